Context: an optimization exercise on an open-source flow, tuned for small area, a short achievable clock period and few clock cycles. The choices shown serve that exercise and are no tape-out recipe. At most, simulation tests tie the RTL to the original design; equivalence was not proved. The runs stand in the order in which they began. Some may have run side by side, so a run need not build on the results above it, and the first need not be the original design. Some runs may be left out. An edit can pass the tests and still lose a function that they never use. Only the layout flow was run in runs 2 to 6, 10 to 15, 18, 19, 22 to 28, 30 and 33; the RTL was not checked for function there. Power figures rest on the tool's default switching activity, not on a simulated workload.

--- constraint.sdc ---
create_clock -name core_clock -period 3.5 [get_ports {clk}]
set_input_delay 0.7000 -clock core_clock [delete_from_list [all_inputs] [get_ports {clk}]]
set_output_delay 0.7000 -clock core_clock [all_outputs]
set_load 0.01 [all_outputs]
--- run.sh ---
#!/bin/bash
# synth_recipe.tcl (not shown) runs the flow's synth.tcl, then flattens the netlist and writes it again
# the make line also repeats each setting of config.mk as NAME=value (left out here)
make -C /OpenROAD-flow-scripts/flow DESIGN_CONFIG=/design/flow/config.mk WORK_HOME=/design/flow/orfs CLKGATE_MAP_FILE= SYNTH_SCRIPT=/design/flow/synth_recipe.tcl finish
--- design.v ---
module gcd2(
    input clk,
    input rst,
    input start,
    input [15:0] a_in,
    input [15:0] b_in,
    output reg valid,
    output reg [15:0] out
);
    localparam IDLE    = 3'd0;
    localparam COMPARE = 3'd1;
    localparam A_GT_B  = 3'd2;
    localparam B_GT_A  = 3'd3;
    localparam EQUAL   = 3'd4;
    reg [2:0] state, nxt_state;
    reg [15:0] a, b;
    reg signed [16:0] y;
    always @(posedge clk) begin
        if (rst) begin
            state <= IDLE;
            a <= 0;
            b <= 0;
            valid <= 0;
            out <= 0;
        end else begin
            state <= nxt_state;
            case (state)
                IDLE: begin
                    valid <= 0;
                    if (start) begin
                        a <= a_in;
                        b <= b_in;
                    end
                end
                A_GT_B: begin
                    a <= a - b;
                end
                B_GT_A: begin
                    b <= b - a;
                end
                EQUAL: begin
                    valid <= 1;
                    valid <= 1;
                    if (a == 0 || b == 0)
                        out <= 0;
                    else
                        out <= a;
                end
                default: ;
            endcase
        end
    end
    always @(*) begin
        nxt_state = state;
        y = $signed({1'b0, a}) - $signed({1'b0, b});
        case (state)
            IDLE: begin
                if (start)
                    nxt_state = COMPARE;
            end
            COMPARE: begin
                if(a == 0 || b == 0) 
                    nxt_state = EQUAL;
                else if (y > 0)
                    nxt_state = A_GT_B;
                else if (y < 0)
                    nxt_state = B_GT_A;
                else
                    nxt_state = EQUAL;
            end
            A_GT_B,
            B_GT_A: begin
                nxt_state = COMPARE;
            end
            EQUAL: begin
                nxt_state = IDLE;
            end
            default: nxt_state = IDLE;
        endcase
    end
endmodule
module gcd3_top (
    input  wire clk,
    input  wire reset,
    input  wire start,
    input  wire [15:0] A,
    input  wire [15:0] B,
    input  wire [15:0] C,
    output reg valid,
    output reg [15:0] D
);
    reg s;
    reg start_gcd;
    wire valid_gcd;
    wire [15:0] gcd_out;
    reg [15:0] in1, in2;
    reg [15:0] result_ab;
    always @(*) begin
        if (s == 0) begin
            in1 = A;
            in2 = B;
        end else begin
            in1 = result_ab;
            in2 = C;
        end
    end
    localparam IDLE = 2'd0,
               FIRST_PASS = 2'd1,
               SECOND_PASS = 2'd2,
               DONE = 2'd3;
    reg [1:0] state, next_state;
    always @(posedge clk) begin
        if (reset) begin
            state <= IDLE;
            start_gcd <= 0;
            s <= 0;
            result_ab <= 0;
            valid <= 0;
            D <= 0;
        end else begin
            state <= next_state;
            case (state)
                IDLE: begin
                    valid <= 0;
                    if (start) begin
                        start_gcd <= 1;
                        s <= 0;
                    end
                end
                FIRST_PASS: begin
                    start_gcd <= 0;
                    if (valid_gcd) begin
                        result_ab <= gcd_out;
                        start_gcd <= 1;
                        s <= 1;
                    end
                end
                SECOND_PASS: begin
                    start_gcd <= 0;
                    if (valid_gcd) begin
                        D <= gcd_out;
                        valid <= 1;
                    end
                end
                DONE: begin
                    start_gcd <= 0;
                    s <= 0;
                end
            endcase
        end
    end
    always @(*) begin
        next_state = state;
        case (state)
            IDLE: if (start) next_state = FIRST_PASS;
            FIRST_PASS: if (valid_gcd) next_state = SECOND_PASS;
            SECOND_PASS: if (valid_gcd) next_state = DONE;
            DONE: next_state = IDLE;
        endcase
    end
    gcd2 cal(
        .clk(clk),
        .rst(reset),
        .start(start_gcd),
        .a_in(in1),
        .b_in(in2),
        .valid(valid_gcd),
        .out(gcd_out)
    );
endmodule
--- config.mk ---
export PLATFORM = sky130hd
export DESIGN_NAME = gcd3_top
export DESIGN_NICKNAME = gcd3_top
export VERILOG_FILES = /design/flow/design.v
export SDC_FILE = /design/flow/constraint.sdc
export NUM_CORES = 4
export LEC_CHECK = 0
export CAP_MARGIN = 20
export CORE_MARGIN = 2
export CORE_UTILIZATION = 40
export SLEW_MARGIN = 20
==> results_dict.tcl, run 1 <==
set metrics [dict create \
    cts_root_buf "clkbuf_16" \
    yosys_warnings 2 \
    finalClockSkew_ns 0.00994 \
    hpwl_um 10400 \
    finalHoldViolCount 0 \
    drive_above_1_share_pct 5.29 \
    synthTopCellsByCount "nand2_1, dfxtp_1, a21oi_1, nor2_1, inv_1" \
    postPlaceCellArea_um2 6220 \
    synth_edf_count 0 \
    max-vdd-ir-drop_mv 0.348 \
    rsz0062_at_grt "false" \
    place_ws_ns 0.386 \
    path_cells "ha_1 > inv_1 > fa_1 > a211oi_2 > o21ai_1 > a31oi_4 > xnor2_1 > or3_1 > or4_1 > nor4_2 > nand4_1 > and3_1" \
    final_nets 841 \
    period_share_pct 89.4 \
    r2r_cells 12 \
    pwr_density_cell_nw_per_um2 965 \
    critPathMaxFanout 5 \
    grt_pass1_vias 4661 \
    die_y_um 120 \
    setup_tns_ns 0 \
    post_cts_buffers 0 \
    worst_slew_pin_slew_ns 0.740 \
    worstSetupEndpointType "register" \
    ys_async_sr_fraction_pct 0 \
    worst_slack_ns 0.370 \
    clk_pin_slew_worst_paths_ns 0.06 \
    cts_buffer_depth 2 \
    critPathKind "register to register" \
    num_vias 4906 \
    h-tree-depth 3 \
    grt_max_degree 45 \
    cts_made_buffers 9 \
    status "complete, no violations" \
    avgSynthCellArea_um2 7.62 \
    worst_ep_required_time_ns 3.74 \
    antenna_cells 0 \
    portBuffers 67 \
    synth_top_area_cell "dfxtp_1" \
    areaGrowthSynthToFinish_pct 19.5 \
    grt_antenna_before_repair 0 \
    slew_violations 0 \
    grt_pass1_wl_um 23200 \
    start_kind "register" \
    cts-resized-gates 0 \
    fp.coreArea_um2 13200 \
    cts_hold_buf 0 \
    cts_num_sinks 89 \
    ys_top_cells_by_area "dfxtp_1, ha_1, a21oi_1, nand2_1, mux2i_1" \
    start_util_pct 41.0 \
    antenna_left 0 \
    via_per_inst 5.26 \
    drcViolationCount 0 \
    setup_violations 0 \
    design_area_um2 6480 \
    slowest_delay_ns 0.43 \
    gp_congestion 0.850 \
    routedWlPerCell_um 14.7 \
    hold_class "register to register" \
    finalPower_uw 6250 \
    critPathArrivalTime_ns 3.37 \
    drt-total-wl_um 13700 \
    p_leak_uw 0.00231 \
    synthFlopType "dfxtp_1" \
    grt_overflow 0 \
    grt_use_total_pct 19.7 \
    synth_top_area_share_pct 32.8 \
    rows 42 \
    ys_seq_area_share_pct 32.8 \
    hold_slack_ns 0.454 \
    relSlewSlack_pct 50.5 \
    die_x_um 120 \
    fill_cells 1344 \
    synth_seq_cells 89 \
    cap_violations 0 \
    fmax_ghz 0.319 \
    clk_latency_ns 0.35 \
    yosysMostFrequentCell "nand2_1" \
    drtPass1Iterations 4 \
    ys_types 56 \
    synthCells 712 \
    period_minus_slack_ns 3.13 \
    cts_tree "built" \
    drt_iter0_markers 313 \
    dieArea_um2 14500 \
    critical-path-slowest-cell "fa_1" \
    holdPathStages 2 \
    syn_area_um2 5430 \
    pin_count 68 \
]
## stage by stage
stage | std cells | util [%]
after floorplan | 712 | -
after global placement | 917 | 46.9
after detailed placement | 917 | 46.9
after CTS | 932 | 49.0
after global routing | 932 | 49.0
final | 932 | 49.0
## cells by family (layout without fill, tap and decap cells)
| group | after synthesis | count (layout) | share of synthesized area, % |
|---|---|---|---|
| adder cells (fa/ha/maj) | 38 | 38 | 9.04 |
| XOR/XNOR | 21 | 21 | 3.39 |
| buffers and inverters | 91 | 135 | 6.53 |
| AND/OR/NAND/NOR | 253 | 253 | 20.4 |
| multiplexers | 40 | 40 | 7.54 |
| AO/OA/AOI/OAI | 180 | 180 | 20.2 |
| flip-flops | 89 | 89 | 32.8 |
## state kept, by name, summed over array words and instances (netlist names)
signal	count
s	1
cal.a	16
result_ab	16
cal.out	16
D	16
valid	1
start_gcd	1
cal.b	16
cal.valid	1
cal.state	3
state	2
## path summary, 6_finish.rpt
check / slack [ns] / end / from
max: 0.37 / cal.state[1] / cal.b[0]
min reg2reg: 0.45 / result_ab[0] / result_ab[0]
max reg2reg: 0.37 / cal.state[1] / cal.b[0]
min: 0.45 / result_ab[0] / result_ab[0]
## power by group
part / switching, uW / leakage (uW) / total [uW] / internal, uW
combinational: 2240 / 0.00145 / 3900 / 1660
clock: 427 / 0.000136 / 908 / 481
sequential: 248 / 0.000724 / 1440 / 1190
## cell type report
class	count	area, um2	area share [%]
flip-flops and latches	89	1780	27.5
repair buffers	75	738	11.4
clock buffers	9	225	3.47
multi-input cells	532	3310	51.0
well taps	176	220	3.40
inverters	45	169	2.61
clock inverters	6	41.3	0.637
## per-layer routing
metal	global-route usage (%)	wire length [um]	vias up
li1	-	-	2533
met1	27.9	6770	2266
met2	30.3	6150	90
met3	3.25	556	17
met4	7.19	251	0
met5	0	0	-
## cells in the final DEF, fill, tap and decap left out, drive strengths merged, types with 4 or more instances in the layout
cell type,instances
nand2,111
dfxtp,89
a21oi,88
nor2,73
clkdlybuf4s50,66
inv,48
ha,36
mux2i,33
a211oi,26
o21ai,25
nand3,17
xnor2,12
nor3,11
nor4,11
xor2,9
clkbuf,9
buf,9
mux2,7
a31oi,7
a21o,6
and2,5
o22ai,5
nand2b,4
o21a,4
and3,4
or3,4
## critical path: cells and delay by family, from the launching register on
kind,cells,cell delay [ns]
AOI/OAI and AO/OA,3,0.62
xor gates and xnor gates,1,0.10
adders and majority gates,2,0.61
buffers and inverters,1,0.05
DFF,1,0.42
and+or+nand+nor,5,1.23
Testbench counts, summed over its fixed seeds: cycles 5,339,654.
==> run 2: changes to the inputs <==
==> design.v (replaced) <==
module gcd3_top #(parameter S = 4) (
    input  wire        clk,
    input  wire        reset,
    input  wire        start,
    input  wire [15:0] A,
    input  wire [15:0] B,
    input  wire [15:0] C,
    output wire        valid,
    output wire [15:0] D
);
    localparam IDLE = 2'd0, P1 = 2'd1, P2 = 2'd2, SHL = 2'd3;
    reg [1:0]  state;
    reg [15:0] a, b;
    reg [3:0]  cnt;
    function [15:0] strip(input [15:0] v);
        integer j;
        reg stop;
        begin
            strip = v;
            stop = 1'b0;
            for (j = 0; j < S; j = j + 1)
                if (!stop && !strip[0]) strip = strip >> 1;
                else stop = 1'b1;
        end
    endfunction
    wire [15:0] x    = A | B | C;
    wire        zero = ~|A | ~|B | ~|C;
    reg  [3:0]  kx;
    integer i;
    always @(*) begin
        kx = 4'd0;
        for (i = 15; i >= 0; i = i - 1)
            if (x[i]) kx = i;
    end
    wire        a_ev = ~a[0];
    wire        b_ev = ~b[0];
    wire [16:0] dab  = {1'b0, a} - {1'b0, b};
    wire [15:0] dba  = b - a;
    wire        a_gt = ~dab[16];
    wire        eq   = (a == b);
    wire        a1   = (a == 16'd1);
    wire        b1   = (b == 16'd1);
    wire        c0   = (cnt == 4'd0);
    wire fin_p1 = (state == P1) & (a1 | b1);    
    wire fin_p2 = (state == P2) & (eq | a1 | b1);
    wire fin    = fin_p1 | fin_p2;
    assign valid = c0 & ((state == SHL) | ((state == P2) & (eq | a1)) | ((state == P1) & a1));
    assign D     = a;
    always @(posedge clk) begin
        if (reset) begin
            state <= IDLE;
        end else begin
            case (state)
                IDLE: if (start) begin
                    a     <= zero ? 16'd0 : strip(A);
                    b     <= zero ? 16'd0 : strip(B);
                    cnt   <= zero ? 4'd0 : kx;
                    state <= zero ? P2 : P1;
                end
                SHL: begin
                    if (c0) state <= IDLE;
                    else begin
                        a   <= a << 1;
                        cnt <= cnt - 4'd1;
                    end
                end
                default: begin  
                    if (fin) begin
                        if (c0 & (eq | a1)) state <= IDLE;
                        else if (c0) begin
                            a     <= 16'd1;
                            state <= SHL;
                        end else begin
                            a     <= (a1 | b1) ? 16'd2 : {a[14:0], 1'b0};
                            cnt   <= cnt - 4'd1;
                            state <= SHL;
                        end
                    end else if (state == P1 && eq) begin
                        b     <= strip(C);
                        state <= P2;
                    end else if (a_ev | b_ev) begin
                        if (a_ev) a <= strip(a);
                        if (b_ev) b <= strip(b);
                    end else if (a_gt) begin
                        a <= strip(dab[15:0]);
                    end else begin
                        b <= strip(dba);
                    end
                end
            endcase
        end
    end
endmodule
==> run 2 against run 1 <==
  * Worst setup slack worse by 0.20 ns
  * Highest routed layer unchanged
  * First-iteration DRC count rose to 3.8 times the previous value
  * Via count up 100%
  * Cell count up 67%
==> results_dict.tcl, run 2 <==
set metrics [dict create \
    critPathArrivalTime_ns 3.48 \
    grt_use_total_pct 32.3 \
    finalHoldViolCount 0 \
    antenna_cells 0 \
    status "complete, no violations" \
    synth_top_area_share_pct 13.7 \
    cap_violations 0 \
    avgSynthCellArea_um2 6.70 \
    synth_seq_cells 38 \
    path_cells "inv_1 > ha_1 > and4_1 > nand2_1 > nor4_4 > buf_4 > a21oi_2 > nand2_2 > a21oi_2 > a311oi_1 > buf_4 > nand2_1" \
    synth_top_family_by_area "compound AO/OA/AOI/OAI gates" \
    final_nets 1378 \
    synthTopCellsByCount "nor2_1, a21oi_1, nand2_1, o21ai_0, clkbuf_1" \
    slowest_delay_ns 0.47 \
    fp.coreArea_um2 19500 \
    synth_compound_area_share_pct 35.8 \
    final_common_cell "nor2_1" \
    grt.met1_usage_pct 45.6 \
    dieArea_um2 20900 \
    met3_usage_pct 4.57 \
    h-tree-depth 2 \
    grt_antenna_before_repair 0 \
    met2_usage_pct 50.8 \
    drtPass1Iterations 6 \
    cts_buffer_depth 2 \
    period_minus_slack_ns 3.33 \
    fmax_ghz 0.300 \
    worst_ep_required_time_ns 3.65 \
    period_share_pct 95.1 \
    drt-total-wl_um 33900 \
    rows 51 \
    critPathMaxFanout 9 \
    r2r-end "b[12]" \
    busiest_layer "met2" \
    syn_area_um2 7920 \
    portBuffers 67 \
    grt_max_degree 34 \
    yosys_warnings 1 \
    grt_overflow 0 \
    cts_made_buffers 5 \
    drive_above_1_share_pct 13.0 \
    critical-path-slowest-cell "a21oi_2" \
    drcViolationCount 0 \
    yosysMostFrequentCell "nor2_1" \
    die_y_um 145 \
    start_util_pct 40.7 \
    finalClockSkew_ns 0.00835 \
    hpwl_um 26800 \
    synth_fa_ha_area_share_pct 6.35 \
    cts_num_sinks 38 \
    reg2reg_setup_slack_ns 0.17 \
    drt_iter0_markers 1197 \
    r2r_cells 12 \
    layout_common_cells "nor2_1, a21oi_1, buf_4, nand2_1, o21ai_0" \
    hold_class "register to register" \
    synth_edf_count 36 \
    reg_top3 "a (16), b (16), cnt (4)" \
    fill_cells 1954 \
    cts_hold_buf 0 \
    synthFlopType "edfxtp_1" \
    synth-simple-area-share_pct 25.9 \
    critPathKind "register to register" \
    relSlewSlack_pct 46.4 \
    worstSetupEndpointType "register" \
    cts_tree "built" \
    slew_violations 0 \
    clk_pin_slew_worst_paths_ns 0.06 \
    worst_slew_pin_slew_ns 0.804 \
    grt_pass1_wl_um 51700 \
    synthCells 1181 \
    areaGrowthSynthToFinish_pct 22.3 \
    crit_path_end "b[12]" \
    antenna_left 0 \
    rr_startpoint "a[4]" \
    grt_pass1_vias 8744 \
    synth_top_area_cell "edfxtp_1" \
    gp_congestion 1.05 \
    synthMuxAreaShare_pct 6.72 \
    start_kind "register" \
    ys_seq_area_share_pct 14.2 \
    die_x_um 145 \
    setup_tns_ns 0 \
    synth_xor_area_share_pct 3.21 \
    rsz0062_at_grt "false" \
    setup_violations 0 \
    routedWlPerCell_um 21.8 \
    clk_latency_ns 0.29 \
    cts_root_buf "clkbuf_16" \
    via_per_inst 6.33 \
    ys_async_sr_fraction_pct 0 \
    num_vias 9834 \
    cp-startpoint "a[4]" \
    ys_types 85 \
    ys_top_cells_by_area "edfxtp_1, a21oi_1, nor2_1, mux2i_1, ha_1" \
    pin_count 68 \
]
-- run 2: changes by cell type in the layout (fill, tap and decap cells not counted), moves of 16 or more --
cell	change
a21oi_1	+49
nand3_1	+16
nor2_1	+77
dfxtp_1	-86
edfxtp_1	+36
buf_4	+114
o22ai_1	+22
o21ai_0	+66
nor3_1	+28
o211ai_1	+17
mux2i_1	+19
-- run 2: critical path, delay by kind of cell (launching register included) --
family / cells / cell delay, ns
AOI/OAI and AO/OA: 3 / 1.13
adders and majority gates: 1 / 0.29
buffers and inverters: 3 / 0.56
DFF: 1 / 0.39
and+or+nand+nor: 5 / 0.81
-- run 2: final cells by class --
cell class                      instances  area [um2]  area share [%]
Clock buffer                            7         143            1.47
Timing Repair Buffer                  189        1590            16.4
Inverter                               61         229            2.36
Tap cell                              265         332            3.42
Multi-Input combinational cell        993        6240            64.4
Clock inverter                          1        30.0           0.310
Sequential cell                        38        1120            11.6
-- run 2: per-stage QoR --
step / hold WS [ns] / instances / worst slack (ns) / utilization [%] / instance area [um2]
floorplan: 0.504 / 1181 / 0.111 / - / 7920
global placement: 0.526 / 1543 / 0.128 / 48.5 / 9430
detailed placement: 0.542 / 1543 / 0.0754 / 48.5 / 9430
CTS: 0.550 / 1554 / 0.0112 / 49.5 / 9630
global route: 0.601 / 1554 / 0.0157 / 49.8 / 9680
finish: 0.554 / 1554 / 0.172 / 49.8 / 9680
-- run 2: cell families after synthesis --
logic type | count (synthesis)
buf+inv | 150
simple gates | 435
fa+ha+maj | 39
mux | 53
flops | 38
xor+xnor | 29
compound gates | 437
-- run 2: layer usage --
metal  up-vias  wire [um]  share of wire [%]
li1       4604          -                  -
met1      4569      14400                 43
met2       576      15200                 45
met3        85       3070                9.0
met4         0       1230                3.6
met5         -          0                  0
-- run 2: how the worst min path moves through the flow --
stage          depth (start not counted)       end  slack [ns]      from
2_1_floorplan                          2  state[1]        0.50  state[1]
3_5_place_dp                           2  state[0]        0.54  state[0]
6_report                               2  state[0]        0.55  state[0]
5_1_grt                                2  state[0]        0.60  state[0]
3_3_place_gp                           2  state[0]        0.53  state[0]
4_1_cts                                2  state[0]        0.55  state[0]
-- run 2: timing repair --
action | CTS | global route
endpoints found under the setup margin | 1 | 37
pin swaps | 0 | 1
setup buffers | 3 | 0
hold endpoints to repair | 0 | 0
resized for setup | 0 | 12
Power of run 2 is not shown: the default activity estimate is doubtful for this run.
==> run 3: changes to the inputs <==
--- a/design.v
+++ b/design.v
@@ -1,4 +1,4 @@
-module gcd3_top #(parameter S = 4) (
+module gcd3_top #(parameter S = 2) (
     input  wire        clk,
     input  wire        reset,
     input  wire        start,
==> run 3 against run 2 <==
  * Routed wire length shrank 21%
  * Count of clock-buffer cells in the layout fell by 2
  * Register-to-register slack better by 0.12 ns
  * Global-route usage shrank 2.3 points
==> results_dict.tcl, run 3 <==
set metrics [dict create \
    fmax_ghz 0.294 \
    avgSynthCellArea_um2 7.49 \
    critPathKind "register to output pin" \
    grt_use_total_pct 30.0 \
    hold_class "register to register" \
    finalClockSkew_ns 0.00862 \
    cts_hold_buf 0 \
    critPathArrivalTime_ns 2.70 \
    rsz0062_at_grt "false" \
    final_common_cell "buf_4" \
    finalHoldViolCount 0 \
    slew_violations 0 \
    die_y_um 132 \
    via_per_inst 6.36 \
    setup_tns_ns 0 \
    period_share_pct 97.2 \
    antenna_left 0 \
    path_cells "inv_1 > ha_2 > nand2_2 > nor4_1 > buf_4 > nand2_1 > a21oi_1 > nor2_1 > nor2_1 > clkdlybuf4s50_1" \
    cts_tree "built" \
    drcViolationCount 0 \
    routedWlPerCell_um 22.4 \
    syn_area_um2 6510 \
    critical-path-slowest-cell "clkdlybuf4s50_1" \
    reg_top3 "a (16), b (16), cnt (4)" \
    cts_root_buf "clkbuf_16" \
    dieArea_um2 17300 \
    worst_ep_required_time_ns 2.80 \
    clk_pin_slew_worst_paths_ns 0.06 \
    grt_pass1_wl_um 40800 \
    num_vias 7601 \
    fill_cells 1606 \
    die_x_um 132 \
    h-tree-depth 2 \
    period_minus_slack_ns 3.40 \
    final_nets 1069 \
    ys_top_cells_by_area "edfxtp_1, mux2i_1, ha_1, o21ai_0, nand2_1" \
    layout_common_cells "buf_4, o21ai_0, nand2_1, mux2i_1, clkdlybuf4s50_1" \
    pin_count 68 \
    clk_latency_ns 0.29 \
    synth_top_area_cell "edfxtp_1" \
    grt_overflow 0 \
    slowest_delay_ns 0.54 \
    drive_above_1_share_pct 12.9 \
    ys_async_sr_fraction_pct 0 \
    ys_seq_area_share_pct 17.2 \
    cts_buffer_depth 2 \
    hpwl_um 21700 \
    fp.coreArea_um2 15900 \
    synthCells 870 \
    gp_congestion 1.04 \
    antenna_cells 0 \
    worst_slew_pin_slew_ns 1.00 \
    cts_num_sinks 38 \
    setup_violations 0 \
    critPathMaxFanout 6 \
    place_ws_ns 0.283 \
    critPathMostFrequentCell "nor2_1" \
    drt_iter0_markers 776 \
    areaGrowthSynthToFinish_pct 23.8 \
    synth_top_area_share_pct 16.6 \
    ys_types 83 \
    worst_slack_ns 0.0997 \
    drtPass1Iterations 6 \
    synth_seq_cells 38 \
    yosysMostFrequentCell "o21ai_0" \
    cts_made_buffers 5 \
    portBuffers 67 \
    grt_max_degree 32 \
    synthFlopType "edfxtp_1" \
    cap_violations 0 \
    hold_slack_ns 0.562 \
    start_util_pct 41.0 \
    grt_pass1_vias 6993 \
    rows 46 \
    drt-total-wl_um 26700 \
    status "complete, no violations" \
    worstSetupEndpointType "output pin" \
    yosys_warnings 1 \
    start_kind "register" \
    grt_antenna_before_repair 0 \
    synth_edf_count 36 \
    synthTopCellsByCount "o21ai_0, nand2_1, mux2i_1, a21oi_1, nor2_1" \
    relSlewSlack_pct 32.7 \
]
run 3: cell types whose count changed after synthesis, sizes merged, moves of 12 or more:
cell and change:
a21oi -81, nor2 -96, mux2i +16, nand2 -28
o221ai -12, clkbuf -32, inv -13
run 3: kinds of logic (layout without fill, tap and decap cells):
| group | count (synthesis) | count (layout) | synth area share (%) |
|---|---|---|---|
| AO/OA/AOI/OAI | 317 | 317 | 33.3 |
| XOR/XNOR | 18 | 18 | 2.42 |
| adder cells (fa/ha/maj) | 39 | 39 | 7.72 |
| buffers and inverters | 104 | 214 | 6.80 |
| flip-flops | 38 | 38 | 17.2 |
| multiplexers | 73 | 73 | 11.3 |
| AND/OR/NAND/NOR | 281 | 281 | 21.3 |
run 3: per-stage QoR:
| step | area [um2] | std cells | utilization [%] |
|---|---|---|---|
| after floorplan | 6530 | 870 | - |
| after global placement | 7870 | 1187 | 49.6 |
| after detailed placement | 7870 | 1187 | 49.6 |
| after CTS | 8040 | 1195 | 50.6 |
| after global routing | 8060 | 1196 | 50.8 |
| final | 8060 | 1196 | 50.8 |
run 3: worst paths after layout:
kind,cells past startpoint,start,end,slack (ns)
worst min-delay path,2,state[1],state[1],0.56
worst max-delay path,10,a[1],valid,0.1
worst min register to register,2,state[1],state[1],0.56
worst max register to register,8,b[2],a[14],0.29
run 3: critical path, delay by kind of cell (launching register included):
family	cells	cell delay, ns
and+or+nand+nor	5	0.65
AOI/OAI and AO/OA	1	0.18
buffers and inverters	3	0.82
adders and majority gates	1	0.42
DFF	1	0.35
run 3: cell type report:
class,count,area [um2],share of cell area (%)
Multi-Input combinational cell,728,4980,61.8
Timing Repair Buffer,156,1340,16.6
Sequential cell,38,1120,13.9
Tap cell,216,270,3.35
Inverter,50,188,2.33
Clock buffer,5,125,1.55
Clock inverter,3,40.0,0.497
run 3: layer usage:
layer  GRT usage (%)  wire length, um  share of wire [%]
met1            40.8            11200                 42
met2            48.3            12100                 45
met3            4.01             2240                8.4
met5               0                0                  0
met4            11.1             1200                4.5
run 3: timing repair:
item / in CTS / in global routing
gates resized for setup: 1 / 3
setup endpoints to repair: 1 / 1
setup buffers: 0 / 1
Power of run 3 is not shown: the default activity estimate is doubtful for this run.
==> run 4: changes to the inputs <==
==> design.v (replaced) <==
module gcd3_top #(parameter N = 2) (
    input  wire        clk,
    input  wire        reset,
    input  wire        start,
    input  wire [15:0] A,
    input  wire [15:0] B,
    input  wire [15:0] C,
    output wire        valid,
    output wire [15:0] D
);
    localparam IDLE = 3'd0, P0 = 3'd1, P1 = 3'd2, P2 = 3'd3, SHL = 3'd4;
    reg [2:0]  state;
    reg [16:0] a, b;
    reg [4:0]  al, bl;
    reg [3:0]  cnt;
    wire [15:0] x    = A | B | C;
    wire        zero = ~|A | ~|B | ~|C;
    reg  [3:0]  kx;
    integer i;
    always @(*) begin
        kx = 4'd0;
        for (i = 15; i >= 0; i = i - 1)
            if (x[i]) kx = i;
    end
    wire [16:0] axb  = a ^ b;
    wire        odd2 = a[0] & b[0];
    wire        tz   = odd2 & ((~|axb[16:1]) | (&axb[16:1]));     
    wire        a1   = a[0] & ((~|a[16:1]) | (&a[16:1]));         
    wire        b1   = b[0] & ((~|b[16:1]) | (&b[16:1]));         
    wire        c0   = (cnt == 4'd0);
    wire        run  = (state == P1) | (state == P2);
    wire        sub  = ~(a[1] ^ b[1]);
    wire [17:0] t    = {a[16], a} + ({b[16], b} ^ {18{sub}}) + {17'd0, sub};
    wire        swap = (al >= bl);
    wire [4:0]  mx   = swap ? al : bl;
    reg  [16:0] u;
    reg  [1:0]  usel;    
    always @(*) begin
        if (state == IDLE)                        usel = 2'd2;
        else if (state == P0 & b[0])              usel = 2'd2;
        else if (state == P1 & tz & ~a1 & ~b1)    usel = 2'd2;
        else if (~b[0])                           usel = 2'd1;
        else                                      usel = 2'd0;
        case (usel)
            2'd0:    u = {t[17], t[17:2]};
            2'd1:    u = b;
            default: u = {1'b0, (state == IDLE) ? A : (state == P0) ? B : C};
        endcase
    end
    reg [16:0] su;
    reg [3:0]  ss;
    reg        stop;
    integer j;
    always @(*) begin
        su = u; ss = 4'd0; stop = 1'b0;
        for (j = 0; j < N; j = j + 1)
            if (!stop && !su[0]) begin su = {su[16], su[16:1]}; ss = ss + 4'd1; end
            else stop = 1'b1;
    end
    wire [16:0] abs_a = {a[16:1] ^ {16{a[16]}}, a[0]};
    assign valid = c0 & ((state == SHL) | ((state == P2) & (tz | a1)) | ((state == P1) & a1));
    assign D     = abs_a[15:0];
    always @(posedge clk) begin
        if (reset) begin
            state <= IDLE;
        end else begin
            case (state)
                IDLE: if (start) begin
                    if (zero) begin
                        a     <= 17'd0;
                        cnt   <= 4'd0;
                        state <= SHL;
                    end else begin
                        b     <= su;
                        bl    <= 5'd16 - {1'b0, ss};
                        cnt   <= kx;
                        state <= P0;
                    end
                end
                P0: begin
                    if (b[0]) begin
                        a     <= b;
                        al    <= bl;
                        bl    <= 5'd16 - {1'b0, ss};
                        state <= P1;
                    end else begin
                        bl    <= bl - {1'b0, ss};
                    end
                    b <= su;
                end
                SHL: begin
                    if (c0) state <= IDLE;
                    else begin
                        a   <= {a[15:0], 1'b0};
                        cnt <= cnt - 4'd1;
                    end
                end
                default: begin  
                    if ((state == P1) & tz & ~a1 & ~b1) begin
                        b     <= su;
                        bl    <= 5'd16 - {1'b0, ss};
                        state <= P2;
                    end else if (a1 | b1 | tz) begin
                        if (c0 & ~(b1 & ~a1)) state <= IDLE;
                        else begin
                            state <= SHL;
                            if (c0) a <= 17'd1;
                            else begin
                                a   <= (b1 & ~a1) ? 17'd2 : {abs_a[15:0], 1'b0};
                                cnt <= cnt - 4'd1;
                            end
                        end
                    end else if (!b[0]) begin
                        b  <= su;
                        bl <= bl - {1'b0, ss};
                    end else begin
                        if (swap) begin
                            a  <= b;
                            al <= bl;
                        end
                        b  <= su;
                        bl <= mx - 5'd1 - {1'b0, ss};
                    end
                end
            endcase
        end
    end
endmodule
==> run 4 against run 3 <==
  * The layout now fails its checks (negative setup slack)
  * Cell count decreased by 8.0%
  * Flip-flop and latch count rose by 13
  * Clock skew rose by 0.0077 ns
  * Global-route usage is 1.2 points higher
  * Synthesized area fell by 11%
  * Critical path depth increased by 10
  * Non-clock buffer count rose by 84
  * Routed wire length is 8.4% lower
  * Core utilization increased by 8.9 points
  * Worst setup slack lost 0.54 ns
==> results_dict.tcl, run 4 <==
set metrics [dict create \
    critPathArrivalTime_ns 4.01 \
    drt_iter0_markers 607 \
    period_share_pct 112 \
    antenna_cells 0 \
    die_x_um 124 \
    period_minus_slack_ns 3.94 \
    worst_slack_ns -0.437 \
    cap_violations 0 \
    cts_root_buf "clkbuf_16" \
    reg_top3 "a (17), b (17)" \
    hold_end "al[4]" \
    finalClockSkew_ns 0.0163 \
    pin_count 68 \
    ys_async_sr_fraction_pct 0 \
    grt_use_total_pct 31.2 \
    ys_seq_area_share_pct 25.9 \
    synth_top_family_by_area "compound AO/OA/AOI/OAI gates" \
    finalHoldViolCount 0 \
    final_common_cell "buf_4" \
    fmax_ghz 0.254 \
    grt_max_degree 36 \
    critPathKind "register to register" \
    drtPass1Iterations 7 \
    fill_cells 1285 \
    final_nets 1001 \
    synth_xor_area_share_pct 10.4 \
    ys_top_cells_by_area "edfxtp_1, ha_1, xor2_1, a21oi_1, nand2_1" \
    cts_buffer_depth 2 \
    grt_antenna_before_repair 0 \
    r2r-end "bl[4]" \
    synth_seq_cells 51 \
    syn_area_um2 5790 \
    areaGrowthSynthToFinish_pct 44.2 \
    relSlewSlack_pct 32.3 \
    reg2reg_setup_slack_ns -0.44 \
    cts_num_sinks 51 \
    synth_fa_ha_area_share_pct 6.96 \
    cts_tree "built" \
    r2r_cells 20 \
    hpwl_um 18900 \
    start_kind "register" \
    cp-startpoint "b[1]" \
    via_per_inst 6.24 \
    drive_above_1_share_pct 27.2 \
    gp_congestion 0.965 \
    num_vias 6860 \
    routedWlPerCell_um 22.3 \
    grt_pass1_wl_um 38300 \
    grt_overflow 0 \
    worst_slew_pin_slew_ns 1.01 \
    synth_top_area_share_pct 24.9 \
    setup_violations 7 \
    synthTopCellsByCount "nand2_1, a21oi_1, edfxtp_1, o21ai_0, nor2_1" \
    synthFlopType "edfxtp_1" \
    critPathMaxFanout 4 \
    min_from "bl[4]" \
    yosysMostFrequentCell "nand2_1" \
    start_util_pct 41.4 \
    dieArea_um2 15400 \
    clk_pin_slew_worst_paths_ns 0.08 \
    synthCells 725 \
    yosys_warnings 1 \
    h-tree-depth 2 \
    hold_slack_ns 0.453 \
    layout_common_cells "buf_4, nand2_1, clkdlybuf4s50_1, a21oi_1, edfxtp_1" \
    die_y_um 124 \
    so.violations "negative setup slack" \
    cts_made_buffers 5 \
    grt_pass1_vias 6849 \
    portBuffers 67 \
    worstSetupEndpointType "register" \
    slew_violations 0 \
    synth_top_area_cell "edfxtp_1" \
    synth_edf_count 48 \
    fp.coreArea_um2 14000 \
    drt-total-wl_um 24500 \
    rows 43 \
    hold_class "register to register" \
    drcViolationCount 0 \
    post-route-util_pct 59.6 \
    rsz0062_at_grt "true" \
    avgSynthCellArea_um2 7.98 \
    synthMuxAreaShare_pct 4.22 \
    rr_startpoint "b[1]" \
    holdPathStages 0 \
    clk_latency_ns 0.32 \
    place_ws_ns -0.604 \
    ys_types 68 \
    status "complete, but fails checks" \
    synth_compound_area_share_pct 25.2 \
    worst_ep_required_time_ns 3.57 \
    synth-simple-area-share_pct 21.8 \
    antenna_left 0 \
]
## run 4: how the worst max path moves through the flow
stage	end	cells after the start
final	bl[4]	20
after floorplan	bl[4]	22
after global routing	bl[4]	20
after detailed placement	bl[3]	17
after global placement	cnt[0]	11
after CTS	bl[4]	19
## run 4: cell type report
type / instances / area [um2] / share of cell area, %
tap: 180 / 225 / 2.70
clock inverter: 3 / 20.0 / 0.240
timing repair buffer: 240 / 2030 / 24.3
multi-input combinational: 596 / 4350 / 52.1
sequential: 51 / 1500 / 18.0
clock buffer: 5 / 125 / 1.50
inverter: 25 / 93.8 / 1.12
## run 4: through the flow
stage / instance area, um2 / TNS [ns] / cells
floorplan: 5890 / -2.46 / 725
global placement: 7730 / -2.82 / 1075
detailed placement: 7730 / -3.21 / 1075
CTS: 8070 / -1.20 / 1091
global route: 8340 / -2.97 / 1100
finish: 8340 / -1.68 / 1100
## run 4: logic make-up after synthesis
family,after synthesis
AND/OR/NAND/NOR,251
XOR/XNOR,68
buffers and inverters,78
multiplexers,24
AO/OA/AOI/OAI,222
flip-flops,51
adder cells (fa/ha/maj),31
## run 4: layer usage
metal	GRT usage [%]	wire length [um]
met5	0	0
met1	44.9	11100
met4	8.92	460
met2	48.0	11000
met3	5.28	1870
## run 4: what timing repair did
action	4_1_cts	5_1_grt
buffers inserted	8	11
endpoints found under the setup margin	12	17
pin swaps	12	29
hold buffers	0	0
resized for setup	32	43
## run 4: worst max-delay path: stages (launching register included)
cell and delay (ns):
edfxtp_1 0.44, xor2_2 0.22, xnor2_2 0.14, ha_1 0.34
nand2_1 0.07, o21a_1 0.19, xor2_1 0.14, buf_4 0.16
a21oi_2 0.15, nor2_2 0.06, or3_4 0.39, nor2_4 0.11
inv_2 0.05, ha_4 0.16, fa_2 0.39, nor3_2 0.14
xnor2_1 0.14, nand2_1 0.07, o21ai_1 0.07, o22ai_1 0.07
a21o_1 0.17
Power of run 4 is not shown: the default activity estimate is doubtful for this run.
==> run 5: changes to the inputs <==
--- a/design.v
+++ b/design.v
@@ -1,4 +1,4 @@
-module gcd3_top #(parameter N = 2) (
+module gcd3_top #(parameter N = 3) (
     input  wire        clk,
     input  wire        reset,
     input  wire        start,
==> run 5 against run 4 <==
  * Still fails the layout checks on negative setup slack
  * Critical path depth decreased by 3
  * Die area is 2.9% higher
  * Count of clock-buffer cells in the layout grew 1
  * Synthesized cell count grew 3.7%
  * Final area up 1.2%
  * Sequential share of layout area is 0.23 points lower
==> results_dict.tcl, run 5 <==
set metrics [dict create \
    finalHoldViolCount 0 \
    grt_max_degree 23 \
    rr_startpoint "a[1]" \
    clk_pin_slew_worst_paths_ns 0.07 \
    worst_ep_required_time_ns 3.55 \
    antenna_cells 0 \
    so.violations "negative setup slack" \
    grt_pass1_vias 6809 \
    gp_congestion 1.00 \
    synth_top_area_share_pct 24.2 \
    hpwl_um 17700 \
    grt_antenna_before_repair 0 \
    reg2reg_setup_slack_ns -0.43 \
    h-tree-depth 2 \
    fp.coreArea_um2 14500 \
    drive_above_1_share_pct 27.2 \
    worst_slew_pin_slew_ns 0.687 \
    synth_seq_cells 51 \
    via_per_inst 6.23 \
    routedWlPerCell_um 20.9 \
    r2r_cells 17 \
    synthFlopType "edfxtp_1" \
    yosysMostFrequentCell "nand2_1" \
    critPathMaxFanout 5 \
    die_x_um 126 \
    ys_seq_area_share_pct 25.2 \
    final_common_cell "buf_4" \
    pin_count 68 \
    grt_pass1_wl_um 36500 \
    reg_top3 "a (17), b (17)" \
    portBuffers 67 \
    cts_buffer_depth 2 \
    slew_violations 0 \
    ys_types 74 \
    grt_overflow 0 \
    hold_class "register to register" \
    final_nets 1015 \
    worst_slack_ns -0.434 \
    num_vias 6945 \
    synthCells 752 \
    syn_area_um2 5960 \
    post-route-util_pct 58.1 \
    synth_edf_count 48 \
    drt-total-wl_um 23300 \
    final-seq-area_um2 1500 \
    finalClockSkew_ns 0.00467 \
    dieArea_um2 15900 \
    multiInputGateArea_um2 4590 \
    cts_tree "built" \
    rows 44 \
    synthTopCellsByCount "nand2_1, a21oi_1, edfxtp_1, nor2_1, o21ai_0" \
    die_y_um 126 \
    avgSynthCellArea_um2 7.93 \
    crit_path_end "bl[4]" \
    start_util_pct 41.0 \
    worstSetupEndpointType "register" \
    layout_common_cells "buf_4, nand2_1, clkdlybuf4s50_1, edfxtp_1, nor2_1" \
    fmax_ghz 0.254 \
    drcViolationCount 0 \
    areaGrowthSynthToFinish_pct 41.7 \
    antenna_left 0 \
    critPathKind "register to register" \
    ys_async_sr_fraction_pct 0 \
    relSlewSlack_pct 53.8 \
    drtPass1Iterations 5 \
    period_minus_slack_ns 3.93 \
    cts_root_buf "clkbuf_16" \
    cts_num_sinks 51 \
    cap_violations 0 \
    grt_use_total_pct 28.7 \
    synth_top_area_cell "edfxtp_1" \
    ys_top_cells_by_area "edfxtp_1, ha_1, nand2_1, xor2_1, a21oi_1" \
    setup_violations 18 \
    cp-startpoint "a[1]" \
    critPathArrivalTime_ns 3.99 \
    status "complete, but fails checks" \
    clk_latency_ns 0.31 \
    fill_cells 1305 \
    period_share_pct 112 \
    start_kind "register" \
    drt_iter0_markers 689 \
    yosys_warnings 1 \
    rsz0062_at_grt "true" \
    cts_made_buffers 5 \
    r2r-end "bl[4]" \
]
## run 5: cell types whose count changed after synthesis, sizes merged, moves of 11 or more
cell,change
a21oi,-11
a221o,+11
a221oi,-17
a22oi,+27
mux2i,-16
nand2,+15
nor2b,+12
## run 5: worst min path at each step
stage / end / cells past startpoint / startpoint
floorplan: al[4] / 0 / bl[4]
global placement: al[4] / 0 / bl[4]
detailed placement: al[4] / 0 / bl[4]
CTS: al[4] / 0 / bl[4]
global route: al[4] / 0 / bl[4]
finish: al[4] / 0 / bl[4]
## run 5: layer usage
| metal | share of wire [%] | GRT usage (%) |
|---|---|---|
| met5 | 0 | 0 |
| met4 | 2.8 | 10.2 |
| met3 | 8.6 | 6.80 |
| met2 | 45 | 44.9 |
| met1 | 43 | 38.9 |
## run 5: worst max-delay path, cell delays in order, from the launching register on
cell	delay, ns
edfxtp_1	0.48
xor2_4	0.23
buf_4	0.16
nor4_1	0.34
nand2_1	0.10
o21a_2	0.25
o22a_2	0.29
o221a_4	0.31
and2_4	0.14
or2_4	0.26
inv_2	0.07
ha_4	0.13
inv_2	0.04
fa_2	0.36
nor3_4	0.18
xnor2_1	0.09
a22oi_1	0.16
o21ai_1	0.10
## run 5: layout make-up
type	count	share of cell area, %
Multi-Input combinational cell	621	54.4
Timing Repair Buffer	221	22.2
Sequential cell	51	17.8
Tap cell	184	2.73
Clock buffer	6	1.53
Inverter	29	1.29
Clock inverter	2	0.148
## run 5: cells by family (layout without fill, tap and decap cells)
group / Yosys count / in the layout / synth area share, %
AND/OR/NAND/NOR: 272 / 272 / 22.3
AO/OA/AOI/OAI: 240 / 240 / 28.1
buffers and inverters: 82 / 258 / 5.71
XOR/XNOR: 63 / 63 / 9.57
flip-flops: 51 / 51 / 25.2
adder cells (fa/ha/maj): 35 / 35 / 7.60
multiplexers: 8 / 8 / 1.41
other: 1 / 3 / 0.0629
## run 5: timing repair
item | in CTS | in global routing
hold buffers | 0 | 0
setup endpoints to repair | 20 | 20
gates resized for setup | 51 | 38
cloned | 0 | 0
pin swaps | 27 | 23
setup buffers | 17 | 11
## run 5: per-stage QoR
stage	instance area, um2	setup TNS [ns]	worst slack [ns]	std cells	hold slack (ns)
floorplan	6100	-2.13	-0.626	754	0.426
finish	8440	-3.67	-0.434	1114	0.463
detailed placement	7710	-5.15	-0.460	1079	0.455
CTS	8190	-1.86	-0.362	1104	0.466
global route	8440	-5.61	-0.589	1114	0.470
global placement	7710	-4.26	-0.380	1079	0.430
Power of run 5 is not shown: default switching activity piles up to over one toggle a cycle in this logic, so the estimate is an artifact.
==> run 6: changes to the inputs <==
==> design.v (replaced) <==
module gcd3_top #(parameter N = 2) (
    input  wire        clk,
    input  wire        reset,
    input  wire        start,
    input  wire [15:0] A,
    input  wire [15:0] B,
    input  wire [15:0] C,
    output wire        valid,
    output wire [15:0] D
);
    localparam IDLE = 3'd0, P0 = 3'd1, P1 = 3'd2, P2 = 3'd3, SHL = 3'd4;
    reg [2:0]  state;
    reg [16:0] a, b;
    reg [3:0]  cnt;
    wire [15:0] x    = A | B | C;
    wire        zero = ~|A | ~|B | ~|C;
    reg  [3:0]  kx;
    integer i;
    always @(*) begin
        kx = 4'd0;
        for (i = 15; i >= 0; i = i - 1)
            if (x[i]) kx = i;
    end
    wire [16:0] axb  = a ^ b;
    wire        odd2 = a[0] & b[0];
    wire        tz   = odd2 & ((~|axb[16:1]) | (&axb[16:1]));     
    wire        a1   = a[0] & ((~|a[16:1]) | (&a[16:1]));         
    wire        b1   = b[0] & ((~|b[16:1]) | (&b[16:1]));         
    wire        c0   = (cnt == 4'd0);
    wire        sub  = ~(a[1] ^ b[1]);
    wire [17:0] t    = {a[16], a} + ({b[16], b} ^ {18{sub}}) + {17'd0, sub};
    wire [14:0] ma   = a[15:1] ^ {15{a[16]}};
    wire [14:0] mb   = b[15:1] ^ {15{b[16]}};
    wire        swap = (ma >= mb);
    wire load_p1 = (state == P0) & b[0];
    wire load_p2 = (state == P1) & tz & ~a1 & ~b1;
    reg  [16:0] u;
    always @(*) begin
        if (state == IDLE)  u = {1'b0, A};
        else if (load_p1)   u = {1'b0, B};
        else if (load_p2)   u = {1'b0, C};
        else if (~b[0])     u = b;
        else                u = {t[17], t[17:2]};
    end
    reg [16:0] su;
    reg        stop;
    integer j;
    always @(*) begin
        su = u; stop = 1'b0;
        for (j = 0; j < N; j = j + 1)
            if (!stop && !su[0]) su = {su[16], su[16:1]};
            else stop = 1'b1;
    end
    wire [16:0] abs_a = {a[16:1] ^ {16{a[16]}}, a[0]};
    assign valid = c0 & ((state == SHL) | ((state == P2) & (tz | a1)) | ((state == P1) & a1));
    assign D     = abs_a[15:0];
    always @(posedge clk) b <= su;
    always @(posedge clk) begin
        if (reset) begin
            state <= IDLE;
        end else begin
            case (state)
                IDLE: if (start) begin
                    if (zero) begin
                        a     <= 17'd0;
                        cnt   <= 4'd0;
                        state <= SHL;
                    end else begin
                        cnt   <= kx;
                        state <= P0;
                    end
                end
                P0: if (b[0]) begin
                    a     <= b;
                    state <= P1;
                end
                SHL: begin
                    if (c0) state <= IDLE;
                    else begin
                        a   <= {a[15:0], 1'b0};
                        cnt <= cnt - 4'd1;
                    end
                end
                default: begin  
                    if (load_p2) begin
                        state <= P2;
                    end else if (a1 | b1 | tz) begin
                        if (c0 & ~(b1 & ~a1)) state <= IDLE;
                        else begin
                            state <= SHL;
                            if (c0) a <= 17'd1;
                            else begin
                                a   <= (b1 & ~a1) ? 17'd2 : {abs_a[15:0], 1'b0};
                                cnt <= cnt - 4'd1;
                            end
                        end
                    end else if (b[0] & swap) begin
                        a <= b;
                    end
                end
            endcase
        end
    end
endmodule
==> run 6 against run 5 <==
  * The run now finishes clean
  * Highest routed layer unchanged
  * First-iteration DRC count is 22% lower
  * Flip-flop and latch count is 10 lower
  * Via count is 7.6% lower
==> results_dict.tcl, run 6 <==
set metrics [dict create \
    areaGrowthSynthToFinish_pct 32.1 \
    critPathMostFrequentCell "buf_4" \
    fin_cells 1025 \
    critical-path-slowest-cell "edfxtp_1" \
    cts_tree "built" \
    path_cells "xor2_4 > buf_4 > buf_4 > xnor2_1 > ha_1 > buf_4 > nand2_1 > a31o_4 > a21oi_4 > buf_4 > a31oi_2 > xnor2_1 > o221ai_1 > a31oi_2 > a221o_1" \
    final-seq-area_um2 1030 \
    drcViolationCount 0 \
    cts_made_buffers 5 \
    reg_top3 "a (17), b (17), cnt (4)" \
    slowest_delay_ns 0.50 \
    slew_violations 0 \
    dp.cells 1005 \
    cap_violations 0 \
    worst_ep_required_time_ns 3.68 \
    drt_iter0_markers 539 \
    grt_pass1_wl_um 34500 \
    ys_types 74 \
    yosys_warnings 1 \
    synth_seq_cells 41 \
    gp_congestion 1.01 \
    relSlewSlack_pct 26.9 \
    critPathKind "register to register" \
    ys_async_sr_fraction_pct 0 \
    start_util_pct 41.4 \
    clk_pin_slew_worst_paths_ns 0.06 \
    critPathMaxFanout 5 \
    antenna_left 0 \
    final_nets 935 \
    period_share_pct 97.2 \
    portBuffers 67 \
    design_area_um2 7290 \
    hpwl_um 17200 \
    drive_above_1_share_pct 18.1 \
    start_kind "register" \
    worstSetupEndpointType "register" \
    pin_count 68 \
    fp.coreArea_um2 13300 \
    synth_top_area_cell "edfxtp_1" \
    avgSynthCellArea_um2 7.57 \
    critPathArrivalTime_ns 3.58 \
    dieArea_um2 14800 \
    synthFlopType "edfxtp_1" \
    grt_max_degree 30 \
    cts_num_sinks 41 \
    postPlaceCellArea_um2 6910 \
    synth_edf_count 21 \
    h-tree-depth 2 \
    routedWlPerCell_um 21.4 \
    hold_class "register to register" \
    multiInputGateArea_um2 4320 \
    die_y_um 121 \
    rsz0062_at_grt "true" \
    synthTopCellsByCount "nand2_1, o21ai_0, a21oi_1, nor2_1" \
    grt_pass1_vias 6359 \
    rows 42 \
    grt_overflow 0 \
    ys_seq_area_share_pct 18.7 \
    finalHoldViolCount 0 \
    status "complete, no violations" \
    fmax_ghz 0.294 \
    synth_top_area_share_pct 11.4 \
    final_common_cell "buf_4" \
    via_per_inst 6.26 \
    post-route-util_pct 54.6 \
    num_vias 6416 \
    setup_violations 0 \
    antenna_cells 0 \
    layout_common_cells "buf_4, clkdlybuf4s50_1, nand2_1, o21ai_0, nor2_1" \
    worst-path-buf-inv 4 \
    synthCells 729 \
    crit_family "compound AO/OA/AOI/OAI gates" \
    finalClockSkew_ns 0.00814 \
    hold_slack_ns 0.593 \
    drt-total-wl_um 21900 \
    clk_latency_ns 0.30 \
    grt_use_total_pct 30.1 \
    worst_slew_pin_slew_ns 1.09 \
    fill_cells 1299 \
    die_x_um 121 \
    ys_top_cells_by_area "edfxtp_1, ha_1, dfxtp_1, xnor2_1, xor2_1" \
    cts_root_buf "clkbuf_16" \
    syn_area_um2 5520 \
    drtPass1Iterations 5 \
    grt_antenna_before_repair 0 \
    period_minus_slack_ns 3.40 \
    cts_buffer_depth 2 \
    yosysMostFrequentCell "nand2_1" \
]
## run 6: metal layers
layer | up-vias | global-route usage (%) | wire, um
met3 | 47 | 4.28 | 1450
met4 | 0 | 10.2 | 651
met2 | 320 | 49.9 | 10200
met1 | 3051 | 40.2 | 9630
li1 | 2998 | - | -
met5 | - | 0 | 0
## run 6: worst reg2reg max path: stages (launching register included)
cell and delay [ns]:
edfxtp_1 0.50, xor2_4 0.24, buf_4 0.17, buf_4 0.14
xnor2_1 0.12, ha_1 0.32, buf_4 0.13, nand2_1 0.10
a31o_4 0.25, a21oi_4 0.17, buf_4 0.14, a31oi_2 0.10
xnor2_1 0.15, o221ai_1 0.24, a31oi_2 0.14, a221o_1 0.37
## run 6: layout make-up
cell class                 count  area share (%)
multi-input combinational    607            59.2
timing repair buffer         171            20.7
sequential                    41            14.2
tap                          176            3.02
clock buffer                   8            1.87
inverter                      22            1.13
## run 6: final timing paths
check	startpoint	endpoint	slack (ns)	cells after the start
max reg2reg	a[1]	b[7]	0.1	15
min reg2reg	b[16]	b[16]	0.59	2
min	b[16]	b[16]	0.59	2
max	a[1]	b[7]	0.1	15
## run 6: cell families after synthesis
group / Yosys count / synth area share (%)
flops: 41 / 18.7
mux: 20 / 3.85
buf+inv: 81 / 6.23
xor+xnor: 68 / 11.1
fa+ha+maj: 36 / 8.16
compound gates: 228 / 27.2
simple gates: 255 / 24.7
## run 6: through the flow
step / setup WS [ns] / setup TNS [ns]
global placement: -0.254 / -0.254
detailed placement: -0.262 / -0.266
CTS: 0.0105 / 0
global route: -0.0308 / -0.0879
floorplan: 0.0342 / 0
finish: 0.0979 / 0
## run 6: repair_timing
action	in CTS	in global routing
resized for setup	4	33
endpoints found under the setup margin	4	28
pin swaps	2	19
hold buffers	0	0
setup buffers	8	4
Power of run 6 is not shown: the default activity estimate is doubtful for this run.
==> run 7: changes to the inputs <==
--- a/design.v
+++ b/design.v
@@ -1,4 +1,4 @@
-module gcd3_top #(parameter N = 2) (
+module gcd3_top #(parameter N = 3) (
     input  wire        clk,
     input  wire        reset,
     input  wire        start,
--- a/config.mk
+++ b/config.mk
@@ -5,7 +5,8 @@
 export SDC_FILE = /design/flow/constraint.sdc
 export NUM_CORES = 4
 export LEC_CHECK = 0
-export CAP_MARGIN = 20
+export ABC_AREA = 1
+export CAP_MARGIN = 0
 export CORE_MARGIN = 2
-export CORE_UTILIZATION = 40
-export SLEW_MARGIN = 20
+export CORE_UTILIZATION = 65
+export SLEW_MARGIN = 0
==> run 7 against run 6 <==
  * Still clean on timing, DRC and antenna
  * Worst setup slack got worse by 0.012 ns
  * First-iteration DRC count increased by 51%
  * Hold slack got worse by 0.0059 ns
  * Final area decreased by 3.6%
  * Global-route usage increased by 12 points
  * Clock skew increased by 0.0091 ns
  * Flip-flop and latch count unchanged
  * Routed wire length decreased by 0.91%
  * Highest routed layer unchanged
==> results_dict.tcl, run 7 <==
set metrics [dict create \
    status "complete, no violations" \
    highest_layer "met4" \
    rr_startpoint "a[1]" \
    setup_violations 0 \
    cts_made_buffers 5 \
    clk_latency_ns 0.32 \
    synth_compound_area_share_pct 12.3 \
    antenna_cells 0 \
    period_share_pct 97.6 \
    met3_length_um 2690 \
    grt_pass1_vias 6843 \
    grt_use_total_pct 42.0 \
    ys_seq_area_share_pct 16.8 \
    antenna_left 0 \
    drive_above_1_share_pct 6.34 \
    drt-total-wl_um 21700 \
    synthCells 1064 \
    r2r-end "b[14]" \
    path_cells "inv_1 > nand2_1 > nand2_1 > nor2_1 > nand2_1 > nor2_1 > nand2_1 > nand2_2 > nand2_2 > clkinv_2 > nand4_1 > a31oi_1 > clkdlybuf4s50_1" \
    slew_violations 0 \
    synth_edf_count 21 \
    portBuffers 67 \
    reg_top3 "a (17), b (17), cnt (4)" \
    synth_top_area_share_pct 22.2 \
    areaGrowthSynthToFinish_pct 14.4 \
    hold_slack_ns 0.587 \
    setup_tns_ns 0 \
    h-tree-depth 2 \
    rsz0062_at_grt "false" \
    die_x_um 101 \
    worst_slack_ns 0.0856 \
    hold_class "register to register" \
    pin_count 68 \
    postPlaceCellArea_um2 6900 \
    num_vias 7679 \
    place_ws_ns 0.359 \
    grt_overflow 0 \
    met1_length_um 7890 \
    synthFlopType "edfxtp_1" \
    min_from "state[2]" \
    synth_seq_cells 41 \
    synthMuxAreaShare_pct 0 \
    dr_wl_met2_um 9950 \
    ys_async_sr_fraction_pct 0 \
    critPathMaxFanout 6 \
    synth_top_family_by_area "simple AND/OR/NAND/NOR gates" \
    drtPass1Iterations 14 \
    layout_common_cells "nand2_1, inv_1, nand3_1, nor2_1, clkdlybuf4s50_1" \
    start_kind "register" \
    yosysMostFrequentCell "nand2_1" \
    period_minus_slack_ns 3.41 \
    drt_iter0_markers 812 \
    fmax_ghz 0.293 \
    fp.coreArea_um2 9200 \
    rows 35 \
    ys_top_cells_by_area "nand2_1, edfxtp_1, nand3_1, ha_1, inv_1" \
    cts_root_buf "clkbuf_8" \
    cp-startpoint "b[10]" \
    synth_fa_ha_area_share_pct 7.33 \
    synthTopCellsByCount "nand2_1, inv_1, nand3_1, nor2_1, a21oi_1" \
    grt_pass1_wl_um 33700 \
    critical-path-slowest-cell "clkdlybuf4s50_1" \
    finalHoldViolCount 0 \
    design_area_um2 7030 \
    via_per_inst 6.24 \
    grt_antenna_before_repair 0 \
    reg2reg_setup_slack_ns 0.40 \
    cts_hold_buf 0 \
    dieArea_um2 10300 \
    final_common_cell "nand2_1" \
    ys_types 47 \
    synth-simple-area-share_pct 45.7 \
    r2r_cells 18 \
    gp_congestion 1.03 \
    worst_ep_required_time_ns 2.80 \
    relSlewSlack_pct 55.2 \
    yosys_warnings 1 \
    die_y_um 101 \
    syn_area_um2 6150 \
    routedWlPerCell_um 17.7 \
    synth_xor_area_share_pct 6.27 \
    cts_tree "built" \
    avgSynthCellArea_um2 5.78 \
    finalClockSkew_ns 0.0172 \
    start_util_pct 66.8 \
    worstSetupEndpointType "output pin" \
    clk_pin_slew_worst_paths_ns 0.09 \
    cap_violations 0 \
    critPathKind "register to output pin" \
    hpwl_um 17200 \
    grt_max_degree 28 \
    cts_num_sinks 41 \
    cts_buffer_depth 2 \
    synth_top_area_cell "nand2_1" \
    worst_slew_pin_slew_ns 0.671 \
    slowest_delay_ns 0.57 \
    final_nets 1205 \
    crit_path_end "valid" \
    critPathArrivalTime_ns 2.71 \
    drcViolationCount 0 \
    critPathMostFrequentCell "nand2_1" \
]
run 7: cell count changes after synthesis, moves of 15 or more:
cell / previous run / this run
nor2_1: 41 / 82
xnor2_1: 35 / 15
clkbuf_1: 34 / 13
nand2_1: 55 / 363
nand4_1: 23 / 38
nand3_1: 20 / 97
inv_1: 22 / 113
nand2b_1: 20 / 0
a22oi_1: 36 / 0
run 7: worst min path at each step:
| stage | slack, ns | to | cells after the start |
|---|---|---|---|
| final | 0.59 | state[2] | 2 |
| after detailed placement | 0.56 | state[2] | 2 |
| after global routing | 0.63 | state[2] | 2 |
| after floorplan | 0.54 | state[2] | 2 |
| after CTS | 0.58 | state[2] | 2 |
| after global placement | 0.56 | state[2] | 2 |
run 7: layout make-up:
| cell class | instances | area (um2) |
|---|---|---|
| clock inverters | 3 | 21.3 |
| well taps | 111 | 139 |
| inverters | 128 | 483 |
| multi-input cells | 848 | 4410 |
| clock buffers | 5 | 68.8 |
| fillers | 783 | 2160 |
| repair buffers | 94 | 873 |
| flip-flops and latches | 41 | 1030 |
run 7: metrics by stage:
stage / std cells / util (%)
floorplan: 1064 / -
global placement: 1218 / 75.0
detailed placement: 1218 / 75.0
CTS: 1226 / 76.0
global route: 1230 / 76.5
finish: 1230 / 76.5
run 7: cells by family (layout without fill, tap and decap cells):
kind of cell,count (synthesis),count (layout)
AOI/OAI and AO/OA,125,125
buffers and inverters,175,230
DFF,41,41
xor gates and xnor gates,44,44
adders and majority gates,36,36
and+or+nand+nor,643,643
run 7: routing by layer:
metal,vias to the layer above,GRT usage (%)
li1,3628,-
met1,3359,52.4
met2,570,71.3
met3,122,6.69
met4,0,18.8
met5,-,0
run 7: worst max-delay path: cells and delay by family, from the launching register on:
kind | cells | cell delay [ns]
flops | 1 | 0.54
compound gates | 1 | 0.19
simple gates | 9 | 0.80
buf+inv | 3 | 0.87
run 7: what timing repair did:
item,in CTS,in global routing
gates resized for setup,0,4
endpoints found under the setup margin,0,14
buffers inserted,0,4
Testbench counts for the RTL of run 7, summed over its fixed seeds: cycles 2,517.
Power of run 7 is not shown: default switching activity piles up to over one toggle a cycle in this logic, so the estimate is an artifact.
==> run 8: changes to the inputs <==
--- a/config.mk
+++ b/config.mk
@@ -5,7 +5,6 @@
 export SDC_FILE = /design/flow/constraint.sdc
 export NUM_CORES = 4
 export LEC_CHECK = 0
-export ABC_AREA = 1
 export CAP_MARGIN = 0
 export CORE_MARGIN = 2
 export CORE_UTILIZATION = 65
==> run 8 against run 7 <==
  * Sequential share of layout area rose by 0.36 points
  * Critical path depth is 1 lower
  * Highest routed layer unchanged
  * Via count is 14% lower
  * Largest cell class unchanged
  * Clock skew is essentially flat
  * Routed wire length decreased by 4.7%
  * Non-clock buffer count grew 52
  * Global-route usage is 3.2 points higher
==> results_dict.tcl, run 8 <==
set metrics [dict create \
    setup_tns_ns 0 \
    ys_top_cells_by_area "edfxtp_1, ha_1, dfxtp_1, xnor2_1, xor2_1" \
    synthCells 707 \
    slew_violations 0 \
    synth_top_area_share_pct 11.5 \
    grt_pass1_vias 6236 \
    cp-startpoint "a[1]" \
    clk_pin_slew_worst_paths_ns 0.10 \
    reg2reg_setup_slack_ns 0.09 \
    grt_overflow 0 \
    h-tree-depth 2 \
    drive_above_1_share_pct 16.1 \
    reg_top3 "a (17), b (17), cnt (4)" \
    place_ws_ns 0.0179 \
    critPathKind "register to register" \
    cts_made_buffers 5 \
    grt_pass1_wl_um 32000 \
    period_minus_slack_ns 3.41 \
    ys_types 80 \
    crit_path_end "b[12]" \
    drtPass1Iterations 9 \
    grt_use_total_pct 45.2 \
    avgSynthCellArea_um2 7.76 \
    worst_ep_required_time_ns 3.71 \
    synth_edf_count 21 \
    cts_root_buf "clkbuf_8" \
    fmax_ghz 0.293 \
    antenna_cells 0 \
    cts_tree "built" \
    areaGrowthSynthToFinish_pct 25.2 \
    ys_seq_area_share_pct 18.8 \
    post-route-util_pct 83.6 \
    yosysMostFrequentCell "nand2_1" \
    r2r_cells 12 \
    fill_cells 517 \
    critPathArrivalTime_ns 3.63 \
    rows 33 \
    hold_class "register to register" \
    period_share_pct 97.5 \
    die_x_um 95.9 \
    cts_hold_buf 0 \
    hpwl_um 15900 \
    fp.coreArea_um2 8220 \
    start_kind "register" \
    path_cells "buf_4 > xnor2_1 > xnor2_1 > ha_1 > inv_1 > nor2_1 > a311oi_2 > o41ai_2 > mux2i_1 > o31a_1 > mux2_2 > a221o_1" \
    status "complete, no violations" \
    die_y_um 95.9 \
    drcViolationCount 0 \
    yosys_warnings 1 \
    layout_common_cells "buf_4, clkdlybuf4s50_1, nand2_1, nor2_1" \
    pin_count 68 \
    final-seq-area_um2 1030 \
    critPathMaxFanout 9 \
    dieArea_um2 9200 \
    rr_startpoint "a[1]" \
    worstSetupEndpointType "register" \
    syn_area_um2 5490 \
    cts_num_sinks 41 \
    num_vias 6571 \
    ys_async_sr_fraction_pct 0 \
    start_util_pct 66.8 \
    drt_iter0_markers 819 \
    worst_slack_ns 0.0873 \
    via_per_inst 7.25 \
    final_nets 887 \
    worst_slew_pin_slew_ns 0.635 \
    relSlewSlack_pct 57.3 \
    gp_congestion 1.14 \
    rsz0062_at_grt "true" \
    drt-total-wl_um 20700 \
    cts_buffer_depth 2 \
    grt_max_degree 32 \
    hold_slack_ns 0.638 \
    setup_violations 0 \
    multiInputGateArea_um2 4220 \
    synthFlopType "edfxtp_1" \
    synth_top_area_cell "edfxtp_1" \
    portBuffers 67 \
    synth_seq_cells 41 \
    routedWlPerCell_um 22.9 \
    r2r-end "b[12]" \
    antenna_left 0 \
    critPathMostFrequentCell "xnor2_1" \
    slowest_delay_ns 0.47 \
    critical-path-slowest-cell "edfxtp_1" \
    finalHoldViolCount 0 \
    final_common_cell "buf_4" \
    synthTopCellsByCount "nand2_1, nor2_1, o21ai_0, ha_1" \
    finalClockSkew_ns 0.0172 \
    cap_violations 0 \
    clk_latency_ns 0.31 \
    grt_antenna_before_repair 0 \
]
-- run 8: cell count changes in the layout (fill, tap and decap cells not counted), sizes merged, moves of 15 or more --
cell,previous run,this run
a221o,0,15
nand4,38,20
xnor2,15,35
buf,27,79
mux2i,0,15
nor2,85,51
inv,127,24
nand2,369,52
nand3,106,21
-- run 8: layer usage --
layer,track usage (%),share of wire (%),vias up
met5,0,0,-
met1,53.4,36,2973
met2,71.8,43,555
li1,-,-,2863
met4,29.5,8.4,0
met3,12.3,12,180
-- run 8: final cells by class --
cell class / instances / area share (%)
clock buffers: 6 / 1.37
well taps: 105 / 1.91
clock inverters: 2 / 0.218
multi-input cells: 583 / 61.4
repair buffers: 146 / 18.8
inverters: 23 / 1.26
flip-flops and latches: 41 / 15.0
-- run 8: per-stage QoR --
step	std cells	area [um2]
finish	906	6870
global route	906	6870
CTS	902	6740
detailed placement	891	6580
global placement	891	6580
floorplan	707	5510
-- run 8: worst min path at each step --
stage | from | end | slack [ns] | cells after the start
after floorplan | cnt[0] | cnt[0] | 0.60 | 1
after global placement | state[1] | state[1] | 0.61 | 2
after detailed placement | cnt[0] | cnt[0] | 0.63 | 1
after CTS | cnt[0] | cnt[0] | 0.64 | 1
after global routing | cnt[0] | cnt[0] | 0.68 | 1
final | cnt[0] | cnt[0] | 0.64 | 1
-- run 8: logic make-up (layout without fill, tap and decap cells) --
family                     Yosys count  in the layout  share of synthesized area (%)
AOI/OAI and AO/OA                  207            207                           27.1
xor gates and xnor gates            67             67                           11.0
and+or+nand+nor                    254            254                           24.3
muxes                               19             19                           3.56
DFF                                 41             41                           18.8
buffers and inverters               83            177                           6.98
adders and majority gates           36             36                           8.21
-- run 8: worst max-delay path, delay by kind of cell, from the launching register on --
family | cells | cell delay (ns)
buffers and inverters | 2 | 0.38
adders and majority gates | 1 | 0.34
muxes | 2 | 0.42
DFF | 1 | 0.47
xor gates and xnor gates | 2 | 0.56
and+or+nand+nor | 1 | 0.11
AOI/OAI and AO/OA | 4 | 1.05
-- run 8: what timing repair did --
item,in CTS,in global routing
setup endpoints to repair,3,42
pin swaps,2,4
buffers inserted,3,4
resized for setup,9,22
Power of run 8 is left out for the same reason.
==> run 9: changes to the inputs <==
--- a/config.mk
+++ b/config.mk
@@ -5,7 +5,7 @@
 export SDC_FILE = /design/flow/constraint.sdc
 export NUM_CORES = 4
 export LEC_CHECK = 0
-export CAP_MARGIN = 0
+export CAP_MARGIN = 20
 export CORE_MARGIN = 2
-export CORE_UTILIZATION = 65
-export SLEW_MARGIN = 0
+export CORE_UTILIZATION = 40
+export SLEW_MARGIN = 20
==> run 9 against run 8 <==
  * Via count shrank 5.2%
  * Synthesized area stayed put
  * Synthesized cell count is the same
  * Global-route usage decreased by 14 points
  * Largest cell class unchanged
==> results_dict.tcl, run 9 <==
set metrics [dict create \
    period_share_pct 97.4 \
    finalClockSkew_ns 0.00827 \
    clk_pin_slew_worst_paths_ns 0.07 \
    relSlewSlack_pct 32.9 \
    avgSynthCellArea_um2 7.76 \
    cts_root_buf "clkbuf_16" \
    fp.coreArea_um2 13300 \
    cts_tree "built" \
    areaGrowthSynthToFinish_pct 27.9 \
    synthCells 707 \
    dp.cells 975 \
    worst-path-buf-inv 1 \
    routedWlPerCell_um 23.1 \
    grt_antenna_before_repair 0 \
    rows 42 \
    gp_congestion 1.03 \
    fin_cells 984 \
    grt_max_degree 34 \
    start_util_pct 41.1 \
    dieArea_um2 14700 \
    synth_top_area_share_pct 11.5 \
    status "complete, no violations" \
    grt_pass1_wl_um 35000 \
    critPathArrivalTime_ns 3.60 \
    portBuffers 67 \
    clk_latency_ns 0.31 \
    syn_area_um2 5490 \
    ys_top_cells_by_area "edfxtp_1, ha_1, dfxtp_1, xnor2_1, xor2_1" \
    hold_class "register to register" \
    layout_common_cells "buf_4, clkdlybuf4s50_1, nand2_1, nor2_1" \
    period_minus_slack_ns 3.41 \
    die_x_um 121 \
    final_common_cell "buf_4" \
    fmax_ghz 0.293 \
    critical-path-slowest-cell "or3_1" \
    drt-total-wl_um 22700 \
    worstSetupEndpointType "register" \
    yosys_warnings 1 \
    final_nets 894 \
    setup_tns_ns 0 \
    antenna_left 0 \
    slew_violations 0 \
    drive_above_1_share_pct 16.1 \
    ys_seq_area_share_pct 18.8 \
    worst_slew_pin_slew_ns 1.00 \
    via_per_inst 6.33 \
    critPathMaxFanout 14 \
    path_cells "xor2_4 > buf_12 > nand4_1 > or4_4 > o21a_2 > or3_1 > o211a_4 > nor2_8 > mux2_2 > a221o_1" \
    hpwl_um 18300 \
    cts_num_sinks 41 \
    synthTopCellsByCount "nand2_1, nor2_1, o21ai_0, ha_1" \
    cap_violations 0 \
    num_vias 6231 \
    drtPass1Iterations 5 \
    pin_count 68 \
    critPathKind "register to register" \
    synthFlopType "edfxtp_1" \
    yosysMostFrequentCell "nand2_1" \
    h-tree-depth 2 \
    grt_overflow 0 \
    synth_seq_cells 41 \
    slowest_delay_ns 0.54 \
    cts_buffer_depth 2 \
    finalHoldViolCount 0 \
    drcViolationCount 0 \
    synth_edf_count 21 \
    worst_ep_required_time_ns 3.69 \
    grt_pass1_vias 6005 \
    rsz0062_at_grt "true" \
    die_y_um 121 \
    drt_iter0_markers 565 \
    antenna_cells 0 \
    reg_top3 "a (17), b (17), cnt (4)" \
    synth_top_area_cell "edfxtp_1" \
    start_kind "register" \
    cts_made_buffers 5 \
    ys_async_sr_fraction_pct 0 \
    ys_types 80 \
    grt_use_total_pct 31.3 \
    crit_family "simple AND/OR/NAND/NOR gates" \
    setup_violations 0 \
]
==> run 9: cell counts after synthesis <==
Identical to the previous run, type by type.
==> run 9: cell type report <==
class	count	area, um2
flip-flops and latches	41	1030
well taps	176	220
fillers	1271	6330
clock buffers	6	150
multi-input cells	583	4190
repair buffers	153	1330
inverters	23	86.3
clock inverters	2	15.0
==> run 9: through the flow <==
step | area, um2 | setup WS [ns] | utilization [%] | hold slack (ns)
CTS | 6930 | 0.00993 | 51.9 | 0.643
floorplan | 5510 | 0.0774 | - | 0.597
finish | 7020 | 0.0903 | 52.6 | 0.640
detailed placement | 6760 | -0.0617 | 50.7 | 0.634
global placement | 6760 | -0.00394 | 50.7 | 0.629
global route | 7020 | -0.00423 | 52.6 | 0.674
==> run 9: what timing repair did <==
action                                  CTS  global route
resized for setup                         6            18
endpoints found under the setup margin    3            10
setup buffers                             0             1
endpoints found under the hold margin     0             0
pin swaps                                 1             8
hold buffers                              0             0
==> run 9: kinds of logic (layout without fill, tap and decap cells) <==
group                    Yosys count  in the layout  synth area share (%)
buffers and inverters             83            184                  6.98
AO/OA/AOI/OAI                    207            207                  27.1
adder cells (fa/ha/maj)           36             36                  8.21
flip-flops                        41             41                  18.8
XOR/XNOR                          67             67                  11.0
AND/OR/NAND/NOR                  254            254                  24.3
multiplexers                      19             19                  3.56
==> run 9: final timing paths <==
check,endpoint,slack (ns),from,cells after the start
worst min register to register,cnt[0],0.64,cnt[0],1
worst max-delay path,b[12],0.09,a[1],10
worst max register to register,b[12],0.09,a[1],10
worst min-delay path,cnt[0],0.64,cnt[0],1
==> run 9: metal layers <==
metal / wire length [um] / up-vias / GRT usage [%]
li1: - / 2890 / -
met1: 9920 / 2969 / 41.2
met2: 10500 / 314 / 52.2
met3: 1460 / 58 / 4.37
met4: 825 / 0 / 11.4
met5: 0 / - / 0
==> run 9: worst register-to-register path, cell delays in order (launching register included) <==
cell and delay [ns]:
edfxtp_1 0.47, xor2_4 0.22, buf_12 0.18, nand4_1 0.09, or4_4 0.50, o21a_2 0.19, or3_1 0.54, o211a_4 0.34
nor2_8 0.10, mux2_2 0.34, a221o_1 0.33
Power of run 9 is not shown: the default activity estimate is doubtful for this run.
==> run 10: changes to the inputs <==
==> design.v (replaced) <==
module gcd3_top (
    input  wire        clk,
    input  wire        reset,
    input  wire        start,
    input  wire [15:0] A,
    input  wire [15:0] B,
    input  wire [15:0] C,
    output wire        valid,
    output wire [15:0] D
);
    localparam IDLE = 3'd0, P0 = 3'd1, P1 = 3'd2, P2 = 3'd3, SHL = 3'd4;
    reg [2:0]  state;
    reg [16:0] a, b;
    reg [3:0]  cnt;
    wire [15:0] x    = A | B | C;
    wire        zero = ~|A | ~|B | ~|C;
    reg  [3:0]  kx;
    integer i;
    always @(*) begin
        kx = 4'd0;
        for (i = 15; i >= 0; i = i - 1)
            if (x[i]) kx = i;
    end
    wire        idle = (state == IDLE);
    wire        p0   = (state == P0);
    wire        p1   = (state == P1);
    wire        p2   = (state == P2);
    wire        shl  = (state == SHL);
    wire [16:0] axb  = a ^ b;
    wire        tz   = a[0] & b[0] & ((~|axb[16:1]) | (&axb[16:1]));    
    wire        a1   = a[0] & ((~|a[16:1]) | (&a[16:1]));                
    wire        c0   = (cnt == 4'd0);
    wire        sub  = ~(a[1] ^ b[1]);
    wire [17:0] t    = {a[16], a} + ({b[16], b} ^ {18{sub}}) + {17'd0, sub};
    wire [15:0] t4   = t[17:2];
    wire [16:0] st   = t4[0] ? {t4[15], t4}
                     : t4[1] ? {{2{t4[15]}}, t4[15:1]}
                     : t4[2] ? {{3{t4[15]}}, t4[15:2]}
                     :         {{4{t4[15]}}, t4[15:3]};
    wire [14:0] ma   = a[15:1] ^ {15{a[16]}};
    wire [14:0] mb   = b[15:1] ^ {15{b[16]}};
    wire        swap = (ma >= mb);
    wire load_p1 = p0 & b[0];
    wire load_p2 = p1 & tz & ~a1;
    wire done    = (p1 & a1) | (p2 & (tz | a1));
    wire step    = (p1 | p2) & b[0] & ~tz & ~a1;
    wire [16:0] w    = ({17{idle}}    & {1'b0, A})
                     | ({17{load_p1}} & {1'b0, B})
                     | ({17{load_p2}} & {1'b0, C})
                     | ({17{~idle & ~load_p1 & ~load_p2}} & b);
    wire [16:0] sw   = w[0] ? w
                     : w[1] ? {w[16], w[16:1]}
                     : w[2] ? {{2{w[16]}}, w[16:2]}
                     :        {{3{w[16]}}, w[16:3]};
    always @(posedge clk) b <= step ? st : sw;
    wire [16:0] abs_a = {a[16:1] ^ {16{a[16]}}, a[0]};
    wire        a_b   = load_p1 | (step & swap);
    wire        a_shl = (done & ~c0) | (shl & ~c0);
    always @(posedge clk)
        a <= ({17{a_b}} & b) | ({17{a_shl}} & {abs_a[15:0], 1'b0})
           | ({17{~a_b & ~a_shl & ~(idle & start & zero)}} & a);
    assign valid = c0 & (shl | done);
    assign D     = abs_a[15:0];
    always @(posedge clk) begin
        if (reset) begin
            state <= IDLE;
        end else begin
            case (state)
                IDLE: if (start) begin
                    cnt   <= zero ? 4'd0 : kx;
                    state <= zero ? SHL : P0;
                end
                P0: if (b[0]) state <= P1;
                SHL: begin
                    if (c0) state <= IDLE;
                    else cnt <= cnt - 4'd1;
                end
                default: begin  
                    if (load_p2) state <= P2;
                    else if (done) begin
                        if (c0) state <= IDLE;
                        else begin
                            state <= SHL;
                            cnt   <= cnt - 4'd1;
                        end
                    end
                end
            endcase
        end
    end
endmodule
==> run 10 against run 9 <==
  * Global-route usage down 2.2 points
  * Final area down 2.1%
  * Synthesized cell count down 6.2%
  * Register-to-register slack better by 0.07 ns
  * Die area down 5.8%
  * First-iteration DRC count up 16%
  * Non-clock buffer count up 8
  * Hold slack worse by 0.011 ns
  * Cell count down 2.5%
  * Critical endpoint is now valid
==> results_dict.tcl, run 10 <==
set metrics [dict create \
    worst_slew_pin_slew_ns 0.824 \
    die_y_um 118 \
    cts_tree "built" \
    reg2reg_setup_slack_ns 0.16 \
    rows 41 \
    die_x_um 118 \
    crit_family "simple AND/OR/NAND/NOR gates" \
    synth_top_area_cell "dfxtp_1" \
    synthCells 663 \
    slowest_delay_ns 0.53 \
    gp_congestion 0.993 \
    worst-path-buf-inv 2 \
    critical-path-slowest-cell "or4_1" \
    yosysMostFrequentCell "nor2_1" \
    finalHoldViolCount 0 \
    start_kind "register" \
    reg_top3 "a (17), b (17), cnt (4)" \
    period_share_pct 95.5 \
    syn_area_um2 5160 \
    drtPass1Iterations 6 \
    drt-total-wl_um 20700 \
    layout_common_cells "buf_4, clkdlybuf4s50_1, nor2_1, xnor2_1, nand2_1" \
    worst_ep_required_time_ns 2.80 \
    start_util_pct 40.9 \
    final_common_cell "buf_4" \
    critPathMaxFanout 5 \
    pin_count 68 \
    antenna_cells 0 \
    drcViolationCount 0 \
    cts_made_buffers 5 \
    post-route-util_pct 54.5 \
    via_per_inst 6.18 \
    hold_class "register to register" \
    relSlewSlack_pct 45.0 \
    dieArea_um2 13800 \
    h-tree-depth 2 \
    cap_violations 0 \
    num_vias 5929 \
    cts_num_sinks 41 \
    areaGrowthSynthToFinish_pct 33.2 \
    finalClockSkew_ns 0.00786 \
    design_area_um2 6870 \
    grt_use_total_pct 29.1 \
    critPathKind "register to output pin" \
    drive_above_1_share_pct 19.1 \
    setup_violations 0 \
    portBuffers 67 \
    synthTopCellsByCount "nor2_1, xnor2_1, nand2_1, dfxtp_1, xor2_1" \
    clk_pin_slew_worst_paths_ns 0.07 \
    yosys_warnings 1 \
    clk_latency_ns 0.29 \
    cts_buffer_depth 2 \
    ys_top_cells_by_area "dfxtp_1, ha_1, xnor2_1, xor2_1, a221o_1" \
    synth_edf_count 4 \
    grt_max_degree 23 \
    avgSynthCellArea_um2 7.78 \
    worstSetupEndpointType "output pin" \
    grt_pass1_vias 5674 \
    grt_antenna_before_repair 0 \
    fp.coreArea_um2 12600 \
    synth_seq_cells 41 \
    synth_top_area_share_pct 14.4 \
    ys_types 82 \
    ys_async_sr_fraction_pct 0 \
    synthFlopType "dfxtp_1" \
    grt_overflow 0 \
    path_cells "xor2_4 > buf_4 > nand4_1 > or4_1 > o21a_1 > o31ai_2 > a21oi_2 > nor2_1 > dlygate4sd2_1" \
    slew_violations 0 \
    period_minus_slack_ns 3.34 \
    routedWlPerCell_um 21.6 \
    postPlaceCellArea_um2 6550 \
    status "complete, no violations" \
    critPathArrivalTime_ns 2.64 \
    cts_root_buf "clkbuf_16" \
    hpwl_um 17000 \
    antenna_left 0 \
    drt_iter0_markers 656 \
    ys_seq_area_share_pct 16.7 \
    fmax_ghz 0.299 \
    grt_pass1_wl_um 31600 \
    final_nets 871 \
    setup_tns_ns 0 \
]
run 10: cell families (layout without fill, tap and decap cells):
kind of cell             Yosys count  after routing  synth area share [%]
buffers and inverters             68            192                  5.62
multiplexers                      20             20                  4.12
AO/OA/AOI/OAI                    192            192                  27.5
adder cells (fa/ha/maj)           34             34                  8.24
flip-flops                        41             41                  16.7
XOR/XNOR                          79             79                  13.8
AND/OR/NAND/NOR                  229            229                  24.1
run 10: final timing paths:
path,startpoint,end,cells after the start
worst max register to register,a[1],b[4],12
worst min-delay path,a[0],a[0],2
worst min register to register,a[0],a[0],2
worst max-delay path,a[1],valid,9
run 10: worst register-to-register path, cell delays in order (launching register included):
cell and delay (ns):
dfxtp_2 0.38, xor2_4 0.23, xnor2_1 0.15, ha_1 0.28
a211oi_2 0.27, nor2_1 0.09, or3_1 0.41, a31o_2 0.27
a21o_1 0.20, xor2_2 0.28, mux2i_1 0.14, a2111oi_2 0.40
or3_1 0.17
run 10: layout make-up:
cell class / instances / area [um2]
flip-flops and latches: 41 / 880
fillers: 1241 / 5750
clock buffers: 6 / 150
well taps: 172 / 215
repair buffers: 161 / 1390
multi-input cells: 554 / 4120
inverters: 23 / 86.3
clock inverters: 2 / 35.0
run 10: stage by stage:
step           hold WS [ns]  std cells  setup slack, ns
4_1_cts               0.628        955           0.0401
3_5_place_dp          0.614        946          -0.0203
2_1_floorplan         0.531        663           0.0330
5_1_grt               0.667        959          -0.0160
6_report              0.629        959            0.158
3_3_place_gp          0.608        946            0.120
run 10: repair_timing:
action | CTS | global route
hold buffers | 0 | 0
pin swaps | 1 | 5
endpoints found under the setup margin | 2 | 16
cloned | 0 | 0
resized for setup | 17 | 13
buffers inserted | 1 | 4
run 10: per-layer routing:
metal  GRT usage (%)  vias up  routed length [um]
met5               0        -                   0
met4            8.36        0                 463
met3            3.59       30                1290
met2            51.1      284               10100
met1            37.5     2820                8900
li1                -     2795                   -
Power of run 10 is left out: the tool's default activity adds up to more than one toggle a clock period on the data nets, which glitch-free logic cannot reach.
==> run 11: changes to the inputs <==
==> flow/run.sh (new file) <==
#!/bin/bash
set -euo pipefail
export BUFFER_PORTS_ARGS="-buffer_cell sky130_fd_sc_hd__buf_2"
bash standard.sh > standard_make.log 2>&1
==> standard.sh (new file) <==
#!/bin/bash
# synth_recipe.tcl (not shown) runs the flow's synth.tcl, then flattens the netlist and writes it again
# the make line also repeats each setting of config.mk as NAME=value (left out here)
make -C /OpenROAD-flow-scripts/flow DESIGN_CONFIG=/design/flow/config.mk WORK_HOME=/design/flow/orfs CLKGATE_MAP_FILE= SYNTH_SCRIPT=/design/flow/synth_recipe.tcl "${@:-finish}"
removed: run.sh
==> run 11 against run 10 <==
  * Count of clock-buffer cells in the layout rose by 1
  * Hold slack got worse by 0.0084 ns
  * Clock skew barely moved
  * Routed wire length fell by 4.5%
  * Global-route usage fell by 1.0 points
==> results_dict.tcl, run 11 <==
set metrics [dict create \
    worst_ep_required_time_ns 3.73 \
    die_x_um 118 \
    path_cells "xor2_4 > buf_4 > xnor2_1 > ha_1 > buf_4 > and4_1 > or3_4 > a31o_2 > a31oi_4 > nor2b_1 > mux2i_1 > a221oi_1 > a22o_1" \
    worst_slack_ns 0.129 \
    synthTopCellsByCount "nor2_1, xnor2_1, nand2_1, dfxtp_1, xor2_1" \
    dieArea_um2 13800 \
    grt_pass1_vias 5585 \
    setup_violations 0 \
    holdPathStages 2 \
    relSlewSlack_pct 49.0 \
    portBuffers 67 \
    critPathMostFrequentCell "buf_4" \
    fill_cells 1286 \
    avgSynthCellArea_um2 7.78 \
    final_nets 850 \
    areaGrowthSynthToFinish_pct 23.6 \
    drtPass1Iterations 6 \
    cts_made_buffers 5 \
    final_common_cell "buf_4" \
    finalHoldViolCount 0 \
    highest_layer "met4" \
    r2r_cells 13 \
    synth_top_area_cell "dfxtp_1" \
    start_kind "register" \
    gp_congestion 0.946 \
    slew_violations 0 \
    worst-path-buf-inv 2 \
    cts_buffer_depth 2 \
    grt_max_degree 31 \
    path_depth 13 \
    critPathArrivalTime_ns 3.60 \
    grt_overflow 0 \
    finalClockSkew_ns 0.00836 \
    critPathMaxFanout 4 \
    num_vias 5867 \
    syn_area_um2 5160 \
    synth_edf_count 4 \
    fp.coreArea_um2 12600 \
    period_minus_slack_ns 3.37 \
    ys_seq_area_share_pct 16.7 \
    drcViolationCount 0 \
    h-tree-depth 2 \
    synth_top_area_share_pct 14.4 \
    met3_length_um 1610 \
    antenna_left 0 \
    worstSetupEndpointType "register" \
    rsz0062_at_grt "false" \
    clk_latency_ns 0.29 \
    routedWlPerCell_um 21.1 \
    clk_pin_slew_worst_paths_ns 0.06 \
    synthCells 663 \
    drt-total-wl_um 19800 \
    crit_family "compound AO/OA/AOI/OAI gates" \
    drive_above_1_share_pct 25.3 \
    die_y_um 118 \
    synthFlopType "dfxtp_1" \
    yosysMostFrequentCell "nor2_1" \
    cts_num_sinks 41 \
    post-route-util_pct 50.5 \
    critical-path-slowest-cell "a221oi_1" \
    cts_root_buf "clkbuf_16" \
    ys_types 82 \
    via_per_inst 6.25 \
    grt_use_total_pct 28.1 \
    worst_slew_pin_slew_ns 0.764 \
    dr_wl_met2_um 9440 \
    place_ws_ns -0.0992 \
    grt_antenna_before_repair 0 \
    start_util_pct 40.9 \
    yosys_warnings 1 \
    layout_common_cells "buf_4, buf_2, nor2_1, xnor2_1, nand2_1" \
    grt_pass1_wl_um 30800 \
    cts_tree "built" \
    critPathKind "register to register" \
    synth_seq_cells 41 \
    rows 41 \
    period_share_pct 96.3 \
    hold_class "register to register" \
    status "complete, no violations" \
    hpwl_um 16000 \
    ys_async_sr_fraction_pct 0 \
    cap_violations 0 \
    drt_iter0_markers 698 \
    ys_top_cells_by_area "dfxtp_1, ha_1, xnor2_1, xor2_1, a221o_1" \
    met1_length_um 8290 \
    slowest_delay_ns 0.38 \
    pin_count 68 \
    reg_top3 "a (17), b (17), cnt (4)" \
    antenna_cells 0 \
    fmax_ghz 0.297 \
]
## run 11: cell types whose count changed in the layout (fill, tap and decap cells not counted), moves of 2 or more
cell,change
buf_2,+67
a31oi_4,+2
a21oi_2,-3
clkbuf_1,+2
dfxtp_2,-4
clkdlybuf4s50_1,-66
dfxtp_1,+3
a31oi_1,-2
a21oi_1,+2
buf_4,-20
## run 11: repair_timing
item	4_1_cts	5_1_grt
setup buffers	1	4
pin swaps	2	4
hold buffers	0	0
gates cloned	0	0
endpoints found under the setup margin	11	17
gates resized for setup	9	27
## run 11: final timing paths
| kind | slack, ns | endpoint | start |
|---|---|---|---|
| hold / removal | 0.62 | state[1] | state[0] |
| setup / recovery | 0.13 | b[13] | b[1] |
| hold reg to reg | 0.62 | state[1] | state[0] |
| setup reg to reg | 0.13 | b[13] | b[1] |
## run 11: through the flow
stage,std cells,hold slack (ns),TNS (ns),area [um2]
after global placement,925,0.596,-0.0676,6050
after global routing,938,0.627,0,6380
after detailed placement,925,0.604,-0.201,6050
after CTS,934,0.617,0,6240
after floorplan,663,0.531,0,5180
final,938,0.621,0,6380
## run 11: layer usage
metal,vias up,global-route usage (%)
met1,2812,36.3
met4,0,8.73
met2,269,46.6
met3,42,6.35
met5,-,0
li1,2744,-
## run 11: worst reg2reg max path: cells and delay by family, from the launching register on
family	cells	cell delay [ns]
AOI/OAI and AO/OA	4	1.12
xor gates and xnor gates	2	0.31
adders and majority gates	1	0.32
buffers and inverters	2	0.32
DFF	1	0.36
muxes	1	0.14
and+or+nand+nor	3	0.76
## run 11: cell families (layout without fill, tap and decap cells)
logic type | after synthesis | count (layout) | synth area share [%]
simple gates | 229 | 229 | 24.1
compound gates | 192 | 192 | 27.5
xor+xnor | 79 | 79 | 13.8
buf+inv | 68 | 171 | 5.62
flops | 41 | 41 | 16.7
fa+ha+maj | 34 | 34 | 8.24
mux | 20 | 20 | 4.12
## run 11: final cells by class
type | count | area, um2 | area share (%)
Inverter | 23 | 86.3 | 1.35
Sequential cell | 41 | 878 | 13.8
Multi-Input combinational cell | 554 | 4170 | 65.4
Clock inverter | 1 | 8.76 | 0.137
Clock buffer | 7 | 133 | 2.08
Timing Repair Buffer | 140 | 887 | 13.9
Tap cell | 172 | 215 | 3.37
Power of run 11 is left out for the same reason.
==> run 12: changes to the inputs <==
==> run.sh (new file) <==
#!/bin/bash
# synth_recipe.tcl (not shown) runs the flow's synth.tcl, then flattens the netlist and writes it again
# the make line also repeats each setting of config.mk as NAME=value (left out here)
make -C /OpenROAD-flow-scripts/flow DESIGN_CONFIG=/design/flow/config.mk WORK_HOME=/design/flow/orfs CLKGATE_MAP_FILE= SYNTH_SCRIPT=/design/flow/synth_recipe.tcl finish
--- a/config.mk
+++ b/config.mk
@@ -8,4 +8,5 @@
 export CAP_MARGIN = 20
 export CORE_MARGIN = 2
 export CORE_UTILIZATION = 40
+export SETUP_SLACK_MARGIN = 0.4
 export SLEW_MARGIN = 20
removed: flow/run.sh
removed: standard.sh
==> run 12 against run 11 <==
  * Still clean on timing, DRC and antenna
  * Synthesized area is the same
  * Via count grew 3.3%
  * Sequential share of layout area shrank 2.0 points
  * Worst setup slack lost 0.059 ns
  * Global-route usage grew 3.1 points
==> results_dict.tcl, run 12 <==
set metrics [dict create \
    cts_root_buf "clkbuf_16" \
    hpwl_um 17300 \
    syn_area_um2 5160 \
    period_share_pct 98.0 \
    place_ws_ns 0.121 \
    synthCells 663 \
    synth_edf_count 4 \
    grt_antenna_before_repair 1 \
    reg_top3 "a (17), b (17), cnt (4)" \
    critPathKind "register to register" \
    slowest_delay_ns 0.40 \
    yosys_warnings 1 \
    path_cells "xor2_4 > buf_12 > buf_12 > xnor2_4 > ha_4 > a211oi_4 > o21ai_1 > or3_4 > a31o_4 > a21o_1 > xor2_2 > buf_4 > mux2i_1 > a21oi_1 > a221o_1" \
    start_kind "register" \
    slew_violations 0 \
    cts_tree "built" \
    grt_pass1_wl_um 33500 \
    antenna_left 0 \
    cts_made_buffers 5 \
    critical-path-slowest-cell "or3_4" \
    fp.coreArea_um2 12600 \
    holdPathStages 2 \
    grt_overflow 0 \
    die_y_um 118 \
    areaGrowthSynthToFinish_pct 45.8 \
    worst_ep_required_time_ns 3.69 \
    ys_async_sr_fraction_pct 0 \
    setup_tns_ns 0 \
    relSlewSlack_pct 36.3 \
    synth_top_area_share_pct 14.4 \
    critPathMaxFanout 5 \
    critPathMostFrequentCell "buf_12" \
    finalHoldViolCount 0 \
    routedWlPerCell_um 22.7 \
    hold_class "register to register" \
    crit_family "compound AO/OA/AOI/OAI gates" \
    via_per_inst 6.20 \
    ys_types 82 \
    critPathArrivalTime_ns 3.62 \
    synth_seq_cells 41 \
    hold_slack_ns 0.627 \
    final_nets 890 \
    period_minus_slack_ns 3.43 \
    grt_max_degree 20 \
    r2r_cells 15 \
    antenna_cells 0 \
    die_x_um 118 \
    portBuffers 67 \
    rows 41 \
    drcViolationCount 0 \
    status "complete, no violations" \
    drive_above_1_share_pct 27.7 \
    h-tree-depth 2 \
    synthTopCellsByCount "nor2_1, xnor2_1, nand2_1, dfxtp_1, xor2_1" \
    ys_top_cells_by_area "dfxtp_1, ha_1, xnor2_1, xor2_1, a221o_1" \
    avgSynthCellArea_um2 7.78 \
    num_vias 6061 \
    ys_seq_area_share_pct 16.7 \
    setup_violations 0 \
    path_depth 15 \
    grt_pass1_vias 6023 \
    fmax_ghz 0.292 \
    drt_iter0_markers 492 \
    gp_congestion 1.00 \
    finalClockSkew_ns 0.00918 \
    yosysMostFrequentCell "nor2_1" \
    cts_buffer_depth 2 \
    layout_common_cells "buf_4, clkdlybuf4s50_1, nor2_1, nand2_1, ha_1" \
    synth_top_area_cell "dfxtp_1" \
    pin_count 68 \
    final_common_cell "buf_4" \
    worst_slack_ns 0.0701 \
    worst_slew_pin_slew_ns 0.953 \
    worstSetupEndpointType "register" \
    synthFlopType "dfxtp_1" \
    post-route-util_pct 59.6 \
    drt-total-wl_um 22200 \
    start_util_pct 40.9 \
    grt_use_total_pct 31.2 \
    clk_pin_slew_worst_paths_ns 0.06 \
    drtPass1Iterations 7 \
    clk_latency_ns 0.31 \
    cts_num_sinks 41 \
    dieArea_um2 13800 \
    rsz0062_at_grt "true" \
    cap_violations 0 \
    worst-path-buf-inv 3 \
]
## run 12: per-layer routing
layer / GRT usage [%] / part of all wire, % / up-vias
li1: - / - / 2821
met5: 0 / 0 / -
met1: 37.2 / 40 / 2897
met2: 55.8 / 50 / 279
met3: 4.07 / 5.3 / 64
met4: 14.2 / 4.6 / 0
## run 12: final timing paths
check	slack, ns	from	end
min reg2reg	0.63	state[0]	state[1]
max	0.07	a[1]	b[5]
min	0.63	state[0]	state[1]
max reg2reg	0.07	a[1]	b[5]
## run 12: logic make-up after synthesis
kind of cell	count (synthesis)	synth area share, %
muxes	20	4.12
adders and majority gates	34	8.24
and+or+nand+nor	229	24.1
AOI/OAI and AO/OA	192	27.5
buffers and inverters	68	5.62
xor gates and xnor gates	79	13.8
DFF	41	16.7
## run 12: layout make-up
cell class / instances / area [um2]
fill: 1162 / 5090
multi-input combinational: 555 / 4600
timing repair buffer: 179 / 1600
sequential: 41 / 887
tap: 172 / 215
clock buffer: 6 / 129
inverter: 23 / 86.3
clock inverter: 2 / 13.8
## run 12: per-stage QoR
stage | instance area (um2) | instances
after detailed placement | 6640 | 937
after global routing | 7530 | 978
after global placement | 6640 | 937
final | 7530 | 978
after CTS | 7210 | 966
after floorplan | 5360 | 663
## run 12: repair_timing
action                     4_1_cts  5_1_grt
cloned                           2        0
setup endpoints to repair       24       39
gates resized for setup         56       46
hold endpoints to repair         0        0
buffers inserted                19       12
pin swaps                       32       24
hold buffers                     0        0
## run 12: tightest hold or removal path, cell delays in order, from the launching register on
cell      delay (ns)
dfxtp_1         0.41
nand2_1         0.10
a311oi_1        0.07
Power of run 12 is left out for the same reason.
==> run 13: changes to the inputs <==
--- a/design.v
+++ b/design.v
@@ -30,8 +30,7 @@
     wire        tz   = a[0] & b[0] & ((~|axb[16:1]) | (&axb[16:1]));    
     wire        a1   = a[0] & ((~|a[16:1]) | (&a[16:1]));                
     wire        c0   = (cnt == 4'd0);
-    wire        sub  = ~(a[1] ^ b[1]);
-    wire [17:0] t    = {a[16], a} + ({b[16], b} ^ {18{sub}}) + {17'd0, sub};
+    wire [17:0] t    = {a[16], a} + {b[16], b};
     wire [15:0] t4   = t[17:2];
     wire [16:0] st   = t4[0] ? {t4[15], t4}
                      : t4[1] ? {{2{t4[15]}}, t4[15:1]}
@@ -52,9 +51,13 @@
                      : w[1] ? {w[16], w[16:1]}
                      : w[2] ? {{2{w[16]}}, w[16:2]}
                      :        {{3{w[16]}}, w[16:3]};
-    always @(posedge clk) b <= step ? st : sw;
     wire [16:0] abs_a = {a[16:1] ^ {16{a[16]}}, a[0]};
     wire        a_b   = load_p1 | (step & swap);
+    wire        an1   = a_b ? b[1] : a[1];
+    wire        neg_t = st[0] & ~(st[1] ^ an1);
+    wire        neg_w = ~idle & sw[0] & ~(sw[1] ^ an1);
+    always @(posedge clk)
+        b <= step ? {st[16:1] ^ {16{neg_t}}, st[0]} : {sw[16:1] ^ {16{neg_w}}, sw[0]};
     wire        a_shl = (done & ~c0) | (shl & ~c0);
     always @(posedge clk)
         a <= ({17{a_b}} & b) | ({17{a_shl}} & {abs_a[15:0], 1'b0})
==> flow/run.sh (new file) <==
#!/bin/bash
set -euo pipefail
export BUFFER_PORTS_ARGS="-buffer_cell sky130_fd_sc_hd__buf_2"
bash standard.sh > standard_make.log 2>&1
==> standard.sh (new file) <==
#!/bin/bash
# synth_recipe.tcl (not shown) runs the flow's synth.tcl, then flattens the netlist and writes it again
# the make line also repeats each setting of config.mk as NAME=value (left out here)
make -C /OpenROAD-flow-scripts/flow DESIGN_CONFIG=/design/flow/config.mk WORK_HOME=/design/flow/orfs CLKGATE_MAP_FILE= SYNTH_SCRIPT=/design/flow/synth_recipe.tcl "${@:-finish}"
--- a/config.mk
+++ b/config.mk
@@ -8,5 +8,4 @@
 export CAP_MARGIN = 20
 export CORE_MARGIN = 2
 export CORE_UTILIZATION = 40
-export SETUP_SLACK_MARGIN = 0.4
 export SLEW_MARGIN = 20
removed: run.sh
==> run 13 against run 12 <==
  * Still clean
  * Fmax grew 0.95%
  * Final area fell by 14%
  * Die area rose by 0.33%
  * Critical path depth is 2 lower
  * Cell count shrank 1.2%
==> results_dict.tcl, run 13 <==
set metrics [dict create \
    status "complete, no violations" \
    worst_slew_pin_slew_ns 0.843 \
    hpwl_um 15500 \
    ys_async_sr_fraction_pct 0 \
    grt_use_total_pct 26.6 \
    cts_made_buffers 5 \
    avgSynthCellArea_um2 7.62 \
    start_util_pct 41.0 \
    h-tree-depth 2 \
    yosys_warnings 1 \
    path_depth 13 \
    portBuffers 67 \
    rows 41 \
    drtPass1Iterations 6 \
    crit_family "compound AO/OA/AOI/OAI gates" \
    cts_buffer_depth 2 \
    holdPathStages 2 \
    cts_hold_buf 0 \
    grt_antenna_before_repair 0 \
    die_y_um 118 \
    yosysMostFrequentCell "nand2_1" \
    final_nets 878 \
    fmax_ghz 0.294 \
    routedWlPerCell_um 20.1 \
    critPathMaxFanout 5 \
    highest_layer "met4" \
    antenna_left 0 \
    finalClockSkew_ns 0.00879 \
    fill_cells 1255 \
    ys_types 65 \
    pin_count 68 \
    synthTopCellsByCount "nand2_1, a21oi_1, xnor2_1, nand3_1, nor2_1" \
    ys_top_cells_by_area "dfxtp_1, ha_1, xnor2_1, mux2i_1, xor2_1" \
    clk_latency_ns 0.30 \
    met1_length_um 8300 \
    finalHoldViolCount 0 \
    design_area_um2 6500 \
    setup_violations 0 \
    die_x_um 118 \
    clk_pin_slew_worst_paths_ns 0.07 \
    start_kind "register" \
    slowest_delay_ns 0.40 \
    r2r_cells 13 \
    cts_root_buf "clkbuf_16" \
    cts_num_sinks 41 \
    synth_edf_count 4 \
    min_from "a[15]" \
    path_cells "ha_2 > buf_4 > a211oi_1 > o211ai_1 > a211oi_1 > buf_4 > o211ai_1 > a31oi_1 > xnor2_1 > nor2_1 > o31ai_1 > xnor2_1 > mux2i_1" \
    worst-path-buf-inv 2 \
    relSlewSlack_pct 43.7 \
    synth_seq_cells 41 \
    r2r-end "b[12]" \
    slew_violations 0 \
    num_vias 5894 \
    met3_length_um 1510 \
    synth_top_area_share_pct 14.3 \
    critical-path-slowest-cell "o31ai_1" \
    hold_end "a[15]" \
    areaGrowthSynthToFinish_pct 25.5 \
    grt_pass1_wl_um 29600 \
    synthCells 680 \
    antenna_cells 0 \
    syn_area_um2 5180 \
    ys_seq_area_share_pct 16.6 \
    fp.coreArea_um2 12600 \
    grt_max_degree 19 \
    grt_overflow 0 \
    cap_violations 0 \
    gp_congestion 0.954 \
    drive_above_1_share_pct 25.1 \
    cts_tree "built" \
    grt_pass1_vias 5498 \
    drt-total-wl_um 19400 \
    drt_iter0_markers 637 \
    dr_wl_met2_um 9020 \
    postPlaceCellArea_um2 6170 \
    reg_top3 "a (17), b (17), cnt (4)" \
    synth_top_area_cell "dfxtp_1" \
    final-seq-area_um2 870 \
    layout_common_cells "buf_4, buf_2, nand2_1, a21oi_1, xnor2_1" \
    rr_startpoint "a[2]" \
    reg2reg_setup_slack_ns 0.10 \
    dieArea_um2 13900 \
    critPathKind "register to register" \
    worstSetupEndpointType "register" \
    worst_ep_required_time_ns 3.67 \
    critPathArrivalTime_ns 3.57 \
    synthFlopType "dfxtp_1" \
    multiInputGateArea_um2 4170 \
    period_minus_slack_ns 3.40 \
    via_per_inst 6.10 \
    drcViolationCount 0 \
    final_common_cell "buf_4" \
    hold_class "register to register" \
    period_share_pct 97.1 \
]
## run 13: metrics by stage
step | cells | util (%) | setup slack (ns) | hold WS, ns | TNS, ns
after floorplan | 680 | - | 0.00795 | 0.464 | 0
after global placement | 954 | 48.9 | -0.0805 | 0.507 | -0.289
after detailed placement | 954 | 48.9 | -0.188 | 0.519 | -2.52
after CTS | 962 | 50.2 | 0.0216 | 0.535 | 0
after global routing | 966 | 51.5 | -0.0633 | 0.516 | -0.691
final | 966 | 51.5 | 0.102 | 0.506 | 0
## run 13: kinds of logic after synthesis
group / synth area share [%]
simple gates: 21.5
compound gates: 26.5
xor+xnor: 13.2
buf+inv: 5.82
flops: 16.6
mux: 8.19
fa+ha+maj: 8.21
## run 13: repair_timing
item,in CTS,in global routing
gates resized for setup,5,28
endpoints found under the setup margin,15,15
pin swaps,2,6
cloned,0,1
setup buffers,0,3
## run 13: worst max path at each step
stage / startpoint / to / slack, ns
2_1_floorplan: a[16] / b[3] / 0.008
5_1_grt: b[6] / b[5] / -0.06
6_report: a[2] / b[12] / 0.10
3_3_place_gp: a[16] / b[16] / -0.08
4_1_cts: a[15] / b[12] / 0.02
3_5_place_dp: a[16] / b[12] / -0.19
## run 13: final cells by class
| type | count | area share (%) |
|---|---|---|
| clock inverter | 3 | 0.443 |
| sequential | 41 | 13.4 |
| tap | 172 | 3.31 |
| inverter | 26 | 1.50 |
| clock buffer | 5 | 1.92 |
| timing repair buffer | 146 | 15.2 |
| multi-input combinational | 573 | 64.2 |
## run 13: worst reg2reg max path, cell delays in order, from the launching register on
cell and delay (ns):
dfxtp_2 0.39, ha_2 0.33, buf_4 0.17, a211oi_1 0.24, o211ai_1 0.19, a211oi_1 0.33
buf_4 0.19, o211ai_1 0.14, a31oi_1 0.35, xnor2_1 0.21, nor2_1 0.07, o31ai_1 0.40
xnor2_1 0.18, mux2i_1 0.10
## run 13: routing by layer
metal,vias up,GRT usage [%]
li1,2793,-
met1,2754,35.4
met2,296,43.8
met3,51,4.36
met4,0,8.96
met5,-,0
Power of run 13 is left out for the same reason.
==> run 14: changes to the inputs <==
--- a/design.v
+++ b/design.v
@@ -30,7 +30,8 @@
     wire        tz   = a[0] & b[0] & ((~|axb[16:1]) | (&axb[16:1]));    
     wire        a1   = a[0] & ((~|a[16:1]) | (&a[16:1]));                
     wire        c0   = (cnt == 4'd0);
-    wire [17:0] t    = {a[16], a} + {b[16], b};
+    wire        sub  = ~(a[1] ^ b[1]);
+    wire [17:0] t    = {a[16], a} + ({b[16], b} ^ {18{sub}}) + {17'd0, sub};
     wire [15:0] t4   = t[17:2];
     wire [16:0] st   = t4[0] ? {t4[15], t4}
                      : t4[1] ? {{2{t4[15]}}, t4[15:1]}
@@ -51,13 +52,9 @@
                      : w[1] ? {w[16], w[16:1]}
                      : w[2] ? {{2{w[16]}}, w[16:2]}
                      :        {{3{w[16]}}, w[16:3]};
+    always @(posedge clk) b <= step ? st : sw;
     wire [16:0] abs_a = {a[16:1] ^ {16{a[16]}}, a[0]};
     wire        a_b   = load_p1 | (step & swap);
-    wire        an1   = a_b ? b[1] : a[1];
-    wire        neg_t = st[0] & ~(st[1] ^ an1);
-    wire        neg_w = ~idle & sw[0] & ~(sw[1] ^ an1);
-    always @(posedge clk)
-        b <= step ? {st[16:1] ^ {16{neg_t}}, st[0]} : {sw[16:1] ^ {16{neg_w}}, sw[0]};
     wire        a_shl = (done & ~c0) | (shl & ~c0);
     always @(posedge clk)
         a <= ({17{a_b}} & b) | ({17{a_shl}} & {abs_a[15:0], 1'b0})
==> flow/run.sh (replaced) <==
#!/bin/bash
set -euo pipefail
export BUFFER_PORTS_ARGS="-buffer_cell sky130_fd_sc_hd__buf_2"
export RECOVER_POWER=100
bash standard.sh > standard_make.log 2>&1
==> run 14 against run 13 <==
  * Still clean
  * Die area shrank 0.33%
  * Worst setup slack gained 0.022 ns
  * Critical path depth unchanged
  * Routed wire length up 2.2%
  * Hold slack improved by 0.10 ns
  * Critical endpoint is now b[13]
==> results_dict.tcl, run 14 <==
set metrics [dict create \
    status "complete, no violations" \
    num_vias 5842 \
    finalHoldViolCount 0 \
    cts_root_buf "clkbuf_16" \
    synth_top_area_cell "dfxtp_1" \
    clk_pin_slew_worst_paths_ns 0.07 \
    min_from "state[0]" \
    h-tree-depth 2 \
    critical-path-slowest-cell "a221oi_1" \
    r2r_cells 13 \
    dieArea_um2 13800 \
    final_common_cell "buf_4" \
    relSlewSlack_pct 44.9 \
    drt-total-wl_um 19800 \
    dp.cells 925 \
    highest_layer "met4" \
    critPathKind "register to register" \
    clk_latency_ns 0.29 \
    synthFlopType "dfxtp_1" \
    start_kind "register" \
    die_y_um 118 \
    synthCells 663 \
    slew_violations 0 \
    reg_top3 "a (17), b (17), cnt (4)" \
    yosysMostFrequentCell "nor2_1" \
    critPathArrivalTime_ns 3.61 \
    r2r-end "b[13]" \
    synth_top_family_by_area "compound AO/OA/AOI/OAI gates" \
    antenna_left 0 \
    hold_end "state[1]" \
    drcViolationCount 0 \
    critPathMaxFanout 4 \
    synth_top_area_share_pct 14.4 \
    final_nets 850 \
    synth_xor_area_share_pct 13.8 \
    met3_length_um 1630 \
    drt_iter0_markers 699 \
    avgSynthCellArea_um2 7.78 \
    antenna_cells 0 \
    worstSetupEndpointType "register" \
    worst-path-buf-inv 2 \
    layout_common_cells "buf_4, buf_2, nor2_1, xnor2_1, nand2_1" \
    grt_max_degree 31 \
    fmax_ghz 0.296 \
    pin_count 68 \
    synth_seq_cells 41 \
    grt_overflow 0 \
    grt_use_total_pct 28.1 \
    grt_pass1_wl_um 30800 \
    cts_num_sinks 41 \
    via_per_inst 6.23 \
    grt_antenna_before_repair 0 \
    synth-simple-area-share_pct 24.1 \
    synthTopCellsByCount "nor2_1, xnor2_1, nand2_1, dfxtp_1, xor2_1" \
    areaGrowthSynthToFinish_pct 22.8 \
    design_area_um2 6340 \
    synth_fa_ha_area_share_pct 8.24 \
    routedWlPerCell_um 21.2 \
    fin_cells 938 \
    rr_startpoint "b[1]" \
    period_share_pct 96.4 \
    slowest_delay_ns 0.38 \
    finalClockSkew_ns 0.00804 \
    cts_made_buffers 5 \
    hpwl_um 16000 \
    ys_seq_area_share_pct 16.7 \
    post-route-util_pct 50.2 \
    path_cells "xor2_4 > buf_4 > xnor2_1 > ha_1 > buf_4 > and4_1 > or3_4 > a31o_2 > a31oi_4 > nor2b_1 > mux2i_1 > a221oi_1 > a22o_1" \
    drtPass1Iterations 5 \
    period_minus_slack_ns 3.38 \
    ys_top_cells_by_area "dfxtp_1, ha_1, xnor2_1, xor2_1, a221o_1" \
    gp_congestion 0.946 \
    met1_length_um 8360 \
    syn_area_um2 5160 \
    hold_class "register to register" \
    cts_tree "built" \
    worst_slew_pin_slew_ns 0.821 \
    synthMuxAreaShare_pct 4.12 \
    die_x_um 118 \
    critPathMostFrequentCell "buf_4" \
    drive_above_1_share_pct 23.1 \
    portBuffers 67 \
    rows 41 \
    setup_violations 0 \
    reg2reg_setup_slack_ns 0.12 \
    rsz0062_at_grt "false" \
    fp.coreArea_um2 12600 \
    synth_compound_area_share_pct 27.5 \
    dr_wl_met2_um 9400 \
    synth_edf_count 4 \
    ys_types 82 \
    grt_pass1_vias 5585 \
    cap_violations 0 \
    start_util_pct 40.9 \
    worst_ep_required_time_ns 3.73 \
    postPlaceCellArea_um2 6050 \
    holdPathStages 2 \
    cts_buffer_depth 2 \
    ys_async_sr_fraction_pct 0 \
    crit_family "compound AO/OA/AOI/OAI gates" \
    yosys_warnings 1 \
]
[run 14: cell count changes after synthesis, sizes merged, moves of 11 or more]
cell / delta
a22oi: -12
a21oi: -13
mux2i: -24
nand3: -21
nand2: -20
o211ai: -13
nor3: +14
o22ai: -11
a221o: +19
[run 14: cell families (layout without fill, tap and decap cells)]
family | after synthesis | count (layout)
flip-flops | 41 | 41
AND/OR/NAND/NOR | 229 | 229
adder cells (fa/ha/maj) | 34 | 34
XOR/XNOR | 79 | 79
multiplexers | 20 | 20
buffers and inverters | 68 | 171
AO/OA/AOI/OAI | 192 | 192
[run 14: metal layers]
layer	GRT usage, %	up-vias
met5	0	-
met3	6.35	38
met4	8.73	0
li1	-	2742
met1	36.3	2810
met2	46.6	252
[run 14: timing repair]
item	in CTS	in global routing
hold buffers	0	0
setup buffers	1	4
gates resized for setup	9	27
setup endpoints to repair	11	17
pin swaps	2	4
[run 14: layout make-up]
type,count,area (um2)
Timing Repair Buffer,140,861
Tap cell,172,215
Fill cell,1294,6280
Clock inverter,1,8.76
Multi-Input combinational cell,554,4160
Inverter,23,86.3
Clock buffer,7,133
Sequential cell,41,878
[run 14: how the worst max path moves through the flow]
stage	to	start	cells after the start
after floorplan	b[5]	a[1]	15
after global placement	b[13]	b[1]	13
after detailed placement	b[13]	a[1]	13
after CTS	b[13]	b[1]	13
after global routing	a[16]	a[16]	9
final	b[13]	b[1]	13
[run 14: worst min-delay path, cell delays in order, from the launching register on]
cell and delay, ns:
dfxtp_1 0.40, nand2_1 0.10, a311oi_1 0.07
[run 14: stage by stage]
stage          worst slack [ns]  hold WS, ns  TNS, ns
2_1_floorplan            0.0330        0.531        0
3_5_place_dp            -0.0992        0.604   -0.201
5_1_grt                 0.00165        0.627        0
6_report                  0.124        0.610        0
3_3_place_gp            -0.0462        0.596  -0.0676
4_1_cts                  0.0122        0.617        0
Power of run 14 is left out for the same reason.
==> run 15: changes to the inputs <==
--- a/design.v
+++ b/design.v
@@ -30,13 +30,7 @@
     wire        tz   = a[0] & b[0] & ((~|axb[16:1]) | (&axb[16:1]));    
     wire        a1   = a[0] & ((~|a[16:1]) | (&a[16:1]));                
     wire        c0   = (cnt == 4'd0);
-    wire        sub  = ~(a[1] ^ b[1]);
-    wire [17:0] t    = {a[16], a} + ({b[16], b} ^ {18{sub}}) + {17'd0, sub};
-    wire [15:0] t4   = t[17:2];
-    wire [16:0] st   = t4[0] ? {t4[15], t4}
-                     : t4[1] ? {{2{t4[15]}}, t4[15:1]}
-                     : t4[2] ? {{3{t4[15]}}, t4[15:2]}
-                     :         {{4{t4[15]}}, t4[15:3]};
+    wire [17:0] t    = {a[16], a} + {b[16], b};
     wire [14:0] ma   = a[15:1] ^ {15{a[16]}};
     wire [14:0] mb   = b[15:1] ^ {15{b[16]}};
     wire        swap = (ma >= mb);
@@ -44,17 +38,19 @@
     wire load_p2 = p1 & tz & ~a1;
     wire done    = (p1 & a1) | (p2 & (tz | a1));
     wire step    = (p1 | p2) & b[0] & ~tz & ~a1;
-    wire [16:0] w    = ({17{idle}}    & {1'b0, A})
+    wire [16:0] w    = ({17{step}}    & {t[17], t[17:2]})
+                     | ({17{idle}}    & {1'b0, A})
                      | ({17{load_p1}} & {1'b0, B})
                      | ({17{load_p2}} & {1'b0, C})
-                     | ({17{~idle & ~load_p1 & ~load_p2}} & b);
-    wire [16:0] sw   = w[0] ? w
-                     : w[1] ? {w[16], w[16:1]}
-                     : w[2] ? {{2{w[16]}}, w[16:2]}
-                     :        {{3{w[16]}}, w[16:3]};
-    always @(posedge clk) b <= step ? st : sw;
+                     | ({17{~step & ~idle & ~load_p1 & ~load_p2}} & b);
+    wire        s2   = ~w[0] & ~w[1];
+    wire [16:0] w2   = s2 ? {{2{w[16]}}, w[16:2]} : w;
+    wire [16:0] sw   = w2[0] ? w2 : {w2[16], w2[16:1]};
     wire [16:0] abs_a = {a[16:1] ^ {16{a[16]}}, a[0]};
     wire        a_b   = load_p1 | (step & swap);
+    wire        an1   = a_b ? b[1] : a[1];
+    wire        neg   = ~idle & sw[0] & ~(sw[1] ^ an1);
+    always @(posedge clk) b <= {sw[16:1] ^ {16{neg}}, sw[0]};
     wire        a_shl = (done & ~c0) | (shl & ~c0);
     always @(posedge clk)
         a <= ({17{a_b}} & b) | ({17{a_shl}} & {abs_a[15:0], 1'b0})
==> flow/run.sh (replaced) <==
#!/bin/bash
set -euo pipefail
export BUFFER_PORTS_ARGS="-buffer_cell sky130_fd_sc_hd__buf_2"
bash standard.sh > standard_make.log 2>&1
==> run 15 against run 14 <==
  * Count of clock-buffer cells in the layout shrank 1
  * Non-clock buffer count shrank 8
  * Register-to-register slack is essentially flat
==> results_dict.tcl, run 15 <==
set metrics [dict create \
    grt_pass1_vias 5002 \
    cts_made_buffers 5 \
    portBuffers 67 \
    die_y_um 112 \
    finalHoldViolCount 0 \
    worst_slew_pin_slew_ns 0.725 \
    met1_length_um 7220 \
    ys_seq_area_share_pct 18.5 \
    antenna_cells 0 \
    ys_top_cells_by_area "dfxtp_1, ha_1, xor2_1, xnor2_1, nand2_1" \
    dr_wl_met2_um 7330 \
    avgSynthCellArea_um2 7.92 \
    critPathArrivalTime_ns 3.62 \
    synth_top_area_cell "dfxtp_1" \
    worst-path-buf-inv 2 \
    hold_slack_ns 0.500 \
    crit_family "compound AO/OA/AOI/OAI gates" \
    relSlewSlack_pct 51.5 \
    synthCells 586 \
    pin_count 68 \
    ys_types 78 \
    worstSetupEndpointType "register" \
    yosysMostFrequentCell "nand2_1" \
    period_share_pct 96.9 \
    antenna_left 0 \
    drt_iter0_markers 346 \
    synthFlopType "dfxtp_1" \
    drt-total-wl_um 16200 \
    critPathMostFrequentCell "nand3_1" \
    drcViolationCount 0 \
    start_kind "register" \
    areaGrowthSynthToFinish_pct 24.2 \
    slowest_delay_ns 0.44 \
    clk_latency_ns 0.30 \
    finalClockSkew_ns 0.0104 \
    grt_use_total_pct 25.6 \
    synthTopCellsByCount "nand2_1, dfxtp_1, ha_1, nand3_1" \
    h-tree-depth 2 \
    gp_congestion 1.02 \
    period_minus_slack_ns 3.39 \
    setup_violations 0 \
    start_util_pct 40.8 \
    cts_tree "built" \
    cts_root_buf "clkbuf_16" \
    worst_slack_ns 0.110 \
    layout_common_cells "buf_2, buf_4, nand2_1, dfxtp_1, ha_1" \
    post_cts_buffers 0 \
    syn_area_um2 4640 \
    final_common_cell "buf_2" \
    fp.coreArea_um2 11400 \
    cts_buffer_depth 2 \
    hpwl_um 13200 \
    synth_edf_count 4 \
    grt_overflow 0 \
    final_nets 775 \
    die_x_um 112 \
    grt_pass1_wl_um 25500 \
    synth_top_area_share_pct 16.0 \
    worst_ep_required_time_ns 3.73 \
    rsz0062_at_grt "false" \
    drtPass1Iterations 5 \
    slew_violations 0 \
    status "complete, no violations" \
    cts_hold_buf 0 \
    post-route-util_pct 50.7 \
    place_ws_ns -0.0157 \
    yosys_warnings 1 \
    cts_num_sinks 41 \
    num_vias 5193 \
    ys_async_sr_fraction_pct 0 \
    grt_antenna_before_repair 0 \
    clk_pin_slew_worst_paths_ns 0.07 \
    drive_above_1_share_pct 26.3 \
    critPathKind "register to register" \
    critPathMaxFanout 15 \
    highest_layer "met4" \
    fmax_ghz 0.295 \
    met3_length_um 1120 \
    cap_violations 0 \
    grt_max_degree 23 \
    hold_class "register to register" \
    via_per_inst 6.23 \
    dieArea_um2 12500 \
    reg_top3 "a (17), b (17), cnt (4)" \
    routedWlPerCell_um 19.4 \
    synth_seq_cells 41 \
    rows 39 \
    critical-path-slowest-cell "dfxtp_1" \
    path_cells "ha_1 > and4_1 > or3_1 > nand3_1 > mux2i_1 > a221o_1 > buf_4 > o21ai_1 > a211o_1 > nand3_1 > a311oi_4 > buf_12 > xor2_1" \
]
-- run 15: changes by cell type in the layout (fill, tap and decap cells not counted), sizes merged, moves of 15 or more --
cell | previous run | this run
nand2 | 38 | 53
xnor2 | 41 | 25
nand3 | 18 | 34
clkbuf | 24 | 6
a221o | 19 | 3
nor2 | 46 | 21
-- run 15: final timing paths --
check | start | to | slack, ns | depth (start not counted)
max | a[2] | b[13] | 0.11 | 13
min | a[11] | a[11] | 0.50 | 2
max reg2reg | a[2] | b[13] | 0.11 | 13
min reg2reg | a[11] | a[11] | 0.50 | 2
-- run 15: routing by layer --
layer / vias up / global-route usage (%)
li1: 2476 / -
met1: 2440 / 34.4
met2: 247 / 41.6
met3: 30 / 3.65
met4: 0 / 9.71
met5: - / 0
-- run 15: worst min-delay path, cell delays in order, from the launching register on --
cell and delay (ns):
dfxtp_2 0.36, nand3_1 0.07, nand2_1 0.04
-- run 15: cell type report --
type | instances | area, um2
inverter | 9 | 33.8
multi-input combinational | 501 | 3680
timing repair buffer | 132 | 836
sequential | 41 | 863
tap | 143 | 179
clock inverter | 2 | 36.3
fill | 1112 | 5600
clock buffer | 6 | 139
-- run 15: repair_timing --
action / in CTS / in global routing
endpoints found under the setup margin: 15 / 15
gates resized for setup: 1 / 16
pin swaps: 0 / 1
-- run 15: kinds of logic after synthesis --
| group | Yosys count | share of synthesized area, % |
|---|---|---|
| AO/OA/AOI/OAI | 173 | 27.5 |
| XOR/XNOR | 54 | 10.2 |
| adder cells (fa/ha/maj) | 34 | 9.16 |
| buffers and inverters | 44 | 4.15 |
| flip-flops | 41 | 18.5 |
| multiplexers | 22 | 4.93 |
| AND/OR/NAND/NOR | 218 | 25.5 |
-- run 15: metrics by stage --
step,instance area [um2],setup TNS [ns],std cells
after CTS,5690,0,834
after global routing,5770,0,834
after floorplan,4680,0,586
after global placement,5510,0,826
final,5770,0,834
after detailed placement,5510,-0.0239,826
Power of run 15 is not shown: the default activity estimate is doubtful for this run.
==> run 16: changes to the inputs <==
--- a/design.v
+++ b/design.v
@@ -10,7 +10,8 @@
 );
     localparam IDLE = 3'd0, P0 = 3'd1, P1 = 3'd2, P2 = 3'd3, SHL = 3'd4;
     reg [2:0]  state;
-    reg [16:0] a, b;
+    reg [15:0] a;
+    reg [16:0] b;
     reg [3:0]  cnt;
     wire [15:0] x    = A | B | C;
     wire        zero = ~|A | ~|B | ~|C;
@@ -26,14 +27,12 @@
     wire        p1   = (state == P1);
     wire        p2   = (state == P2);
     wire        shl  = (state == SHL);
-    wire [16:0] axb  = a ^ b;
-    wire        tz   = a[0] & b[0] & ((~|axb[16:1]) | (&axb[16:1]));    
-    wire        a1   = a[0] & ((~|a[16:1]) | (&a[16:1]));                
+    wire [15:0] mb   = {b[15:1] ^ {15{b[16]}}, b[0]};
+    wire        tz   = a[0] & b[0] & ((a[15:1] ^ b[15:1]) == {15{b[16]}});   
+    wire        a1   = (a == 16'd1);
     wire        c0   = (cnt == 4'd0);
-    wire [17:0] t    = {a[16], a} + {b[16], b};
-    wire [14:0] ma   = a[15:1] ^ {15{a[16]}};
-    wire [14:0] mb   = b[15:1] ^ {15{b[16]}};
-    wire        swap = (ma >= mb);
+    wire        swap = (a[15:1] >= mb[15:1]);                               
+    wire [17:0] t    = {2'b00, a} + {b[16], b};
     wire load_p1 = p0 & b[0];
     wire load_p2 = p1 & tz & ~a1;
     wire done    = (p1 & a1) | (p2 & (tz | a1));
@@ -46,17 +45,16 @@
     wire        s2   = ~w[0] & ~w[1];
     wire [16:0] w2   = s2 ? {{2{w[16]}}, w[16:2]} : w;
     wire [16:0] sw   = w2[0] ? w2 : {w2[16], w2[16:1]};
-    wire [16:0] abs_a = {a[16:1] ^ {16{a[16]}}, a[0]};
     wire        a_b   = load_p1 | (step & swap);
-    wire        an1   = a_b ? b[1] : a[1];
+    wire        an1   = a_b ? mb[1] : a[1];
     wire        neg   = ~idle & sw[0] & ~(sw[1] ^ an1);
     always @(posedge clk) b <= {sw[16:1] ^ {16{neg}}, sw[0]};
-    wire        a_shl = (done & ~c0) | (shl & ~c0);
+    wire        a_shl = (done | shl) & ~c0;
     always @(posedge clk)
-        a <= ({17{a_b}} & b) | ({17{a_shl}} & {abs_a[15:0], 1'b0})
-           | ({17{~a_b & ~a_shl & ~(idle & start & zero)}} & a);
+        a <= ({16{a_b}} & mb) | ({16{a_shl}} & {a[14:0], 1'b0})
+           | ({16{~a_b & ~a_shl & ~(idle & start & zero)}} & a);
     assign valid = c0 & (shl | done);
-    assign D     = abs_a[15:0];
+    assign D     = a;
     always @(posedge clk) begin
         if (reset) begin
             state <= IDLE;
==> run 16 against run 15 <==
  * Count of clock-buffer cells in the layout shrank 1
  * Core utilization rose by 0.91 points
  * Clock skew down 0.0051 ns
  * Synthesized cell count is 18% lower
  * Fmax rose by 2.0%
  * First-iteration DRC count shrank 8.1%
  * Still clean on timing, DRC and antenna
  * Synthesized area shrank 12%
  * Largest cell class unchanged
  * Routed wire length is 14% lower
  * Sequential share of layout area increased by 1.8 points
  * Flip-flop and latch count is 1 lower
  * Cell count fell by 15%
==> results_dict.tcl, run 16 <==
set metrics [dict create \
    status "complete, no violations" \
    yosys_warnings 1 \
    via_per_inst 6.05 \
    grt_overflow 0 \
    hold_class "register to register" \
    num_vias 4315 \
    slew_violations 0 \
    synth_seq_cells 40 \
    grt_antenna_before_repair 0 \
    final-seq-area_um2 848 \
    worstSetupEndpointType "register" \
    drt-total-wl_um 13900 \
    hpwl_um 11100 \
    place_ws_ns 0.0463 \
    avgSynthCellArea_um2 8.45 \
    clk_latency_ns 0.31 \
    synth_top_area_share_pct 17.7 \
    grt_use_total_pct 24.8 \
    hold_slack_ns 0.596 \
    period_minus_slack_ns 3.32 \
    synthCells 481 \
    cts_num_sinks 40 \
    setup_violations 0 \
    drtPass1Iterations 5 \
    drive_above_1_share_pct 29.8 \
    largest-register "b" \
    yosysMostFrequentCell "dfxtp_1" \
    worst_ep_required_time_ns 3.69 \
    fill_cells 997 \
    start_kind "register" \
    ys_top_cells_by_area "dfxtp_1, ha_1, mux2i_1, xnor2_1, a221o_1" \
    drt_iter0_markers 318 \
    antenna_left 0 \
    holdPathStages 3 \
    grt_pass1_vias 4143 \
    grt_pass1_wl_um 21800 \
    fp.coreArea_um2 9820 \
    final_nets 662 \
    gp_congestion 0.917 \
    antenna_cells 0 \
    portBuffers 67 \
    worst_slack_ns 0.177 \
    reg_top3 "b (17), a (16), cnt (4)" \
    drcViolationCount 0 \
    worst_slew_pin_slew_ns 0.663 \
    synthFlopType "dfxtp_1" \
    die_x_um 105 \
    dieArea_um2 11000 \
    die_y_um 105 \
    fmax_ghz 0.301 \
    cts_tree "built" \
    routedWlPerCell_um 19.4 \
    synthTopCellsByCount "dfxtp_1, nor2_1, ha_1, o21ai_0" \
    cap_violations 0 \
    cts_buffer_depth 2 \
    multiInputGateArea_um2 3180 \
    ys_async_sr_fraction_pct 0 \
    largest_register_ff_count 17 \
    finalHoldViolCount 0 \
    period_share_pct 94.9 \
    cts_hold_buf 0 \
    synth_edf_count 4 \
    start_util_pct 41.4 \
    r2r_cells 13 \
    areaGrowthSynthToFinish_pct 24.7 \
    critPathMaxFanout 6 \
    cts_made_buffers 5 \
    relSlewSlack_pct 55.8 \
    clk_pin_slew_worst_paths_ns 0.09 \
    ys_seq_area_share_pct 20.7 \
    layout_common_cells "buf_2, buf_4, o21ai_0, nor2_1, dfxtp_1" \
    critPathKind "register to register" \
    final_common_cell "buf_2" \
    pin_count 68 \
    cts_root_buf "clkbuf_8" \
    h-tree-depth 2 \
    rows 36 \
    grt_max_degree 25 \
    critPathArrivalTime_ns 3.52 \
    ys_types 72 \
    synth_top_area_cell "dfxtp_1" \
    finalClockSkew_ns 0.00532 \
    syn_area_um2 4060 \
]
## run 16: layout make-up
class / instances / area share, %
multi-input cells: 408 / 62.7
flip-flops and latches: 40 / 16.7
repair buffers: 111 / 14.1
well taps: 133 / 3.28
clock buffers: 5 / 1.36
inverters: 13 / 0.963
clock inverters: 3 / 0.839
## run 16: stage by stage
step	cell area, um2	std cells	setup TNS [ns]	util, %
6_report	5070	713	0	51.6
4_1_cts	4930	711	0	50.3
5_1_grt	5070	713	-0.493	51.6
3_3_place_gp	4820	703	0	49.1
3_5_place_dp	4820	703	0	49.1
2_1_floorplan	4070	481	0	-
## run 16: cell families after synthesis
kind of cell,after synthesis,share of synthesized area [%]
AOI/OAI and AO/OA,152,28.4
xor gates and xnor gates,43,9.82
adders and majority gates,32,9.85
buffers and inverters,33,3.79
DFF,40,20.7
muxes,27,6.74
and+or+nand+nor,154,20.7
## run 16: timing repair
item | 4_1_cts | 5_1_grt
setup buffers | 0 | 2
setup endpoints to repair | 0 | 31
resized for setup | 0 | 34
## run 16: path summary, 6_finish.rpt
kind,startpoint,endpoint,slack [ns]
setup reg to reg,a[10],b[7],0.18
setup / recovery,a[10],b[7],0.18
hold reg to reg,a[0],a[0],0.60
hold / removal,a[0],a[0],0.60
## run 16: routing by layer
layer  global-route usage, %  vias up  wire (um)
li1                        -     2095          -
met1                    33.5     2072       6240
met2                    40.5      122       6660
met3                    4.05       26        648
met4                    7.81        0        320
met5                       0        -          0
## run 16: worst max-delay path, stage by stage (launching register included)
cell and delay, ns:
dfxtp_1 0.48, ha_2 0.37, nand3_1 0.21, nor4_4 0.07, buf_4 0.14, o2111ai_2 0.26
o21ai_0 0.19, a221o_2 0.40, nor2b_1 0.12, buf_4 0.17, mux2_2 0.34, a21oi_1 0.19
mux2i_1 0.12, xor2_1 0.15
Testbench counts for the RTL of run 16, summed over its fixed seeds: cycles 2,531.
Power of run 16 is not shown: the default activity estimate is doubtful for this run.
==> run 17: changes to the inputs <==
==> run.sh (new file) <==
#!/bin/bash
# synth_recipe.tcl (not shown) runs the flow's synth.tcl, then flattens the netlist and writes it again
# the make line also repeats each setting of config.mk as NAME=value (left out here)
make -C /OpenROAD-flow-scripts/flow DESIGN_CONFIG=/design/flow/config.mk WORK_HOME=/design/flow/orfs CLKGATE_MAP_FILE= SYNTH_SCRIPT=/design/flow/synth_recipe.tcl finish
removed: flow/run.sh
removed: standard.sh
==> run 17 against run 16 <==
  * Critical endpoint unchanged
  * Register-to-register slack got worse by 0.12 ns
  * Via count increased by 1.7%
  * Sequential share of layout area decreased by 1.3 points
  * Fmax decreased by 3.5%
  * Largest cell class unchanged
  * Count of clock-buffer cells in the layout unchanged
  * Synthesized area unchanged
  * Critical path type unchanged
  * Worst setup slack got worse by 0.12 ns
==> results_dict.tcl, run 17 <==
set metrics [dict create \
    grt_pass1_vias 4246 \
    yosysMostFrequentCell "dfxtp_1" \
    finalHoldViolCount 0 \
    drive_above_1_share_pct 19.3 \
    start_util_pct 41.4 \
    clk_pin_slew_worst_paths_ns 0.09 \
    areaGrowthSynthToFinish_pct 35.2 \
    avgSynthCellArea_um2 8.45 \
    drcViolationCount 0 \
    num_vias 4389 \
    cts_buffer_depth 2 \
    yosys_warnings 1 \
    synth_seq_cells 40 \
    status "complete, no violations" \
    worst-path-buf-inv 2 \
    critPathKind "register to register" \
    grt_pass1_wl_um 21500 \
    synth_top_area_share_pct 17.7 \
    gp_congestion 0.981 \
    drt_iter0_markers 338 \
    relSlewSlack_pct 58.3 \
    drtPass1Iterations 5 \
    start_kind "register" \
    antenna_left 0 \
    hold_class "register to register" \
    period_minus_slack_ns 3.45 \
    cap_violations 0 \
    grt_use_total_pct 24.3 \
    critPathArrivalTime_ns 3.63 \
    final_nets 673 \
    path_cells "ha_4 > buf_6 > nand4_1 > nor4_4 > o2111a_2 > a211oi_4 > a221o_2 > nor2b_1 > buf_6 > mux2_2 > a21oi_2 > mux2i_1 > xor2_1" \
    synthTopCellsByCount "dfxtp_1, nor2_1, ha_1, o21ai_0" \
    die_x_um 105 \
    final_common_cell "clkdlybuf4s50_1" \
    crit_family "compound AO/OA/AOI/OAI gates" \
    slew_violations 0 \
    largest-register "b" \
    grt_overflow 0 \
    synth_top_area_cell "dfxtp_1" \
    h-tree-depth 2 \
    ys_top_cells_by_area "dfxtp_1, ha_1, mux2i_1, xnor2_1, a221o_1" \
    critPathMaxFanout 8 \
    fin_cells 724 \
    worstSetupEndpointType "register" \
    grt_antenna_before_repair 0 \
    layout_common_cells "clkdlybuf4s50_1, buf_4, nor2_1, dfxtp_1, o21ai_0" \
    cts_made_buffers 5 \
    routedWlPerCell_um 19.2 \
    finalClockSkew_ns 0.00932 \
    die_y_um 105 \
    dp.cells 711 \
    setup_violations 0 \
    synthCells 481 \
    drt-total-wl_um 13900 \
    critPathMostFrequentCell "buf_6" \
    synthFlopType "dfxtp_1" \
    slowest_delay_ns 0.46 \
    clk_latency_ns 0.30 \
    cts_hold_buf 0 \
    portBuffers 67 \
    hold_slack_ns 0.598 \
    largest_register_ff_count 17 \
    period_share_pct 98.4 \
    fp.coreArea_um2 9820 \
    grt_max_degree 26 \
    pin_count 68 \
    ys_async_sr_fraction_pct 0 \
    fill_cells 939 \
    fmax_ghz 0.290 \
    worst_ep_required_time_ns 3.68 \
    rows 36 \
    syn_area_um2 4060 \
    critical-path-slowest-cell "nor4_4" \
    worst_slew_pin_slew_ns 0.626 \
    ys_seq_area_share_pct 20.7 \
    ys_types 72 \
    cts_tree "built" \
    cts_root_buf "clkbuf_8" \
    dieArea_um2 11000 \
    antenna_cells 0 \
    reg_top3 "b (17), a (16), cnt (4)" \
    synth_edf_count 4 \
    hpwl_um 10900 \
    via_per_inst 6.06 \
    cts_num_sinks 40 \
]
[run 17: cell counts after synthesis]
Identical to the previous run, type by type.
[run 17: timing repair]
| item | in CTS | in global routing |
|---|---|---|
| buffers inserted | 0 | 4 |
| resized for setup | 0 | 38 |
| setup endpoints to repair | 0 | 33 |
[run 17: layout make-up]
type | instances | area, um2 | area share [%]
clock buffer | 5 | 68.8 | 1.25
timing repair buffer | 122 | 1150 | 21.0
clock inverter | 3 | 13.8 | 0.251
multi-input combinational | 408 | 3200 | 58.2
sequential | 40 | 847 | 15.4
inverter | 13 | 48.8 | 0.888
tap | 133 | 166 | 3.03
[run 17: tightest hold or removal path: stages (launching register included)]
cell and delay (ns):
dfxtp_1 0.32, buf_4 0.15, nand2_1 0.05, nand2_1 0.04
[run 17: kinds of logic after synthesis]
logic type | share of synthesized area (%)
compound gates | 28.4
xor+xnor | 9.82
fa+ha+maj | 9.85
buf+inv | 3.79
flops | 20.7
mux | 6.74
simple gates | 20.7
[run 17: worst paths after layout]
kind	slack, ns	cells after the start	start	end
setup / recovery	0.05	13	b[3]	b[7]
hold / removal	0.60	3	a[0]	a[0]
setup reg to reg	0.05	13	b[3]	b[7]
hold reg to reg	0.60	3	a[0]	a[0]
[run 17: layer usage]
layer  vias up  wire length [um]  track usage (%)
li1       2114                 -                -
met1      2081              5940             31.8
met2       167              6820             41.1
met3        27               778             3.56
met4         0               369             7.71
met5         -                 0                0
[run 17: per-stage QoR]
| stage | setup TNS [ns] | instance area, um2 | setup slack (ns) | utilization, % |
|---|---|---|---|---|
| floorplan | 0 | 4070 | 0.0158 | - |
| global placement | -0.0170 | 5210 | -0.0170 | 53.0 |
| detailed placement | -0.00722 | 5210 | -0.00722 | 53.0 |
| CTS | 0 | 5290 | 0.0126 | 53.9 |
| global route | -0.185 | 5490 | -0.0602 | 56.0 |
| finish | 0 | 5490 | 0.0548 | 56.0 |
Power of run 17 is not shown: the default activity estimate is doubtful for this run.
==> run 18: changes to the inputs <==
--- a/design.v
+++ b/design.v
@@ -37,16 +37,17 @@
     wire load_p2 = p1 & tz & ~a1;
     wire done    = (p1 & a1) | (p2 & (tz | a1));
     wire step    = (p1 | p2) & b[0] & ~tz & ~a1;
-    wire [16:0] w    = ({17{step}}    & {t[17], t[17:2]})
-                     | ({17{idle}}    & {1'b0, A})
-                     | ({17{load_p1}} & {1'b0, B})
-                     | ({17{load_p2}} & {1'b0, C})
-                     | ({17{~step & ~idle & ~load_p1 & ~load_p2}} & b);
+    wire        odd  = (p1 | p2) & b[0];
+    wire [16:0] w    = ({17{odd}}             & {t[17], t[17:2]})
+                     | ({17{idle}}            & {1'b0, A})
+                     | ({17{load_p1}}         & {1'b0, B})
+                     | ({17{load_p2}}         & {1'b0, C})
+                     | ({17{~idle & ~b[0]}}   & b);
     wire        s2   = ~w[0] & ~w[1];
     wire [16:0] w2   = s2 ? {{2{w[16]}}, w[16:2]} : w;
     wire [16:0] sw   = w2[0] ? w2 : {w2[16], w2[16:1]};
     wire        a_b   = load_p1 | (step & swap);
-    wire        an1   = a_b ? mb[1] : a[1];
+    wire        an1   = (load_p1 | (odd & swap)) ? mb[1] : a[1];
     wire        neg   = ~idle & sw[0] & ~(sw[1] ^ an1);
     always @(posedge clk) b <= {sw[16:1] ^ {16{neg}}, sw[0]};
     wire        a_shl = (done | shl) & ~c0;
==> flow/run.sh (new file) <==
#!/bin/bash
set -euo pipefail
export BUFFER_PORTS_ARGS="-buffer_cell sky130_fd_sc_hd__buf_2"
bash standard.sh > standard_make.log 2>&1
==> standard.sh (new file) <==
#!/bin/bash
# synth_recipe.tcl (not shown) runs the flow's synth.tcl, then flattens the netlist and writes it again
# the make line also repeats each setting of config.mk as NAME=value (left out here)
make -C /OpenROAD-flow-scripts/flow DESIGN_CONFIG=/design/flow/config.mk WORK_HOME=/design/flow/orfs CLKGATE_MAP_FILE= SYNTH_SCRIPT=/design/flow/synth_recipe.tcl "${@:-finish}"
removed: run.sh
==> run 18 against run 17 <==
  * Die area is 8.0% higher
  * Via count grew 11%
  * First-iteration DRC count decreased by 11%
  * Critical path type unchanged
==> results_dict.tcl, run 18 <==
set metrics [dict create \
    synthCells 562 \
    setup_violations 0 \
    grt_pass1_wl_um 24800 \
    status "complete, no violations" \
    fill_cells 1079 \
    worstSetupEndpointType "register" \
    cts_root_buf "clkbuf_8" \
    die_y_um 109 \
    relSlewSlack_pct 51.3 \
    clk_latency_ns 0.32 \
    crit_family "simple AND/OR/NAND/NOR gates" \
    syn_area_um2 4400 \
    drive_above_1_share_pct 25.8 \
    worst_slew_pin_slew_ns 0.712 \
    finalHoldViolCount 0 \
    setup_tns_ns 0 \
    hpwl_um 12700 \
    ys_seq_area_share_pct 19.1 \
    areaGrowthSynthToFinish_pct 22.5 \
    cap_violations 0 \
    synthTopCellsByCount "nand2_1, a21oi_1, dfxtp_1, nor2_1, ha_1" \
    period_share_pct 97.2 \
    cts_made_buffers 5 \
    synth_top_area_cell "dfxtp_1" \
    dp.cells 793 \
    ys_types 73 \
    dieArea_um2 11900 \
    rr_startpoint "a[15]" \
    hold_class "register to register" \
    grt_use_total_pct 27.0 \
    grt_pass1_vias 4749 \
    grt_overflow 0 \
    cts_tree "built" \
    cts_buffer_depth 2 \
    fp.coreArea_um2 10800 \
    synth-simple-area-share_pct 25.5 \
    synth_top_area_share_pct 16.4 \
    r2r_cells 11 \
    min_from "a[11]" \
    slowest_delay_ns 0.56 \
    final_common_cell "buf_2" \
    die_x_um 109 \
    drt_iter0_markers 302 \
    finalClockSkew_ns 0.0131 \
    grt_max_degree 32 \
    ys_top_cells_by_area "dfxtp_1, ha_1, a21oi_1, mux2i_1, xnor2_1" \
    yosysMostFrequentCell "nand2_1" \
    reg_top3 "b (17), a (16), cnt (4)" \
    r2r-end "b[3]" \
    worst_ep_required_time_ns 3.69 \
    ys_async_sr_fraction_pct 0 \
    synth_compound_area_share_pct 26.9 \
    hold_end "a[12]" \
    antenna_left 0 \
    num_vias 4874 \
    avgSynthCellArea_um2 7.83 \
    synth_top_family_by_area "compound AO/OA/AOI/OAI gates" \
    start_util_pct 40.8 \
    routedWlPerCell_um 19.5 \
    synthFlopType "dfxtp_1" \
    fin_cells 804 \
    critPathKind "register to register" \
    cts_hold_buf 0 \
    synth_xor_area_share_pct 9.15 \
    pin_count 68 \
    antenna_cells 0 \
    postPlaceCellArea_um2 5200 \
    drtPass1Iterations 6 \
    worst-path-buf-inv 1 \
    final_nets 746 \
    drcViolationCount 0 \
    portBuffers 67 \
    clk_pin_slew_worst_paths_ns 0.10 \
    design_area_um2 5390 \
    critPathArrivalTime_ns 3.59 \
    layout_common_cells "buf_2, buf_4, nand2_1, a21oi_1, dfxtp_1" \
    synth_seq_cells 40 \
    via_per_inst 6.06 \
    largest_register_ff_count 17 \
    drt-total-wl_um 15700 \
    h-tree-depth 2 \
    synthMuxAreaShare_pct 5.54 \
    rows 38 \
    start_kind "register" \
    slew_violations 0 \
    synth_fa_ha_area_share_pct 9.10 \
    gp_congestion 0.960 \
    cts_num_sinks 40 \
    yosys_warnings 1 \
    critPathMostFrequentCell "ha_1" \
    synth_edf_count 4 \
    path_cells "ha_1 > ha_1 > nor4_2 > o211a_1 > a211o_2 > nand3_1 > a221oi_4 > mux2i_1 > or4b_1 > buf_12 > xor2_1" \
    fmax_ghz 0.294 \
    reg2reg_setup_slack_ns 0.1 \
    period_minus_slack_ns 3.40 \
    largest-register "b" \
    critPathMaxFanout 15 \
    critical-path-slowest-cell "or4b_1" \
    grt_antenna_before_repair 0 \
    holdPathStages 2 \
]
==> run 18: timing repair <==
item	4_1_cts	5_1_grt
setup endpoints to repair	15	15
gates resized for setup	1	11
pin swaps	1	2
buffers inserted	2	1
==> run 18: metrics by stage <==
| stage | setup slack, ns | util, % | hold slack [ns] |
|---|---|---|---|
| 5_1_grt | -0.0281 | 50.0 | 0.604 |
| 6_report | 0.0987 | 50.0 | 0.575 |
| 4_1_cts | 0.00143 | 49.4 | 0.577 |
| 3_5_place_dp | -0.118 | 48.2 | 0.565 |
| 2_1_floorplan | 0.0265 | - | 0.523 |
| 3_3_place_gp | 0.140 | 48.2 | 0.558 |
==> run 18: how the worst max path moves through the flow <==
stage / from / to / slack [ns] / cells after the start
after floorplan: b[16] / b[10] / 0.03 / 14
after global placement: a[4] / b[3] / 0.14 / 12
after detailed placement: a[15] / b[2] / -0.12 / 12
after CTS: a[15] / b[2] / 0.001 / 12
after global routing: b[2] / b[2] / -0.03 / 12
final: a[15] / b[3] / 0.1 / 11
==> run 18: cells by family after synthesis <==
| logic type | Yosys count |
|---|---|
| AOI/OAI and AO/OA | 171 |
| xor gates and xnor gates | 40 |
| adders and majority gates | 32 |
| buffers and inverters | 44 |
| DFF | 40 |
| and+or+nand+nor | 211 |
| muxes | 24 |
==> run 18: layout make-up <==
class | instances | area (um2) | area share, %
multi-input combinational | 478 | 3420 | 63.3
sequential | 40 | 843 | 15.6
timing repair buffer | 125 | 796 | 14.8
tap | 140 | 175 | 3.25
clock buffer | 5 | 68.8 | 1.28
inverter | 13 | 48.8 | 0.905
clock inverter | 3 | 45.0 | 0.835
==> run 18: metal layers <==
layer	GRT usage (%)	vias up	part of all wire, %
li1	-	2351	-
met1	35.9	2320	44
met2	44.0	164	48
met3	3.59	39	4.6
met4	10.9	0	3.5
met5	0	-	0
==> run 18: worst reg2reg max path, stage by stage (launching register included) <==
cell	delay, ns
dfxtp_1	0.33
ha_1	0.32
ha_1	0.38
nor4_2	0.30
o211a_1	0.27
a211o_2	0.17
nand3_1	0.15
a221oi_4	0.31
mux2i_1	0.11
or4b_1	0.56
buf_12	0.20
xor2_1	0.17
Power of run 18 is not shown: the default activity estimate is doubtful for this run.
==> run 19: changes to the inputs <==
==> design.v (replaced) <==
module gcd3_top (
    input  wire        clk,
    input  wire        reset,
    input  wire        start,
    input  wire [15:0] A,
    input  wire [15:0] B,
    input  wire [15:0] C,
    output wire        valid,
    output wire [15:0] D
);
    localparam IDLE = 3'd0, P0 = 3'd1, P1 = 3'd2, P2 = 3'd3, SHL = 3'd4;
    reg [2:0]  state;
    reg [16:0] a, b;
    reg [3:0]  cnt;
    wire [15:0] x    = A | B | C;
    wire        zero = ~|A | ~|B | ~|C;
    reg  [3:0]  kx;
    integer i;
    always @(*) begin
        kx = 4'd0;
        for (i = 15; i >= 0; i = i - 1)
            if (x[i]) kx = i;
    end
    wire        idle = (state == IDLE);
    wire        p0   = (state == P0);
    wire        p1   = (state == P1);
    wire        p2   = (state == P2);
    wire        shl  = (state == SHL);
    wire        tz   = b[0] & (a == b);                    
    wire        a1   = (a == 17'd1);
    wire        c0   = (cnt == 4'd0);
    wire [14:0] ma   = a[15:1] ^ {15{a[16]}};
    wire [14:0] mb   = b[15:1] ^ {15{b[16]}};
    wire        swap = (ma >= mb);
    wire [17:0] t    = {a[16], a} - {b[16], b};            
    wire load_p1 = p0 & b[0];
    wire load_p2 = p1 & tz & ~a1;
    wire done    = (p1 & a1) | (p2 & (tz | a1));
    wire odd     = (p1 | p2) & b[0];
    wire step    = odd & ~tz & ~a1;
    wire [16:0] w    = ({17{odd}}                   & {t[17], t[17:2]})
                     | ({17{idle & ~A[0]}}          & {1'b0, A})
                     | ({17{load_p1 | idle & A[0]}} & {1'b0, B})
                     | ({17{load_p2}}               & {1'b0, C})
                     | ({17{~idle & ~b[0]}}         & b);
    wire        s2   = ~w[0] & ~w[1];
    wire [16:0] w2   = s2 ? {{2{w[16]}}, w[16:2]} : w;
    wire [16:0] sw   = w2[0] ? w2 : {w2[16], w2[16:1]};
    wire        neg  = sw[0] & sw[1];
    always @(posedge clk) b <= {sw[16:1] ^ {16{neg}}, sw[0]};
    wire [16:0] abs_a = {a[16:1] ^ {16{a[16]}}, a[0]};
    wire        a_b   = load_p1 | (step & swap);
    wire        a_shl = (done | shl) & ~c0;
    wire        a_in  = idle & start & A[0] & ~zero;
    always @(posedge clk)
        a <= ({17{a_b}} & b) | ({17{a_shl}} & {abs_a[15:0], 1'b0})
           | ({17{a_in}} & {A[1], A[15:1] ^ {15{A[1]}}, 1'b1})
           | ({17{~a_b & ~a_shl & ~(idle & start)}} & a);
    assign valid = c0 & (shl | done);
    assign D     = abs_a[15:0];
    always @(posedge clk) begin
        if (reset) begin
            state <= IDLE;
        end else begin
            case (state)
                IDLE: if (start) begin
                    cnt   <= zero ? 4'd0 : kx;
                    state <= zero ? SHL : A[0] ? P1 : P0;
                end
                P0: if (b[0]) state <= P1;
                SHL: begin
                    if (c0) state <= IDLE;
                    else cnt <= cnt - 4'd1;
                end
                default: begin  
                    if (load_p2) state <= P2;
                    else if (done) begin
                        if (c0) state <= IDLE;
                        else begin
                            state <= SHL;
                            cnt   <= cnt - 4'd1;
                        end
                    end
                end
            endcase
        end
    end
endmodule
==> run 19 against run 18 <==
  * Register-to-register slack improved by 0.13 ns
  * Synthesized area rose by 7.0%
  * Final area rose by 5.5%
  * Via count rose by 12%
  * Core utilization fell by 0.34 points
  * Critical path type is now register to output pin
  * Critical endpoint is now valid
==> results_dict.tcl, run 19 <==
set metrics [dict create \
    setup_violations 0 \
    design_area_um2 5690 \
    cts_hold_buf 0 \
    yosys_warnings 1 \
    cts_root_buf "clkbuf_16" \
    hpwl_um 16400 \
    period_minus_slack_ns 3.27 \
    fmax_ghz 0.305 \
    antenna_cells 0 \
    portBuffers 67 \
    worst-path-buf-inv 3 \
    clk_latency_ns 0.29 \
    ys_types 70 \
    rsz0062_at_grt "false" \
    synthFlopType "dfxtp_1" \
    antenna_left 0 \
    grt_antenna_before_repair 1 \
    post_cts_buffers 0 \
    critPathMostFrequentCell "a21oi_1" \
    postPlaceCellArea_um2 5510 \
    start_kind "register" \
    ys_top_cells_by_area "dfxtp_1, ha_1, xor2_1, xnor2_1, mux2i_1" \
    dieArea_um2 12700 \
    cap_violations 0 \
    synth_top_area_cell "dfxtp_1" \
    drtPass1Iterations 8 \
    syn_area_um2 4710 \
    synth_top_area_share_pct 15.7 \
    grt_use_total_pct 30.9 \
    critPathArrivalTime_ns 2.57 \
    num_vias 5437 \
    grt_overflow 0 \
    setup_tns_ns 0 \
    ys_seq_area_share_pct 18.3 \
    ys_async_sr_fraction_pct 0 \
    cts_num_sinks 41 \
    critical-path-slowest-cell "ha_1" \
    layout_common_cells "buf_2, nand2_1, buf_4, xor2_1, dfxtp_1" \
    finalHoldViolCount 0 \
    fp.coreArea_um2 11500 \
    relSlewSlack_pct 44.3 \
    synthCells 606 \
    die_y_um 113 \
    synth_seq_cells 41 \
    pin_count 68 \
    areaGrowthSynthToFinish_pct 20.8 \
    critPathMaxFanout 7 \
    slew_violations 0 \
    grt_pass1_vias 5168 \
    slowest_delay_ns 0.49 \
    avgSynthCellArea_um2 7.78 \
    drt_iter0_markers 822 \
    via_per_inst 6.48 \
    yosysMostFrequentCell "nand2_1" \
    reg_top3 "a (17), b (17), cnt (4)" \
    period_share_pct 93.6 \
    drcViolationCount 0 \
    final_nets 779 \
    critPathKind "register to output pin" \
    cts_made_buffers 5 \
    path_cells "inv_1 > ha_1 > nand3_1 > nor2_1 > buf_4 > nand4_1 > a21oi_1 > a21oi_1 > nor2b_1 > buf_2" \
    hold_class "register to register" \
    rows 39 \
    drive_above_1_share_pct 20.4 \
    gp_congestion 0.963 \
    worstSetupEndpointType "output pin" \
    cts_tree "built" \
    routedWlPerCell_um 23.9 \
    synthTopCellsByCount "nand2_1, dfxtp_1, xor2_1, o21ai_0" \
    h-tree-depth 2 \
    status "complete, no violations" \
    cts_buffer_depth 2 \
    worst_slew_pin_slew_ns 0.835 \
    synth_edf_count 4 \
    drt-total-wl_um 20000 \
    clk_pin_slew_worst_paths_ns 0.07 \
    die_x_um 113 \
    worst_ep_required_time_ns 2.80 \
    start_util_pct 41.1 \
    grt_pass1_wl_um 30000 \
    final_common_cell "buf_2" \
    finalClockSkew_ns 0.00925 \
    grt_max_degree 20 \
    crit_family "simple AND/OR/NAND/NOR gates" \
]
## run 19: changes by cell type after synthesis, sizes merged, moves of 9 or more
cell,previous run,this run
o211ai,16,3
xor2,10,37
a222oi,1,16
inv,13,32
a21oi,45,36
nor3,16,30
## run 19: final cells by class
type                            count  area (um2)
Clock buffer                        6         129
Clock inverter                      2        38.8
Fill cell                        1166        5780
Inverter                           32         120
Multi-Input combinational cell    500        3630
Sequential cell                    41         861
Tap cell                          143         179
Timing Repair Buffer              115         733
## run 19: worst reg2reg max path, stage by stage, from the launching register on
cell and delay, ns:
dfxtp_1 0.39, inv_1 0.10, ha_1 0.40, nand2_1 0.20
a211oi_1 0.42, a2111oi_1 0.11, buf_4 0.20, o21ai_0 0.24
xor2_1 0.33, a221oi_2 0.13, mux2i_1 0.28, mux2i_1 0.15
xnor2_1 0.23
## run 19: timing repair
action | CTS | global route
hold endpoints to repair | 0 | 0
endpoints found under the setup margin | 0 | 3
resized for setup | 0 | 3
## run 19: kinds of logic after synthesis
group,share of synthesized area (%)
AND/OR/NAND/NOR,22.0
adder cells (fa/ha/maj),8.76
flip-flops,18.3
buffers and inverters,5.76
multiplexers,5.42
AO/OA/AOI/OAI,27.4
XOR/XNOR,12.4
## run 19: metal layers
metal	track usage, %	share of wire (%)	vias up
li1	-	-	2507
met1	42.5	43	2576
met2	50.4	46	305
met3	4.10	7.8	47
met4	9.35	3.4	2
met5	0	0.065	-
## run 19: worst paths after layout
path,startpoint,to,slack [ns],cells after the start
worst max-delay path,b[15],valid,0.23,10
worst min-delay path,a[12],a[12],0.52,2
worst max register to register,b[6],b[8],0.23,12
worst min register to register,a[12],a[12],0.52,2
## run 19: metrics by stage
step	std cells	worst slack, ns	util, %	hold slack [ns]
after CTS	839	0.193	49.5	0.520
after global routing	839	0.0142	49.6	0.544
after global placement	830	0.110	48.0	0.497
final	839	0.226	49.6	0.522
after floorplan	606	0.0416	-	0.472
after detailed placement	831	0.229	48.0	0.512
Power of run 19 is not shown: the default activity estimate is doubtful for this run.
==> run 20: changes to the inputs <==
--- a/design.v
+++ b/design.v
@@ -10,7 +10,8 @@
 );
     localparam IDLE = 3'd0, P0 = 3'd1, P1 = 3'd2, P2 = 3'd3, SHL = 3'd4;
     reg [2:0]  state;
-    reg [16:0] a, b;
+    reg [15:0] a;
+    reg [16:0] b;
     reg [3:0]  cnt;
     wire [15:0] x    = A | B | C;
     wire        zero = ~|A | ~|B | ~|C;
@@ -26,38 +27,36 @@
     wire        p1   = (state == P1);
     wire        p2   = (state == P2);
     wire        shl  = (state == SHL);
-    wire        tz   = b[0] & (a == b);                    
-    wire        a1   = (a == 17'd1);
+    wire [15:0] mb   = {b[15:1] ^ {15{b[16]}}, b[0]};
+    wire        tz   = a[0] & b[0] & ((a[15:1] ^ b[15:1]) == {15{b[16]}});   
+    wire        a1   = (a == 16'd1);
     wire        c0   = (cnt == 4'd0);
-    wire [14:0] ma   = a[15:1] ^ {15{a[16]}};
-    wire [14:0] mb   = b[15:1] ^ {15{b[16]}};
-    wire        swap = (ma >= mb);
-    wire [17:0] t    = {a[16], a} - {b[16], b};            
+    wire        swap = (a[15:1] >= mb[15:1]);                               
+    wire [17:0] t    = {2'b00, a} + {b[16], b};
     wire load_p1 = p0 & b[0];
     wire load_p2 = p1 & tz & ~a1;
     wire done    = (p1 & a1) | (p2 & (tz | a1));
-    wire odd     = (p1 | p2) & b[0];
-    wire step    = odd & ~tz & ~a1;
-    wire [16:0] w    = ({17{odd}}                   & {t[17], t[17:2]})
-                     | ({17{idle & ~A[0]}}          & {1'b0, A})
+    wire step    = (p1 | p2) & b[0] & ~tz & ~a1;
+    wire        odd  = (p1 | p2) & b[0];
+    wire [16:0] w    = ({17{odd}}             & {t[17], t[17:2]})
+                     | ({17{idle & ~A[0]}}    & {1'b0, A})
                      | ({17{load_p1 | idle & A[0]}} & {1'b0, B})
-                     | ({17{load_p2}}               & {1'b0, C})
-                     | ({17{~idle & ~b[0]}}         & b);
+                     | ({17{load_p2}}         & {1'b0, C})
+                     | ({17{~idle & ~b[0]}}   & b);
     wire        s2   = ~w[0] & ~w[1];
     wire [16:0] w2   = s2 ? {{2{w[16]}}, w[16:2]} : w;
     wire [16:0] sw   = w2[0] ? w2 : {w2[16], w2[16:1]};
-    wire        neg  = sw[0] & sw[1];
+    wire        a_b   = load_p1 | (step & swap);
+    wire        an1   = idle ? A[1] : (load_p1 | (odd & swap)) ? mb[1] : a[1];
+    wire        neg   = (~idle | A[0]) & sw[0] & ~(sw[1] ^ an1);
     always @(posedge clk) b <= {sw[16:1] ^ {16{neg}}, sw[0]};
-    wire [16:0] abs_a = {a[16:1] ^ {16{a[16]}}, a[0]};
-    wire        a_b   = load_p1 | (step & swap);
     wire        a_shl = (done | shl) & ~c0;
     wire        a_in  = idle & start & A[0] & ~zero;
     always @(posedge clk)
-        a <= ({17{a_b}} & b) | ({17{a_shl}} & {abs_a[15:0], 1'b0})
-           | ({17{a_in}} & {A[1], A[15:1] ^ {15{A[1]}}, 1'b1})
-           | ({17{~a_b & ~a_shl & ~(idle & start)}} & a);
+        a <= ({16{a_b}} & mb) | ({16{a_shl}} & {a[14:0], 1'b0}) | ({16{a_in}} & A)
+           | ({16{~a_b & ~a_shl & ~(idle & start)}} & a);
     assign valid = c0 & (shl | done);
-    assign D     = abs_a[15:0];
+    assign D     = a;
     always @(posedge clk) begin
         if (reset) begin
             state <= IDLE;
==> run 20 against run 19 <==
  * Still clean on timing, DRC and antenna
  * Sequential share of layout area grew 1.8 points
  * Critical path depth stayed put
  * First-iteration DRC count decreased by 48%
  * Fmax down 3.1%
  * Routed wire length down 23%
  * Critical endpoint unchanged
  * Largest cell class unchanged
==> results_dict.tcl, run 20 <==
set metrics [dict create \
    drive_above_1_share_pct 20.8 \
    yosys_warnings 1 \
    die_y_um 107 \
    finalHoldViolCount 0 \
    cts_root_buf "clkbuf_8" \
    synth-simple-area-share_pct 22.4 \
    drt-total-wl_um 15500 \
    worst_ep_required_time_ns 2.80 \
    synth_compound_area_share_pct 29.9 \
    hold_slack_ns 0.552 \
    rows 37 \
    antenna_left 0 \
    clk_latency_ns 0.30 \
    cts_hold_buf 0 \
    start_util_pct 41.4 \
    fmax_ghz 0.296 \
    ys_types 68 \
    synth_edf_count 4 \
    hold_class "register to register" \
    grt_overflow 0 \
    critPathArrivalTime_ns 2.68 \
    synthFlopType "dfxtp_1" \
    design_area_um2 5010 \
    dieArea_um2 11500 \
    largest-register "b" \
    grt_pass1_wl_um 24400 \
    cts_num_sinks 40 \
    drtPass1Iterations 6 \
    areaGrowthSynthToFinish_pct 17.3 \
    worstSetupEndpointType "output pin" \
    fp.coreArea_um2 10300 \
    avgSynthCellArea_um2 7.94 \
    hpwl_um 12700 \
    h-tree-depth 2 \
    synthMuxAreaShare_pct 5.48 \
    synth_xor_area_share_pct 9.02 \
    drt_iter0_markers 431 \
    grt_max_degree 19 \
    worst-path-buf-inv 1 \
    slowest_delay_ns 0.38 \
    synth_top_area_cell "dfxtp_1" \
    largest_register_ff_count 17 \
    status "complete, no violations" \
    reg_top3 "b (17), a (16), cnt (4)" \
    critPathMaxFanout 6 \
    pin_count 68 \
    rsz0062_at_grt "false" \
    worst_slew_pin_slew_ns 0.608 \
    via_per_inst 6.32 \
    grt_pass1_vias 4497 \
    period_share_pct 96.6 \
    critical-path-slowest-cell "dfxtp_2" \
    worst_slack_ns 0.120 \
    num_vias 4750 \
    crit_family "simple AND/OR/NAND/NOR gates" \
    antenna_cells 0 \
    synth_seq_cells 40 \
    synth_fa_ha_area_share_pct 9.38 \
    period_minus_slack_ns 3.38 \
    finalClockSkew_ns 0.00679 \
    synthCells 538 \
    final_nets 697 \
    final_common_cell "buf_2" \
    synth_top_family_by_area "compound AO/OA/AOI/OAI gates" \
    syn_area_um2 4270 \
    slew_violations 0 \
    portBuffers 67 \
    routedWlPerCell_um 20.6 \
    path_cells "ha_2 > ha_1 > nor4_2 > and3_1 > a22oi_2 > nand2b_1 > a21oi_2 > a21oi_1 > nor2_1 > buf_2" \
    clk_pin_slew_worst_paths_ns 0.09 \
    synthTopCellsByCount "nand2_1, o21ai_0, dfxtp_1, xnor2_1, ha_1" \
    layout_common_cells "buf_2, nand2_1, o21ai_0, xnor2_1, dfxtp_1" \
    postPlaceCellArea_um2 4830 \
    gp_congestion 1.00 \
    cap_violations 0 \
    cts_made_buffers 5 \
    relSlewSlack_pct 59.3 \
    post-route-util_pct 48.5 \
    grt_antenna_before_repair 0 \
    cts_tree "built" \
    setup_violations 0 \
    yosysMostFrequentCell "nand2_1" \
    start_kind "register" \
    synth_top_area_share_pct 16.9 \
    cts_buffer_depth 2 \
    place_ws_ns -0.148 \
    drcViolationCount 0 \
    ys_seq_area_share_pct 19.7 \
    die_x_um 107 \
    ys_top_cells_by_area "dfxtp_1, ha_1, xnor2_1, o21ai_0, mux2i_1" \
    grt_use_total_pct 27.3 \
    ys_async_sr_fraction_pct 0 \
    critPathKind "register to output pin" \
]
[run 20: cell types whose count changed after synthesis, sizes merged, moves of 9 or more]
cell,before,now
a21oi,36,27
a221o,6,18
a221oi,10,0
clkbuf,27,14
inv,32,15
nor3,30,15
o21ai,35,47
xor2,37,9
[run 20: final timing paths]
kind / from / end / slack [ns] / depth (start not counted)
max reg2reg: b[15] / b[6] / 0.15 / 12
max: b[15] / valid / 0.12 / 10
min: a[15] / a[15] / 0.55 / 1
min reg2reg: a[15] / a[15] / 0.55 / 1
[run 20: per-layer routing]
| metal | share of wire [%] | GRT usage [%] |
|---|---|---|
| met5 | 0 | 0 |
| met4 | 2.2 | 6.86 |
| met3 | 9.2 | 5.21 |
| met2 | 44 | 41.8 |
| met1 | 45 | 39.1 |
[run 20: final cells by class]
class	instances	area, um2
multi-input cells	459	3290
well taps	136	170
repair buffers	93	543
clock buffers	5	68.8
inverters	15	56.3
flip-flops and latches	40	847
fillers	1068	5320
clock inverters	3	37.5
[run 20: logic make-up after synthesis]
logic type / after synthesis
AND/OR/NAND/NOR: 180
XOR/XNOR: 44
buffers and inverters: 39
multiplexers: 23
AO/OA/AOI/OAI: 180
adder cells (fa/ha/maj): 32
flip-flops: 40
[run 20: repair_timing]
item                       in CTS  in global routing
setup buffers                   1                  1
gates cloned                    0                  0
gates resized for setup         4                  9
setup endpoints to repair      16                 31
[run 20: per-stage QoR]
stage          setup TNS [ns]  cells
4_1_cts                     0    750
3_3_place_gp            -1.11    741
6_report                    0    751
3_5_place_dp            -1.85    741
5_1_grt                     0    751
2_1_floorplan               0    538
Testbench counts for the RTL of run 20, summed over its fixed seeds: cycles 2,454.
Power of run 20 is not shown: the default activity estimate is doubtful for this run.
==> run 21: changes to the inputs <==
==> flow/run.sh (replaced) <==
#!/bin/bash
set -euo pipefail
export BUFFER_PORTS_ARGS="-buffer_cell sky130_fd_sc_hd__buf_1"
export RECOVER_POWER=100
bash standard.sh > standard_make.log 2>&1
==> run 21 against run 20 <==
  * First-iteration DRC count grew 32%
  * Hold slack improved by 0.093 ns
  * Via count is 3.3% higher
  * Fmax is essentially flat
  * Critical path depth stayed put
  * Register-to-register slack improved by 0.02 ns
  * Core utilization fell by 0.19 points
  * Largest cell class unchanged
  * Critical path type unchanged
==> results_dict.tcl, run 21 <==
set metrics [dict create \
    status "complete, no violations" \
    drtPass1Iterations 7 \
    grt_antenna_before_repair 0 \
    fp.coreArea_um2 10300 \
    routedWlPerCell_um 21.3 \
    gp_congestion 1.02 \
    design_area_um2 4990 \
    synthCells 538 \
    crit_family "simple AND/OR/NAND/NOR gates" \
    synthTopCellsByCount "nand2_1, o21ai_0, dfxtp_1, xnor2_1, ha_1" \
    reg2reg_setup_slack_ns 0.17 \
    setup_violations 0 \
    antenna_cells 0 \
    cts_tree "built" \
    r2r-end "b[14]" \
    synth_edf_count 4 \
    clk_latency_ns 0.31 \
    critical-path-slowest-cell "dfxtp_2" \
    postPlaceCellArea_um2 4820 \
    critPathMaxFanout 8 \
    drt-total-wl_um 16200 \
    finalClockSkew_ns 0.0133 \
    grt_max_degree 19 \
    drt_iter0_markers 570 \
    drive_above_1_share_pct 11.2 \
    grt_use_total_pct 28.2 \
    ys_async_sr_fraction_pct 0 \
    finalHoldViolCount 0 \
    drcViolationCount 0 \
    multiInputGateArea_um2 3300 \
    antenna_left 0 \
    slew_violations 0 \
    final-seq-area_um2 847 \
    layout_common_cells "buf_1, nand2_1, o21ai_0, xnor2_1, dfxtp_1" \
    grt_pass1_vias 4542 \
    yosys_warnings 1 \
    start_util_pct 41.4 \
    largest_register_ff_count 17 \
    cp-startpoint "b[16]" \
    worst-path-buf-inv 2 \
    worstSetupEndpointType "output pin" \
    crit_path_end "valid" \
    synth_top_area_cell "dfxtp_1" \
    die_y_um 107 \
    portBuffers 67 \
    num_vias 4909 \
    ys_top_cells_by_area "dfxtp_1, ha_1, xnor2_1, o21ai_0, mux2i_1" \
    avgSynthCellArea_um2 7.94 \
    fill_cells 1043 \
    fmax_ghz 0.296 \
    reg_top3 "b (17), a (16), cnt (4)" \
    hpwl_um 13000 \
    clk_pin_slew_worst_paths_ns 0.10 \
    via_per_inst 6.44 \
    die_x_um 107 \
    grt_pass1_wl_um 25000 \
    final_common_cell "buf_1" \
    critPathArrivalTime_ns 2.68 \
    hold_class "register to register" \
    relSlewSlack_pct 48.6 \
    syn_area_um2 4270 \
    worst_ep_required_time_ns 2.80 \
    cap_violations 0 \
    dieArea_um2 11500 \
    cts_buffer_depth 2 \
    r2r_cells 11 \
    synth_top_area_share_pct 16.9 \
    areaGrowthSynthToFinish_pct 16.8 \
    path_cells "buf_4 > ha_1 > nor4_2 > and3_1 > a22oi_2 > nand2b_1 > a21oi_2 > a21oi_1 > nor2_1 > clkbuf_2" \
    start_kind "register" \
    pin_count 68 \
    period_share_pct 96.5 \
    period_minus_slack_ns 3.38 \
    cts_num_sinks 40 \
    synth_seq_cells 40 \
    largest-register "b" \
    cts_made_buffers 5 \
    worst_slew_pin_slew_ns 0.770 \
    ys_types 68 \
    cts_root_buf "clkbuf_8" \
    path_depth 10 \
    h-tree-depth 2 \
    rows 37 \
    synthFlopType "dfxtp_1" \
    grt_overflow 0 \
    rsz0062_at_grt "false" \
    yosysMostFrequentCell "nand2_1" \
    slowest_delay_ns 0.46 \
    ys_seq_area_share_pct 19.7 \
    critPathKind "register to output pin" \
    final_nets 708 \
    rr_startpoint "b[9]" \
]
==> run 21: cell counts after synthesis <==
No cell type changed its count.
==> run 21: layout make-up <==
| type | instances | area share (%) |
|---|---|---|
| Multi-Input combinational cell | 459 | 66.1 |
| Sequential cell | 40 | 17.0 |
| Timing Repair Buffer | 104 | 10.6 |
| Tap cell | 136 | 3.41 |
| Clock buffer | 5 | 1.38 |
| Inverter | 15 | 1.13 |
| Clock inverter | 3 | 0.376 |
==> run 21: cells by family (layout without fill, tap and decap cells) <==
| logic type | after synthesis | in the layout | synth area share [%] |
|---|---|---|---|
| AND/OR/NAND/NOR | 180 | 180 | 22.4 |
| adder cells (fa/ha/maj) | 32 | 32 | 9.38 |
| multiplexers | 23 | 23 | 5.48 |
| buffers and inverters | 39 | 127 | 4.19 |
| AO/OA/AOI/OAI | 180 | 180 | 29.9 |
| flip-flops | 40 | 40 | 19.7 |
| XOR/XNOR | 44 | 44 | 9.02 |
==> run 21: repair_timing <==
item / CTS / global route
hold buffers: 0 / 0
pin swaps: 1 / 2
resized for setup: 5 / 12
setup endpoints to repair: 16 / 31
buffers inserted: 1 / 3
==> run 21: through the flow <==
stage	hold slack [ns]	setup WS, ns	cells	utilization, %	TNS [ns]
after floorplan	0.559	0.104	538	-	0
after global placement	0.613	-0.154	750	46.7	-2.06
after detailed placement	0.620	-0.144	750	46.7	-1.74
after CTS	0.641	0.00774	759	47.8	0
after global routing	0.664	0.00655	762	48.3	0
final	0.646	0.121	762	48.3	0
==> run 21: worst min-delay path by stage <==
stage / startpoint / depth (start not counted) / endpoint
after floorplan: a[1] / 2 / a[1]
after global placement: a[6] / 1 / a[6]
after detailed placement: a[8] / 1 / a[8]
after CTS: a[8] / 1 / a[8]
after global routing: cnt[0] / 1 / cnt[0]
final: cnt[0] / 1 / cnt[0]
==> run 21: worst reg2reg max path, delay by kind of cell, from the launching register on <==
| family | cells | cell delay [ns] |
|---|---|---|
| AO/OA/AOI/OAI | 3 | 0.88 |
| XOR/XNOR | 1 | 0.19 |
| adder cells (fa/ha/maj) | 1 | 0.40 |
| buffers and inverters | 1 | 0.18 |
| flip-flops | 1 | 0.49 |
| multiplexers | 1 | 0.35 |
| AND/OR/NAND/NOR | 4 | 0.73 |
==> run 21: routing by layer <==
metal | vias to the layer above | global-route usage (%) | part of all wire, %
li1 | 2269 | - | -
met1 | 2329 | 40.6 | 43
met2 | 280 | 43.2 | 43
met3 | 31 | 5.39 | 11
met4 | 0 | 6.86 | 2.5
met5 | - | 0 | 0
Power of run 21 is not shown: the default activity estimate is doubtful for this run.
==> run 22: changes to the inputs <==
--- a/design.v
+++ b/design.v
@@ -32,24 +32,24 @@
     wire        a1   = (a == 16'd1);
     wire        c0   = (cnt == 4'd0);
     wire        swap = (a[15:1] >= mb[15:1]);                               
-    wire [17:0] t    = {2'b00, a} + {b[16], b};
+    wire        add  = a[1];
+    wire [17:0] t    = {2'b00, a} + ({b[16], b} ^ {18{~add}}) + {17'd0, ~add};
     wire load_p1 = p0 & b[0];
     wire load_p2 = p1 & tz & ~a1;
     wire done    = (p1 & a1) | (p2 & (tz | a1));
-    wire step    = (p1 | p2) & b[0] & ~tz & ~a1;
-    wire        odd  = (p1 | p2) & b[0];
-    wire [16:0] w    = ({17{odd}}             & {t[17], t[17:2]})
-                     | ({17{idle & ~A[0]}}    & {1'b0, A})
+    wire odd     = (p1 | p2) & b[0];
+    wire step    = odd & ~tz & ~a1;
+    wire [16:0] w    = ({17{odd}}                   & {t[17], t[17:2]})
+                     | ({17{idle & ~A[0]}}          & {1'b0, A})
                      | ({17{load_p1 | idle & A[0]}} & {1'b0, B})
-                     | ({17{load_p2}}         & {1'b0, C})
-                     | ({17{~idle & ~b[0]}}   & b);
+                     | ({17{load_p2}}               & {1'b0, C})
+                     | ({17{~idle & ~b[0]}}         & b);
     wire        s2   = ~w[0] & ~w[1];
     wire [16:0] w2   = s2 ? {{2{w[16]}}, w[16:2]} : w;
     wire [16:0] sw   = w2[0] ? w2 : {w2[16], w2[16:1]};
+    wire        neg  = sw[0] & sw[1];
+    always @(posedge clk) b <= {sw[16:1] ^ {16{neg}}, sw[0]};
     wire        a_b   = load_p1 | (step & swap);
-    wire        an1   = idle ? A[1] : (load_p1 | (odd & swap)) ? mb[1] : a[1];
-    wire        neg   = (~idle | A[0]) & sw[0] & ~(sw[1] ^ an1);
-    always @(posedge clk) b <= {sw[16:1] ^ {16{neg}}, sw[0]};
     wire        a_shl = (done | shl) & ~c0;
     wire        a_in  = idle & start & A[0] & ~zero;
     always @(posedge clk)
==> flow/run.sh (replaced) <==
#!/bin/bash
set -euo pipefail
export BUFFER_PORTS_ARGS="-buffer_cell sky130_fd_sc_hd__buf_2"
bash standard.sh > standard_make.log 2>&1
==> run 22 against run 21 <==
  * Core utilization rose by 0.77 points
  * Global-route usage fell by 0.058 points
  * Sequential share of layout area fell by 1.9 points
  * Clock skew fell by 0.0058 ns
  * Non-clock buffer count rose by 5
  * Highest routed layer unchanged
==> results_dict.tcl, run 22 <==
set metrics [dict create \
    cts_buffer_depth 2 \
    grt_pass1_wl_um 27800 \
    syn_area_um2 4640 \
    fmax_ghz 0.301 \
    largest-register "b" \
    cts_tree "built" \
    critPathMostFrequentCell "buf_4" \
    ys_async_sr_fraction_pct 0 \
    grt_use_total_pct 28.2 \
    slew_violations 0 \
    rsz0062_at_grt "false" \
    critPathKind "register to register" \
    portBuffers 67 \
    die_x_um 112 \
    hpwl_um 14200 \
    routedWlPerCell_um 21.5 \
    antenna_cells 0 \
    synth_top_area_cell "dfxtp_1" \
    cap_violations 0 \
    grt_max_degree 22 \
    slowest_delay_ns 0.60 \
    num_vias 5258 \
    path_cells "buf_4 > nor4_1 > and4_1 > nor3b_1 > and2_1 > a21oi_1 > o21ai_4 > buf_4 > o21ai_0 > o22ai_1 > xor2_2" \
    layout_common_cells "nand2_1, buf_2, xnor2_1, buf_4" \
    grt_overflow 0 \
    synth_edf_count 4 \
    ys_types 76 \
    status "complete, no violations" \
    dieArea_um2 12500 \
    cts_hold_buf 0 \
    period_share_pct 94.9 \
    critPathMaxFanout 16 \
    synthFlopType "dfxtp_1" \
    crit_path_end "b[14]" \
    place_ws_ns 0.127 \
    critical-path-slowest-cell "nor4_1" \
    via_per_inst 6.32 \
    drt-total-wl_um 17900 \
    synthTopCellsByCount "nand2_1, xnor2_1, dfxtp_1, a21oi_1" \
    hold_class "register to register" \
    areaGrowthSynthToFinish_pct 20.3 \
    worst_slew_pin_slew_ns 0.654 \
    start_kind "register" \
    setup_tns_ns 0 \
    critPathArrivalTime_ns 3.51 \
    cts_num_sinks 40 \
    yosys_warnings 1 \
    start_util_pct 40.8 \
    synth_top_area_share_pct 15.5 \
    grt_pass1_vias 5112 \
    ys_top_cells_by_area "dfxtp_1, ha_1, xnor2_1, nand2_1, xor2_1" \
    r2r_cells 11 \
    r2r-end "b[14]" \
    die_y_um 112 \
    grt_antenna_before_repair 0 \
    final_common_cell "nand2_1" \
    drt_iter0_markers 593 \
    post-route-util_pct 49.1 \
    dp.cells 824 \
    worst_slack_ns 0.178 \
    relSlewSlack_pct 56.0 \
    pin_count 68 \
    finalClockSkew_ns 0.00758 \
    clk_latency_ns 0.31 \
    yosysMostFrequentCell "nand2_1" \
    ys_seq_area_share_pct 18.1 \
    drtPass1Iterations 6 \
    post_cts_buffers 0 \
    rr_startpoint "a[11]" \
    reg_top3 "b (17), a (16), cnt (4)" \
    synth_seq_cells 40 \
    reg2reg_setup_slack_ns 0.18 \
    worst_ep_required_time_ns 3.69 \
    antenna_left 0 \
    finalHoldViolCount 0 \
    largest_register_ff_count 17 \
    cts_root_buf "clkbuf_16" \
    h-tree-depth 2 \
    drive_above_1_share_pct 21.2 \
    avgSynthCellArea_um2 7.76 \
    cts_made_buffers 5 \
    worstSetupEndpointType "register" \
    final_nets 770 \
    fin_cells 832 \
    clk_pin_slew_worst_paths_ns 0.07 \
    period_minus_slack_ns 3.32 \
    rows 39 \
    gp_congestion 0.966 \
    drcViolationCount 0 \
    cp-startpoint "a[11]" \
    synthCells 598 \
    fp.coreArea_um2 11400 \
    setup_violations 0 \
]
## run 22: cell types whose count changed after synthesis, sizes merged, moves of 7 or more
cell and change:
a222oi +10, a221oi +7, inv +17, a221o -14, a21oi +10, nand2 +29, xor2 +17, o21ai -20
## run 22: cell families after synthesis
logic type | count (synthesis) | synth area share [%]
AOI/OAI and AO/OA | 175 | 27.7
xor gates and xnor gates | 66 | 12.6
adders and majority gates | 31 | 8.36
buffers and inverters | 58 | 5.75
DFF | 40 | 18.1
muxes | 25 | 5.56
and+or+nand+nor | 203 | 21.9
## run 22: worst max-delay path: cells and delay by family, from the launching register on
kind                      cells  cell delay [ns]
and+or+nand+nor               4             1.32
AOI/OAI and AO/OA             4             1.01
buffers and inverters         2             0.40
DFF                           1             0.33
xor gates and xnor gates      1             0.15
## run 22: worst min-delay path by stage
stage                from        to  slack [ns]  cells after the start
floorplan            a[6]      a[6]        0.54                      2
global placement     a[9]      a[9]        0.56                      2
detailed placement   a[9]      a[9]        0.58                      2
CTS                  a[9]      a[9]        0.59                      2
global route        reset  state[0]        0.60                      2
finish               a[9]      a[9]        0.59                      2
## run 22: stage by stage
step / cell area [um2] / hold WS [ns]
floorplan: 4640 / 0.541
global placement: 5360 / 0.558
detailed placement: 5360 / 0.578
CTS: 5550 / 0.586
global route: 5580 / 0.603
finish: 5580 / 0.586
## run 22: layout make-up
| class | count | area (um2) |
|---|---|---|
| clock buffer | 6 | 129 |
| timing repair buffer | 109 | 676 |
| clock inverter | 2 | 60.1 |
| fill | 1144 | 5790 |
| inverter | 32 | 120 |
| tap | 143 | 179 |
| multi-input combinational | 500 | 3580 |
| sequential | 40 | 842 |
## run 22: routing by layer
layer	GRT usage, %	share of wire [%]	vias to the layer above
met3	5.01	7.1	71
met5	0	0	-
met1	36.2	42	2484
met2	43.8	44	260
met4	17.2	6.1	0
li1	-	-	2443
## run 22: what timing repair did
| action | in CTS | in global routing |
|---|---|---|
| gates resized for setup | 0 | 8 |
| endpoints found under the setup margin | 0 | 7 |
| endpoints found under the hold margin | 0 | 0 |
Power of run 22 is not shown: the default activity estimate is doubtful for this run.
==> run 23: changes to the inputs <==
==> design.v (replaced) <==
module gcd3_top (
    input  wire        clk,
    input  wire        reset,
    input  wire        start,
    input  wire [15:0] A,
    input  wire [15:0] B,
    input  wire [15:0] C,
    output wire        valid,
    output wire [15:0] D
);
    localparam IDLE = 3'd0, P0 = 3'd1, P1 = 3'd2, P2 = 3'd3, SHL = 3'd4, ZERO = 3'd5;
    reg [2:0]  state;
    reg [15:0] a;
    reg [16:0] b;
    wire [15:0] x    = A | B | C;
    wire        zero = ~|A | ~|B | ~|C;
    wire        idle = (state == IDLE);
    wire        p0   = (state == P0);
    wire        p1   = (state == P1);
    wire        p2   = (state == P2);
    wire        shl  = (state == SHL);
    wire        zst  = (state == ZERO);      
    wire [15:0] mb   = {b[15:1] ^ {15{b[16]}}, b[0]};
    wire        tz   = a[0] & b[0] & ((a[15:1] ^ b[15:1]) == {15{b[16]}});   
    wire        a1   = (a == 16'd1);
    wire        swap = (a[15:1] >= mb[15:1]);                               
    wire [17:0] t    = {2'b00, a} + {b[16], b};
    wire load_p1 = p0 & b[0];
    wire load_p2 = p1 & tz & ~a1;
    wire done    = (p1 & a1) | (p2 & (tz | a1));
    wire step    = (p1 | p2) & b[0] & ~tz & ~a1;
    wire        odd  = (p1 | p2) & b[0] & ~a1;
    wire        shx  = done & ~x[0];
    wire        sh1  = shl | shx;
    wire [16:0] w    = ({17{odd}}                           & {t[17], t[17:2]})
                     | ({17{idle & ~A[0]}}                  & {1'b0, A})
                     | ({17{load_p1 | idle & A[0]}}         & {1'b0, B})
                     | ({17{load_p2}}                       & {1'b0, C})
                     | ({17{shx}}                           & {1'b0, x})
                     | ({17{~idle & ~b[0] & ~shx}}          & b);
    wire        s2   = ~w[0] & ~w[1] & ~sh1;
    wire [16:0] w2   = s2 ? {{2{w[16]}}, w[16:2]} : w;
    wire [16:0] sw   = w2[0] ? w2 : {w2[16], w2[16:1]};
    wire        a_b   = load_p1 | (step & swap);
    wire        an1   = idle ? A[1] : (load_p1 | (odd & swap)) ? mb[1] : a[1];
    wire        neg   = (~idle | A[0]) & sw[0] & ~(sw[1] ^ an1);
    always @(posedge clk) b <= {sw[16:1] ^ {16{neg}}, sw[0]};
    wire        a_shl = shx | (shl & ~b[0]);
    wire        a_in  = idle & start & A[0] & ~zero;
    always @(posedge clk)
        a <= ({16{a_b}} & mb) | ({16{a_shl}} & {a[14:0], 1'b0}) | ({16{a_in}} & A)
           | ({16{~a_b & ~a_shl & ~(idle & start)}} & a);
    assign valid = (shl & b[0]) | (done & x[0]) | zst;
    assign D     = a;
    always @(posedge clk) begin
        if (reset) begin
            state <= IDLE;
        end else begin
            case (state)
                IDLE: if (start) state <= zero ? ZERO : A[0] ? P1 : P0;
                ZERO: state <= IDLE;
                P0:   if (b[0]) state <= P1;
                SHL:  if (b[0]) state <= IDLE;
                default: begin  
                    if (load_p2) state <= P2;
                    else if (done) state <= x[0] ? IDLE : SHL;
                end
            endcase
        end
    end
endmodule
==> run 23 against run 22 <==
  * Still clean on timing, DRC and antenna
  * Non-clock buffer count rose by 24
  * Via count is 14% lower
  * Sequential share of layout area shrank 0.87 points
  * Clock skew fell by 0.0020 ns
  * Routed wire length is 16% lower
  * Final area decreased by 6.8%
  * Global-route usage barely moved
  * Cell count fell by 13%
  * Hold slack got worse by 0.029 ns
  * Flip-flop and latch count fell by 4
==> results_dict.tcl, run 23 <==
set metrics [dict create \
    synth_compound_area_share_pct 30.1 \
    grt_pass1_vias 4305 \
    critPathKind "register to register" \
    worstSetupEndpointType "register" \
    cts_num_sinks 36 \
    ys_top_cells_by_area "dfxtp_1, ha_1, xnor2_1, mux2i_1, a221o_1" \
    ys_async_sr_fraction_pct 0 \
    grt_antenna_before_repair 0 \
    ys_seq_area_share_pct 18.7 \
    drt_iter0_markers 520 \
    antenna_cells 0 \
    hold_slack_ns 0.557 \
    areaGrowthSynthToFinish_pct 35.1 \
    grt_use_total_pct 28.1 \
    finalHoldViolCount 0 \
    synth_top_area_cell "dfxtp_1" \
    drcViolationCount 0 \
    cts_made_buffers 5 \
    period_minus_slack_ns 3.40 \
    hold_end "a[3]" \
    largest_register_ff_count 17 \
    synth-simple-area-share_pct 21.6 \
    antenna_left 0 \
    syn_area_um2 3850 \
    final-seq-area_um2 739 \
    rows 35 \
    synthFlopType "dfxtp_1" \
    critPathArrivalTime_ns 3.63 \
    synth_top_family_by_area "compound AO/OA/AOI/OAI gates" \
    final_nets 678 \
    cts_hold_buf 0 \
    gp_congestion 0.979 \
    drive_above_1_share_pct 32.3 \
    critical-path-slowest-cell "or3_1" \
    hold_class "register to register" \
    die_x_um 102 \
    hpwl_um 12000 \
    path_cells "ha_1 > or3_1 > nor4_4 > o211ai_2 > a21oi_4 > a221o_1 > o21bai_4 > o21ai_2 > xnor2_2 > a211oi_4 > clkbuf_16 > xor2_1" \
    yosys_warnings 1 \
    yosysMostFrequentCell "dfxtp_1" \
    synth_edf_count 0 \
    synth_fa_ha_area_share_pct 10.1 \
    final_common_cell "buf_2" \
    worst_slack_ns 0.105 \
    cts_root_buf "clkbuf_8" \
    avgSynthCellArea_um2 8.07 \
    setup_violations 0 \
    grt_overflow 0 \
    synth_seq_cells 36 \
    r2r_cells 12 \
    clk_pin_slew_worst_paths_ns 0.09 \
    cap_violations 0 \
    layout_common_cells "buf_2, buf_4, nand2_1, o21ai_0, xnor2_1" \
    period_share_pct 97.0 \
    worst-path-buf-inv 1 \
    drt-total-wl_um 14900 \
    largest-register "b" \
    holdPathStages 1 \
    dieArea_um2 10400 \
    r2r-end "b[14]" \
    place_ws_ns -0.0164 \
    slew_violations 0 \
    synthMuxAreaShare_pct 6.86 \
    worst_ep_required_time_ns 3.73 \
    ys_types 62 \
    portBuffers 67 \
    cts_buffer_depth 2 \
    die_y_um 102 \
    synth_top_area_share_pct 18.7 \
    fill_cells 896 \
    num_vias 4528 \
    path_depth 12 \
    via_per_inst 6.24 \
    grt_pass1_wl_um 22500 \
    clk_latency_ns 0.30 \
    routedWlPerCell_um 20.6 \
    slowest_delay_ns 0.43 \
    min_from "a[2]" \
    cts_tree "built" \
    pin_count 68 \
    critPathMaxFanout 7 \
    synthCells 477 \
    multiInputGateArea_um2 3270 \
    fp.coreArea_um2 9280 \
    worst_slew_pin_slew_ns 0.876 \
    synthTopCellsByCount "dfxtp_1, nand2_1, o21ai_0, xnor2_1, ha_1" \
    drtPass1Iterations 6 \
    crit_family "compound AO/OA/AOI/OAI gates" \
    start_kind "register" \
    grt_max_degree 32 \
    reg_top3 "b (17), a (16), state (3)" \
    relSlewSlack_pct 41.5 \
    start_util_pct 41.5 \
    finalClockSkew_ns 0.00556 \
    h-tree-depth 2 \
    fmax_ghz 0.295 \
    rr_startpoint "a[5]" \
    synth_xor_area_share_pct 9.56 \
    rsz0062_at_grt "true" \
    post-route-util_pct 56.0 \
    status "complete, no violations" \
    reg2reg_setup_slack_ns 0.10 \
]
==> run 23: cell count changes after synthesis, moves of 8 or more <==
cell      before  now
a222oi_1      21    9
a221o_1        4   18
xnor2_1       40   32
nand3_1       14   23
xor2_1        25   10
o21ai_0       24   33
a21oi_1       35   24
inv_1         31    8
nand2_1       73   35
==> run 23: what timing repair did <==
action / 4_1_cts / 5_1_grt
endpoints found under the setup margin: 15 / 17
buffers inserted: 0 / 6
resized for setup: 1 / 54
pin swaps: 0 / 4
cloned: 0 / 1
==> run 23: worst max path at each step <==
stage	from	end	slack, ns
after floorplan	a[13]	b[10]	0.001
after global placement	b[9]	b[12]	0.06
after detailed placement	b[9]	b[11]	-0.02
after CTS	b[9]	b[11]	0.008
after global routing	a[5]	b[3]	-0.05
final	a[5]	b[14]	0.10
==> run 23: worst register-to-register path, delay by kind of cell, from the launching register on <==
family	cells	cell delay [ns]
AO/OA/AOI/OAI	6	1.32
buffers and inverters	1	0.23
flip-flops	1	0.34
XOR/XNOR	2	0.28
adder cells (fa/ha/maj)	1	0.37
AND/OR/NAND/NOR	2	0.79
==> run 23: area by class of cell <==
cell class	instances	area share, %
clock buffer	6	1.59
clock inverter	2	0.289
inverter	8	0.577
multi-input combinational	412	62.8
sequential	36	14.2
tap	129	3.10
timing repair buffer	133	17.4
==> run 23: kinds of logic after synthesis <==
kind of cell    Yosys count
fa+ha+maj                31
simple gates            158
mux                      26
flops                    36
xor+xnor                 42
buf+inv                  29
compound gates          155
==> run 23: per-stage QoR <==
stage	cells	cell area [um2]	TNS, ns
global route	726	5200	-0.256
CTS	719	4850	0
detailed placement	711	4750	-0.0512
floorplan	477	3860	0
finish	726	5200	0
global placement	711	4750	0
==> run 23: routing by layer <==
metal	wire length, um	up-vias	GRT usage [%]
met5	0	-	0
met3	1340	42	5.47
met4	415	0	9.95
met2	6600	249	42.9
li1	-	2100	-
met1	6580	2137	39.6
Power of run 23 is not shown: the default activity estimate is doubtful for this run.
==> run 24: changes to the inputs <==
--- a/design.v
+++ b/design.v
@@ -12,6 +12,7 @@
     reg [2:0]  state;
     reg [15:0] a;
     reg [16:0] b;
+    reg        nb;       
     wire [15:0] x    = A | B | C;
     wire        zero = ~|A | ~|B | ~|C;
     wire        idle = (state == IDLE);
@@ -24,7 +25,8 @@
     wire        tz   = a[0] & b[0] & ((a[15:1] ^ b[15:1]) == {15{b[16]}});   
     wire        a1   = (a == 16'd1);
     wire        swap = (a[15:1] >= mb[15:1]);                               
-    wire [17:0] t    = {2'b00, a} + {b[16], b};
+    wire [16:0] bn   = {b[16:1] ^ {16{nb}}, b[0]};         
+    wire [17:0] t    = {2'b00, a} + {bn[16], bn};
     wire load_p1 = p0 & b[0];
     wire load_p2 = p1 & tz & ~a1;
     wire done    = (p1 & a1) | (p2 & (tz | a1));
@@ -44,7 +46,10 @@
     wire        a_b   = load_p1 | (step & swap);
     wire        an1   = idle ? A[1] : (load_p1 | (odd & swap)) ? mb[1] : a[1];
     wire        neg   = (~idle | A[0]) & sw[0] & ~(sw[1] ^ an1);
-    always @(posedge clk) b <= {sw[16:1] ^ {16{neg}}, sw[0]};
+    always @(posedge clk) begin
+        b  <= sw;
+        nb <= neg;
+    end
     wire        a_shl = shx | (shl & ~b[0]);
     wire        a_in  = idle & start & A[0] & ~zero;
     always @(posedge clk)
==> run 24 against run 23 <==
  * Clock skew rose by 0.0044 ns
  * Global-route usage increased by 0.34 points
  * Hold slack better by 0.019 ns
==> results_dict.tcl, run 24 <==
set metrics [dict create \
    final_nets 704 \
    largest_register_ff_count 17 \
    critPathMaxFanout 5 \
    rsz0062_at_grt "false" \
    largest-register "b" \
    grt_overflow 0 \
    cts_made_buffers 5 \
    fmax_ghz 0.302 \
    drive_above_1_share_pct 22.8 \
    setup_violations 0 \
    gp_congestion 0.979 \
    areaGrowthSynthToFinish_pct 16.6 \
    cts_tree "built" \
    dieArea_um2 11600 \
    cts_root_buf "clkbuf_8" \
    grt_pass1_vias 4611 \
    grt_use_total_pct 28.5 \
    path_cells "xor2_1 > o2111ai_1 > a211o_1 > a211oi_4 > and2_1 > a21oi_1 > o32ai_1 > buf_2" \
    die_x_um 108 \
    synth_top_area_cell "dfxtp_1" \
    period_minus_slack_ns 3.31 \
    grt_max_degree 22 \
    hold_class "register to register" \
    fp.coreArea_um2 10400 \
    synth_seq_cells 37 \
    worst-path-buf-inv 1 \
    start_kind "register" \
    relSlewSlack_pct 24.4 \
    period_share_pct 94.5 \
    avgSynthCellArea_um2 7.98 \
    drtPass1Iterations 6 \
    drcViolationCount 0 \
    ys_seq_area_share_pct 17.2 \
    cts_num_sinks 37 \
    ys_async_sr_fraction_pct 0 \
    portBuffers 67 \
    clk_pin_slew_worst_paths_ns 0.07 \
    critical-path-slowest-cell "dfxtp_1" \
    routedWlPerCell_um 21.5 \
    syn_area_um2 4320 \
    ys_top_cells_by_area "dfxtp_1, ha_1, mux2i_1, xnor2_1, o21ai_0" \
    cap_violations 0 \
    setup_tns_ns 0 \
    antenna_left 0 \
    post-route-util_pct 48.3 \
    synthFlopType "dfxtp_1" \
    reg2reg_setup_slack_ns 0.20 \
    pin_count 68 \
    synth_edf_count 0 \
    slew_violations 0 \
    cts_buffer_depth 2 \
    h-tree-depth 2 \
    grt_pass1_wl_um 25300 \
    critPathArrivalTime_ns 2.61 \
    drt-total-wl_um 16300 \
    critPathKind "register to output pin" \
    rows 37 \
    antenna_cells 0 \
    yosys_warnings 1 \
    finalClockSkew_ns 0.00998 \
    status "complete, no violations" \
    reg_top3 "b (17), a (16), state (3)" \
    yosysMostFrequentCell "nand2_1" \
    via_per_inst 6.41 \
    slowest_delay_ns 0.50 \
    synth_top_area_share_pct 17.2 \
    grt_antenna_before_repair 0 \
    crit_family "compound AO/OA/AOI/OAI gates" \
    hpwl_um 13000 \
    ys_types 77 \
    synthCells 541 \
    cts_hold_buf 0 \
    die_y_um 108 \
    clk_latency_ns 0.30 \
    place_ws_ns -0.0706 \
    worst_slew_pin_slew_ns 1.13 \
    final_common_cell "buf_2" \
    worstSetupEndpointType "output pin" \
    drt_iter0_markers 460 \
    worst_slack_ns 0.191 \
    synthTopCellsByCount "nand2_1, o21ai_0, dfxtp_1, ha_1, a21oi_1" \
    worst_ep_required_time_ns 2.80 \
    num_vias 4860 \
    start_util_pct 41.5 \
    layout_common_cells "buf_2, nand2_1, o21ai_0, buf_4" \
    finalHoldViolCount 0 \
]
==> run 24: cell type report <==
cell class,count,area [um2]
clock buffer,5,68.8
timing repair buffer,99,588
inverter,18,67.6
sequential,37,749
tap,136,170
fill,1050,5380
clock inverter,1,5.00
multi-input combinational,462,3390
==> run 24: routing by layer <==
metal	GRT usage [%]	vias to the layer above	share of wire, %	wire length [um]
li1	-	2274	-	-
met4	9.71	0	2.7	446
met2	42.3	262	44	7130
met1	40.1	2287	44	7100
met5	0	-	0	0
met3	6.60	37	9.8	1600
==> run 24: cells by family (layout without fill, tap and decap cells) <==
family | Yosys count | after routing | share of synthesized area [%]
fa+ha+maj | 30 | 30 | 8.69
compound gates | 193 | 193 | 33.2
flops | 37 | 37 | 17.2
xor+xnor | 50 | 50 | 10.1
mux | 28 | 28 | 6.52
simple gates | 161 | 161 | 19.3
buf+inv | 42 | 123 | 4.95
==> run 24: path summary, 6_finish.rpt <==
kind,depth (start not counted),from,endpoint
min reg2reg,2,a[0],a[0]
max,8,b[9],valid
min,2,a[0],a[0]
max reg2reg,9,a[10],nb
==> run 24: tightest hold or removal path, stage by stage (launching register included) <==
cell,delay (ns)
dfxtp_1,0.38
nand2_1,0.08
nand3b_1,0.06
==> run 24: metrics by stage <==
stage                     instance area (um2)  hold slack [ns]  cells
after floorplan                          4320            0.535    541
after global placement                   4900            0.557    748
after detailed placement                 4900            0.560    748
after CTS                                4980            0.573    754
after global routing                     5040            0.593    758
final                                    5040            0.576    758
==> run 24: timing repair <==
action / in CTS / in global routing
hold endpoints to repair: 0 / 0
setup buffers: 0 / 4
resized for setup: 1 / 9
pin swaps: 0 / 1
setup endpoints to repair: 1 / 14
Power of run 24 is not shown: the default activity estimate is doubtful for this run.
==> run 25: changes to the inputs <==
--- a/config.mk
+++ b/config.mk
@@ -7,5 +7,6 @@
 export LEC_CHECK = 0
 export CAP_MARGIN = 20
 export CORE_MARGIN = 2
-export CORE_UTILIZATION = 40
+export CORE_UTILIZATION = 60
+export PLACE_DENSITY = 0.7
 export SLEW_MARGIN = 20
==> run 25 against run 24 <==
  * Cell count shrank 5.9%
  * Global-route usage grew 12 points
  * Hold slack gained 0.0027 ns
  * Core utilization grew 24 points
  * Register-to-register slack gained 0.03 ns
  * Count of clock-buffer cells in the layout grew 1
  * Routed wire length shrank 1.6%
==> results_dict.tcl, run 25 <==
set metrics [dict create \
    period_minus_slack_ns 3.35 \
    holdPathStages 2 \
    reg_top3 "b (17), a (16), state (3)" \
    largest-register "b" \
    worst-path-buf-inv 1 \
    rows 30 \
    drtPass1Iterations 5 \
    r2r-end "b[10]" \
    finalClockSkew_ns 0.0106 \
    portBuffers 67 \
    drive_above_1_share_pct 22.7 \
    grt_use_total_pct 40.9 \
    synth_top_area_share_pct 17.2 \
    yosysMostFrequentCell "nand2_1" \
    via_per_inst 7.14 \
    setup_violations 0 \
    avgSynthCellArea_um2 7.98 \
    h-tree-depth 2 \
    pin_count 68 \
    cts_root_buf "clkbuf_8" \
    reg2reg_setup_slack_ns 0.23 \
    cts_num_sinks 37 \
    grt_pass1_vias 4690 \
    synth_compound_area_share_pct 33.2 \
    synth_seq_cells 37 \
    min_from "a[0]" \
    start_util_pct 62.9 \
    layout_common_cells "buf_2, nand2_1, o21ai_0, ha_1, dfxtp_1" \
    worstSetupEndpointType "output pin" \
    final_common_cell "buf_2" \
    critPathKind "register to output pin" \
    r2r_cells 12 \
    synth_top_area_cell "dfxtp_1" \
    synth_fa_ha_area_share_pct 8.69 \
    die_x_um 88.8 \
    worst_slew_pin_slew_ns 0.719 \
    synthCells 541 \
    hold_end "a[0]" \
    rsz0062_at_grt "false" \
    antenna_left 0 \
    fmax_ghz 0.299 \
    multiInputGateArea_um2 3380 \
    drcViolationCount 0 \
    grt_overflow 0 \
    crit_family "compound AO/OA/AOI/OAI gates" \
    slew_violations 0 \
    hold_class "register to register" \
    final-seq-area_um2 751 \
    areaGrowthSynthToFinish_pct 15.2 \
    critical-path-slowest-cell "dfxtp_2" \
    critPathArrivalTime_ns 2.65 \
    grt_pass1_wl_um 24300 \
    slowest_delay_ns 0.41 \
    finalHoldViolCount 0 \
    fp.coreArea_um2 6870 \
    cts_made_buffers 5 \
    relSlewSlack_pct 52.0 \
    synth-simple-area-share_pct 19.3 \
    grt_antenna_before_repair 0 \
    grt_max_degree 24 \
    cts_tree "built" \
    synthMuxAreaShare_pct 6.52 \
    drt_iter0_markers 613 \
    antenna_cells 0 \
    num_vias 5091 \
    synthTopCellsByCount "nand2_1, o21ai_0, dfxtp_1, ha_1, a21oi_1" \
    worst_ep_required_time_ns 2.80 \
    path_cells "xor2_1 > o2111ai_1 > a211o_1 > a211oi_4 > and2_4 > a21oi_1 > o32ai_1 > buf_2" \
    drt-total-wl_um 16000 \
    period_share_pct 95.6 \
    clk_pin_slew_worst_paths_ns 0.09 \
    start_kind "register" \
    ys_async_sr_fraction_pct 0 \
    fill_cells 583 \
    die_y_um 88.8 \
    status "complete, no violations" \
    synth_top_family_by_area "compound AO/OA/AOI/OAI gates" \
    cts_buffer_depth 2 \
    routedWlPerCell_um 22.5 \
    synth_xor_area_share_pct 10.1 \
    clk_latency_ns 0.31 \
    gp_congestion 1.05 \
    dieArea_um2 7890 \
    syn_area_um2 4320 \
    ys_top_cells_by_area "dfxtp_1, ha_1, mux2i_1, xnor2_1, o21ai_0" \
    ys_seq_area_share_pct 17.2 \
    critPathMaxFanout 7 \
    hpwl_um 12500 \
    ys_types 77 \
    setup_tns_ns 0 \
    synthFlopType "dfxtp_1" \
    largest_register_ff_count 17 \
    cap_violations 0 \
    rr_startpoint "nb" \
    synth_edf_count 0 \
    yosys_warnings 1 \
    final_nets 697 \
]
run 25: cell counts after synthesis:
Identical to the previous run, type by type.
run 25: worst max path at each step:
| stage | from | to | slack [ns] | cells after the start |
|---|---|---|---|---|
| final | a[9] | valid | 0.15 | 8 |
| after global routing | a[6] | valid | 0.02 | 8 |
| after CTS | a[9] | valid | 0.02 | 8 |
| after detailed placement | nb | b[11] | 0.23 | 12 |
| after global placement | nb | b[11] | 0.29 | 12 |
| after floorplan | nb | b[11] | 0.12 | 13 |
run 25: metrics by stage:
step           std cells  setup slack [ns]  area, um2  utilization [%]  hold WS, ns
3_5_place_dp         704             0.226       4820             70.2        0.562
5_1_grt              713            0.0161       4980             72.4        0.598
6_report             713             0.154       4980             72.4        0.579
4_1_cts              712            0.0200       4940             71.9        0.573
3_3_place_gp         704             0.295       4820             70.2        0.532
2_1_floorplan        541             0.119       4320                -        0.535
run 25: cells by family (layout without fill, tap and decap cells):
| kind of cell | Yosys count | count (layout) |
|---|---|---|
| buffers and inverters | 42 | 118 |
| multiplexers | 28 | 28 |
| flip-flops | 37 | 37 |
| adder cells (fa/ha/maj) | 30 | 30 |
| XOR/XNOR | 50 | 50 |
| AO/OA/AOI/OAI | 193 | 193 |
| AND/OR/NAND/NOR | 161 | 161 |
run 25: layer usage:
layer  vias up  global-route usage [%]  wire length [um]
met5         -                    2.60                 0
met4         0                    17.4               690
met3        67                    8.12              1850
met2       369                    63.8              7050
met1      2397                    54.4              6420
li1       2258                       -                 -
run 25: what timing repair did:
item                                    4_1_cts  5_1_grt
gates resized for setup                       2       12
hold buffers                                  0        0
setup buffers                                 0        1
endpoints found under the setup margin        1       19
pin swaps                                     0        1
run 25: cell type report:
cell class / count / share of cell area (%)
Multi-Input combinational cell: 462 / 68.0
Tap cell: 96 / 2.41
Clock inverter: 2 / 0.754
Timing Repair Buffer: 92 / 10.8
Sequential cell: 37 / 15.1
Clock buffer: 6 / 1.66
Inverter: 18 / 1.36
run 25: tightest hold or removal path, delay by kind of cell (launching register included):
| family | cells | cell delay (ns) |
|---|---|---|
| flip-flops | 1 | 0.37 |
| AND/OR/NAND/NOR | 2 | 0.16 |
Power of run 25 is not shown: the default activity estimate is doubtful for this run.
==> run 26: changes to the inputs <==
--- a/design.v
+++ b/design.v
@@ -13,6 +13,7 @@
     reg [15:0] a;
     reg [16:0] b;
     reg        nb;       
+    reg        a1;       
     wire [15:0] x    = A | B | C;
     wire        zero = ~|A | ~|B | ~|C;
     wire        idle = (state == IDLE);
@@ -23,10 +24,15 @@
     wire        zst  = (state == ZERO);      
     wire [15:0] mb   = {b[15:1] ^ {15{b[16]}}, b[0]};
     wire        tz   = a[0] & b[0] & ((a[15:1] ^ b[15:1]) == {15{b[16]}});   
-    wire        a1   = (a == 16'd1);
+    wire        b1   = b[0] & ((b[15:1] ^ {15{b[16]}}) == 15'd0);    
     wire        swap = (a[15:1] >= mb[15:1]);                               
     wire [16:0] bn   = {b[16:1] ^ {16{nb}}, b[0]};         
-    wire [17:0] t    = {2'b00, a} + {bn[16], bn};
+    wire [17:0] ta   = {2'b00, a};
+    wire [17:0] tb   = {bn[16], bn};
+    wire [9:0]  tlo  = {1'b0, ta[8:0]} + {1'b0, tb[8:0]};
+    wire [8:0]  thi0 = ta[17:9] + tb[17:9];
+    wire [8:0]  thi1 = ta[17:9] + tb[17:9] + 9'd1;
+    wire [17:0] t    = {tlo[9] ? thi1 : thi0, tlo[8:0]};
     wire load_p1 = p0 & b[0];
     wire load_p2 = p1 & tz & ~a1;
     wire done    = (p1 & a1) | (p2 & (tz | a1));
@@ -55,6 +61,8 @@
     always @(posedge clk)
         a <= ({16{a_b}} & mb) | ({16{a_shl}} & {a[14:0], 1'b0}) | ({16{a_in}} & A)
            | ({16{~a_b & ~a_shl & ~(idle & start)}} & a);
+    always @(posedge clk)
+        a1 <= (a_b & b1) | (a_in & (A == 16'd1)) | (~a_b & ~a_shl & ~(idle & start) & a1);
     assign valid = (shl & b[0]) | (done & x[0]) | zst;
     assign D     = a;
     always @(posedge clk) begin
--- a/config.mk
+++ b/config.mk
@@ -7,6 +7,5 @@
 export LEC_CHECK = 0
 export CAP_MARGIN = 20
 export CORE_MARGIN = 2
-export CORE_UTILIZATION = 60
-export PLACE_DENSITY = 0.7
+export CORE_UTILIZATION = 40
 export SLEW_MARGIN = 20
==> run 26 against run 25 <==
  * Register-to-register slack worse by 0.03 ns
  * Non-clock buffer count up 19
  * Cell count up 11%
  * Synthesized area up 4.2%
  * Critical path type unchanged
  * Final area up 9.4%
  * Critical path depth up 2
  * Synthesized cell count up 3.7%
  * Clock skew up 0.0026 ns
  * First-iteration DRC count down 30%
  * Die area up 53%
  * Routed wire length up 6.6%
==> results_dict.tcl, run 26 <==
set metrics [dict create \
    largest_register_ff_count 17 \
    layout_common_cells "buf_2, buf_4, xor2_1, dfxtp_1, nand2_1" \
    hold_class "input port to register" \
    cap_violations 0 \
    fp.coreArea_um2 10900 \
    ys_async_sr_fraction_pct 0 \
    slowest_delay_ns 0.59 \
    period_share_pct 96.9 \
    syn_area_um2 4500 \
    die_x_um 110 \
    h-tree-depth 2 \
    r2r-end "b[13]" \
    antenna_left 0 \
    drtPass1Iterations 5 \
    crit_family "simple AND/OR/NAND/NOR gates" \
    ys_types 74 \
    rr_startpoint "nb" \
    largest-register "b" \
    start_util_pct 41.3 \
    synth_top_area_cell "dfxtp_1" \
    grt_antenna_before_repair 0 \
    hold_end "state[0]" \
    synth_seq_cells 38 \
    drcViolationCount 0 \
    ys_seq_area_share_pct 16.9 \
    synth_edf_count 0 \
    critPathMostFrequentCell "nand3_1" \
    portBuffers 67 \
    avgSynthCellArea_um2 8.02 \
    start_kind "register" \
    synth_top_area_share_pct 16.9 \
    finalHoldViolCount 0 \
    reg_top3 "b (17), a (16), state (3)" \
    finalClockSkew_ns 0.0132 \
    cts_num_sinks 38 \
    worst_ep_required_time_ns 2.80 \
    relSlewSlack_pct 55.0 \
    synthFlopType "dfxtp_1" \
    drt_iter0_markers 428 \
    cts_buffer_depth 2 \
    synthCells 561 \
    clk_latency_ns 0.31 \
    grt_overflow 0 \
    status "complete, no violations" \
    final_nets 736 \
    critPathKind "register to output pin" \
    reg2reg_setup_slack_ns 0.20 \
    areaGrowthSynthToFinish_pct 21.0 \
    path_cells "xnor2_1 > nand3_1 > or4_4 > a21boi_4 > nand3_1 > nor2_1 > o21a_1 > nor2b_1 > a31o_2 > buf_2" \
    r2r_cells 13 \
    num_vias 4947 \
    antenna_cells 0 \
    grt_max_degree 18 \
    ys_top_cells_by_area "dfxtp_1, ha_1, xor2_1, mux2i_1, a221o_1" \
    dieArea_um2 12100 \
    routedWlPerCell_um 21.5 \
    critical-path-slowest-cell "or4_4" \
    via_per_inst 6.25 \
    drive_above_1_share_pct 24.7 \
    drt-total-wl_um 17100 \
    cts_root_buf "clkbuf_8" \
    slew_violations 0 \
    fmax_ghz 0.295 \
    pin_count 68 \
    worst-path-buf-inv 1 \
    holdPathStages 2 \
    period_minus_slack_ns 3.39 \
    cts_made_buffers 5 \
    cts_hold_buf 0 \
    postPlaceCellArea_um2 5230 \
    critPathArrivalTime_ns 2.69 \
    grt_use_total_pct 28.7 \
    critPathMaxFanout 4 \
    grt_pass1_vias 4804 \
    gp_congestion 0.922 \
    cts_tree "built" \
    hpwl_um 13800 \
    worst_slew_pin_slew_ns 0.674 \
    yosysMostFrequentCell "xor2_1" \
    setup_violations 0 \
    grt_pass1_wl_um 26300 \
    yosys_warnings 1 \
    final_common_cell "buf_2" \
    die_y_um 110 \
    clk_pin_slew_worst_paths_ns 0.10 \
    rows 38 \
    worstSetupEndpointType "output pin" \
    design_area_um2 5440 \
    synthTopCellsByCount "xor2_1, dfxtp_1, nand2_1, ha_1, nor2_1" \
    min_from "reset" \
]
[run 26: cell types whose count changed after synthesis, sizes merged, moves of 6 or more]
cell	change
nand2	-22
o2111ai	-6
inv	+7
nor2b	+7
a21oi	-8
a22o	+18
xor2	+17
xnor2	-10
a22oi	+8
o21ai	-27
nor2	+16
a222oi	-6
[run 26: how the worst max path moves through the flow]
stage	endpoint	cells after the start	startpoint	slack, ns
4_1_cts	valid	10	b[0]	0.03
3_5_place_dp	nb	12	A[0]	-0.05
3_3_place_gp	nb	12	A[0]	-0.12
5_1_grt	valid	10	b[3]	-0.01
6_report	valid	10	b[3]	0.11
2_1_floorplan	b[6]	13	nb	0.02
[run 26: cell type report]
| type | instances | area, um2 |
|---|---|---|
| flip-flops and latches | 38 | 764 |
| clock inverters | 2 | 60.1 |
| well taps | 140 | 175 |
| fillers | 1051 | 5450 |
| repair buffers | 111 | 691 |
| clock buffers | 6 | 82.6 |
| multi-input cells | 470 | 3570 |
| inverters | 25 | 93.8 |
[run 26: cells by family after synthesis]
logic type / count (synthesis) / share of synthesized area (%)
XOR/XNOR: 57 / 11.1
AND/OR/NAND/NOR: 185 / 22.1
multiplexers: 28 / 6.37
flip-flops: 38 / 16.9
adder cells (fa/ha/maj): 34 / 9.62
buffers and inverters: 53 / 5.01
AO/OA/AOI/OAI: 166 / 28.9
[run 26: what timing repair did]
item	CTS	global route
buffers inserted	0	2
setup endpoints to repair	1	6
resized for setup	3	10
pin swaps	0	3
gates cloned	0	0
[run 26: stage by stage]
| stage | setup TNS (ns) | hold slack [ns] | utilization (%) | std cells | setup WS [ns] |
|---|---|---|---|---|---|
| after CTS | 0 | 0.563 | 49.4 | 790 | 0.0309 |
| after detailed placement | -0.0527 | 0.645 | 48.0 | 782 | -0.0527 |
| final | 0 | 0.567 | 50.0 | 792 | 0.108 |
| after floorplan | 0 | 0.556 | - | 561 | 0.0218 |
| after global routing | -0.0105 | 0.564 | 50.0 | 792 | -0.0105 |
| after global placement | -0.119 | 0.643 | 48.0 | 782 | -0.119 |
[run 26: layer usage]
metal  part of all wire [%]  GRT usage (%)  routed length (um)  vias to the layer above
met2                     44           45.1                7580                      250
li1                       -              -                   -                     2326
met4                    1.8           7.41                 301                        0
met3                    8.8           4.29                1500                       31
met5                      0              0                   0                        -
met1                     45           41.0                7680                     2340
Power of run 26 is not shown: the default activity estimate is doubtful for this run.
==> run 27: changes to the inputs <==
--- a/design.v
+++ b/design.v
@@ -27,12 +27,7 @@
     wire        b1   = b[0] & ((b[15:1] ^ {15{b[16]}}) == 15'd0);    
     wire        swap = (a[15:1] >= mb[15:1]);                               
     wire [16:0] bn   = {b[16:1] ^ {16{nb}}, b[0]};         
-    wire [17:0] ta   = {2'b00, a};
-    wire [17:0] tb   = {bn[16], bn};
-    wire [9:0]  tlo  = {1'b0, ta[8:0]} + {1'b0, tb[8:0]};
-    wire [8:0]  thi0 = ta[17:9] + tb[17:9];
-    wire [8:0]  thi1 = ta[17:9] + tb[17:9] + 9'd1;
-    wire [17:0] t    = {tlo[9] ? thi1 : thi0, tlo[8:0]};
+    wire [17:0] t    = {2'b00, a} + {bn[16], bn};
     wire load_p1 = p0 & b[0];
     wire load_p2 = p1 & tz & ~a1;
     wire done    = (p1 & a1) | (p2 & (tz | a1));
@@ -63,8 +58,9 @@
            | ({16{~a_b & ~a_shl & ~(idle & start)}} & a);
     always @(posedge clk)
         a1 <= (a_b & b1) | (a_in & (A == 16'd1)) | (~a_b & ~a_shl & ~(idle & start) & a1);
-    assign valid = (shl & b[0]) | (done & x[0]) | zst;
-    assign D     = a;
+    wire        rb1   = (p1 | p2) & b1;
+    assign valid = (shl & b[0]) | ((done | rb1) & x[0]) | zst;
+    assign D     = {a[15:1] & ~{15{rb1}}, a[0] | rb1};
     always @(posedge clk) begin
         if (reset) begin
             state <= IDLE;
@@ -77,6 +73,7 @@
                 default: begin  
                     if (load_p2) state <= P2;
                     else if (done) state <= x[0] ? IDLE : SHL;
+                    else if (rb1 & x[0]) state <= IDLE;
                 end
             endcase
         end
==> run 27 against run 26 <==
  * Still clean on timing, DRC and antenna
  * Non-clock buffer count decreased by 15
  * Final area decreased by 0.60%
  * Global-route usage decreased by 1.1 points
  * Core utilization decreased by 2.8 points
  * Synthesized cell count increased by 1.1%
  * Routed wire length increased by 3.9%
  * Critical path depth increased by 2
  * Flip-flop and latch count unchanged
  * Sequential share of layout area increased by 0.061 points
  * Cell count decreased by 1.0%
  * Count of clock-buffer cells in the layout increased by 1
  * Critical path type is now register to register
  * Critical endpoint is now b[10]
==> results_dict.tcl, run 27 <==
set metrics [dict create \
    status "complete, no violations" \
    fill_cells 1140 \
    rows 39 \
    clk_pin_slew_worst_paths_ns 0.06 \
    critPathKind "register to register" \
    drive_above_1_share_pct 24.6 \
    fp.coreArea_um2 11500 \
    cp-startpoint "b[2]" \
    ys_async_sr_fraction_pct 0 \
    yosys_warnings 1 \
    dieArea_um2 12700 \
    worstSetupEndpointType "register" \
    start_kind "register" \
    synth_seq_cells 38 \
    cts_buffer_depth 2 \
    finalClockSkew_ns 0.00484 \
    die_y_um 113 \
    period_share_pct 95.6 \
    reg_top3 "b (17), a (16), state (3)" \
    cts_made_buffers 5 \
    ys_seq_area_share_pct 16.1 \
    synthCells 567 \
    finalHoldViolCount 0 \
    grt_pass1_wl_um 27300 \
    slew_violations 0 \
    layout_common_cells "buf_2, dfxtp_1, ha_1, nand2_1, buf_4" \
    grt_max_degree 18 \
    yosysMostFrequentCell "dfxtp_1" \
    synthTopCellsByCount "dfxtp_1, ha_1, nand2_1, inv_1, nor2_1" \
    postPlaceCellArea_um2 5240 \
    antenna_left 0 \
    num_vias 5062 \
    ys_top_cells_by_area "dfxtp_1, ha_1, xor2_1, xnor2_1, a221o_1" \
    cts_hold_buf 0 \
    drt-total-wl_um 17700 \
    cts_num_sinks 38 \
    synth_top_area_share_pct 16.1 \
    hold_slack_ns 0.611 \
    worst_ep_required_time_ns 3.69 \
    synthFlopType "dfxtp_1" \
    routedWlPerCell_um 22.6 \
    synth_top_area_cell "dfxtp_1" \
    hpwl_um 14400 \
    period_minus_slack_ns 3.35 \
    worst_slew_pin_slew_ns 0.768 \
    syn_area_um2 4730 \
    grt_use_total_pct 27.6 \
    rr_startpoint "b[2]" \
    final_common_cell "buf_2" \
    hold_class "input port to register" \
    grt_pass1_vias 4772 \
    fmax_ghz 0.299 \
    portBuffers 67 \
    largest_register_ff_count 17 \
    via_per_inst 6.46 \
    antenna_cells 0 \
    ys_types 84 \
    fin_cells 784 \
    avgSynthCellArea_um2 8.35 \
    setup_tns_ns 0 \
    critPathMaxFanout 8 \
    cap_violations 0 \
    setup_violations 0 \
    dp.cells 776 \
    h-tree-depth 2 \
    synth_edf_count 0 \
    clk_latency_ns 0.28 \
    cts_tree "built" \
    min_from "reset" \
    pin_count 68 \
    gp_congestion 0.923 \
    relSlewSlack_pct 48.8 \
    final_nets 721 \
    grt_antenna_before_repair 0 \
    design_area_um2 5410 \
    die_x_um 113 \
    grt_overflow 0 \
    largest-register "b" \
    drtPass1Iterations 8 \
    rsz0062_at_grt "false" \
    drt_iter0_markers 519 \
    start_util_pct 41.3 \
    drcViolationCount 0 \
    areaGrowthSynthToFinish_pct 14.2 \
    critPathArrivalTime_ns 3.53 \
    cts_root_buf "clkbuf_16" \
]
run 27: changes by cell type after synthesis, moves of 7 or more:
cell      delta
a222oi_1     +8
and2_1      +12
buf_6        +7
clkbuf_1     -8
or2b_2       +7
xor2_1      -14
run 27: worst max-delay path, cell delays in order, from the launching register on:
cell	delay, ns
dfxtp_1	0.56
xor2_1	0.12
ha_1	0.34
o21ai_0	0.08
o21bai_1	0.50
a221oi_4	0.15
buf_4	0.19
o21ai_0	0.42
xor2_1	0.19
a22oi_1	0.11
and3_1	0.21
a21o_1	0.16
mux2i_1	0.21
run 27: cell families (layout without fill, tap and decap cells):
family | Yosys count | count (layout) | share of synthesized area [%]
compound gates | 186 | 186 | 32.6
xor+xnor | 49 | 49 | 9.06
fa+ha+maj | 30 | 30 | 7.93
buf+inv | 58 | 132 | 7.03
flops | 38 | 38 | 16.1
mux | 22 | 22 | 4.86
simple gates | 184 | 184 | 22.5
run 27: through the flow:
stage          utilization, %  worst slack, ns
3_5_place_dp             45.7           0.0323
5_1_grt                  47.2         0.000554
3_3_place_gp             45.7           0.0537
2_1_floorplan               -           0.0567
6_report                 47.2            0.154
4_1_cts                  47.0           0.0511
run 27: layout make-up:
cell class,instances,area (um2),share of cell area (%)
repair buffers,96,553,10.2
flip-flops and latches,38,763,14.1
clock inverters,1,5.00,0.0925
well taps,143,179,3.31
clock buffers,7,143,2.64
multi-input cells,471,3660,67.7
inverters,28,105,1.94
run 27: metal layers:
layer	vias up	share of wire (%)	GRT usage, %
met2	266	45	43.0
li1	2338	-	-
met3	39	9.2	5.14
met1	2419	44	39.0
met5	-	0	0
met4	0	2.4	7.89
run 27: worst paths after layout:
path | slack [ns] | end | depth (start not counted)
setup / recovery | 0.15 | b[10] | 12
hold / removal | 0.61 | state[1] | 2
setup reg to reg | 0.15 | b[10] | 12
hold reg to reg | 0.61 | a[0] | 1
run 27: what timing repair did:
item / 4_1_cts / 5_1_grt
buffers inserted: 0 / 0
setup endpoints to repair: 1 / 4
resized for setup: 1 / 4
Power of run 27 is not shown: the default activity estimate is doubtful for this run.
==> run 28: changes to the inputs <==
--- a/design.v
+++ b/design.v
@@ -14,6 +14,7 @@
     reg [16:0] b;
     reg        nb;       
     reg        a1;       
+    reg        lb;       
     wire [15:0] x    = A | B | C;
     wire        zero = ~|A | ~|B | ~|C;
     wire        idle = (state == IDLE);
@@ -37,27 +38,28 @@
     wire        sh1  = shl | shx;
     wire [16:0] w    = ({17{odd}}                           & {t[17], t[17:2]})
                      | ({17{idle & ~A[0]}}                  & {1'b0, A})
-                     | ({17{load_p1 | idle & A[0]}}         & {1'b0, B})
-                     | ({17{load_p2}}                       & {1'b0, C})
+                     | ({17{load_p1 | idle & A[0] | load_p2 & lb}} & {1'b0, B})
+                     | ({17{load_p2 & ~lb}}                 & {1'b0, C})
                      | ({17{shx}}                           & {1'b0, x})
                      | ({17{~idle & ~b[0] & ~shx}}          & b);
     wire        s2   = ~w[0] & ~w[1] & ~sh1;
     wire [16:0] w2   = s2 ? {{2{w[16]}}, w[16:2]} : w;
     wire [16:0] sw   = w2[0] ? w2 : {w2[16], w2[16:1]};
     wire        a_b   = load_p1 | (step & swap);
-    wire        an1   = idle ? A[1] : (load_p1 | (odd & swap)) ? mb[1] : a[1];
-    wire        neg   = (~idle | A[0]) & sw[0] & ~(sw[1] ^ an1);
+    wire [15:0] av    = A[0] ? A : B[0] ? B : C;
+    wire        an1   = idle ? av[1] : (load_p1 | (odd & swap)) ? mb[1] : a[1];
+    wire        neg   = (~idle | x[0]) & sw[0] & ~(sw[1] ^ an1);
     always @(posedge clk) begin
         b  <= sw;
         nb <= neg;
     end
     wire        a_shl = shx | (shl & ~b[0]);
-    wire        a_in  = idle & start & A[0] & ~zero;
+    wire        a_in  = idle & start & x[0] & ~zero;
     always @(posedge clk)
-        a <= ({16{a_b}} & mb) | ({16{a_shl}} & {a[14:0], 1'b0}) | ({16{a_in}} & A)
+        a <= ({16{a_b}} & mb) | ({16{a_shl}} & {a[14:0], 1'b0}) | ({16{a_in}} & av)
            | ({16{~a_b & ~a_shl & ~(idle & start)}} & a);
     always @(posedge clk)
-        a1 <= (a_b & b1) | (a_in & (A == 16'd1)) | (~a_b & ~a_shl & ~(idle & start) & a1);
+        a1 <= (a_b & b1) | (a_in & (av == 16'd1)) | (~a_b & ~a_shl & ~(idle & start) & a1);
     wire        rb1   = (p1 | p2) & b1;
     assign valid = (shl & b[0]) | ((done | rb1) & x[0]) | zst;
     assign D     = {a[15:1] & ~{15{rb1}}, a[0] | rb1};
@@ -66,7 +68,10 @@
             state <= IDLE;
         end else begin
             case (state)
-                IDLE: if (start) state <= zero ? ZERO : A[0] ? P1 : P0;
+                IDLE: if (start) begin
+                    state <= zero ? ZERO : x[0] ? P1 : P0;
+                    lb    <= ~A[0] & ~B[0] & C[0];
+                end
                 ZERO: state <= IDLE;
                 P0:   if (b[0]) state <= P1;
                 SHL:  if (b[0]) state <= IDLE;
==> run 28 against run 27 <==
  * Global-route usage increased by 0.50 points
  * Clock skew about the same
  * Hold slack got worse by 0.014 ns
  * Synthesized cell count increased by 7.9%
  * Core utilization increased by 2.4 points
  * Flip-flop and latch count increased by 1
  * Register-to-register slack got worse by 0.04 ns
  * Final area increased by 5.0%
  * Non-clock buffer count increased by 24
  * Critical path type is now register to output pin
==> results_dict.tcl, run 28 <==
set metrics [dict create \
    clk_pin_slew_worst_paths_ns 0.06 \
    critPathArrivalTime_ns 2.70 \
    largest-register "b" \
    rr_startpoint "b[14]" \
    grt_max_degree 34 \
    ys_top_cells_by_area "dfxtp_1, ha_1, a21oi_1, mux2i_1, xnor2_1" \
    pin_count 68 \
    start_util_pct 41.1 \
    finalClockSkew_ns 0.00442 \
    fp.coreArea_um2 11500 \
    reg_top3 "b (17), a (16), state (3)" \
    r2r-end "b[5]" \
    drt_iter0_markers 506 \
    grt_pass1_vias 5061 \
    synthTopCellsByCount "a21oi_1, nand2_1, o21ai_0, dfxtp_1, nor2_1" \
    critPathMaxFanout 4 \
    gp_congestion 0.980 \
    r2r_cells 12 \
    antenna_cells 0 \
    status "complete, no violations" \
    cts_num_sinks 39 \
    clk_latency_ns 0.29 \
    postPlaceCellArea_um2 5470 \
    place_ws_ns -0.0740 \
    worst_slack_ns 0.0980 \
    synth_fa_ha_area_share_pct 7.96 \
    cts_buffer_depth 2 \
    die_x_um 113 \
    synth_compound_area_share_pct 29.7 \
    synth-simple-area-share_pct 22.6 \
    ys_async_sr_fraction_pct 0 \
    syn_area_um2 4720 \
    rows 39 \
    yosysMostFrequentCell "a21oi_1" \
    drive_above_1_share_pct 24.3 \
    grt_overflow 0 \
    die_y_um 113 \
    largest_register_ff_count 17 \
    antenna_left 0 \
    via_per_inst 6.25 \
    dp.cells 839 \
    num_vias 5303 \
    dieArea_um2 12700 \
    grt_use_total_pct 28.1 \
    avgSynthCellArea_um2 7.71 \
    layout_common_cells "buf_2, buf_4, a21oi_1, nand2_1, o21ai_0" \
    cts_root_buf "clkbuf_16" \
    cp-startpoint "b[6]" \
    ys_types 74 \
    worst_ep_required_time_ns 2.80 \
    synthFlopType "dfxtp_1" \
    grt_antenna_before_repair 0 \
    synth_edf_count 1 \
    start_kind "register" \
    synth_top_area_cell "dfxtp_1" \
    final_nets 785 \
    fmax_ghz 0.294 \
    worstSetupEndpointType "output pin" \
    final_common_cell "buf_2" \
    cap_violations 0 \
    slew_violations 0 \
    critPathKind "register to output pin" \
    drt-total-wl_um 18000 \
    drcViolationCount 0 \
    synthCells 612 \
    synth_top_family_by_area "compound AO/OA/AOI/OAI gates" \
    hold_class "register to register" \
    finalHoldViolCount 0 \
    synth_xor_area_share_pct 9.28 \
    reg2reg_setup_slack_ns 0.11 \
    cts_made_buffers 5 \
    routedWlPerCell_um 21.2 \
    h-tree-depth 2 \
    portBuffers 67 \
    rsz0062_at_grt "false" \
    relSlewSlack_pct 60.2 \
    yosys_warnings 1 \
    setup_violations 0 \
    ys_seq_area_share_pct 16.8 \
    fill_cells 1117 \
    synth_top_area_share_pct 16.1 \
    hpwl_um 14600 \
    grt_pass1_wl_um 28200 \
    crit_path_end "valid" \
    worst_slew_pin_slew_ns 0.588 \
    drtPass1Iterations 7 \
    design_area_um2 5680 \
    cts_tree "built" \
    period_share_pct 97.2 \
    synthMuxAreaShare_pct 8.04 \
    fin_cells 848 \
    areaGrowthSynthToFinish_pct 20.4 \
    period_minus_slack_ns 3.40 \
    synth_seq_cells 39 \
]
run 28: changes by cell type in the layout (fill, tap and decap cells not counted), sizes merged, moves of 7 or more:
cell / before / now
a21oi: 23 / 51
buf: 96 / 120
nand2: 31 / 49
o21ai: 27 / 39
a22o: 18 / 7
mux2: 5 / 12
mux2i: 17 / 24
or2b: 7 / 0
run 28: area by class of cell:
class,instances,area [um2],share of cell area [%]
multi-input combinational,512,3700,65.2
sequential,39,793,14.0
timing repair buffer,120,733,12.9
tap,143,179,3.15
clock buffer,6,139,2.44
inverter,26,97.6,1.72
clock inverter,2,35.0,0.617
run 28: worst min path at each step:
| stage | slack, ns | from | end | depth (start not counted) |
|---|---|---|---|---|
| global placement | 0.55 | state[1] | state[1] | 2 |
| global route | 0.63 | a[0] | a[0] | 2 |
| finish | 0.60 | a[0] | a[0] | 2 |
| CTS | 0.59 | state[1] | state[1] | 2 |
| detailed placement | 0.58 | state[1] | state[1] | 2 |
| floorplan | 0.50 | a[0] | a[0] | 2 |
run 28: timing repair:
item	CTS	global route
setup buffers	0	1
hold buffers	0	0
resized for setup	3	7
endpoints found under the setup margin	9	27
pin swaps	1	2
run 28: kinds of logic (layout without fill, tap and decap cells):
group / Yosys count / in the layout
buffers and inverters: 61 / 154
flip-flops: 39 / 39
XOR/XNOR: 50 / 50
multiplexers: 36 / 36
AND/OR/NAND/NOR: 199 / 199
AO/OA/AOI/OAI: 197 / 197
adder cells (fa/ha/maj): 30 / 30
run 28: through the flow:
stage | util (%) | setup TNS, ns | hold WS [ns]
6_report | 49.5 | 0 | 0.597
5_1_grt | 49.5 | 0 | 0.635
4_1_cts | 49.2 | 0 | 0.595
3_5_place_dp | 47.7 | -0.255 | 0.583
3_3_place_gp | 47.7 | 0 | 0.547
2_1_floorplan | - | 0 | 0.499
run 28: per-layer routing:
metal | track usage (%) | up-vias | part of all wire [%]
li1 | - | 2494 | -
met1 | 41.7 | 2522 | 46
met2 | 42.9 | 267 | 43
met3 | 4.16 | 20 | 9.2
met4 | 6.42 | 0 | 1.5
met5 | 0 | - | 0
run 28: critical path, stage by stage, from the launching register on:
cell and delay [ns]:
dfxtp_1 0.45, xnor2_1 0.12, or4b_1 0.55, or3_4 0.40, a211oi_4 0.26, buf_4 0.16, a211oi_1 0.07, o32ai_1 0.25
buf_2 0.18
Power of run 28 is not shown: the default activity estimate is doubtful for this run.
==> run 29: changes to the inputs <==
==> design.v (replaced) <==
module gcd3_top (
    input  wire        clk,
    input  wire        reset,
    input  wire        start,
    input  wire [15:0] A,
    input  wire [15:0] B,
    input  wire [15:0] C,
    output wire        valid,
    output wire [15:0] D
);
    localparam IDLE = 3'd0, P0 = 3'd1, P1 = 3'd2, P2 = 3'd3, SHL = 3'd4, ZERO = 3'd5;
    reg [2:0]  state;
    reg [15:0] a;
    reg [16:0] b;
    reg        nb;       
    reg        a1;       
    reg        k0;       
    wire [15:0] x    = A | B | C;
    wire        zero = ~|A | ~|B | ~|C;
    wire        idle = (state == IDLE);
    wire        p0   = (state == P0);
    wire        p1   = (state == P1);
    wire        p2   = (state == P2);
    wire        shl  = (state == SHL);
    wire        zst  = (state == ZERO);      
    wire [15:0] mb   = {b[15:1] ^ {15{b[16]}}, b[0]};
    wire        tz   = a[0] & b[0] & ((a[15:1] ^ b[15:1]) == {15{b[16]}});   
    wire        b1   = b[0] & ((b[15:1] ^ {15{b[16]}}) == 15'd0);    
    wire        swap = (a[15:1] >= mb[15:1]);                               
    wire [16:0] bn   = {b[16:1] ^ {16{nb}}, b[0]};         
    wire [17:0] t    = {2'b00, a} + {bn[16], bn};
    wire load_p1 = p0 & b[0];
    wire load_p2 = p1 & tz & ~a1;
    wire done    = (p1 & a1) | (p2 & (tz | a1));
    wire step    = (p1 | p2) & b[0] & ~tz & ~a1;
    wire        odd  = (p1 | p2) & b[0] & ~a1;
    wire        shx  = done & ~k0;
    wire        sh1  = shl | shx;
    wire [16:0] w    = ({17{odd}}                           & {t[17], t[17:2]})
                     | ({17{idle & ~A[0]}}                  & {1'b0, A})
                     | ({17{load_p1 | idle & A[0]}}         & {1'b0, B})
                     | ({17{load_p2}}                       & {1'b0, C})
                     | ({17{shx}}                           & {1'b0, x})
                     | ({17{~idle & ~b[0] & ~shx}}          & b);
    wire        s2   = ~w[0] & ~w[1] & ~sh1;
    wire [16:0] w2   = s2 ? {{2{w[16]}}, w[16:2]} : w;
    wire [16:0] sw   = w2[0] ? w2 : {w2[16], w2[16:1]};
    wire        a_b   = load_p1 | (step & swap);
    wire        an1   = idle ? A[1] : (load_p1 | (odd & swap)) ? mb[1] : a[1];
    wire        neg   = (~idle | A[0]) & sw[0] & ~(sw[1] ^ an1);
    always @(posedge clk) begin
        b  <= sw;
        nb <= neg;
    end
    wire        a_shl = shx | (shl & ~b[0]);
    wire        a_in  = idle & start & A[0] & ~zero;
    always @(posedge clk)
        a <= ({16{a_b}} & mb) | ({16{a_shl}} & {a[14:0], 1'b0}) | ({16{a_in}} & A)
           | ({16{~a_b & ~a_shl & ~(idle & start)}} & a);
    always @(posedge clk)
        a1 <= (a_b & b1) | (a_in & (A == 16'd1)) | (~a_b & ~a_shl & ~(idle & start) & a1);
    assign valid = (shl & b[0]) | (done & k0) | zst;
    assign D     = a;
    always @(posedge clk) begin
        if (reset) begin
            state <= IDLE;
        end else begin
            case (state)
                IDLE: if (start) begin
                    state <= zero ? ZERO : A[0] ? P1 : P0;
                    k0    <= x[0];
                end
                ZERO: state <= IDLE;
                P0:   if (b[0]) state <= P1;
                SHL:  if (b[0]) state <= IDLE;
                default: begin  
                    if (load_p2) state <= P2;
                    else if (done) state <= k0 ? IDLE : SHL;
                end
            endcase
        end
    end
endmodule
==> run 29 against run 28 <==
  * Final area decreased by 14%
  * Via count decreased by 11%
  * Non-clock buffer count decreased by 28
  * Register-to-register slack improved by 0.12 ns
  * Critical endpoint unchanged
  * Synthesized cell count decreased by 9.3%
  * Still clean
  * Sequential share of layout area increased by 2.3 points
==> results_dict.tcl, run 29 <==
set metrics [dict create \
    ys_seq_area_share_pct 18.8 \
    fp.coreArea_um2 10300 \
    drive_above_1_share_pct 19.3 \
    cts_hold_buf 0 \
    period_minus_slack_ns 3.34 \
    cts-resized-gates 0 \
    finalClockSkew_ns 0.00946 \
    rows 37 \
    slew_violations 0 \
    portBuffers 67 \
    ys_top_cells_by_area "dfxtp_1, ha_1, xor2_1, nand2_1, a222oi_1" \
    clk_pin_slew_worst_paths_ns 0.09 \
    grt_pass1_vias 4415 \
    synth_top_area_cell "dfxtp_1" \
    gp_congestion 0.914 \
    synth_top_area_share_pct 18.1 \
    critPathArrivalTime_ns 2.64 \
    grt_overflow 0 \
    areaGrowthSynthToFinish_pct 15.6 \
    largest_register_ff_count 17 \
    finalHoldViolCount 0 \
    synth_edf_count 1 \
    critPathMaxFanout 5 \
    h-tree-depth 2 \
    start_kind "register" \
    avgSynthCellArea_um2 7.58 \
    largest-register "b" \
    pin_count 68 \
    drtPass1Iterations 6 \
    num_vias 4713 \
    grt_max_degree 24 \
    synthCells 555 \
    antenna_cells 0 \
    path_cells "xor2_1 > o211ai_1 > nor4_2 > o2bb2ai_2 > nor3_2 > buf_4 > a21o_1 > a32o_1 > buf_2" \
    status "complete, no violations" \
    hpwl_um 12500 \
    reg_top3 "b (17), a (16), state (3)" \
    antenna_left 0 \
    cts_made_buffers 5 \
    hold_class "register to register" \
    worst_ep_required_time_ns 2.80 \
    fill_cells 1076 \
    routedWlPerCell_um 20.6 \
    setup_violations 0 \
    yosysMostFrequentCell "nand2_1" \
    worst-path-buf-inv 2 \
    slowest_delay_ns 0.47 \
    cts_num_sinks 39 \
    grt_pass1_wl_um 24200 \
    synthTopCellsByCount "nand2_1, dfxtp_1, xor2_1, inv_1, o21ai_0" \
    cts_root_buf "clkbuf_8" \
    ys_async_sr_fraction_pct 0 \
    drt_iter0_markers 546 \
    die_x_um 107 \
    start_util_pct 41.0 \
    grt_antenna_before_repair 0 \
    setup_tns_ns 0 \
    via_per_inst 6.21 \
    cap_violations 0 \
    relSlewSlack_pct 47.5 \
    final_common_cell "nand2_1" \
    layout_common_cells "nand2_1, buf_2, xor2_1, dfxtp_1" \
    syn_area_um2 4210 \
    synth_seq_cells 39 \
    critPathKind "register to output pin" \
    worstSetupEndpointType "output pin" \
    grt_use_total_pct 27.4 \
    cts_buffer_depth 2 \
    rsz0062_at_grt "false" \
    yosys_warnings 1 \
    post_cts_buffers 0 \
    final_nets 703 \
    critical-path-slowest-cell "dfxtp_1" \
    dieArea_um2 11400 \
    worst_slew_pin_slew_ns 0.787 \
    drt-total-wl_um 15600 \
    crit_family "simple AND/OR/NAND/NOR gates" \
    synthFlopType "dfxtp_1" \
    die_y_um 107 \
    drcViolationCount 0 \
    period_share_pct 95.3 \
    clk_latency_ns 0.30 \
    ys_types 68 \
    cts_tree "built" \
    fmax_ghz 0.300 \
]
[run 29: cell types whose count changed in the layout (fill, tap and decap cells not counted), sizes merged, moves of 15 or more]
| cell | change |
|---|---|
| nand2 | +28 |
| a222oi | +19 |
| a21oi | -21 |
| a221o | -19 |
| xor2 | +15 |
| buf | -28 |
[run 29: tightest hold or removal path, cell delays in order, from the launching register on]
cell	delay, ns
dfxtp_1	0.39
nand2_1	0.09
nand2_1	0.05
[run 29: logic make-up (layout without fill, tap and decap cells)]
group | count (synthesis) | after routing | synth area share (%)
compound gates | 158 | 158 | 26.7
xor+xnor | 53 | 53 | 11.0
fa+ha+maj | 30 | 30 | 8.92
buf+inv | 64 | 132 | 6.72
flops | 39 | 39 | 18.8
mux | 17 | 17 | 4.13
simple gates | 194 | 194 | 23.7
[run 29: per-stage QoR]
stage               worst slack [ns]  instance area, um2  cells  hold slack, ns  utilization, %
finish                         0.165                4870    759           0.561            47.4
CTS                            0.203                4870    759           0.555            47.4
detailed placement             0.287                4750    751           0.544            46.3
global placement               0.287                4750    751           0.525            46.2
global route                  0.0677                4870    759           0.580            47.4
floorplan                     0.0890                4210    555           0.520               -
[run 29: area by class of cell]
class	count	area, um2	share of cell area [%]
Clock buffer	7	108	2.21
Timing Repair Buffer	92	536	11.0
Multi-Input combinational cell	452	3140	64.5
Inverter	32	120	2.47
Sequential cell	39	791	16.2
Tap cell	136	170	3.50
Clock inverter	1	5.00	0.103
[run 29: path summary, 6_finish.rpt]
check / startpoint / endpoint / slack (ns) / cells past startpoint
worst min register to register: a[8] / a[8] / 0.56 / 2
worst max-delay path: b[12] / valid / 0.16 / 9
worst min-delay path: a[8] / a[8] / 0.56 / 2
worst max register to register: nb / b[12] / 0.23 / 13
[run 29: layer usage]
layer,GRT usage (%),vias up,wire (um)
li1,-,2206,-
met1,35.8,2203,6630
met2,45.7,263,7320
met3,3.47,41,1120
met4,10.7,0,546
met5,0,-,0
Testbench counts for the RTL of run 29, summed over its fixed seeds: cycles 2,454.
Power of run 29 is not shown: the default activity estimate is doubtful for this run.
==> run 30: changes to the inputs <==
--- a/design.v
+++ b/design.v
@@ -59,8 +59,9 @@
            | ({16{~a_b & ~a_shl & ~(idle & start)}} & a);
     always @(posedge clk)
         a1 <= (a_b & b1) | (a_in & (A == 16'd1)) | (~a_b & ~a_shl & ~(idle & start) & a1);
-    assign valid = (shl & b[0]) | (done & k0) | zst;
-    assign D     = a;
+    wire        rb1   = (p1 | p2) & b1;
+    assign valid = (shl & b[0]) | ((done | rb1) & k0) | zst;
+    assign D     = {a[15:1] & ~{15{rb1}}, a[0]};
     always @(posedge clk) begin
         if (reset) begin
             state <= IDLE;
@@ -76,6 +77,7 @@
                 default: begin  
                     if (load_p2) state <= P2;
                     else if (done) state <= k0 ? IDLE : SHL;
+                    else if (rb1 & k0) state <= IDLE;
                 end
             endcase
         end
==> run 30 against run 29 <==
  * Largest cell class unchanged
  * Count of clock-buffer cells in the layout decreased by 1
  * First-iteration DRC count increased by 0.92%
  * Core utilization increased by 1.8 points
==> results_dict.tcl, run 30 <==
set metrics [dict create \
    r2r_cells 12 \
    cts_tree "built" \
    slew_violations 0 \
    setup_tns_ns 0 \
    final_nets 715 \
    synth_edf_count 1 \
    worst_ep_required_time_ns 2.80 \
    layout_common_cells "buf_2, nand2_1, buf_4, dfxtp_1, inv_1" \
    worst_slew_pin_slew_ns 0.729 \
    die_y_um 108 \
    routedWlPerCell_um 19.3 \
    die_x_um 108 \
    synthFlopType "dfxtp_1" \
    crit_family "buffers and inverters" \
    cap_violations 0 \
    synth_top_area_share_pct 17.6 \
    worstSetupEndpointType "output pin" \
    via_per_inst 6.14 \
    worst-path-buf-inv 5 \
    hold_class "register to register" \
    rows 37 \
    synthCells 550 \
    cts_hold_buf 0 \
    fp.coreArea_um2 10400 \
    synthTopCellsByCount "nand2_1, dfxtp_1, inv_1, ha_1, xnor2_1" \
    grt_max_degree 18 \
    finalClockSkew_ns 0.0185 \
    hpwl_um 12200 \
    relSlewSlack_pct 51.3 \
    drt-total-wl_um 14900 \
    ys_top_cells_by_area "dfxtp_1, ha_1, xnor2_1, xor2_1, nand2_1" \
    critPathArrivalTime_ns 2.60 \
    grt_overflow 0 \
    setup_violations 0 \
    critPathMostFrequentCell "buf_4" \
    dieArea_um2 11600 \
    drtPass1Iterations 7 \
    antenna_cells 0 \
    slowest_delay_ns 0.46 \
    gp_congestion 0.983 \
    reg_top3 "b (17), a (16), state (3)" \
    final_common_cell "buf_2" \
    cts_num_sinks 39 \
    period_share_pct 94.4 \
    critPathKind "register to output pin" \
    ys_async_sr_fraction_pct 0 \
    finalHoldViolCount 0 \
    grt_antenna_before_repair 0 \
    avgSynthCellArea_um2 7.85 \
    critical-path-slowest-cell "nor4_1" \
    path_depth 10 \
    rsz0062_at_grt "false" \
    path_cells "buf_4 > xnor2_1 > buf_4 > nand4_1 > nor4_1 > buf_4 > nand3b_1 > buf_4 > and2_1 > buf_2" \
    period_minus_slack_ns 3.30 \
    cts_buffer_depth 2 \
    num_vias 4730 \
    antenna_left 0 \
    h-tree-depth 2 \
    largest_register_ff_count 17 \
    holdPathStages 2 \
    ys_types 69 \
    areaGrowthSynthToFinish_pct 18.6 \
    synth_seq_cells 39 \
    start_kind "register" \
    grt_pass1_vias 4505 \
    synth_top_area_cell "dfxtp_1" \
    cts_made_buffers 5 \
    clk_latency_ns 0.32 \
    cts_root_buf "clkbuf_8" \
    drcViolationCount 0 \
    critPathMaxFanout 15 \
    status "complete, no violations" \
    yosys_warnings 1 \
    syn_area_um2 4320 \
    ys_seq_area_share_pct 18.3 \
    grt_pass1_wl_um 23800 \
    largest-register "b" \
    drt_iter0_markers 551 \
    yosysMostFrequentCell "nand2_1" \
    portBuffers 67 \
    drive_above_1_share_pct 22.6 \
    hold_slack_ns 0.547 \
    grt_use_total_pct 26.3 \
    post-route-util_pct 49.2 \
    fmax_ghz 0.303 \
    clk_pin_slew_worst_paths_ns 0.08 \
    start_util_pct 41.4 \
    pin_count 68 \
]
run 30: final timing paths:
check                             end  slack [ns]   from
worst max-delay path            D[13]        0.20  b[16]
worst min-delay path               a1        0.55     a1
worst max register to register   b[8]        0.20   b[1]
worst min register to register     a1        0.55     a1
run 30: cells by family (layout without fill, tap and decap cells):
group	Yosys count	after routing	share of synthesized area [%]
adders and majority gates	30	30	8.70
AOI/OAI and AO/OA	151	151	26.7
and+or+nand+nor	188	188	22.6
muxes	28	28	6.72
buffers and inverters	61	145	6.20
DFF	39	39	18.3
xor gates and xnor gates	53	53	10.8
run 30: what timing repair did:
action                     in CTS  in global routing
setup endpoints to repair      21                 21
gates resized for setup         2                  6
buffers inserted                0                  1
pin swaps                       0                  1
run 30: per-stage QoR:
stage	std cells	cell area [um2]	setup slack, ns
finish	770	5120	0.198
global route	770	5120	0.0187
CTS	769	5070	0.0720
detailed placement	762	4980	-0.112
global placement	762	4980	0.0178
floorplan	550	4320	0.0549
run 30: area by class of cell:
class / count / area (um2)
clock buffer: 6 / 82.6
clock inverter: 1 / 5.00
fill: 1069 / 5300
inverter: 31 / 116
multi-input combinational: 450 / 3290
sequential: 39 / 793
tap: 136 / 170
timing repair buffer: 107 / 661
run 30: tightest hold or removal path, delay by kind of cell (launching register included):
kind	cells	cell delay, ns
flip-flops	1	0.38
AND/OR/NAND/NOR	2	0.12
run 30: per-layer routing:
| metal | part of all wire (%) | track usage, % | vias to the layer above |
|---|---|---|---|
| li1 | - | - | 2237 |
| met4 | 2.7 | 8.61 | 0 |
| met1 | 46 | 38.4 | 2232 |
| met5 | 0 | 0 | - |
| met3 | 9.4 | 4.12 | 29 |
| met2 | 42 | 39.1 | 232 |
Power of run 30 is not shown: the default activity estimate is doubtful for this run.
==> run 31: changes to the inputs <==
--- a/design.v
+++ b/design.v
@@ -59,9 +59,8 @@
            | ({16{~a_b & ~a_shl & ~(idle & start)}} & a);
     always @(posedge clk)
         a1 <= (a_b & b1) | (a_in & (A == 16'd1)) | (~a_b & ~a_shl & ~(idle & start) & a1);
-    wire        rb1   = (p1 | p2) & b1;
-    assign valid = (shl & b[0]) | ((done | rb1) & k0) | zst;
-    assign D     = {a[15:1] & ~{15{rb1}}, a[0]};
+    assign valid = (shl & b[0]) | (done & k0) | zst;
+    assign D     = a;
     always @(posedge clk) begin
         if (reset) begin
             state <= IDLE;
@@ -77,7 +76,6 @@
                 default: begin  
                     if (load_p2) state <= P2;
                     else if (done) state <= k0 ? IDLE : SHL;
-                    else if (rb1 & k0) state <= IDLE;
                 end
             endcase
         end
==> run.sh (new file) <==
#!/bin/bash
# synth_recipe.tcl (not shown) runs the flow's synth.tcl, then flattens the netlist and writes it again
# the make line also repeats each setting of config.mk as NAME=value (left out here)
make -C /OpenROAD-flow-scripts/flow DESIGN_CONFIG=/design/flow/config.mk WORK_HOME=/design/flow/orfs CLKGATE_MAP_FILE= SYNTH_SCRIPT=/design/flow/synth_recipe.tcl finish
removed: flow/run.sh
removed: standard.sh
==> run 31 against run 30 <==
  * Via count fell by 0.63%
  * Fmax shrank 0.75%
  * Sequential share of layout area decreased by 0.23 points
  * Critical path type unchanged
==> results_dict.tcl, run 31 <==
set metrics [dict create \
    worst_slew_pin_slew_ns 0.752 \
    status "complete, no violations" \
    largest_register_ff_count 17 \
    grt_pass1_vias 4585 \
    worst_ep_required_time_ns 2.80 \
    cts_num_sinks 39 \
    h-tree-depth 2 \
    fill_cells 1024 \
    areaGrowthSynthToFinish_pct 23.5 \
    yosys_warnings 1 \
    hold_class "register to register" \
    die_x_um 107 \
    fmax_ghz 0.301 \
    finalHoldViolCount 0 \
    critPathKind "register to output pin" \
    critPathArrivalTime_ns 2.63 \
    grt_antenna_before_repair 0 \
    cts_hold_buf 0 \
    clk_pin_slew_worst_paths_ns 0.08 \
    grt_overflow 0 \
    grt.met1_usage_pct 35.0 \
    drt_iter0_markers 498 \
    fin_cells 760 \
    grt_max_degree 24 \
    worst-path-buf-inv 3 \
    avgSynthCellArea_um2 7.58 \
    grt_use_total_pct 28.7 \
    finalClockSkew_ns 0.0141 \
    antenna_left 0 \
    num_vias 4700 \
    reg_top3 "b (17), a (16), state (3)" \
    cts_root_buf "clkbuf_8" \
    synth_top_area_share_pct 18.1 \
    via_per_inst 6.18 \
    drive_above_1_share_pct 8.97 \
    final_common_cell "nand2_1" \
    hpwl_um 13200 \
    drtPass1Iterations 6 \
    grt_pass1_wl_um 25200 \
    busiest_layer "met2" \
    worstSetupEndpointType "output pin" \
    routedWlPerCell_um 21.2 \
    antenna_cells 0 \
    critical-path-slowest-cell "clkdlybuf4s50_1" \
    ys_async_sr_fraction_pct 0 \
    syn_area_um2 4210 \
    post-route-util_pct 50.6 \
    synth_edf_count 1 \
    cts_tree "built" \
    synthTopCellsByCount "nand2_1, dfxtp_1, xor2_1, inv_1, o21ai_0" \
    synthCells 555 \
    cts_buffer_depth 2 \
    start_kind "register" \
    dieArea_um2 11400 \
    synth_seq_cells 39 \
    cts_made_buffers 5 \
    dp.cells 753 \
    layout_common_cells "nand2_1, clkdlybuf4s50_1, xor2_1, dfxtp_1" \
    largest-register "b" \
    drcViolationCount 0 \
    pin_count 68 \
    multiInputGateArea_um2 3150 \
    period_share_pct 95.1 \
    ys_types 68 \
    portBuffers 67 \
    cap_violations 0 \
    final_nets 705 \
    met3_usage_pct 5.59 \
    setup_violations 0 \
    clk_latency_ns 0.30 \
    critPathMaxFanout 23 \
    rsz0062_at_grt "false" \
    slew_violations 0 \
    crit_family "buffers and inverters" \
    met2_usage_pct 49.2 \
    yosysMostFrequentCell "nand2_1" \
    synthFlopType "dfxtp_1" \
    final-seq-area_um2 793 \
    drt-total-wl_um 16100 \
    gp_congestion 0.951 \
    path_cells "buf_12 > xor2_1 > inv_1 > o211ai_2 > nor3_2 > a21o_1 > a32o_1 > clkdlybuf4s50_1" \
    fp.coreArea_um2 10300 \
    die_y_um 107 \
    slowest_delay_ns 0.48 \
    period_minus_slack_ns 3.33 \
    setup_tns_ns 0 \
    ys_seq_area_share_pct 18.8 \
    ys_top_cells_by_area "dfxtp_1, ha_1, xor2_1, nand2_1, a222oi_1" \
    synth_top_area_cell "dfxtp_1" \
    rows 37 \
    start_util_pct 41.0 \
    relSlewSlack_pct 49.6 \
]
-- run 31: cell types whose count changed after synthesis, moves of 8 or more --
| cell | before | now |
|---|---|---|
| and2_1 | 22 | 0 |
| xor2_1 | 26 | 38 |
| o21ai_0 | 18 | 32 |
| a21oi_1 | 22 | 30 |
| xnor2_1 | 27 | 15 |
| nand2_1 | 59 | 77 |
-- run 31: cells by family after synthesis --
| group | count (synthesis) | share of synthesized area [%] |
|---|---|---|
| mux | 17 | 4.13 |
| simple gates | 194 | 23.7 |
| compound gates | 158 | 26.7 |
| flops | 39 | 18.8 |
| xor+xnor | 53 | 11.0 |
| buf+inv | 64 | 6.72 |
| fa+ha+maj | 30 | 8.92 |
-- run 31: cell type report --
type	instances	share of cell area (%)
inverter	32	2.31
timing repair buffer	94	17.0
clock buffer	7	1.47
sequential	39	15.3
tap	136	3.27
multi-input combinational	452	60.6
-- run 31: through the flow --
step           setup slack, ns  hold WS, ns  instance area [um2]
2_1_floorplan           0.0890        0.520                 4210
3_3_place_gp             0.126        0.531                 5100
3_5_place_dp             0.137        0.551                 5110
4_1_cts                 0.0881        0.565                 5180
5_1_grt                0.00762        0.555                 5200
6_report                 0.173        0.515                 5200
-- run 31: per-layer routing --
metal,wire length [um],share of wire [%]
met1,6350,39
met2,7800,48
met3,1290,8.0
met4,701,4.3
met5,0,0
-- run 31: worst register-to-register path: cells and delay by family (launching register included) --
kind                     cells  cell delay [ns]
flip-flops                   1             0.37
XOR/XNOR                     1             0.35
AND/OR/NAND/NOR              2             0.25
buffers and inverters        3             0.52
AO/OA/AOI/OAI                5             1.35
adder cells (fa/ha/maj)      1             0.30
-- run 31: what timing repair did --
item | CTS | global route
gates resized for setup | 0 | 4
setup endpoints to repair | 0 | 4
buffers inserted | 0 | 0
-- run 31: path summary, 6_finish.rpt --
| check | startpoint | end | slack [ns] | cells after the start |
|---|---|---|---|---|
| max | b[16] | valid | 0.17 | 8 |
| min | a[12] | a[12] | 0.52 | 2 |
| max reg2reg | b[16] | a[14] | 0.26 | 12 |
| min reg2reg | a[12] | a[12] | 0.52 | 2 |
Testbench counts for the RTL of run 31, summed over its fixed seeds: cycles 2,454.
Power of run 31 is not shown: the default activity estimate is doubtful for this run.
==> run 32: changes to the inputs <==
==> flow/run.sh (new file) <==
#!/bin/bash
set -euo pipefail
export BUFFER_PORTS_ARGS="-buffer_cell sky130_fd_sc_hd__buf_1"
bash standard.sh > standard_make.log 2>&1
==> standard.sh (new file) <==
#!/bin/bash
# synth_recipe.tcl (not shown) runs the flow's synth.tcl, then flattens the netlist and writes it again
# the make line also repeats each setting of config.mk as NAME=value (left out here)
make -C /OpenROAD-flow-scripts/flow DESIGN_CONFIG=/design/flow/config.mk WORK_HOME=/design/flow/orfs CLKGATE_MAP_FILE= SYNTH_SCRIPT=/design/flow/synth_recipe.tcl "${@:-finish}"
removed: run.sh
==> run 32 against run 31 <==
  * Die area unchanged
  * Synthesized cell count did not move
  * Worst setup slack worse by 0.026 ns
  * Synthesized area is the same
  * Critical path depth is 1 higher
  * Count of clock-buffer cells in the layout shrank 2
  * Cell count down 0.26%
  * Flip-flop and latch count is the same
==> results_dict.tcl, run 32 <==
set metrics [dict create \
    synthCells 555 \
    cap_violations 0 \
    layout_common_cells "nand2_1, buf_1, xor2_1, dfxtp_1" \
    fp.coreArea_um2 10300 \
    worstSetupEndpointType "output pin" \
    slew_violations 0 \
    pin_count 68 \
    cts_made_buffers 5 \
    setup_tns_ns 0 \
    drt_iter0_markers 495 \
    final_nets 702 \
    largest_register_ff_count 17 \
    ys_async_sr_fraction_pct 0 \
    grt.met1_usage_pct 34.1 \
    finalHoldViolCount 0 \
    finalClockSkew_ns 0.0104 \
    drcViolationCount 0 \
    routedWlPerCell_um 19.6 \
    antenna_cells 0 \
    grt_use_total_pct 26.8 \
    reg_top3 "b (17), a (16), state (3)" \
    grt_pass1_vias 4583 \
    period_share_pct 95.8 \
    h-tree-depth 2 \
    ys_top_cells_by_area "dfxtp_1, ha_1, xor2_1, nand2_1, a222oi_1" \
    rsz0062_at_grt "false" \
    critPathMaxFanout 4 \
    rows 37 \
    synth_top_area_share_pct 18.1 \
    start_util_pct 41.0 \
    portBuffers 67 \
    ys_types 68 \
    drive_above_1_share_pct 8.36 \
    critPathKind "register to output pin" \
    final_common_cell "nand2_1" \
    setup_violations 0 \
    busiest_layer "met2" \
    met2_usage_pct 45.2 \
    areaGrowthSynthToFinish_pct 13.0 \
    hold_class "register to register" \
    antenna_left 0 \
    synthFlopType "dfxtp_1" \
    cts_tree "built" \
    via_per_inst 6.17 \
    cts_root_buf "clkbuf_8" \
    clk_pin_slew_worst_paths_ns 0.09 \
    avgSynthCellArea_um2 7.58 \
    relSlewSlack_pct 62.2 \
    period_minus_slack_ns 3.35 \
    gp_congestion 0.928 \
    met3_usage_pct 3.83 \
    worst_ep_required_time_ns 2.80 \
    cts_hold_buf 0 \
    ys_seq_area_share_pct 18.8 \
    grt_antenna_before_repair 0 \
    critPathArrivalTime_ns 2.65 \
    clk_latency_ns 0.31 \
    start_kind "register" \
    synthTopCellsByCount "nand2_1, dfxtp_1, xor2_1, inv_1, o21ai_0" \
    grt_overflow 0 \
    die_x_um 107 \
    yosysMostFrequentCell "nand2_1" \
    largest-register "b" \
    cts_buffer_depth 2 \
    die_y_um 107 \
    grt_pass1_wl_um 24100 \
    status "complete, no violations" \
    drt-total-wl_um 14900 \
    synth_edf_count 1 \
    syn_area_um2 4210 \
    hpwl_um 12100 \
    cts_num_sinks 39 \
    dieArea_um2 11400 \
    num_vias 4674 \
    synth_top_area_cell "dfxtp_1" \
    synth_seq_cells 39 \
    worst_slew_pin_slew_ns 0.566 \
    drtPass1Iterations 6 \
    fmax_ghz 0.298 \
    grt_max_degree 24 \
    yosys_warnings 1 \
]
run 32: timing repair:
| action | CTS | global route |
|---|---|---|
| gates resized for setup | 0 | 1 |
| setup buffers | 0 | 0 |
| setup endpoints to repair | 0 | 1 |
run 32: logic make-up (layout without fill, tap and decap cells):
| kind of cell | after synthesis | after routing | share of synthesized area, % |
|---|---|---|---|
| adders and majority gates | 30 | 30 | 8.92 |
| DFF | 39 | 39 | 18.8 |
| AOI/OAI and AO/OA | 158 | 158 | 26.7 |
| and+or+nand+nor | 194 | 194 | 23.7 |
| muxes | 17 | 17 | 4.13 |
| xor gates and xnor gates | 53 | 53 | 11.0 |
| buffers and inverters | 64 | 131 | 6.72 |
run 32: area by class of cell:
cell class	instances	area, um2
Sequential cell	39	791
Inverter	32	120
Multi-Input combinational cell	452	3140
Fill cell	1105	5520
Clock inverter	3	18.8
Timing Repair Buffer	91	444
Clock buffer	5	68.8
Tap cell	136	170
run 32: per-stage QoR:
stage,setup slack [ns],utilization (%),hold WS (ns),cell area (um2),cells
3_3_place_gp,0.402,45.3,0.539,4650,749
4_1_cts,0.152,46.2,0.552,4750,758
5_1_grt,0.00764,46.3,0.585,4750,758
3_5_place_dp,0.369,45.3,0.539,4660,750
2_1_floorplan,0.0890,-,0.520,4210,555
6_report,0.147,46.3,0.557,4750,758
run 32: critical path, stage by stage, from the launching register on:
cell	delay [ns]
dfxtp_1	0.44
xor2_1	0.32
nand4_1	0.13
nor3_1	0.32
nor2_2	0.15
nor3_2	0.34
buf_4	0.20
a21o_1	0.12
a32o_1	0.17
buf_1	0.15
run 32: worst paths after layout:
kind,end,slack (ns),from,cells after the start
setup / recovery,valid,0.15,b[15],9
hold / removal,a[9],0.56,a[9],2
setup reg to reg,nb,0.28,b[16],15
hold reg to reg,a[9],0.56,a[9],2
run 32: routing by layer:
metal	vias up	wire, um	share of wire, %
li1	2201	-	-
met1	2193	6150	41
met2	231	7000	47
met3	49	1180	7.9
met4	0	561	3.8
met5	-	0	0
Power of run 32 is not shown: the default activity estimate is doubtful for this run.
==> run 33: changes to the inputs <==
--- a/design.v
+++ b/design.v
@@ -15,7 +15,6 @@
     reg        nb;       
     reg        a1;       
     reg        k0;       
-    wire [15:0] x    = A | B | C;
     wire        zero = ~|A | ~|B | ~|C;
     wire        idle = (state == IDLE);
     wire        p0   = (state == P0);
@@ -37,10 +36,9 @@
     wire        shx  = done & ~k0;
     wire        sh1  = shl | shx;
     wire [16:0] w    = ({17{odd}}                           & {t[17], t[17:2]})
-                     | ({17{idle & ~A[0]}}                  & {1'b0, A})
-                     | ({17{load_p1 | idle & A[0]}}         & {1'b0, B})
-                     | ({17{load_p2}}                       & {1'b0, C})
-                     | ({17{shx}}                           & {1'b0, x})
+                     | ({17{idle & ~A[0] | shx}}            & {1'b0, A})
+                     | ({17{load_p1 | idle & A[0] | shx}}   & {1'b0, B})
+                     | ({17{load_p2 | shx}}                 & {1'b0, C})
                      | ({17{~idle & ~b[0] & ~shx}}          & b);
     wire        s2   = ~w[0] & ~w[1] & ~sh1;
     wire [16:0] w2   = s2 ? {{2{w[16]}}, w[16:2]} : w;
@@ -58,7 +56,7 @@
         a <= ({16{a_b}} & mb) | ({16{a_shl}} & {a[14:0], 1'b0}) | ({16{a_in}} & A)
            | ({16{~a_b & ~a_shl & ~(idle & start)}} & a);
     always @(posedge clk)
-        a1 <= (a_b & b1) | (a_in & (A == 16'd1)) | (~a_b & ~a_shl & ~(idle & start) & a1);
+        a1 <= (a_b & b1) | (~a_b & ~a_shl & ~(idle & start) & a1);
     assign valid = (shl & b[0]) | (done & k0) | zst;
     assign D     = a;
     always @(posedge clk) begin
@@ -68,7 +66,7 @@
             case (state)
                 IDLE: if (start) begin
                     state <= zero ? ZERO : A[0] ? P1 : P0;
-                    k0    <= x[0];
+                    k0    <= A[0] | B[0] | C[0];
                 end
                 ZERO: state <= IDLE;
                 P0:   if (b[0]) state <= P1;
==> run 33 against run 32 <==
  * Still clean
  * Synthesized cell count shrank 4.7%
  * Final area grew 2.7%
  * First-iteration DRC count fell by 8.3%
  * Hold slack worse by 0.026 ns
  * Non-clock buffer count decreased by 3
  * Clock skew down 0.0035 ns
  * Fmax decreased by 0.15%
  * Highest routed layer unchanged
==> results_dict.tcl, run 33 <==
set metrics [dict create \
    ys_async_sr_fraction_pct 0 \
    worst-path-buf-inv 1 \
    ys_seq_area_share_pct 18.5 \
    synthFlopType "dfxtp_1" \
    cts_num_sinks 39 \
    portBuffers 67 \
    via_per_inst 6.43 \
    pin_count 68 \
    critPathKind "register to output pin" \
    cts_hold_buf 0 \
    die_y_um 107 \
    synth_edf_count 1 \
    path_cells "nor2_1 > a221o_1 > nor4_4 > o211ai_4 > nor2_2 > a21o_1 > a32o_1 > buf_1" \
    drt_iter0_markers 454 \
    hold_class "register to register" \
    grt_use_total_pct 27.3 \
    dieArea_um2 11500 \
    start_kind "register" \
    drive_above_1_share_pct 9.70 \
    grt_max_degree 25 \
    worst_slew_pin_slew_ns 1.15 \
    antenna_left 0 \
    grt_overflow 0 \
    setup_violations 0 \
    fmax_ghz 0.298 \
    place_ws_ns 0.148 \
    critPathArrivalTime_ns 2.66 \
    die_x_um 107 \
    layout_common_cells "buf_1, nand2_1, dfxtp_1, ha_1, inv_1" \
    largest-register "b" \
    ys_top_cells_by_area "dfxtp_1, ha_1, a222oi_1, xnor2_1, nand2_1" \
    synthTopCellsByCount "nand2_1, dfxtp_1, ha_1, xnor2_1, inv_1" \
    cts_root_buf "clkbuf_8" \
    gp_congestion 0.972 \
    post-route-util_pct 47.1 \
    critical-path-slowest-cell "dfxtp_1" \
    start_util_pct 41.2 \
    routedWlPerCell_um 21.3 \
    slew_violations 0 \
    antenna_cells 0 \
    fp.coreArea_um2 10400 \
    final_nets 678 \
    grt_antenna_before_repair 0 \
    cts_tree "built" \
    period_share_pct 95.9 \
    reg_top3 "b (17), a (16), state (3)" \
    final_common_cell "buf_1" \
    slowest_delay_ns 0.52 \
    synthCells 529 \
    period_minus_slack_ns 3.36 \
    worst_ep_required_time_ns 2.80 \
    largest_register_ff_count 17 \
    synth_top_area_cell "dfxtp_1" \
    finalHoldViolCount 0 \
    ys_types 82 \
    grt_pass1_wl_um 24500 \
    drcViolationCount 0 \
    drtPass1Iterations 8 \
    h-tree-depth 2 \
    grt_pass1_vias 4481 \
    synth_seq_cells 39 \
    drt-total-wl_um 15600 \
    yosysMostFrequentCell "nand2_1" \
    avgSynthCellArea_um2 8.08 \
    finalClockSkew_ns 0.00695 \
    hpwl_um 12400 \
    relSlewSlack_pct 23.1 \
    crit_family "compound AO/OA/AOI/OAI gates" \
    cts-resized-gates 0 \
    yosys_warnings 1 \
    clk_latency_ns 0.31 \
    cts_made_buffers 5 \
    synth_top_area_share_pct 17.8 \
    num_vias 4720 \
    post_cts_buffers 0 \
    cap_violations 0 \
    critPathMaxFanout 8 \
    worstSetupEndpointType "output pin" \
    cts_buffer_depth 2 \
    clk_pin_slew_worst_paths_ns 0.09 \
    syn_area_um2 4280 \
    status "complete, no violations" \
    areaGrowthSynthToFinish_pct 14.3 \
    rows 37 \
    worst_slack_ns 0.142 \
]
-- run 33: cell types whose count changed in the layout (fill, tap and decap cells not counted), moves of 4 or more --
cell and delta:
mux2i_1 +7, a21o_1 -5, o21ai_0 -11, a21oi_1 -11, nor3_1 -4, xnor2_1 +12
nor2_1 +4, nand2_1 -19, nand4_1 -5, xor2_1 -14, buf_4 -4, a222oi_1 +5
and3_1 -4
-- run 33: metal layers --
metal | vias up | wire, um | global-route usage, %
met3 | 34 | 1460 | 4.24
met4 | 0 | 405 | 9.52
met5 | - | 0 | 0
met1 | 2249 | 6850 | 38.5
li1 | 2169 | - | -
met2 | 268 | 6890 | 42.0
-- run 33: final timing paths --
kind                            slack, ns  depth (start not counted)    end   from
worst min register to register       0.53                          2   a[8]   a[8]
worst max-delay path                 0.14                          8  valid  b[14]
worst max register to register       0.26                         11     nb   b[2]
worst min-delay path                 0.53                          2   a[8]   a[8]
-- run 33: final cells by class --
type                    instances  area, um2
well taps                     136        170
clock buffers                   7       96.3
multi-input cells             433       3280
fillers                      1076       5490
clock inverters                 1       6.26
flip-flops and latches         39        793
inverters                      30        113
repair buffers                 88        425
-- run 33: kinds of logic after synthesis --
kind of cell,after synthesis,synth area share [%]
AND/OR/NAND/NOR,166,20.9
XOR/XNOR,54,11.1
flip-flops,39,18.5
adder cells (fa/ha/maj),30,8.78
multiplexers,23,5.71
AO/OA/AOI/OAI,160,29.4
buffers and inverters,57,5.62
-- run 33: tightest hold or removal path: stages, from the launching register on --
cell     delay, ns
dfxtp_2       0.39
nand2_1       0.07
nand2_1       0.04
-- run 33: through the flow --
step,instance area (um2),hold WS [ns],cells,TNS (ns)
2_1_floorplan,4280,0.531,529,0
4_1_cts,4840,0.567,734,0
3_5_place_dp,4740,0.556,726,0
6_report,4880,0.531,734,0
5_1_grt,4880,0.567,734,-0.00653
3_3_place_gp,4740,0.547,726,0
Power of run 33 is not shown: the default activity estimate is doubtful for this run.
==> run 34: changes to the inputs <==
--- a/design.v
+++ b/design.v
@@ -15,6 +15,7 @@
     reg        nb;       
     reg        a1;       
     reg        k0;       
+    wire [15:0] x    = A | B | C;
     wire        zero = ~|A | ~|B | ~|C;
     wire        idle = (state == IDLE);
     wire        p0   = (state == P0);
@@ -36,9 +37,10 @@
     wire        shx  = done & ~k0;
     wire        sh1  = shl | shx;
     wire [16:0] w    = ({17{odd}}                           & {t[17], t[17:2]})
-                     | ({17{idle & ~A[0] | shx}}            & {1'b0, A})
-                     | ({17{load_p1 | idle & A[0] | shx}}   & {1'b0, B})
-                     | ({17{load_p2 | shx}}                 & {1'b0, C})
+                     | ({17{idle & ~A[0]}}                  & {1'b0, A})
+                     | ({17{load_p1 | idle & A[0]}}         & {1'b0, B})
+                     | ({17{load_p2}}                       & {1'b0, C})
+                     | ({17{shx}}                           & {1'b0, x})
                      | ({17{~idle & ~b[0] & ~shx}}          & b);
     wire        s2   = ~w[0] & ~w[1] & ~sh1;
     wire [16:0] w2   = s2 ? {{2{w[16]}}, w[16:2]} : w;
@@ -56,7 +58,7 @@
         a <= ({16{a_b}} & mb) | ({16{a_shl}} & {a[14:0], 1'b0}) | ({16{a_in}} & A)
            | ({16{~a_b & ~a_shl & ~(idle & start)}} & a);
     always @(posedge clk)
-        a1 <= (a_b & b1) | (~a_b & ~a_shl & ~(idle & start) & a1);
+        a1 <= (a_b & b1) | (a_in & (A == 16'd1)) | (~a_b & ~a_shl & ~(idle & start) & a1);
     assign valid = (shl & b[0]) | (done & k0) | zst;
     assign D     = a;
     always @(posedge clk) begin
@@ -66,7 +68,7 @@
             case (state)
                 IDLE: if (start) begin
                     state <= zero ? ZERO : A[0] ? P1 : P0;
-                    k0    <= A[0] | B[0] | C[0];
+                    k0    <= x[0];
                 end
                 ZERO: state <= IDLE;
                 P0:   if (b[0]) state <= P1;
==> flow/run.sh (replaced) <==
#!/bin/bash
set -euo pipefail
export BUFFER_PORTS_ARGS="-buffer_cell sky130_fd_sc_hd__buf_1"
export RECOVER_POWER=100
bash standard.sh > standard_make.log 2>&1
==> run 34 against run 33 <==
  * Via count fell by 0.57%
  * First-iteration DRC count rose by 3.1%
  * Final area fell by 3.3%
  * Register-to-register slack got worse by 0.08 ns
  * Count of clock-buffer cells in the layout fell by 2
  * Cell count rose by 3.3%
  * Hold slack improved by 0.022 ns
  * Routed wire length fell by 4.5%
  * Die area fell by 1.5%
  * Worst setup slack improved by 0.0065 ns
  * Clock skew rose by 0.0049 ns
  * Still clean
  * Sequential share of layout area rose by 0.50 points
==> results_dict.tcl, run 34 <==
set metrics [dict create \
    worst_ep_required_time_ns 2.80 \
    status "complete, no violations" \
    hold_class "register to register" \
    synthFlopType "dfxtp_1" \
    hold_slack_ns 0.553 \
    synthTopCellsByCount "nand2_1, dfxtp_1, xor2_1, inv_1, o21ai_0" \
    setup_violations 0 \
    grt_antenna_before_repair 0 \
    pin_count 68 \
    synth_top_area_share_pct 18.1 \
    r2r_cells 14 \
    multiInputGateArea_um2 3140 \
    finalHoldViolCount 0 \
    drive_above_1_share_pct 7.23 \
    reg_top3 "b (17), a (16), state (3)" \
    cts_root_buf "clkbuf_8" \
    period_share_pct 95.8 \
    rsz0062_at_grt "false" \
    areaGrowthSynthToFinish_pct 12.2 \
    h-tree-depth 2 \
    synth_top_area_cell "dfxtp_1" \
    cts_tree "built" \
    start_util_pct 41.0 \
    slew_violations 0 \
    die_y_um 107 \
    cts_buffer_depth 2 \
    drtPass1Iterations 8 \
    clk_latency_ns 0.31 \
    ys_async_sr_fraction_pct 0 \
    synth_seq_cells 39 \
    crit_path_end "valid" \
    grt_overflow 0 \
    ys_seq_area_share_pct 18.8 \
    critical-path-slowest-cell "dfxtp_1" \
    worst-path-buf-inv 2 \
    syn_area_um2 4210 \
    path_depth 9 \
    fill_cells 1112 \
    grt_pass1_vias 4583 \
    final_nets 702 \
    yosys_warnings 1 \
    crit_family "simple AND/OR/NAND/NOR gates" \
    drt-total-wl_um 14900 \
    largest_register_ff_count 17 \
    die_x_um 107 \
    ys_types 68 \
    cts_num_sinks 39 \
    cp-startpoint "b[15]" \
    rows 37 \
    start_kind "register" \
    fin_cells 758 \
    dieArea_um2 11400 \
    grt_use_total_pct 26.8 \
    rr_startpoint "b[16]" \
    fp.coreArea_um2 10300 \
    hpwl_um 12100 \
    yosysMostFrequentCell "nand2_1" \
    cap_violations 0 \
    dp.cells 750 \
    routedWlPerCell_um 19.7 \
    period_minus_slack_ns 3.35 \
    synth_edf_count 1 \
    critPathKind "register to output pin" \
    r2r-end "a[1]" \
    gp_congestion 0.928 \
    portBuffers 67 \
    largest-register "b" \
    num_vias 4693 \
    clk_pin_slew_worst_paths_ns 0.09 \
    layout_common_cells "nand2_1, buf_1, xor2_1, dfxtp_1, o21ai_0" \
    cts_hold_buf 0 \
    cts_made_buffers 5 \
    synthCells 555 \
    via_per_inst 6.19 \
    drt_iter0_markers 468 \
    antenna_cells 0 \
    avgSynthCellArea_um2 7.58 \
    grt_pass1_wl_um 24100 \
    final_common_cell "nand2_1" \
    critPathArrivalTime_ns 2.65 \
    reg2reg_setup_slack_ns 0.18 \
    final-seq-area_um2 791 \
    grt_max_degree 24 \
    slowest_delay_ns 0.44 \
    fmax_ghz 0.298 \
    critPathMaxFanout 4 \
    ys_top_cells_by_area "dfxtp_1, ha_1, xor2_1, nand2_1, a222oi_1" \
    drcViolationCount 0 \
    path_cells "xor2_1 > nand4_1 > nor3_1 > nor2_2 > nor3_2 > buf_4 > a21o_1 > a32o_1 > buf_1" \
    min_from "a[9]" \
    worstSetupEndpointType "output pin" \
    setup_tns_ns 0 \
    finalClockSkew_ns 0.0119 \
    relSlewSlack_pct 57.2 \
    worst_slew_pin_slew_ns 0.636 \
    antenna_left 0 \
]
run 34: stage by stage:
step / area, um2 / util, % / setup WS [ns]
6_report: 4720 / 46.0 / 0.148
5_1_grt: 4720 / 46.0 / 0.0137
4_1_cts: 4750 / 46.2 / 0.152
3_5_place_dp: 4660 / 45.3 / 0.369
3_3_place_gp: 4650 / 45.3 / 0.402
2_1_floorplan: 4210 / - / 0.0890
run 34: kinds of logic (layout without fill, tap and decap cells):
family / count (synthesis) / in the layout / synth area share (%)
mux: 17 / 17 / 4.13
simple gates: 194 / 194 / 23.7
flops: 39 / 39 / 18.8
fa+ha+maj: 30 / 30 / 8.92
xor+xnor: 53 / 53 / 11.0
buf+inv: 64 / 131 / 6.72
compound gates: 158 / 158 / 26.7
run 34: worst min-delay path by stage:
| stage | end | slack (ns) | cells after the start |
|---|---|---|---|
| 2_1_floorplan | a[15] | 0.52 | 2 |
| 3_3_place_gp | a[2] | 0.54 | 2 |
| 3_5_place_dp | a[9] | 0.54 | 2 |
| 4_1_cts | a[9] | 0.55 | 2 |
| 5_1_grt | a[13] | 0.59 | 2 |
| 6_report | a[9] | 0.55 | 2 |
run 34: layer usage:
| metal | vias up | global-route usage (%) | wire length, um |
|---|---|---|---|
| met3 | 50 | 3.83 | 1160 |
| met4 | 0 | 11.3 | 551 |
| met1 | 2202 | 34.1 | 6210 |
| met2 | 241 | 45.2 | 7000 |
| li1 | 2200 | - | - |
| met5 | - | 0 | 0 |
run 34: what timing repair did:
action                                  CTS  global route
endpoints found under the setup margin    0             1
resized for setup                         0             1
endpoints found under the hold margin     0             0
setup buffers                             0             0
run 34: worst register-to-register path: cells and delay by family, from the launching register on:
kind,cells,cell delay [ns]
AOI/OAI and AO/OA,6,1.36
buffers and inverters,4,0.76
DFF,1,0.37
adders and majority gates,1,0.30
xor gates and xnor gates,1,0.21
and+or+nand+nor,2,0.19
run 34: layout make-up:
cell class / instances / share of cell area (%)
clock inverter: 3 / 0.397
sequential: 39 / 16.7
tap: 136 / 3.60
timing repair buffer: 91 / 8.90
inverter: 32 / 2.54
clock buffer: 5 / 1.46
multi-input combinational: 452 / 66.4
Testbench counts for the RTL of run 34, summed over its fixed seeds: cycles 2,454.
Power of run 34 is not shown: the default activity estimate is doubtful for this run.

==> afterwards: timing with drivers on the ports <==
Ports are ideal in the flow. The routed layouts listed here were re-timed in OpenROAD. Step 1, drivers: a clkbuf_16 drives clk and a buf_2 each remaining input, both assumed. Step 2 adds t to the input delays and takes it off the output delays; t is the mean of the earliest and latest rising clock arrival at the registers after step 1. Input paths then give back, and output paths get back, about the clock's delay inside the block. Slacks: ideal ports / drivers / drivers and shift; pairs: ideal ports / drivers.
run | t (ns) | setup WS [ns] | cell pins on the clock port's net
run 1 | 0.386 | 0.370 / 0.370 / 0.370 | 1
run 2 | 0.325 | 0.172 / 0.172 / 0.037 | 1
run 3 | 0.327 | 0.100 / 0.060 / 0.204 | 1
run 4 | 0.354 | -0.437 / -0.437 / -0.657 | 1
run 5 | 0.347 | -0.434 / -0.434 / -0.434 | 1
run 6 | 0.334 | 0.098 / 0.089 / -0.064 | 1
run 7 | 0.345 | 0.086 / 0.050 / 0.388 | 1
run 8 | 0.343 | 0.087 / 0.087 / 0.017 | 1
run 9 | 0.344 | 0.090 / 0.090 / 0.039 | 1
run 10 | 0.336 | 0.158 / 0.110 / 0.163 | 1
run 11 | 0.332 | 0.129 / 0.129 / 0.129 | 1
run 12 | 0.341 | 0.070 / 0.070 / 0.070 | 1
run 13 | 0.329 | 0.102 / 0.102 / 0.102 | 1
run 14 | 0.333 | 0.124 / 0.124 / 0.124 | 1
run 15 | 0.339 | 0.110 / 0.110 / 0.110 | 1
run 16 | 0.339 | 0.177 / 0.177 / 0.177 | 1
run 17 | 0.334 | 0.055 / 0.055 / 0.011 | 1
run 18 | 0.345 | 0.099 / 0.099 / 0.099 | 1
run 19 | 0.331 | 0.226 / 0.184 / 0.233 | 1
run 20 | 0.333 | 0.120 / 0.087 / 0.155 | 1
run 21 | 0.333 | 0.121 / 0.087 / 0.167 | 1
run 22 | 0.341 | 0.178 / 0.141 / 0.178 | 1
run 23 | 0.329 | 0.105 / 0.090 / 0.073 | 1
run 24 | 0.335 | 0.191 / 0.154 / 0.202 | 1
run 25 | 0.338 | 0.154 / 0.119 / 0.227 | 1
run 26 | 0.337 | 0.108 / 0.075 / -0.136 | 1
run 27 | 0.321 | 0.154 / 0.119 / 0.064 | 1
run 28 | 0.327 | 0.098 / 0.055 / 0.107 | 1
run 29 | 0.332 | 0.165 / 0.133 / 0.231 | 1
run 30 | 0.341 | 0.198 / 0.165 / 0.203 | 1
run 31 | 0.327 | 0.173 / 0.137 / 0.072 | 1
run 32 | 0.341 | 0.147 / 0.112 / 0.282 | 1
run 33 | 0.346 | 0.142 / 0.106 / 0.258 | 1
run 34 | 0.341 | 0.148 / 0.114 / 0.176 | 1
Met with ideal ports but missed after step 2: setup timing in run 6 and run 26. The setup slack of run 26, which loses most, moves by -0.033 ns with the drivers and by -0.244 ns with both steps.
